This design comes from an exercise in tuning for small area on the open sky130 flow, not from production work. At most, simulation tests tie the RTL to the original design; equivalence was not proved. Runs are listed by start time; runs that overlapped did not see each other's results, and the first one shown may already differ from the original design. The series may have gaps, and a smaller design here may also do less where the tests do not look. For runs 1 and 5, only the layout was checked, not whether the RTL still works. No driver is modelled on the clock port, so clocking that relies on it looks cheaper here than on a real chip. Power figures rest on the tool's default switching activity, not on a simulated workload.

===== design.v =====
`timescale 1ns / 1ps
module twosec_clk(fastclk, rst, slowclk, rise);
    input fastclk;  
    input rst;  
    output reg slowclk;  
    output rise;  
    reg[31:0] counter;
    assign rise = (counter == 50) && !slowclk;
    always @ (posedge fastclk)
    begin
    if(rst)
    begin
              counter <= 0;
              slowclk <= 0;
        end
    else if(counter == 50)
    begin
              counter <= 1;
              slowclk <= ~slowclk;
        end
    else
    begin
              counter <= counter + 1;
        end
    end
endmodule
`timescale 1ns / 1ps
module onesec_clk(fastclk, rst, slowclk, rise);
    input fastclk;  
    input rst;  
    output reg slowclk;  
    output rise;  
    reg[31:0] counter;
    assign rise = (counter == 100) && !slowclk;
    always @ (posedge fastclk)
    begin
    if(rst)
    begin
              counter <= 0;
              slowclk <= 0;
        end
    else if(counter == 100)
    begin
              counter <= 1;
              slowclk <= ~slowclk;
        end
    else
    begin
              counter <= counter + 1;
        end
    end
endmodule
`timescale 1ns / 1ps
module show_clk(fastclk, rst, slowclk, rise);
    input fastclk;  
    input rst;  
    output reg slowclk;  
    output rise;  
    reg[31:0] counter;
    assign rise = (counter == 5) && !slowclk;
    always @ (posedge fastclk)
    begin
    if(rst)
    begin
              counter <= 0;
              slowclk <= 0;
        end
    else if(counter == 5)
    begin
              counter <= 1;
              slowclk <= ~slowclk;
        end
    else
    begin
              counter <= counter + 1;
        end
    end
endmodule
`timescale 1ns / 1ps
module debounce_mod(
                    input clk,
                    input rst,
                    input en,
                    input PB,
                    output reg PB_state
                    );
 reg first_sync;
 always @(posedge clk)
    if(rst) begin
        first_sync <= 0;
        PB_state <= 0;
    end
    else if(en) begin
        first_sync <= PB;
        PB_state <= first_sync;
    end
endmodule
`timescale 1ns / 1ps
module synch_input(
                    input clk,
                    input rst,
                    input sync_button,
                    output reg one_pulse
                    );
    reg [2:0] current_state;
    reg [2:0] state_next;
always @(*)
begin
    begin
    case(current_state)
    0:begin
        if(sync_button == 1'b1)
        begin
            one_pulse = 1;
            state_next = 1;
        end
        else
        begin
            one_pulse = 0;
            state_next = 0;
        end
    end
    1:begin
        if(sync_button == 1'b0)
            begin
                one_pulse = 0;
                state_next = 0;
            end
        else
            begin
                one_pulse = 0;
                state_next = 1;
            end
        end
    default : begin
        one_pulse = 0;
        state_next = 0;
    end
    endcase
    end
end
always @ (posedge clk)
    begin
        if(rst)
            current_state <= 0;
        else
            current_state <= state_next;
    end
endmodule
`timescale 1ns / 1ps
module button_counter(CLK, RST, CLK_1sec, CLK_2sec, button_U, button_L, button_R, button_D, RESET_10, RESET_205, sec_out0, sec_out1, sec_out2, sec_out3, LED);
input CLK, RST, CLK_1sec, CLK_2sec, button_U, button_L, button_R, button_D, RESET_10, RESET_205;
output reg LED;
output reg[3:0] sec_out0;
output reg[3:0] sec_out1;
output reg[3:0] sec_out2;
output reg[3:0] sec_out3;
reg[15:0] count;
reg[1:0] module_type;
reg[1:0] next_module;
always @(posedge CLK)
begin
  if(RST)
  begin
    count <= 0;
    LED <= 0;
  end
  else
  begin
    if(RESET_10)
    begin 
        count <= 10;
        LED <= 1;
    end
    else if(RESET_205)
    begin
        count <= 205;
        LED <= 1;
    end
    else if(count >= 9999)
    begin
        count <= 9999;
    end
    else if(button_U)
    begin
        if((count + 10) >= 9999)
        begin
            count <= 9999;
        end
        else
        begin 
            count <= count + 10;
        end
    end
    else if(button_L == 1)
    begin 
        if((count + 180) >= 9999)
        begin
            count <= 9999;
        end
        else
        begin 
            count <= count + 180;
        end
    end
    else if(button_R == 1)
    begin 
        if((count + 200) >= 9999)
        begin
            count <= 9999;
        end
        else
        begin 
            count <= count + 200;
        end
    end
    else if(button_D == 1)
    begin 
        if((count + 550) >= 9999)
        begin
            count <= 9999;
        end
        else
        begin 
            count <= count + 550;
        end
    end
    else
    begin
        count <= count; 
    end
    if(CLK_1sec)
    begin
        if((count > 0) && (RESET_10 == 0) && (RESET_205 == 0))
        begin
            count <= count - 1;
        end
        else
        begin
            count <= count;
        end
     end
  end
end
always @(*) 
    begin
        case(module_type)   
            2'b00: next_module = 2'b01;
            2'b01: next_module = 2'b10;
            2'b10: next_module = 2'b11;
            2'b11: next_module = 2'b00;
        endcase
    end    
always @(*)
    begin    
        case (module_type)
            2'b00: 
                begin
                    if((count == 0))
                    begin
                        sec_out0 = 0;
                        sec_out1 = 0;
                        sec_out2 = 0;
                        sec_out3 = 0;    
                    end
                    else if(count < 200)
                    begin
                        sec_out0 = (count % 10);
                        sec_out1 = ((count / 10) % 10);
                        sec_out2 = ((count / 100) % 10);
                        sec_out3 = ((count / 1000) % 10);
                    end  
                    else
                    begin
                        sec_out0 = (count % 10);
                        sec_out1 = ((count / 10) % 10);
                        sec_out2 = ((count / 100) % 10);
                        sec_out3 = ((count / 1000) % 10);
                    end    
                end
            2'b01:
                begin
                    if((count == 0))
                    begin
                        sec_out0 = 4'b1111;
                        sec_out1 = 4'b1111;
                        sec_out2 = 4'b1111;
                        sec_out3 = 4'b1111;    
                    end
                    else if(count < 200)
                    begin
                        sec_out0 = (count % 10);
                        sec_out1 = ((count / 10) % 10);
                        sec_out2 = ((count / 100) % 10);
                        sec_out3 = ((count / 1000) % 10);
                    end  
                    else
                    begin
                        sec_out0 = (count % 10);
                        sec_out1 = ((count / 10) % 10);
                        sec_out2 = ((count / 100) % 10);
                        sec_out3 = ((count / 1000) % 10);
                    end                       
                end
            2'b10:
                begin 
                    if(count == 0)
                    begin
                        sec_out0 = 0;
                        sec_out1 = 0;
                        sec_out2 = 0;
                        sec_out3 = 0;    
                    end
                    else if(count < 200)
                    begin
                        sec_out0 = 4'b1111;
                        sec_out1 = 4'b1111;
                        sec_out2 = 4'b1111;
                        sec_out3 = 4'b1111; 
                    end  
                    else
                    begin
                        sec_out0 = (count % 10);
                        sec_out1 = ((count / 10) % 10);
                        sec_out2 = ((count / 100) % 10);
                        sec_out3 = ((count / 1000) % 10);
                    end
                end
        2'b11:
            begin
                    if(count == 0)
                    begin
                        sec_out0 = 4'b1111;
                        sec_out1 = 4'b1111;
                        sec_out2 = 4'b1111;
                        sec_out3 = 4'b1111;    
                    end
                    else if(count < 200)
                    begin
                        sec_out0 = 4'b1111;
                        sec_out1 = 4'b1111;
                        sec_out2 = 4'b1111;
                        sec_out3 = 4'b1111; 
                    end  
                    else
                    begin
                        sec_out0 = (count % 10);
                        sec_out1 = ((count / 10) % 10);
                        sec_out2 = ((count / 100) % 10);
                        sec_out3 = ((count / 1000) % 10);
                    end
            end 
        default: 
            begin
                sec_out0 = 0;
                sec_out1 = 0;
                sec_out2 = 0;
                sec_out3 = 0;
            end
    endcase
end
always @(posedge CLK) 
    begin
        if(RST)
            module_type <= 0;
        else if(CLK_2sec)
            module_type <= next_module;
    end
endmodule
`timescale 1ns / 1ps
module hexto7segment(x, r);
    input [3:0] x;
    output reg [6:0] r;
    always @(*) begin
        case (x) 
            4'b0000: r = 7'b0000001;
            4'b0001: r = 7'b1001111;
            4'b0010: r = 7'b0010010;
            4'b0011: r = 7'b0000110;
            4'b0100: r = 7'b1001100;
            4'b0101: r = 7'b0100100;
            4'b0110: r = 7'b0100000;
            4'b0111: r = 7'b0001111;
            4'b1000: r = 7'b0000000;
            4'b1001: r = 7'b0000100;
            4'b1010: r = 7'b0000010;
            4'b1011 : r = 7'b1100000;
            4'b1100 : r = 7'b0110001;
            4'b1101 : r = 7'b1000010;
            4'b1110 : r = 7'b0110000;
            4'b1111 : r = 7'b1111111;
        endcase
    end
endmodule
`timescale 1ns / 1ps
module clock_display(
    input CLK,
    input rst,
    output clk_rise
);
    reg[2:0] COUNT;
    assign clk_rise = (COUNT == 3'b011);
    always @(posedge CLK) begin
        if(rst)
            COUNT <= 0;
        else
            COUNT <= COUNT + 1;
    end
endmodule
`timescale 1ns / 1ps
module display_board(input clk,
    input rst,
    input en,
    input [6:0] in0,
    input [6:0] in1,
    input [6:0] in2,
    input [6:0] in3,
    output reg[3:0] an,
    output reg[6:0] sseg,
    output reg dp
);
    reg[1:0] state;
    reg[1:0] next_state;
    always @(*) begin
        case(state)
            2'b00: next_state = 2'b01;
            2'b01: next_state = 2'b10;
            2'b10: next_state = 2'b11;
            2'b11: next_state = 2'b00;
        endcase
    end
    always @(*) begin
        case(state)
            2'b00: begin sseg = in0; dp = 1; end
            2'b01: begin sseg = in1; dp = 1; end
            2'b10: begin sseg = in2; dp = 1; end
            2'b11: begin sseg = in3; dp = 1; end
        endcase
    end
    always @(*) begin
        case(state)
            2'b00: an = 4'b1110;
            2'b01: an = 4'b1101;
            2'b10: an = 4'b1011;
            2'b11: an = 4'b0111;
        endcase
    end
    always @(posedge clk) begin
        if(rst)
            state <= 0;
        else if(en)
            state <= next_state;
    end
endmodule
`timescale 1ns / 1ps
module Top(CLK, RST, BUTTON_U, BUTTON_L, BUTTON_R, BUTTON_D, RESET_10, RESET_205, an, sseg, dp, LED);
input CLK, RST, BUTTON_U, BUTTON_L, BUTTON_R, BUTTON_D, RESET_10, RESET_205;
output [3:0] an;
output [6:0] sseg;
output dp;
output LED;
wire[3:0] sec_out0;
wire[3:0] sec_out1;
wire[3:0] sec_out2;
wire[3:0] sec_out3;
wire two_clock;
wire two_clock_rise;
wire one_clock;
wire one_clock_rise;
wire one_clock_single_pulse;
wire show_clock;
wire show_clock_rise;
wire slow_clock_rise;
wire out_buttonU;
wire out_buttonL;
wire out_buttonR;
wire out_buttonD;
wire out_buttonU_1;
wire out_buttonL_1;
wire out_buttonR_1;
wire out_buttonD_1;
wire[6:0] in0;
wire[6:0] in1, in2, in3;
twosec_clk c1(CLK, RST, two_clock, two_clock_rise);
onesec_clk c2(CLK, RST, one_clock, one_clock_rise);
show_clk c18(CLK, RST, show_clock, show_clock_rise);
debounce_mod c3(CLK, RST, show_clock_rise, BUTTON_U, out_buttonU);
debounce_mod c4(CLK, RST, show_clock_rise, BUTTON_L, out_buttonL);
debounce_mod c5(CLK, RST, show_clock_rise, BUTTON_R, out_buttonR);
debounce_mod c6(CLK, RST, show_clock_rise, BUTTON_D, out_buttonD);
synch_input c7(CLK, RST, out_buttonU, out_buttonU_1);
synch_input c8(CLK, RST, out_buttonL, out_buttonL_1);
synch_input c9(CLK, RST, out_buttonR, out_buttonR_1);
synch_input c10(CLK, RST, out_buttonD, out_buttonD_1);
synch_input c20(CLK, RST, one_clock, one_clock_single_pulse);
button_counter c11(CLK, RST, one_clock_single_pulse, two_clock_rise, out_buttonU_1, out_buttonL_1, out_buttonR_1, out_buttonD_1, RESET_10, RESET_205, sec_out0, sec_out1, sec_out2, sec_out3, LED);
hexto7segment c12(.x(sec_out0), .r(in0));
hexto7segment c13(.x(sec_out1), .r(in1));
hexto7segment c14(.x(sec_out2), .r(in2));
hexto7segment c15(.x(sec_out3), .r(in3));
clock_display c16(CLK, RST, slow_clock_rise);
display_board c17(CLK, RST, slow_clock_rise, in0, in1, in2, in3, an, sseg, dp);
endmodule

===== constraint.sdc =====
create_clock -name core_clock -period 15.0 [get_ports {CLK}]
set_input_delay 3.0000 -clock core_clock [delete_from_list [all_inputs] [get_ports {CLK}]]
set_output_delay 3.0000 -clock core_clock [all_outputs]
set_load 0.01 [all_outputs]

===== run.sh =====
#!/bin/bash
# synth_recipe.tcl (not shown) runs the flow's synth.tcl, then flattens the netlist and writes it again
# the make line also repeats each setting of config.mk as NAME=value (left out here)
make -C /OpenROAD-flow-scripts/flow DESIGN_CONFIG=/design/flow/config.mk WORK_HOME=/design/flow/orfs CLKGATE_MAP_FILE= SYNTH_SCRIPT=/design/flow/synth_recipe.tcl finish

===== config.mk =====
export PLATFORM = sky130hd
export DESIGN_NAME = Top
export DESIGN_NICKNAME = Top
export VERILOG_FILES = /design/flow/design.v
export SDC_FILE = /design/flow/constraint.sdc
export NUM_CORES = 4
export LEC_CHECK = 0
export CAP_MARGIN = 20
export CORE_MARGIN = 2
export CORE_UTILIZATION = 40
export PLACE_DENSITY = 0.6
export SLEW_MARGIN = 20

==> results of run 1 <==
cell families (layout without fill, tap and decap cells):
family | after synthesis | after routing | share of synthesized area
adder cells (fa/ha/maj) | 92 | 92 | 0.0555
flip-flops | 136 | 136 | 0.135
buffers and inverters | 277 | 319 | 0.0610
multiplexers | 76 | 76 | 0.0416
AO/OA/AOI/OAI | 918 | 918 | 0.321
other | 1 | 1 | 0.000186
AND/OR/NAND/NOR | 1234 | 1234 | 0.302
XOR/XNOR | 187 | 187 | 0.0834
cell type report:
class,count,area (um2),area share
tap,672,841,0.0369
inverter,91,345,0.0151
clock inverter,7,96.3,0.00423
clock buffer,23,468,0.0205
sequential,136,2730,0.120
multi-input combinational,2508,16800,0.735
timing repair buffer,198,1560,0.0682
worst paths after layout:
| check | cells past startpoint | endpoint |
|---|---|---|
| setup reg to reg | 21 | c11.count[1] |
| setup / recovery | 45 | sseg[4] |
| hold reg to reg | 1 | c16.COUNT[0] |
| hold / removal | 1 | c16.COUNT[0] |
routing by layer:
layer  wire length [um]  up-vias
met4               2290        0
met3               3510      137
met1              31400    10900
met5                  0        -
met2              32100      745
li1                   -    11000
sequential cells by signal, summed over array words and instances, names as in the netlist, 2 cells and up:
| name | flops |
|---|---|
| c11.count | 16 |
| c16.COUNT | 3 |
| c1.counter | 32 |
| c11.module_type | 2 |
| c18.counter | 32 |
| c2.counter | 32 |
| c17.state | 2 |
placed cells by master, fill, tap and decap left out, types with 13 or more instances in the layout:
master / synthesis / routed
sky130_fd_sc_hd__or2_2: 26 / 26
sky130_fd_sc_hd__o21ai_0: 189 / 184
sky130_fd_sc_hd__or3_1: 38 / 37
sky130_fd_sc_hd__o22ai_1: 28 / 27
sky130_fd_sc_hd__xor2_1: 83 / 83
sky130_fd_sc_hd__a22oi_1: 16 / 16
sky130_fd_sc_hd__a211o_1: 18 / 17
sky130_fd_sc_hd__xnor2_1: 101 / 97
sky130_fd_sc_hd__a31oi_1: 49 / 49
sky130_fd_sc_hd__ha_1: 80 / 77
sky130_fd_sc_hd__mux2i_1: 56 / 54
sky130_fd_sc_hd__nand2_1: 281 / 281
sky130_fd_sc_hd__nor2b_1: 30 / 28
sky130_fd_sc_hd__nor3_1: 112 / 103
sky130_fd_sc_hd__a21boi_0: 13 / 13
sky130_fd_sc_hd__o211ai_1: 32 / 32
sky130_fd_sc_hd__nand3_1: 126 / 126
sky130_fd_sc_hd__clkbuf_16: 0 / 17
sky130_fd_sc_hd__o21ai_1: 18 / 21
sky130_fd_sc_hd__and3_1: 36 / 33
sky130_fd_sc_hd__inv_1: 82 / 81
sky130_fd_sc_hd__a21oi_1: 174 / 166
sky130_fd_sc_hd__nand4_1: 39 / 39
sky130_fd_sc_hd__a21o_1: 29 / 29
sky130_fd_sc_hd__nor2_1: 351 / 348
sky130_fd_sc_hd__o31ai_1: 22 / 21
sky130_fd_sc_hd__nand2b_1: 34 / 34
sky130_fd_sc_hd__nor4_1: 42 / 38
sky130_fd_sc_hd__a221oi_1: 19 / 15
sky130_fd_sc_hd__o21a_1: 21 / 18
sky130_fd_sc_hd__dfxtp_1: 136 / 133
sky130_fd_sc_hd__a211oi_1: 46 / 38
sky130_fd_sc_hd__buf_4: 15 / 176
sky130_fd_sc_hd__a31o_2: 21 / 21
sky130_fd_sc_hd__and2_1: 26 / 24
worst register-to-register path, cell delays in order (launching register included):
cell and delay, ns:
sky130_fd_sc_hd__dfxtp_2 0.33, sky130_fd_sc_hd__buf_4 0.48, sky130_fd_sc_hd__clkinv_1 0.79, sky130_fd_sc_hd__nand2_1 0.35, sky130_fd_sc_hd__o21ai_0 0.18, sky130_fd_sc_hd__and2_1 0.27, sky130_fd_sc_hd__o21ai_0 0.15, sky130_fd_sc_hd__o22ai_1 0.09
sky130_fd_sc_hd__o211ai_1 0.10, sky130_fd_sc_hd__and2_1 0.19, sky130_fd_sc_hd__a21oi_1 0.09, sky130_fd_sc_hd__o21a_1 0.20, sky130_fd_sc_hd__a2111oi_0 0.96, sky130_fd_sc_hd__nor2_1 0.07, sky130_fd_sc_hd__a31oi_1 0.28, sky130_fd_sc_hd__o21bai_1 0.20
sky130_fd_sc_hd__nor2_1 0.36, sky130_fd_sc_hd__a21oi_1 0.11, sky130_fd_sc_hd__o21ai_0 0.22, sky130_fd_sc_hd__o21ai_0 0.13, sky130_fd_sc_hd__mux2i_1 0.14, sky130_fd_sc_hd__nor2_1 0.05
power groups by stage:
stage | sequential [W] | clock (W) | combinational (W)
floorplan | 0.000379 | 0 | 0.000622
global placement | 0.000379 | 0 | 0.000868
detailed placement | 0.000379 | 0 | 0.000864
CTS | 0.000371 | 0.000414 | 0.000881
global route | 0.000372 | 0.000428 | 0.00103
finish | 0.000371 | 0.000406 | 0.000949
stage by stage:
| stage | worst slack (ns) | utilization | instance area [um2] | hold slack (ns) |
|---|---|---|---|---|
| 2_1_floorplan | 1.45 | - | 20200 | 0.399 |
| 3_3_place_gp | -0.169 | 0.428 | 21400 | 0.409 |
| 3_5_place_dp | -0.343 | 0.428 | 21400 | 0.414 |
| 4_1_cts | -0.0387 | 0.442 | 22100 | 0.422 |
| 5_1_grt | -0.0327 | 0.456 | 22800 | 0.451 |
| 6_report | 0.323 | 0.456 | 22800 | 0.421 |
repair_timing:
item / 4_1_cts / 5_1_grt
gates cloned: 0 / 0
buffers inserted: 2 / 40
pin swaps: 3 / 37
resized for setup: 32 / 91
endpoints found under the setup margin: 7 / 7
==> summary.md, run 1 <==
| Metric | Value |
|---|---|
| Tightest slew margin relative to the limit | `0.235` |
| CTS Root Cell | `sky130_fd_sc_hd__clkbuf_16` |
| Fraction of final layout cells with drive strength greater than 1 | `0.146` |
| Relative contribution of combinational cells to total power | `0.550` |
| Post-synthesis instance total | `2921` |
| Peak supply drop | `0.113 mV` |
| Pin count of the biggest net entering global routing | `50` |
| Internal power component | `0.00101 W` |
| Power Dens Cells | `75.7 nW/um2` |
| Worst setup path category | `register to primary output` |
| Starting DRC count in detailed routing | `between 2000 and 2500` |
| Critical Path Most Common Cell | `sky130_fd_sc_hd__buf_4` |
| Global routing met3 resource utilization | `0.0216` |
| Total net switching power | `~0.00071 W` |
| Cell with the most instances after synthesis | `sky130_fd_sc_hd__nor2_1` |
| Placeable core area | `50000 um2` |
| Synthesized Nets | `3009` |
| Min-delay worst type | `register to register` |
| Grt met2 use | `0.422` |
| Clock-pin slew on the worst setup and hold paths | `0.06 ns` |
| Overall power consumption | `around 0.0017 W` |
| Synthesized area divided by synthesized cell count | `slightly below 7 um2` |
| CP delay by family, top | `compound AO/OA/AOI/OAI gates` |
| Synth cell count leaders | `sky130_fd_sc_hd__nor2_1, sky130_fd_sc_hd__nand2_1, sky130_fd_sc_hd__o21ai_0` |
| Global routing's busiest layer | `met2` |
| Shortest period the worst path allows | `14.68 ns` |
| Die outline height | `229 um` |
| Max Fclk | `0.0681 GHz` |
| Relative contribution of the clock network to total power | `0.235` |
| Starting utilization of the core area | `0.404` |
| Wire length of the first global-routing pass | `approximately 110 mm` |
| Sinks on the clock net | `136` |
| H-tree levels | `4` |
| Average routed wire per standard cell | `19.1 um` |
| Routability congestion estimate from global placement | `0.969` |
| Number of placed instances, taps included | `3563` |
| Number of buffers created by CTS | `17` |
| Number of antenna violations at the first check in global routing | `2` |
| Flops & latches, synth | `136` |
| Warnings from Yosys | `9` |
| Die width | `229 um` |
| Slowest cell on the critical path | `sky130_fd_sc_hd__or4b_1` |
| Cell taking the most area after synthesis | `sky130_fd_sc_hd__dfxtp_1` |
| Startpoint type of the worst setup path | `register` |
| Setup_tns | `0 ns` |
| Worst setup path startpoint | `c11.count[13]` |
| Yosys cell types | `roughly 130` |
| Period utilisation layout | `0.978` |
| Fraction of synthesis flops using an asynchronous set or reset pin | `0` |
| Buffer levels on the longest clock path | `2` |
| Top-area cell type share of the netlist area | `0.135` |
| Cell types occupying the most area after synthesis | `sky130_fd_sc_hd__dfxtp_1, sky130_fd_sc_hd__nor2_1, sky130_fd_sc_hd__nand2_1` |
| Fraction of the yosys area taken by sequential cells | `0.135` |
| Reg2reg setup slack | `9.13 ns` |
| Worst EP arrival | `11.68 ns` |
| Remaining global-route overflow | `0` |
| Static Leakage | `8.63 nW` |
| Area growth from synthesis to final layout | `12.9%` |
| Max-capacitance violation count | `0` |
| DRC errors left | `0` |
| Total length of routed wires | `69.3 mm` |
| Buffers and inverters on the worst path | `6` |
| DR vias/cell | `6.25` |
| Net total in the final layout | `3040` |
| Drt pass-1 iters | `5` |
| Area of the mapped netlist | `20200 um2` |
| Post-detailed-placement half-perimeter wirelength | `52.5 mm` |
| # setup viols final | `0` |
| Worst Setup End Kind | `primary output` |
| Worst clock skew | `0.0109 ns` |
| Clk Latency, worst-skew pair | `0.43 ns` |
| Met1 layer usage reported by global route | `0.338` |
| Number of non-filler instances in the completed layout | `3635` |
| Number of pins with negative max-slew slack in the final report | `0` |
| Crit-path max FO | `6` |
| Fraction of power spent switching nets | `0.414` |
| Worst endpoint required time | `roughly 12 ns` |
| Routed Antenna Nets | `0` |
| Cts hold-fix bufs | `0` |
| Worst R2R Start | `c11.count[5]` |
| Number of ports placed on the die boundary | `21` |
| Via count | `22700` |
| Number of synthesized flops with an enable pin | `0` |
| ANT cells | `0` |
| Port Buffer Count | `19` |
| Worst Max-Slew Pin Slew | `between 1 and 1.5 ns` |
| Hold path start | `c16.COUNT[0]` |
| Sequential share of power | `0.215` |
| Final Hold Vio Count | `0` |
| Largest incremental delay on the critical path | `about 0.6 ns` |
| Most frequently used flop master after synthesis | `sky130_fd_sc_hd__dfxtp_1` |
| Row count | `between 80 and 90` |
| Status | `finished clean` |
| TritonCTS clock tree | `done` |
| Number of filler cells placed in the layout | `between 5000 and 6000` |
| GR Util All Layers | `0.253` |
| Die Area | `52300 um2` |
| Vias in the first global route | `~21000` |
==> run 2, diff against run 1 <==
==> design.v (replaced) <==
`timescale 1ns / 1ps
module Top(CLK, RST, BUTTON_U, BUTTON_L, BUTTON_R, BUTTON_D, RESET_10, RESET_205, an, sseg, dp, LED);
input CLK, RST, BUTTON_U, BUTTON_L, BUTTON_R, BUTTON_D, RESET_10, RESET_205;
output [3:0] an;
output [6:0] sseg;
output dp;
output reg LED;
reg [4:0] u;    
reg [4:0] v;    
wire v5   = (v == 5'd0) | (v == 5'd5) | (v == 5'd10) | (v == 5'd15) | (v == 5'd20);
wire samp = u[0] & v5;
wire tick = (u[2:0] == 3'd1) & (v == 5'd1);
wire madv = (u[1:0] == 2'd2) & (v == 5'd0);
reg [3:0] f1, f2, tq;
wire [3:0] p = f2 & ~tq;    
reg [3:0] d0, d1, d2, d3;
reg [1:0] m;
function [4:0] bcdadd;   
    input [3:0] a;
    input [3:0] b;
    input c;
    reg [4:0] s;
    begin
        s = a + b + c;
        bcdadd = (s > 9) ? {1'b1, s[3:0] + 4'd6} : s;
    end
endfunction
reg [3:0] a1, a2;
always @(*) begin
    a1 = 0; a2 = 0;
    if (p[3])      begin a1 = 1; a2 = 0; end
    else if (p[2]) begin a1 = 8; a2 = 1; end
    else if (p[1]) begin a1 = 0; a2 = 2; end
    else if (p[0]) begin a1 = 5; a2 = 5; end
end
wire [4:0] s1 = bcdadd(d1, a1, 1'b0);
wire [4:0] s2 = bcdadd(d2, a2, s1[4]);
wire [4:0] s3 = bcdadd(d3, 4'd0, s2[4]);
wire sat = s3[4];
wire zero = ({d3, d2, d1, d0} == 16'd0);
wire b0 = (d0 == 0);
wire b1 = b0 & (d1 == 0);
wire b2 = b1 & (d2 == 0);
wire [3:0] m0 = b0 ? 4'd9 : d0 - 4'd1;
wire [3:0] m1 = b0 ? (d1 == 0 ? 4'd9 : d1 - 4'd1) : d1;
wire [3:0] m2 = b1 ? (d2 == 0 ? 4'd9 : d2 - 4'd1) : d2;
wire [3:0] m3 = b2 ? d3 - 4'd1 : d3;
always @(posedge CLK) begin
    if (RST) begin
        u <= 5'd4; v <= 0; f1 <= 0; f2 <= 0; tq <= 0;
        d0 <= 0; d1 <= 0; d2 <= 0; d3 <= 0; LED <= 0; m <= 0;
    end else begin
        u <= u + 1'b1;
        v <= (v == 5'd24) ? 5'd0 : v + 1'b1;
        if (samp) begin f1 <= {BUTTON_U, BUTTON_L, BUTTON_R, BUTTON_D}; f2 <= f1; end
        tq <= f2;
        if (madv) m <= m + 1'b1;
        if (RESET_10 | RESET_205) LED <= 1;
        if (tick) begin
            if (!zero && !RESET_10 && !RESET_205) {d3, d2, d1, d0} <= {m3, m2, m1, m0};
        end else if (RESET_10) {d3, d2, d1, d0} <= 16'h0010;
        else if (RESET_205) {d3, d2, d1, d0} <= 16'h0205;
        else if (sat) {d3, d2, d1, d0} <= 16'h9999;
        else if (|p) {d3, d2, d1} <= {s3[3:0], s2[3:0], s1[3:0]};
    end
end
wire lt200 = (d3 == 0) & (d2 < 2);
wire blank = zero ? m[0] : (lt200 & m[1]);
wire [1:0] k = u[4:3];
reg [3:0] dig;
always @(*) begin
    case (k)
        2'd0: dig = d0;
        2'd1: dig = d1;
        2'd2: dig = d2;
        default: dig = d3;
    endcase
end
reg [6:0] seg;
always @(*) begin
    case (dig)
        4'd0: seg = 7'b0000001;
        4'd1: seg = 7'b1001111;
        4'd2: seg = 7'b0010010;
        4'd3: seg = 7'b0000110;
        4'd4: seg = 7'b1001100;
        4'd5: seg = 7'b0100100;
        4'd6: seg = 7'b0100000;
        4'd7: seg = 7'b0001111;
        4'd8: seg = 7'b0000000;
        default: seg = 7'b0000100;
    endcase
end
assign sseg = blank ? 7'b1111111 : seg;
assign an = ~(4'b0001 << k);
assign dp = 1'b1;
endmodule
--- a/config.mk
+++ b/config.mk
@@ -6,4 +6,5 @@
 export NUM_CORES = 4
 export LEC_CHECK = 0
+export ABC_AREA = 1
 export CAP_MARGIN = 20
 export CORE_MARGIN = 2
==> run 2 against run 1 <==
- still clean on timing, DRC and antenna
- synthesized area shrank 85%
- flip-flop and latch count shrank 95
- utilization grew 0.59 points
- clock skew shrank 0.00056 ns
- register-to-register slack gained 0.49 ns
- routed wire length shrank 90%
- sequential power shrank 66%
- fmax grew to 2.5 times the previous value
- critical path depth shrank 37
- critical endpoint is now sseg[3]
- highest routed layer unchanged
==> summary.md, run 2 <==
| Metric | Value |
|---|---|
| Setup repair bufs after CTS | `0 (-2)` |
| RR Endpoint | `d2[3]` |
| Slowest cell on the critical path | `sky130_fd_sc_hd__clkdlybuf4s50_1` |
| Power Dens Cells | `90.0 nW/um2 (+19%)` |
| Met1 layer usage reported by global route | `0.246 (-0.0923)` |
| Number of buffers created by CTS | `5 (-12)` |
| Via count | `2805 (-88%)` |
| Cell-by-cell trace of the critical path | `nand2_1, o21ai_0, inv_1, ha_1, nand2_1, inv_1, o21ai_0, clkdlybuf4s50_1` |
| Global routing's busiest layer | `met2` |
| Buffer levels on the longest clock path | `2 (unchanged)` |
| Placeable core area | `7250 um2 (-85%)` |
| Reg2reg setup slack | `9.62 ns (+0.49 ns)` |
| Fraction of final layout cells with drive strength greater than 1 | `0.0817 (-0.0644)` |
| CTS Root Cell | `sky130_fd_sc_hd__clkbuf_8` |
| Warnings from Yosys | `1 (-8)` |
| Status | `finished clean` |
| Die width | `90.6 um (-60%)` |
| Termination of the worst setup path | `sseg[3]` |
| Cell with the most instances after synthesis | `sky130_fd_sc_hd__nand2_1` |
| Min-delay worst type | `register to register` |
| Remaining global-route overflow | `0 (unchanged)` |
| Peak supply drop | `0.0501 mV (-56%)` |
| Post-detailed-placement half-perimeter wirelength | `5.73 mm (-89%)` |
| Worst Setup End Kind | `primary output` |
| Average routed wire per standard cell | `12.7 um (-33%)` |
| GR Util All Layers | `0.183 (-0.0703)` |
| Total length of routed wires | `7.19 mm (-90%)` |
| Post-route cell area | `3350 um2 (-85%)` |
| Drt pass-1 iters | `6 (+1)` |
| Synthesized area divided by synthesized cell count | `6.69 um2 (-3.3%)` |
| Most frequently used flop master after synthesis | `sky130_fd_sc_hd__dfxtp_1` |
| Number of gates given a new drive strength after cts | `0 (-100%)` |
| DR vias/cell | `4.97 (-20%)` |
| Clock-pin slew on the worst setup and hold paths | `0.09 ns (+0.03 ns)` |
| Fraction of the yosys area taken by sequential cells | `0.273 (+0.139)` |
| Row count | `31 (-62%)` |
| Overall power consumption | `0.000302 W (-83%)` |
| Cell types occupying the most area after synthesis | `sky130_fd_sc_hd__dfxtp_1, sky130_fd_sc_hd__ha_1, sky130_fd_sc_hd__nand2_1` |
| Global routing met3 resource utilization | `0.0467 (+0.0252)` |
| DRC errors left | `0 (unchanged)` |
| Clk Latency, worst-skew pair | `0.31 ns (-0.12 ns)` |
| Buffers and inverters on the worst path | `3 (-3)` |
| Worst EP arrival | `2.77 ns (-8.91 ns)` |
| Post-synthesis instance total | `449 (-85%)` |
| Die Area | `8210 um2 (-84%)` |
| Final Hold Vio Count | `0 (unchanged)` |
| Max Fclk | `0.173 GHz (+150%)` |
| Routed Antenna Nets | `0 (unchanged)` |
| CP delay by family, top | `buffers and inverters` |
| Cts hold-fix bufs | `0 (unchanged)` |
| Number of pins with negative max-slew slack in the final report | `0 (unchanged)` |
| Final design utilization | `0.462 (+0.00588)` |
| Worst endpoint required time | `12.00 ns (about the same)` |
| Top-area cell type share of the netlist area | `0.273 (+0.139)` |
| Area of the mapped netlist | `3000 um2 (-85%)` |
| Synth cell count leaders | `sky130_fd_sc_hd__nand2_1, sky130_fd_sc_hd__inv_1, sky130_fd_sc_hd__nor2_1` |
| Wire length of the first global-routing pass | `12.2 mm (-89%)` |
| Number of antenna violations at the first check in global routing | `0 (-2)` |
| Worst Max-Slew Pin Slew | `0.876 ns (-0.243 ns)` |
| Die outline height | `90.6 um (-60%)` |
| Shortest period the worst path allows | `5.77 ns (-8.91 ns)` |
| Number of synthesized flops with an enable pin | `0 (unchanged)` |
| ANT cells | `0 (unchanged)` |
| Unrepaired setup endpoints after global routing | `false` |
| Yosys cell types | `42 (-68%)` |
| Startpoint type of the worst setup path | `register` |
| Area growth from synthesis to final layout | `11.7%` |
| Worst clock skew | `0.0103 ns (-0.000562 ns)` |
| Number of ports placed on the die boundary | `21 (unchanged)` |
| Setup_tns | `0 ns (unchanged)` |
| H-tree levels | `2 (-2)` |
| Worst Reg-to-Reg Cells | `36 (+71%)` |
| # setup viols final | `0 (unchanged)` |
| Largest regs | `u (5), v (5)` |
| Commonest non-fill, non-tap cells in the layout | `sky130_fd_sc_hd__nand2_1, sky130_fd_sc_hd__inv_1, sky130_fd_sc_hd__nor2_1` |
| Worst setup path startpoint | `u[3]` |
| TritonCTS clock tree | `done` |
| Tightest hold margin | `0.446 ns (+0.0251 ns)` |
| Vias in the first global route | `2518 (-88%)` |
| Leading cell type in the layout, fill and taps excluded | `sky130_fd_sc_hd__nand2_1` |
| Port Buffer Count | `19 (unchanged)` |
| Worst R2R Start | `f2[1]` |
| Starting utilization of the core area | `0.414 (+0.00977)` |
| Pin count of the biggest net entering global routing | `30 (-40%)` |
| Starting DRC count in detailed routing | `118 (-94%)` |
| Period utilisation layout | `0.385 (-0.594)` |
| Cell taking the most area after synthesis | `sky130_fd_sc_hd__dfxtp_1` |
| Sinks on the clock net | `41 (-70%)` |
| Max-capacitance violation count | `0 (unchanged)` |
| Worst setup path category | `register to primary output` |
| Synthesized Nets | `485 (-84%)` |
| Fraction of synthesis flops using an asynchronous set or reset pin | `0 (unchanged)` |
| Area after detailed placement | `3260 um2 (-85%)` |
| Flops & latches, synth | `41 (-70%)` |
| Crit-path max FO | `9 (+3)` |
| Routability congestion estimate from global placement | `0.897 (-7.4%)` |
| Tightest slew margin relative to the limit | `0.408 (+0.174)` |
| Largest incremental delay on the critical path | `0.55 ns (-0.04 ns)` |
| Grt met2 use | `0.292 (-0.130)` |
| Crit path depth | `8 (-82%)` |
| Static Leakage | `1.54 nW (-82%)` |
| Net total in the final layout | `500 (-84%)` |
run 2: cell types whose count changed in the layout (fill, tap and decap cells not counted), moves of 80 or more:
cell                      delta
sky130_fd_sc_hd__o21ai_0   -142
sky130_fd_sc_hd__nor3_1    -101
sky130_fd_sc_hd__nand2_1   -206
sky130_fd_sc_hd__nor2_1    -298
sky130_fd_sc_hd__dfxtp_1    -92
sky130_fd_sc_hd__xnor2_1    -95
sky130_fd_sc_hd__nand3_1    -95
sky130_fd_sc_hd__a21oi_1   -131
sky130_fd_sc_hd__xor2_1     -80
sky130_fd_sc_hd__buf_4     -176
run 2: area by class of cell:
type | instances | area (um2)
Timing Repair Buffer | 19 | 190
Multi-Input combinational cell | 320 | 1830
Inverter | 77 | 289
Clock buffer | 5 | 68.8
Sequential cell | 41 | 821
Tap cell | 99 | 124
Fill cell | 770 | 3900
Clock inverter | 3 | 25.0
run 2: where the power goes:
part | leakage, nW | switching [W] | internal [W]
Clock | 0.0447 | 0.0000437 | 0.0000336
Combinational | 1.16 | 0.0000589 | 0.0000383
Sequential | 0.336 | 0.0000102 | 0.000117
Total | 1.54 | 0.000113 | 0.000189
run 2: cells by family after synthesis:
group / count (synthesis) / share of synthesized area
adders and majority gates: 28 / 0.122
DFF: 41 / 0.273
buffers and inverters: 88 / 0.115
other: 1 / 0.00125
and+or+nand+nor: 186 / 0.282
AOI/OAI and AO/OA: 99 / 0.183
xor gates and xnor gates: 6 / 0.0238
run 2: how the worst min path moves through the flow:
| stage | startpoint | endpoint | slack, ns | depth (start not counted) |
|---|---|---|---|---|
| after floorplan | f2[0] | tq[0] | 0.42 | 2 |
| after global placement | f2[3] | tq[3] | 0.44 | 2 |
| after detailed placement | f2[0] | tq[0] | 0.44 | 2 |
| after CTS | f2[0] | tq[0] | 0.44 | 2 |
| after global routing | f2[0] | tq[0] | 0.46 | 2 |
| final | f2[3] | tq[3] | 0.45 | 2 |
run 2: through the flow:
stage                     setup slack (ns)  std cells
final                                 9.23        564
after global routing                  8.99        564
after CTS                             9.27        564
after detailed placement              9.62        556
after global placement                9.69        556
after floorplan                      10.14        449
run 2: worst reg2reg max path, delay by kind of cell (launching register included):
family / cells / cell delay, ns
buf+inv: 4 / 0.24
simple gates: 19 / 1.93
xor+xnor: 1 / 0.15
flops: 1 / 0.31
fa+ha+maj: 9 / 2.23
compound gates: 3 / 0.40
run 2: metal layers:
layer	vias up	share of wire
met5	-	0
met4	0	0.017
met3	12	0.058
met2	69	0.46
met1	1244	0.47
li1	1480	-
==> run 3, diff against run 2 <==
==> design.v (replaced) <==
`timescale 1ns / 1ps
module Top(CLK, RST, BUTTON_U, BUTTON_L, BUTTON_R, BUTTON_D, RESET_10, RESET_205, an, sseg, dp, LED);
input CLK, RST, BUTTON_U, BUTTON_L, BUTTON_R, BUTTON_D, RESET_10, RESET_205;
output [3:0] an;
output [6:0] sseg;
output dp;
output reg LED;
localparam [4:0] J0 = 5'b00000, J1 = 5'b00001, J2 = 5'b00011, J5 = 5'b11111, J9 = 5'b10000;
function [4:0] dm; input [4:0] j; dm = {~j[0], j[4:1]}; endfunction             
function [4:0] p1; input [4:0] j; p1 = {j[3:0], ~j[4]}; endfunction             
function [4:0] p2; input [4:0] j; p2 = {j[2:0], ~j[4:3]}; endfunction           
function [4:0] p5; input [4:0] j; p5 = ~j; endfunction                           
function [4:0] p6; input [4:0] j; p6 = {~j[3:0], j[4]}; endfunction             
function [4:0] p8; input [4:0] j; p8 = {~j[1:0], j[4:2]}; endfunction           
function isz; input [4:0] j; isz = ~j[4] & ~j[0]; endfunction
function is9; input [4:0] j; is9 = j[4] & ~j[3]; endfunction
function ge2; input [4:0] j; ge2 = j[4] | j[1]; endfunction
function ge4; input [4:0] j; ge4 = j[4] | j[3]; endfunction
function ge8; input [4:0] j; ge8 = j[4] & ~j[2]; endfunction
function lt2; input [4:0] j; lt2 = ~j[4] & ~j[1]; endfunction
function [6:0] seg; input [4:0] x;
    begin
        seg[0] = (~x[1] & x[2]) | (~x[1] & ~x[4]);
        seg[1] = (~x[1] & x[2]) | (x[0] & ~x[3]);
        seg[2] = (~x[3] & x[4]) | (x[0] & ~x[1]) | (~x[1] & x[2]) | (x[0] & x[2]);
        seg[3] = (x[0] & ~x[1]) | (~x[1] & x[2]) | (x[3] & ~x[4]);
        seg[4] = (x[1] & ~x[2]);
        seg[5] = (x[1] & x[4]);
        seg[6] = (x[0] & ~x[1]) | (x[3] & ~x[4]);
    end
endfunction
reg [4:0] u;
reg [4:0] v;
wire v5   = (v == 5'd0) | (v == 5'd5) | (v == 5'd10) | (v == 5'd15) | (v == 5'd20);
wire samp = u[0] & v5;
wire tick = (u[2:0] == 3'd1) & (v == 5'd1);
wire madv = (u[1:0] == 2'd2) & (v == 5'd0);
reg [3:0] f1, f2, tq;
wire [3:0] p = f2 & ~tq;    
wire pu = p[3];
wire pl = p[2] & ~p[3];
wire pr = p[1] & ~p[2] & ~p[3];
wire pd = p[0] & ~p[1] & ~p[2] & ~p[3];
reg [4:0] d0, d1, d2, d3;
reg [1:0] m;
wire z0 = isz(d0), z1 = isz(d1), z2 = isz(d2), z3 = isz(d3);
wire zero = z0 & z1 & z2 & z3;
wire c1 = pu & is9(d1) | pl & ge2(d1) | pd & d1[4];
wire h1 = pu & c1 | pl & ~c1;
wire h2 = pl & c1 | pr;
wire h5 = pd & ~c1;
wire h6 = pd & c1;
wire c2 = h1 & is9(d2) | h2 & ge8(d2) | h5 & d2[4] | h6 & ge4(d2);
wire sat = c2 & is9(d3);
wire [4:0] a1 = pu ? p1(d1) : pl ? p8(d1) : pd ? p5(d1) : d1;
wire [4:0] a2 = h1 ? p1(d2) : h2 ? p2(d2) : h5 ? p5(d2) : h6 ? p6(d2) : d2;
wire [4:0] a3 = c2 ? p1(d3) : d3;
wire dec0 = tick & ~RESET_10 & ~RESET_205 & ~zero;
wire dec1 = dec0 & z0, dec2 = dec1 & z1, dec3 = dec2 & z2;
always @(posedge CLK) begin
    if (RST) begin
        u <= 5'd4; v <= 0; f1 <= 0; f2 <= 0;
        d0 <= J0; d1 <= J0; d2 <= J0; d3 <= J0; LED <= 0; m <= 0;
    end else begin
        u <= u + 1'b1;
        v <= (v == 5'd24) ? 5'd0 : v + 1'b1;
        if (samp) begin f1 <= {BUTTON_U, BUTTON_L, BUTTON_R, BUTTON_D}; f2 <= f1; end
        if (madv) m <= m + 1'b1;
        if (RESET_10 | RESET_205) LED <= 1;
        if (tick) begin
            if (dec0) d0 <= dm(d0);
            if (dec1) d1 <= dm(d1);
            if (dec2) d2 <= dm(d2);
            if (dec3) d3 <= dm(d3);
        end else if (RESET_10) begin d3 <= J0; d2 <= J0; d1 <= J1; d0 <= J0; end
        else if (RESET_205) begin d3 <= J0; d2 <= J2; d1 <= J0; d0 <= J5; end
        else if (sat) begin d3 <= J9; d2 <= J9; d1 <= J9; d0 <= J9; end
        else begin d1 <= a1; d2 <= a2; d3 <= a3; end
    end
end
always @(posedge CLK) tq <= f2;
wire lt200 = z3 & lt2(d2);
wire blank = zero ? m[0] : (lt200 & m[1]);
wire [1:0] k = u[4:3];
reg [4:0] dig;
always @(*) begin
    case (k)
        2'd0: dig = d0;
        2'd1: dig = d1;
        2'd2: dig = d2;
        default: dig = d3;
    endcase
end
assign sseg = blank ? 7'b1111111 : seg(dig);
assign an = ~(4'b0001 << k);
assign dp = 1'b1;
endmodule
==> run 3 against run 2 <==
- still clean
- synthesized cell count down 3.6%
- fmax grew 6.2%
- power down 1.1%
- non-clock buffer count is the same
- sequential power is 9% higher
- critical path depth fell by 1
- global-route usage up 0.15 points
- sequential share of layout area increased by 4.0 points
- critical path type unchanged
- critical endpoint is now sseg[0]
==> summary.md, run 3 <==
| Metric | Value |
|---|---|
| Leading cell type in the layout, fill and taps excluded | `sky130_fd_sc_hd__nand2_1` |
| Total length of routed wires | `6.74 mm (-6.2%)` |
| Die width | `88.2 um (-2.7%)` |
| Number of gates given a new drive strength after cts | `0 (unchanged)` |
| Static Leakage | `1.39 nW (-9.6%)` |
| Power Dens Cells | `94.3 nW/um2 (+4.8%)` |
| Fraction of the yosys area taken by sequential cells | `0.318 (+0.0444)` |
| Min-delay worst type | `register to register` |
| Startpoint type of the worst setup path | `register` |
| Number of pins with negative max-slew slack in the final report | `0 (unchanged)` |
| Worst Setup End Kind | `primary output` |
| Average routed wire per standard cell | `12.4 um (-2.7%)` |
| Wire length of the first global-routing pass | `11.3 mm (-6.8%)` |
| Clk Latency, worst-skew pair | `0.31 ns (about the same)` |
| Tightest slew margin relative to the limit | `0.509 (+0.100)` |
| Top-area cell type share of the netlist area | `0.318 (+0.0444)` |
| Placeable core area | `6830 um2 (-5.8%)` |
| Reg2reg setup slack | `12.66 ns (+3.04 ns)` |
| Buffer levels on the longest clock path | `2 (unchanged)` |
| Shortest period the worst path allows | `5.44 ns (-0.335 ns)` |
| Worst Hold Endpoint | `tq[0]` |
| Worst R2R Start | `v[1]` |
| Fraction of final layout cells with drive strength greater than 1 | `0.0848 (+0.00310)` |
| Starting DRC count in detailed routing | `161 (+36%)` |
| GR Util All Layers | `0.184 (+0.00147)` |
| Area growth from synthesis to final layout | `11.6% (about the same)` |
| Post-detailed-placement half-perimeter wirelength | `4.97 mm (-13%)` |
| Post-synthesis instance total | `433 (-3.6%)` |
| Cell types occupying the most area after synthesis | `sky130_fd_sc_hd__dfxtp_1, sky130_fd_sc_hd__nand2_1, sky130_fd_sc_hd__nor2_1` |
| Synthesized area divided by synthesized cell count | `6.54 um2 (-2.1%)` |
| Final Hold Vio Count | `0 (unchanged)` |
| Global routing's busiest layer | `met2` |
| Hold Path Depth | `0 (-2)` |
| Row count | `30 (-3.2%)` |
| Met1 layer usage reported by global route | `0.237 (-0.00859)` |
| Max-capacitance violation count | `0 (unchanged)` |
| Warnings from Yosys | `1 (unchanged)` |
| Worst endpoint required time | `12.00 ns (about the same)` |
| Global routing met3 resource utilization | `0.0386 (-0.00810)` |
| Routed Antenna Nets | `0 (unchanged)` |
| Starting utilization of the core area | `0.415 (+0.00100)` |
| Number of ports placed on the die boundary | `21 (unchanged)` |
| Cell taking the most area after synthesis | `sky130_fd_sc_hd__dfxtp_1` |
| Die outline height | `88.2 um (-2.7%)` |
| Drt pass-1 iters | `5 (-1)` |
| Sinks on the clock net | `45 (+9.8%)` |
| Worst Reg-to-Reg Cells | `12 (-67%)` |
| Worst clock skew | `0.00663 ns (-0.00371 ns)` |
| Crit-path max FO | `7 (-2)` |
| Grt met2 use | `0.306 (+0.0132)` |
| Hold path start | `f2[0]` |
| Max Fclk | `0.184 GHz (+6.2%)` |
| Area after detailed placement | `3080 um2 (-5.5%)` |
| Clock-pin slew on the worst setup and hold paths | `0.09 ns (about the same)` |
| # setup viols final | `0 (unchanged)` |
| Area of the mapped netlist | `2830 um2 (-5.6%)` |
| Tightest hold margin | `0.353 ns (-0.0924 ns)` |
| Yosys cell types | `40 (-4.8%)` |
| Setup repair bufs after CTS | `0 (unchanged)` |
| Number of buffers created by CTS | `5 (unchanged)` |
| Worst Max-Slew Pin Slew | `0.732 ns (-0.144 ns)` |
| Cell with the most instances after synthesis | `sky130_fd_sc_hd__nand2_1` |
| Synth cell count leaders | `sky130_fd_sc_hd__nand2_1, sky130_fd_sc_hd__nor2_1, sky130_fd_sc_hd__inv_1` |
| Cts hold-fix bufs | `0 (unchanged)` |
| Port Buffer Count | `19 (unchanged)` |
| Final design utilization | `0.463 (+0.000868)` |
| Net total in the final layout | `464 (-7.2%)` |
| Fraction of synthesis flops using an asynchronous set or reset pin | `0 (unchanged)` |
| Overall power consumption | `0.000298 W (-1.1%)` |
| Routability congestion estimate from global placement | `0.898 (+0.11%)` |
| TritonCTS clock tree | `done` |
| Most frequently used flop master after synthesis | `sky130_fd_sc_hd__dfxtp_1` |
| Worst setup path category | `register to primary output` |
| DR vias/cell | `5.00 (+0.61%)` |
| Number of synthesized flops with an enable pin | `0 (unchanged)` |
| CTS Root Cell | `sky130_fd_sc_hd__clkbuf_8` |
| Via count | `2722 (-3.0%)` |
| Commonest non-fill, non-tap cells in the layout | `sky130_fd_sc_hd__nand2_1, sky130_fd_sc_hd__nor2_1, sky130_fd_sc_hd__inv_1` |
| Status | `finished clean` |
| Post-route cell area | `3160 um2 (-5.6%)` |
| Unrepaired setup endpoints after global routing | `false` |
| Die Area | `7770 um2 (-5.3%)` |
| Worst EP arrival | `2.44 ns (-0.33 ns)` |
| Peak supply drop | `0.0451 mV (-10%)` |
| ANT cells | `0 (unchanged)` |
| Period utilisation layout | `0.362 (-0.0223)` |
| Remaining global-route overflow | `0 (unchanged)` |
| RR Endpoint | `d3[1]` |
| Flops & latches, synth | `45 (+9.8%)` |
| Pin count of the biggest net entering global routing | `29 (-3.3%)` |
| DRC errors left | `0 (unchanged)` |
| Number of antenna violations at the first check in global routing | `0 (unchanged)` |
| Setup_tns | `0 ns (unchanged)` |
| Vias in the first global route | `2477 (-1.6%)` |
| H-tree levels | `2 (unchanged)` |
| Synthesized Nets | `449 (-7.4%)` |
[run 3: cell families (layout without fill, tap and decap cells)]
kind of cell | Yosys count | in the layout | share of synthesized area
and+or+nand+nor | 223 | 223 | 0.371
AOI/OAI and AO/OA | 86 | 86 | 0.169
buffers and inverters | 68 | 83 | 0.0989
DFF | 45 | 45 | 0.318
adders and majority gates | 8 | 8 | 0.0353
xor gates and xnor gates | 2 | 2 | 0.00618
other | 1 | 1 | 0.00132
[run 3: critical path, cell delays in order (launching register included)]
cell and delay, ns:
sky130_fd_sc_hd__dfxtp_1 0.38, sky130_fd_sc_hd__inv_1 0.18, sky130_fd_sc_hd__nand3_1 0.13, sky130_fd_sc_hd__nand3b_1 0.25
sky130_fd_sc_hd__o21ai_0 0.36, sky130_fd_sc_hd__o21a_1 0.24, sky130_fd_sc_hd__o21ai_0 0.10, sky130_fd_sc_hd__clkdlybuf4s50_1 0.49
[run 3: stage by stage]
stage / instances / setup WS [ns]
after floorplan: 433 / 10.57
after global placement: 537 / 10.00
after detailed placement: 537 / 9.95
after CTS: 544 / 9.59
after global routing: 544 / 9.45
final: 544 / 9.56
[run 3: per-layer routing]
metal	part of all wire	up-vias
met2	0.46	37
met3	0.027	8
met1	0.50	1248
met5	0	-
met4	0.015	0
li1	-	1429
[run 3: worst max path at each step]
stage               depth (start not counted)       to  startpoint
floorplan                                   6  sseg[0]       d2[4]
global placement                            7  sseg[0]       d2[4]
detailed placement                          7  sseg[0]       d2[4]
CTS                                         7  sseg[0]       d2[4]
global route                                7  sseg[2]       d2[4]
finish                                      7  sseg[0]       d2[4]
[run 3: cell type report]
| type | instances | area (um2) |
|---|---|---|
| fillers | 745 | 3670 |
| repair buffers | 19 | 190 |
| multi-input cells | 320 | 1650 |
| flip-flops and latches | 45 | 901 |
| well taps | 96 | 120 |
| clock buffers | 5 | 68.8 |
| clock inverters | 2 | 16.3 |
| inverters | 57 | 214 |
[run 3: power by group]
group          internal (W)  switching, W
Sequential         0.000129    0.00000859
Clock             0.0000322     0.0000439
Combinational     0.0000331     0.0000517
Total              0.000194      0.000104
==> run 4, diff against run 3 <==
==> flow/run.sh (new file) <==
#!/bin/bash
# Own layout flow: the standard flow (standard.sh) with two changes:
#  - Yosys's ABC technology mapping uses the area-oriented script flow/abc_area.script
#    instead of ORFS's (which maps for delay, then buffers and upsizes);
#  - the port buffers are sky130_fd_sc_hd__buf_1 cells.
# Synthesis is otherwise synth_recipe.tcl unchanged, so the registers and their names are
# the standard synthesis's. Each tool's log: orfs/logs/..., make's output: flow_standard.log.
set -euo pipefail
W=$(pwd)
{
  head -n 1 synth_recipe.tcl
  echo "proc abc {args} { set i [lsearch -exact \$args -script]; if {\$i >= 0} { lset args [expr {\$i + 1}] $W/flow/abc_area.script }; yosys abc {*}\$args }"
  tail -n +2 synth_recipe.tcl
} > flow_synth.tcl
sed "s#$W/synth_recipe.tcl#$W/flow_synth.tcl#g" standard.sh > flow_standard.sh
grep -q flow_synth.tcl flow_standard.sh
export BUFFER_PORTS_ARGS="-buffer_cell sky130_fd_sc_hd__buf_1"
bash flow_standard.sh > flow_standard.log 2>&1
==> flow/abc_area.script (new file) <==
strash
dch
amap
topo
==> standard.sh (new file) <==
#!/bin/bash
# synth_recipe.tcl (not shown) runs the flow's synth.tcl, then flattens the netlist and writes it again
# the make line also repeats each setting of config.mk as NAME=value (left out here)
make -C /OpenROAD-flow-scripts/flow DESIGN_CONFIG=/design/flow/config.mk WORK_HOME=/design/flow/orfs CLKGATE_MAP_FILE= SYNTH_SCRIPT=/design/flow/synth_recipe.tcl "${@:-finish}"
removed: run.sh
==> run 4 against run 3 <==
- still clean on timing, DRC and antenna
- die area is 16% lower
- clock-buffer cell count rose by 1
- sequential power down 4%
- clock skew rose by 0.0022 ns
- utilization decreased by 0.86 points
- register-to-register slack got worse by 2.4 ns
- power decreased by 15%
- fmax is 3.0% lower
- combinational power down 47%
- largest cell class unchanged
==> summary.md, run 4 <==
| Metric | Value |
|---|---|
| Number of buffers created by CTS | `5 (unchanged)` |
| Buffer levels on the longest clock path | `2 (unchanged)` |
| Total length of routed wires | `6.05 mm (-10%)` |
| Starting DRC count in detailed routing | `178 (+11%)` |
| Setup repair bufs after CTS | `0 (unchanged)` |
| Routed Antenna Nets | `0 (unchanged)` |
| Post-detailed-placement half-perimeter wirelength | `4.49 mm (-9.7%)` |
| Average routed wire per standard cell | `14.6 um (+18%)` |
| Number of filler cells placed in the layout | `627 (-16%)` |
| Area growth from synthesis to final layout | `11.6% (about the same)` |
| Routability congestion estimate from global placement | `0.857 (-4.6%)` |
| Die outline height | `81.0 um (-8.2%)` |
| Setup_tns | `0 ns (unchanged)` |
| Synthesized area divided by synthesized cell count | `7.64 um2 (+17%)` |
| Tightest hold margin | `0.366 ns (+0.0127 ns)` |
| DR vias/cell | `5.77 (+15%)` |
| Vias in the first global route | `2094 (-15%)` |
| Cell types occupying the most area after synthesis | `sky130_fd_sc_hd__dfxtp_1, sky130_fd_sc_hd__clkinv_1, sky130_fd_sc_hd__nor2_1` |
| Min-delay worst type | `register to register` |
| Period utilisation layout | `0.374 (+0.0111)` |
| Cell with the most instances after synthesis | `sky130_fd_sc_hd__clkinv_1` |
| CTS Root Cell | `sky130_fd_sc_hd__clkbuf_8` |
| Die Area | `6550 um2 (-16%)` |
| Placeable core area | `5820 um2 (-15%)` |
| Unrepaired setup endpoints after global routing | `false` |
| Sequential standard cell area | `901 um2 (unchanged)` |
| Synth cell count leaders | `sky130_fd_sc_hd__clkinv_1, sky130_fd_sc_hd__dfxtp_1, sky130_fd_sc_hd__nor2_1` |
| Final Hold Vio Count | `0 (unchanged)` |
| H-tree levels | `2 (unchanged)` |
| Most frequently used flop master after synthesis | `sky130_fd_sc_hd__dfxtp_1` |
| Die width | `81.0 um (-8.2%)` |
| Peak supply drop | `0.0466 mV (+3.4%)` |
| Status | `finished clean` |
| Number of gates given a new drive strength after cts | `0 (unchanged)` |
| DRC errors left | `0 (unchanged)` |
| Warnings from Yosys | `1 (unchanged)` |
| Port Buffer Count | `19 (unchanged)` |
| Number of synthesized flops with an enable pin | `0 (unchanged)` |
| ANT cells | `0 (unchanged)` |
| Cts hold-fix bufs | `0 (unchanged)` |
| Post-synthesis instance total | `310 (-28%)` |
| Cell taking the most area after synthesis | `sky130_fd_sc_hd__dfxtp_1` |
| Number of placed instances, taps included | `406 (-24%)` |
| Fraction of the yosys area taken by sequential cells | `0.380 (+0.0625)` |
| Starting utilization of the core area | `0.407 (-0.00756)` |
| Commonest non-fill, non-tap cells in the layout | `sky130_fd_sc_hd__clkinv_1, sky130_fd_sc_hd__dfxtp_1, sky130_fd_sc_hd__nor2_1` |
| Final design utilization | `0.454 (-0.00862)` |
| Worst Setup End Kind | `primary output` |
| Fraction of synthesis flops using an asynchronous set or reset pin | `0 (unchanged)` |
| Flops & latches, synth | `45 (unchanged)` |
| Number of ports placed on the die boundary | `21 (unchanged)` |
| GR Util All Layers | `0.198 (+0.0139)` |
| Pin count of the biggest net entering global routing | `24 (-17%)` |
| Power Dens Cells | `95.7 nW/um2 (+1.4%)` |
| Area of the mapped netlist | `2370 um2 (-16%)` |
| Max-capacitance violation count | `0 (unchanged)` |
| Leading cell type in the layout, fill and taps excluded | `sky130_fd_sc_hd__clkinv_1` |
| TritonCTS clock tree | `done` |
| Worst endpoint required time | `12.00 ns (about the same)` |
| Net total in the final layout | `354 (-24%)` |
| # setup viols final | `0 (unchanged)` |
| Worst EP arrival | `2.60 ns (+0.16 ns)` |
| Max Fclk | `0.178 GHz (-3.0%)` |
| Sinks on the clock net | `45 (unchanged)` |
| Number of antenna violations at the first check in global routing | `0 (unchanged)` |
| Static Leakage | `0.879 nW (-37%)` |
| Multi-input gate area in the final layout | `1280 um2 (-22%)` |
| Drt pass-1 iters | `4 (-1)` |
| Wire length of the first global-routing pass | `10.1 mm (-11%)` |
| Worst setup path category | `register to primary output` |
| Number of non-filler instances in the completed layout | `414 (-24%)` |
| Remaining global-route overflow | `0 (unchanged)` |
| Clock-pin slew on the worst setup and hold paths | `0.09 ns (about the same)` |
| Top-area cell type share of the netlist area | `0.380 (+0.0625)` |
| Crit-path max FO | `8 (+1)` |
| Worst Max-Slew Pin Slew | `0.898 ns (+0.166 ns)` |
| Yosys cell types | `32 (-20%)` |
| Number of pins with negative max-slew slack in the final report | `0 (unchanged)` |
| Clk Latency, worst-skew pair | `0.30 ns (about the same)` |
| Shortest period the worst path allows | `5.60 ns (+0.167 ns)` |
| Row count | `28 (-6.7%)` |
| Fraction of final layout cells with drive strength greater than 1 | `0.0324 (-0.0524)` |
| Startpoint type of the worst setup path | `register` |
| Worst clock skew | `0.00878 ns (+0.00215 ns)` |
| Tightest slew margin relative to the limit | `0.393 (-0.115)` |
| Via count | `2387 (-12%)` |
| Synthesized Nets | `326 (-27%)` |
## run 4: changes by cell type after synthesis, sizes merged, moves of 9 or more
cell    delta
clkinv    +48
a21oi      -9
nand2     -89
o21ai      -9
a221oi    +11
a22oi     +12
nand3     -24
inv       -56
nor2      -37
## run 4: path summary, 6_finish.rpt
| check | startpoint | endpoint | slack (ns) | cells after the start |
|---|---|---|---|---|
| worst max register to register | f2[3] | d0[0] | 10.22 | 15 |
| worst max-delay path | u[3] | sseg[1] | 9.40 | 8 |
| worst min-delay path | f2[3] | tq[3] | 0.37 | 0 |
| worst min register to register | f2[3] | tq[3] | 0.37 | 0 |
## run 4: worst max-delay path, cell delays in order (launching register included)
cell and delay (ns):
sky130_fd_sc_hd__dfxtp_1 0.36, sky130_fd_sc_hd__clkinv_1 0.19, sky130_fd_sc_hd__nor2_1 0.37, sky130_fd_sc_hd__clkinv_1 0.26
sky130_fd_sc_hd__o32ai_1 0.27, sky130_fd_sc_hd__clkinv_1 0.19, sky130_fd_sc_hd__o21ai_0 0.33, sky130_fd_sc_hd__o21bai_1 0.17
sky130_fd_sc_hd__buf_1 0.16
## run 4: per-stage QoR
stage          instance area (um2)  setup WS [ns]  total power [W]
2_1_floorplan                 2370          10.03         0.000165
3_3_place_gp                  2550           9.64         0.000179
3_5_place_dp                  2550           9.53         0.000180
4_1_cts                       2640           9.39         0.000256
5_1_grt                       2640           9.06         0.000268
6_report                      2640           9.40         0.000253
## run 4: per-layer routing
layer  track usage  up-vias  part of all wire
met1         0.272     1066              0.48
li1              -     1209                 -
met5             0        -                 0
met4        0.0729        0             0.022
met2         0.310       97              0.43
met3        0.0356       15             0.063
## run 4: layout make-up
class,instances,share of cell area
Inverter,49,0.0696
Multi-Input combinational cell,215,0.485
Tap cell,75,0.0355
Sequential cell,45,0.341
Clock buffer,6,0.0275
Timing Repair Buffer,22,0.0355
Clock inverter,2,0.00568
## run 4: where the power goes
group | switching, W | internal, W
logic | 0.0000284 | 0.0000163
clock network | 0.0000425 | 0.0000329
registers | 0.00000669 | 0.000126
## run 4: logic make-up (layout without fill, tap and decap cells)
logic type,after synthesis,after routing,share of synthesized area
AO/OA/AOI/OAI,119,119,0.329
adder cells (fa/ha/maj),8,8,0.0423
buffers and inverters,50,79,0.0808
flip-flops,45,45,0.380
other,1,1,0.00158
AND/OR/NAND/NOR,87,87,0.166
==> run 5, diff against run 4 <==
--- a/design.v
+++ b/design.v
@@ -30,10 +30,13 @@
     end
 endfunction
-reg [4:0] u;
-reg [4:0] v;
-wire v5   = (v == 5'd0) | (v == 5'd5) | (v == 5'd10) | (v == 5'd15) | (v == 5'd20);
+reg [4:0] u;    
+reg [4:0] v;    
+wire vfb  = (~v[2] & ~v[3] & ~v[4]) | (v[0] & v[1] & ~v[3] & ~v[4]) | (v[3] & v[4]) | (~v[0] & ~v[1] & v[4]);
+wire v5   = v[0] & ~v[1] & (~v[2] | v[4]);         
+wire v0   = ~v[1] & ~v[2] & ~v[3] & ~v[4];         
+wire v1   = v[0] & v[1] & ~v[2] & ~v[4];           
 wire samp = u[0] & v5;
-wire tick = (u[2:0] == 3'd1) & (v == 5'd1);
-wire madv = (u[1:0] == 2'd2) & (v == 5'd0);
+wire tick = (u[2:0] == 3'd1) & v1;
+wire madv = (u[1:0] == 2'd2) & v0;
 reg [3:0] f1, f2, tq;
 wire [3:0] p = f2 & ~tq;    
@@ -60,9 +63,9 @@
 always @(posedge CLK) begin
     if (RST) begin
-        u <= 5'd4; v <= 0; f1 <= 0; f2 <= 0;
+        u <= 5'd4; v <= 5'd1; f1 <= 0; f2 <= 0;
         d0 <= J0; d1 <= J0; d2 <= J0; d3 <= J0; LED <= 0; m <= 0;
     end else begin
         u <= u + 1'b1;
-        v <= (v == 5'd24) ? 5'd0 : v + 1'b1;
+        v <= {v[3:0], vfb};
         if (samp) begin f1 <= {BUTTON_U, BUTTON_L, BUTTON_R, BUTTON_D}; f2 <= f1; end
         if (madv) m <= m + 1'b1;
--- a/config.mk
+++ b/config.mk
@@ -10,4 +10,7 @@
 export CORE_MARGIN = 2
 export CORE_UTILIZATION = 40
+export CTS_BUF_LIST = sky130_fd_sc_hd__clkbuf_8
+export CTS_CLUSTER_DIAMETER = 500
+export CTS_CLUSTER_SIZE = 50
 export PLACE_DENSITY = 0.6
 export SLEW_MARGIN = 20
==> run 5 against run 4 <==
- fmax rose by 2.2%
- sequential power about the same
- synthesized area shrank 4.0%
- clock power is 21% higher
- die area is 3.8% lower
- design area down 3.5%
- largest power group unchanged
- highest routed layer unchanged
==> summary.md, run 5 <==
| Metric | Value |
|---|---|
| Min-delay worst type | `register to register` |
| Tightest slew margin relative to the limit | `0.376 (-0.0171)` |
| Crit path depth | `9 (+1)` |
| Tightest hold margin | `0.371 ns (+0.00481 ns)` |
| Critical Path Most Common Cell | `sky130_fd_sc_hd__clkinv_1` |
| TritonCTS clock tree | `done` |
| Crit-path max FO | `7 (-1)` |
| Area growth from synthesis to final layout | `12.2%` |
| Startpoint type of the worst setup path | `register` |
| Grt met2 use | `0.306 (-0.00399)` |
| H-tree levels | `2 (unchanged)` |
| Worst EP arrival | `2.48 ns (-0.12 ns)` |
| Number of buffers created by CTS | `5 (unchanged)` |
| Synthesized area divided by synthesized cell count | `7.58 um2 (-0.82%)` |
| Sinks on the clock net | `45 (unchanged)` |
| Post-route cell area | `2550 um2 (-3.5%)` |
| Die outline height | `79.4 um (-1.9%)` |
| Number of filler cells placed in the layout | `564 (-10%)` |
| Die Area | `6300 um2 (-3.8%)` |
| Worst Max-Slew Pin Slew | `0.930 ns (+0.0318 ns)` |
| Average routed wire per standard cell | `14.4 um (-1.6%)` |
| Via count | `2268 (-5.0%)` |
| Setup repair bufs after CTS | `0 (unchanged)` |
| Number of placed instances, taps included | `392 (-3.4%)` |
| Total length of routed wires | `5.74 mm (-5.2%)` |
| Fraction of final layout cells with drive strength greater than 1 | `0.0275 (-0.00493)` |
| Shortest period the worst path allows | `5.48 ns (-0.119 ns)` |
| Clk Latency, worst-skew pair | `0.29 ns (about the same)` |
| Number of ports placed on the die boundary | `21 (unchanged)` |
| Post-synthesis instance total | `300 (-3.2%)` |
| Placeable core area | `5510 um2 (-5.3%)` |
| Number of pins with negative max-slew slack in the final report | `0 (unchanged)` |
| CP delay by family, top | `compound AO/OA/AOI/OAI gates` |
| Fraction of the yosys area taken by sequential cells | `0.396 (+0.0159)` |
| Routability congestion estimate from global placement | `0.927 (+8.1%)` |
| Remaining global-route overflow | `0 (unchanged)` |
| Worst Setup End Kind | `primary output` |
| # setup viols final | `0 (unchanged)` |
| Row count | `27 (-3.6%)` |
| Max Fclk | `0.182 GHz (+2.2%)` |
| Period utilisation layout | `0.366 (-0.00790)` |
| Power Dens Cells | `103 nW/um2 (+7.6%)` |
| Flops & latches, synth | `45 (unchanged)` |
| Buffer levels on the longest clock path | `2 (unchanged)` |
| Buffers and inverters on the worst path | `3 (-1)` |
| Vias in the first global route | `2024 (-3.3%)` |
| Synthesized Nets | `311 (-4.6%)` |
| Slowest cell on the critical path | `sky130_fd_sc_hd__o32ai_1` |
| Number of synthesized flops with an enable pin | `0 (unchanged)` |
| DR vias/cell | `5.68 (-1.4%)` |
| DRC errors left | `0 (unchanged)` |
| Setup_tns | `0 ns (unchanged)` |
| Static Leakage | `0.848 nW (-3.6%)` |
| GR Util All Layers | `0.192 (-0.00639)` |
| Post-detailed-placement half-perimeter wirelength | `4.19 mm (-6.7%)` |
| Area after detailed placement | `2440 um2 (-4.4%)` |
| Most frequently used flop master after synthesis | `sky130_fd_sc_hd__dfxtp_1` |
| Global routing's busiest layer | `met2` |
| Worst Reg-to-Reg Cells | `16 (+1)` |
| Warnings from Yosys | `1 (unchanged)` |
| ANT cells | `0 (unchanged)` |
| Status | `finished clean` |
| Clock-pin slew on the worst setup and hold paths | `0.08 ns (about the same)` |
| Die width | `79.4 um (-1.9%)` |
| Cell-by-cell trace of the critical path | `clkinv_1, nand2_1, nor2_1, o32ai_1, clkinv_1, o21bai_1, a21oi_1, o21ai_0, buf_1` |
| Drt pass-1 iters | `5 (+1)` |
| Number of antenna violations at the first check in global routing | `0 (unchanged)` |
| Largest incremental delay on the critical path | `0.45 ns (+0.08 ns)` |
| Fraction of synthesis flops using an asynchronous set or reset pin | `0 (unchanged)` |
| Routed Antenna Nets | `0 (unchanged)` |
| Commonest non-fill, non-tap cells in the layout | `sky130_fd_sc_hd__clkinv_1, sky130_fd_sc_hd__dfxtp_1, sky130_fd_sc_hd__nor2_1` |
| Starting DRC count in detailed routing | `195 (+9.6%)` |
| Worst endpoint required time | `12.00 ns (about the same)` |
| Starting utilization of the core area | `0.413 (+0.00559)` |
| Cell taking the most area after synthesis | `sky130_fd_sc_hd__dfxtp_1` |
| Cts hold-fix bufs | `0 (unchanged)` |
| Net total in the final layout | `338 (-4.5%)` |
| Global routing met3 resource utilization | `0.0351 (-0.000488)` |
| Synth cell count leaders | `sky130_fd_sc_hd__clkinv_1, sky130_fd_sc_hd__dfxtp_1, sky130_fd_sc_hd__nor2_1` |
| Top-area cell type share of the netlist area | `0.396 (+0.0159)` |
| Number of gates given a new drive strength after cts | `0 (unchanged)` |
| Cell with the most instances after synthesis | `sky130_fd_sc_hd__clkinv_1` |
| Port Buffer Count | `19 (unchanged)` |
| Wire length of the first global-routing pass | `9.52 mm (-5.3%)` |
| Worst clock skew | `0.00416 ns (-0.00462 ns)` |
| Leading cell type in the layout, fill and taps excluded | `sky130_fd_sc_hd__clkinv_1` |
| Cell types occupying the most area after synthesis | `sky130_fd_sc_hd__dfxtp_1, sky130_fd_sc_hd__clkinv_1, sky130_fd_sc_hd__nor2_1` |
| Final Hold Vio Count | `0 (unchanged)` |
| Number of non-filler instances in the completed layout | `399 (-3.6%)` |
| Peak supply drop | `0.0620 mV (+33%)` |
| Worst setup path category | `register to primary output` |
| Pin count of the biggest net entering global routing | `31 (+29%)` |
| Yosys cell types | `32 (unchanged)` |
| Hold Path Depth | `0 (unchanged)` |
| CTS Root Cell | `sky130_fd_sc_hd__clkbuf_8` |
| Max-capacitance violation count | `0 (unchanged)` |
| Unrepaired setup endpoints after global routing | `false` |
| Area of the mapped netlist | `2270 um2 (-4.0%)` |
| Met1 layer usage reported by global route | `0.267 (-0.00536)` |
[run 5: final cells by class]
type,count,area (um2),area share
clock buffers,5,68.8,0.0270
clock inverters,2,38.8,0.0152
inverters,46,173,0.0677
multi-input cells,208,1190,0.468
flip-flops and latches,45,901,0.353
well taps,72,90.1,0.0353
repair buffers,21,86.3,0.0339
[run 5: through the flow]
step	utilization	worst slack, ns	total power (W)
6_report	0.463	9.52	0.000263
2_1_floorplan	-	10.15	0.000161
3_3_place_gp	0.444	9.82	0.000174
4_1_cts	0.463	9.54	0.000266
3_5_place_dp	0.444	9.62	0.000174
5_1_grt	0.463	9.26	0.000276
[run 5: worst paths after layout]
kind                             from      end  slack (ns)
worst max-delay path             u[3]  sseg[2]        9.52
worst min-delay path            f2[2]    tq[2]        0.37
worst max register to register  f2[3]    d1[0]       10.26
worst min register to register  f2[2]    tq[2]        0.37
[run 5: worst reg2reg max path, stage by stage, from the launching register on]
cell                       delay, ns
sky130_fd_sc_hd__dfxtp_1        0.35
sky130_fd_sc_hd__nor2b_1        0.24
sky130_fd_sc_hd__clkinv_1       0.18
sky130_fd_sc_hd__nand2_1        0.16
sky130_fd_sc_hd__clkinv_1       0.13
sky130_fd_sc_hd__o21ai_0        0.13
sky130_fd_sc_hd__o211ai_1       0.18
sky130_fd_sc_hd__o21ai_0        0.70
sky130_fd_sc_hd__clkinv_1       0.40
sky130_fd_sc_hd__nor3_1         0.22
sky130_fd_sc_hd__a311oi_1       0.10
sky130_fd_sc_hd__nor3_1         0.52
sky130_fd_sc_hd__nor2_1         0.26
sky130_fd_sc_hd__a32oi_1        0.48
sky130_fd_sc_hd__clkinv_1       0.29
sky130_fd_sc_hd__a22oi_1        0.24
sky130_fd_sc_hd__nor2_1         0.05
[run 5: kinds of logic after synthesis]
| family | after synthesis | share of synthesized area |
|---|---|---|
| AO/OA/AOI/OAI | 115 | 0.334 |
| adder cells (fa/ha/maj) | 3 | 0.0165 |
| buffers and inverters | 47 | 0.0793 |
| flip-flops | 45 | 0.396 |
| other | 1 | 0.00165 |
| AND/OR/NAND/NOR | 89 | 0.173 |
[run 5: power breakdown]
| part | internal, W | total [W] | switching (W) |
|---|---|---|---|
| logic | 0.0000144 | 0.0000397 | 0.0000254 |
| clock network | 0.0000493 | 0.0000911 | 0.0000418 |
| registers | 0.000126 | 0.000132 | 0.00000591 |
[run 5: routing by layer]
| metal | share of wire | wire, um |
|---|---|---|
| met2 | 0.46 | 2640 |
| met5 | 0 | 0 |
| met3 | 0.049 | 280 |
| met1 | 0.48 | 2780 |
| met4 | 0.0070 | 40 |
==> run 6, diff against run 5 <==
--- a/design.v
+++ b/design.v
@@ -6,26 +6,30 @@
 output dp;
 output reg LED;
-localparam [4:0] J0 = 5'b00000, J1 = 5'b00001, J2 = 5'b00011, J5 = 5'b11111, J9 = 5'b10000;
-function [4:0] dm; input [4:0] j; dm = {~j[0], j[4:1]}; endfunction             
-function [4:0] p1; input [4:0] j; p1 = {j[3:0], ~j[4]}; endfunction             
-function [4:0] p2; input [4:0] j; p2 = {j[2:0], ~j[4:3]}; endfunction           
-function [4:0] p5; input [4:0] j; p5 = ~j; endfunction                           
-function [4:0] p6; input [4:0] j; p6 = {~j[3:0], j[4]}; endfunction             
-function [4:0] p8; input [4:0] j; p8 = {~j[1:0], j[4:2]}; endfunction           
-function isz; input [4:0] j; isz = ~j[4] & ~j[0]; endfunction
-function is9; input [4:0] j; is9 = j[4] & ~j[3]; endfunction
-function ge2; input [4:0] j; ge2 = j[4] | j[1]; endfunction
-function ge4; input [4:0] j; ge4 = j[4] | j[3]; endfunction
-function ge8; input [4:0] j; ge8 = j[4] & ~j[2]; endfunction
-function lt2; input [4:0] j; lt2 = ~j[4] & ~j[1]; endfunction
-function [6:0] seg; input [4:0] x;
+localparam [3:0] J0 = 4'b0000, J1 = 4'b0001, J2 = 4'b0011, J5 = 4'b1000, J9 = 4'b1100;
+function [2:0] li; input [2:0] l; li = {l[1:0], ~(l[2] | l[1])}; endfunction     
+function [2:0] ld; input [2:0] l; ld = {~(l[0] | l[1]), l[2:1]}; endfunction     
+function wu; input [3:0] x; wu = x[2] & ~x[1]; endfunction                      
+function wd; input [3:0] x; wd = ~x[2] & ~x[0]; endfunction                     
+function [3:0] dm; input [3:0] x; dm = {x[3] ^ wd(x), ld(x[2:0])}; endfunction              
+function [3:0] p1; input [3:0] x; p1 = {x[3] ^ wu(x), li(x[2:0])}; endfunction              
+function [3:0] p2; input [3:0] x; p2 = {x[3] ^ x[2], li(li(x[2:0]))}; endfunction           
+function [3:0] p5; input [3:0] x; p5 = {~x[3], x[2:0]}; endfunction                         
+function [3:0] p6; input [3:0] x; p6 = {~(x[3] ^ wu(x)), li(x[2:0])}; endfunction           
+function [3:0] p8; input [3:0] x; p8 = {x[3] ^ (~x[2] & ~x[1]), ld(ld(x[2:0]))}; endfunction  
+function isz; input [3:0] x; isz = ~x[3] & wd(x); endfunction
+function is9; input [3:0] x; is9 = x[3] & wu(x); endfunction
+function ge2; input [3:0] x; ge2 = x[3] | x[2] | x[1]; endfunction
+function ge4; input [3:0] x; ge4 = x[3] | wu(x); endfunction
+function ge8; input [3:0] x; ge8 = x[3] & x[2]; endfunction
+function lt2; input [3:0] x; lt2 = ~x[3] & ~x[2] & ~x[1]; endfunction
+function [6:0] seg; input [3:0] x;
     begin
-        seg[0] = (~x[1] & x[2]) | (~x[1] & ~x[4]);
-        seg[1] = (~x[1] & x[2]) | (x[0] & ~x[3]);
-        seg[2] = (~x[3] & x[4]) | (x[0] & ~x[1]) | (~x[1] & x[2]) | (x[0] & x[2]);
-        seg[3] = (x[0] & ~x[1]) | (~x[1] & x[2]) | (x[3] & ~x[4]);
-        seg[4] = (x[1] & ~x[2]);
-        seg[5] = (x[1] & x[4]);
-        seg[6] = (x[0] & ~x[1]) | (x[3] & ~x[4]);
+        seg[0] = (~x[1] & ~x[2] & ~x[3]) | (x[1] & ~x[2] & x[3]);
+        seg[1] = (x[0] & ~x[3]) | (x[1] & ~x[3]) | (x[1] & ~x[2]);
+        seg[2] = (x[0] & ~x[1] & ~x[3]) | (x[2] & ~x[3]) | (~x[0] & ~x[1] & x[3]) | (x[1] & ~x[2] & x[3]);
+        seg[3] = (x[0] & ~x[1] & ~x[3]) | (~x[1] & x[2] & ~x[3]) | (x[1] & ~x[2] & x[3]);
+        seg[4] = (x[1] & ~x[2] & ~x[3]);
+        seg[5] = (~x[1] & ~x[2] & x[3]);
+        seg[6] = (x[0] & ~x[1] & ~x[3]) | (~x[1] & x[2] & ~x[3]);
     end
 endfunction
@@ -45,18 +49,18 @@
 wire pr = p[1] & ~p[2] & ~p[3];
 wire pd = p[0] & ~p[1] & ~p[2] & ~p[3];
-reg [4:0] d0, d1, d2, d3;
+reg [3:0] d0, d1, d2, d3;
 reg [1:0] m;
 wire z0 = isz(d0), z1 = isz(d1), z2 = isz(d2), z3 = isz(d3);
 wire zero = z0 & z1 & z2 & z3;
-wire c1 = pu & is9(d1) | pl & ge2(d1) | pd & d1[4];
+wire c1 = pu & is9(d1) | pl & ge2(d1) | pd & d1[3];
 wire h1 = pu & c1 | pl & ~c1;
 wire h2 = pl & c1 | pr;
 wire h5 = pd & ~c1;
 wire h6 = pd & c1;
-wire c2 = h1 & is9(d2) | h2 & ge8(d2) | h5 & d2[4] | h6 & ge4(d2);
+wire c2 = h1 & is9(d2) | h2 & ge8(d2) | h5 & d2[3] | h6 & ge4(d2);
 wire sat = c2 & is9(d3);
-wire [4:0] a1 = pu ? p1(d1) : pl ? p8(d1) : pd ? p5(d1) : d1;
-wire [4:0] a2 = h1 ? p1(d2) : h2 ? p2(d2) : h5 ? p5(d2) : h6 ? p6(d2) : d2;
-wire [4:0] a3 = c2 ? p1(d3) : d3;
+wire [3:0] a1 = pu ? p1(d1) : pl ? p8(d1) : pd ? p5(d1) : d1;
+wire [3:0] a2 = h1 ? p1(d2) : h2 ? p2(d2) : h5 ? p5(d2) : h6 ? p6(d2) : d2;
+wire [3:0] a3 = c2 ? p1(d3) : d3;
 wire dec0 = tick & ~RESET_10 & ~RESET_205 & ~zero;
 wire dec1 = dec0 & z0, dec2 = dec1 & z1, dec3 = dec2 & z2;
@@ -86,5 +90,5 @@
 wire blank = zero ? m[0] : (lt200 & m[1]);
 wire [1:0] k = u[4:3];
-reg [4:0] dig;
+reg [3:0] dig;
 always @(*) begin
     case (k)
==> run 6 against run 5 <==
- sequential share of layout area down 2.5 points
- critical endpoint is now sseg[3]
- still clean on timing, DRC and antenna
- largest cell class unchanged
- die area down 2.3%
- fmax down 2.1%
- clock power up 3.0%
- clock-buffer cell count up 1
- utilization down 0.32 points
- via count down 5.8%
==> summary.md, run 6 <==
| Metric | Value |
|---|---|
| Routability congestion estimate from global placement | `0.912 (-1.6%)` |
| Number of buffers created by CTS | `5 (unchanged)` |
| Worst Max-Slew Pin Slew | `0.803 ns (-0.126 ns)` |
| Total length of routed wires | `5.22 mm (-9.0%)` |
| DR vias/cell | `5.45 (-4.1%)` |
| Final worst-path setup slack | `9.40 ns (-0.115 ns)` |
| Max Fclk | `0.179 GHz (-2.1%)` |
| Critical Path Most Common Cell | `sky130_fd_sc_hd__clkinv_1` |
| Worst setup path startpoint | `d2[3]` |
| Cell-by-cell trace of the critical path | `clkinv_1, ha_1, and2_0, nand3_1, clkinv_1, o22ai_1, nor2_1, a21oi_1, o21a_1, or2_0, buf_1` |
| Shortest period the worst path allows | `5.60 ns (+0.115 ns)` |
| GR Util All Layers | `0.180 (-0.0115)` |
| Final design utilization | `0.460 (-0.00322)` |
| Number of gates given a new drive strength after cts | `0 (unchanged)` |
| Worst setup path category | `register to primary output` |
| Relative contribution of the clock network to total power | `0.379 (+0.032)` |
| Tightest slew margin relative to the limit | `0.459 (+0.0824)` |
| Crit-path max FO | `6 (-1)` |
| Total net switching power | `0.0000667 W (-8.7%)` |
| Power Dens Cells | `99.1 nW/um2 (-3.7%)` |
| Termination of the worst setup path | `sseg[3]` |
| Number of synthesized flops with an enable pin | `0 (unchanged)` |
| Worst R2R Start | `tq[1]` |
| Peak supply drop | `0.0543 mV (-12%)` |
| Net total in the final layout | `340 (+0.59%)` |
| Clk Latency, worst-skew pair | `0.29 ns (about the same)` |
| Average routed wire per standard cell | `13.3 um (-7.4%)` |
| Area growth from synthesis to final layout | `12.7%` |
| Min-delay worst type | `register to register` |
| Commonest non-fill, non-tap cells in the layout | `sky130_fd_sc_hd__nor2_1, sky130_fd_sc_hd__clkinv_1, sky130_fd_sc_hd__dfxtp_1` |
| Number of placed instances, taps included | `384 (-2.0%)` |
| Wire length of the first global-routing pass | `8.86 mm (-7.0%)` |
| Largest incremental delay on the critical path | `0.39 ns (-0.06 ns)` |
| Synthesized area divided by synthesized cell count | `7.58 um2 (about the same)` |
| Cts hold-fix bufs | `0 (unchanged)` |
| Port Buffer Count | `19 (unchanged)` |
| Worst Reg-to-Reg Cells | `16 (unchanged)` |
| Number of antenna violations at the first check in global routing | `0 (unchanged)` |
| Fraction of synthesis flops using an asynchronous set or reset pin | `0 (unchanged)` |
| Multi-input gate area in the final layout | `1230 um2 (+2.8%)` |
| Number of non-filler instances in the completed layout | `392 (-1.8%)` |
| Fraction of the yosys area taken by sequential cells | `0.370 (-0.0265)` |
| Reg2reg setup slack | `11.01 ns (+0.75 ns)` |
| Max-capacitance violation count | `0 (unchanged)` |
| Row count | `27 (unchanged)` |
| Setup_tns | `0 ns (unchanged)` |
| Starting DRC count in detailed routing | `223 (+14%)` |
| Overall power consumption | `0.000248 W (-5.6%)` |
| Pin count of the biggest net entering global routing | `33 (+6.5%)` |
| Worst endpoint required time | `12.00 ns (about the same)` |
| RR Endpoint | `d1[3]` |
| DRC errors left | `0 (unchanged)` |
| Area of the mapped netlist | `2220 um2 (-2.4%)` |
| Crit path depth | `11 (+2)` |
| Static Leakage | `0.901 nW (+6.3%)` |
| Leading cell type in the layout, fill and taps excluded | `sky130_fd_sc_hd__nor2_1` |
| Final Hold Vio Count | `0 (unchanged)` |
| Drt pass-1 iters | `4 (-1)` |
| Largest regs | `u (5), v (5)` |
| Number of pins with negative max-slew slack in the final report | `0 (unchanged)` |
| Top-area cell type share of the netlist area | `0.370 (-0.0265)` |
| Slowest cell on the critical path | `sky130_fd_sc_hd__dfxtp_1` |
| Placeable core area | `5440 um2 (-1.2%)` |
| Sinks on the clock net | `41 (-8.9%)` |
| CP delay by family, top | `compound AO/OA/AOI/OAI gates` |
| H-tree levels | `2 (unchanged)` |
| Clock-pin slew on the worst setup and hold paths | `0.08 ns (about the same)` |
| Remaining global-route overflow | `0 (unchanged)` |
| Vias in the first global route | `1955 (-3.4%)` |
| Via count | `2136 (-5.8%)` |
| Relative contribution of combinational cells to total power | `0.147 (-0.004)` |
| Status | `finished clean` |
| Worst clock skew | `0.00652 ns (+0.00236 ns)` |
| Period utilisation layout | `0.373 (+0.00767)` |
| Warnings from Yosys | `1 (unchanged)` |
| Buffer levels on the longest clock path | `2 (unchanged)` |
| Worst slack after detailed placement | `9.60 ns (-0.0234 ns)` |
| Startpoint type of the worst setup path | `register` |
| Flops & latches, synth | `41 (-8.9%)` |
| Fraction of final layout cells with drive strength greater than 1 | `0.0281 (+0.000602)` |
| Sequential share of power | `0.475 (-0.027)` |
| Buffers and inverters on the worst path | `3 (unchanged)` |
| # setup viols final | `0 (unchanged)` |
| Cell types occupying the most area after synthesis | `sky130_fd_sc_hd__dfxtp_1, sky130_fd_sc_hd__nor2_1, sky130_fd_sc_hd__clkinv_1` |
| Cell with the most instances after synthesis | `sky130_fd_sc_hd__nor2_1` |
| Sequential standard cell area | `821 um2 (-8.9%)` |
| Synthesized Nets | `314 (+0.96%)` |
| Setup repair bufs after CTS | `0 (unchanged)` |
| Number of filler cells placed in the layout | `551 (-2.3%)` |
| Die width | `78.5 um (-1.1%)` |
| Internal power component | `0.000181 W (-4.4%)` |
| Post-synthesis instance total | `293 (-2.3%)` |
| Cell taking the most area after synthesis | `sky130_fd_sc_hd__dfxtp_1` |
| Unrepaired setup endpoints after global routing | `false` |
| Die outline height | `78.5 um (-1.1%)` |
| Number of ports placed on the die boundary | `21 (unchanged)` |
| Worst EP arrival | `2.60 ns (+0.12 ns)` |
| CTS Root Cell | `sky130_fd_sc_hd__clkbuf_8` |
| Routed Antenna Nets | `0 (unchanged)` |
| ANT cells | `0 (unchanged)` |
| Die Area | `6160 um2 (-2.3%)` |
| Most frequently used flop master after synthesis | `sky130_fd_sc_hd__dfxtp_1` |
| Yosys cell types | `35 (+9.4%)` |
| Synth cell count leaders | `sky130_fd_sc_hd__nor2_1, sky130_fd_sc_hd__clkinv_1, sky130_fd_sc_hd__dfxtp_1` |
| TritonCTS clock tree | `done` |
| Starting utilization of the core area | `0.408 (-0.00476)` |
| Worst Setup End Kind | `primary output` |
| Post-detailed-placement half-perimeter wirelength | `3.98 mm (-4.8%)` |
| Fraction of power spent switching nets | `0.269 (-0.00922)` |
[run 6: cell types whose count changed after synthesis, moves of 3 or more]
cell	change
sky130_fd_sc_hd__ha_1	+10
sky130_fd_sc_hd__o22ai_1	-7
sky130_fd_sc_hd__nand2_1	-6
sky130_fd_sc_hd__a221oi_1	-3
sky130_fd_sc_hd__o221a_1	+3
sky130_fd_sc_hd__o221ai_1	-3
sky130_fd_sc_hd__dfxtp_1	-4
sky130_fd_sc_hd__a21oi_1	-4
sky130_fd_sc_hd__o21bai_1	-3
sky130_fd_sc_hd__nor2_1	+17
[run 6: cells by family (layout without fill, tap and decap cells)]
logic type,after synthesis,in the layout,synth area share
AO/OA/AOI/OAI,95,95,0.287
flip-flops,41,41,0.370
AND/OR/NAND/NOR,98,98,0.191
adder cells (fa/ha/maj),13,13,0.0733
buffers and inverters,45,72,0.0778
other,1,1,0.00169
[run 6: cell type report]
class	count	share of cell area
inverters	44	0.0660
repair buffers	20	0.0315
well taps	72	0.0360
clock inverters	2	0.0150
multi-input cells	207	0.490
clock buffers	6	0.0330
flip-flops and latches	41	0.328
[run 6: worst min-delay path by stage]
| stage | startpoint | to | cells after the start |
|---|---|---|---|
| 2_1_floorplan | f2[2] | tq[2] | 0 |
| 3_3_place_gp | f2[3] | tq[3] | 0 |
| 3_5_place_dp | f2[3] | tq[3] | 0 |
| 4_1_cts | f2[3] | tq[3] | 0 |
| 5_1_grt | f2[2] | tq[2] | 0 |
| 6_report | f2[3] | tq[3] | 0 |
[run 6: metrics by stage]
stage / hold slack [ns] / instance area (um2)
after global routing: 0.391 / 2500
after global placement: 0.359 / 2380
after floorplan: 0.344 / 2220
final: 0.370 / 2500
after detailed placement: 0.365 / 2380
after CTS: 0.376 / 2500
[run 6: worst reg2reg max path: cells and delay by family, from the launching register on]
kind                   cells  cell delay [ns]
AO/OA/AOI/OAI              7             1.75
flip-flops                 1             0.31
buffers and inverters      2             0.39
AND/OR/NAND/NOR            7             1.48
[run 6: metal layers]
metal / vias up / global-route usage / wire length (um)
li1: 1097 / - / -
met1: 960 / 0.230 / 2430
met2: 65 / 0.299 / 2430
met3: 14 / 0.0368 / 233
met4: 0 / 0.0684 / 129
met5: - / 0 / 0
[run 6: power by group through the flow]
stage / clock, W / combinational, W / sequential [W]
finish: 0.0000938 / 0.0000364 / 0.000118
global route: 0.000101 / 0.0000415 / 0.000119
CTS: 0.0000955 / 0.0000364 / 0.000118
detailed placement: 0 / 0.0000363 / 0.000120
global placement: 0 / 0.0000363 / 0.000120
floorplan: 0 / 0.0000262 / 0.000119
==> run 7, diff against run 6 <==
--- a/config.mk
+++ b/config.mk
@@ -9,8 +9,8 @@
 export CAP_MARGIN = 20
 export CORE_MARGIN = 2
-export CORE_UTILIZATION = 40
+export CORE_UTILIZATION = 65
 export CTS_BUF_LIST = sky130_fd_sc_hd__clkbuf_8
 export CTS_CLUSTER_DIAMETER = 500
 export CTS_CLUSTER_SIZE = 50
-export PLACE_DENSITY = 0.6
+export PLACE_DENSITY = 0.8
 export SLEW_MARGIN = 20
==> run 7 against run 6 <==
- still clean
- hold slack got worse by 0.0018 ns
- synthesized cell count unchanged
- register-to-register slack improved by 0.07 ns
- critical path type unchanged
- largest power group unchanged
==> summary.md, run 7 <==
| Metric | Value |
|---|---|
| # setup viols final | `0 (unchanged)` |
| Port Buffer Count | `19 (unchanged)` |
| Largest regs | `u (5), v (5)` |
| Number of gates given a new drive strength after cts | `0 (unchanged)` |
| Relative contribution of the clock network to total power | `0.312 (-0.067)` |
| Number of synthesized flops with an enable pin | `0 (unchanged)` |
| Relative contribution of combinational cells to total power | `0.164 (+0.017)` |
| Top-area cell type share of the netlist area | `0.370 (unchanged)` |
| Cell taking the most area after synthesis | `sky130_fd_sc_hd__dfxtp_1` |
| Total length of routed wires | `5.07 mm (-3.0%)` |
| Worst setup path category | `register to primary output` |
| Worst setup path startpoint | `d1[3]` |
| H-tree levels | `2 (unchanged)` |
| Cell with the most instances after synthesis | `sky130_fd_sc_hd__nor2_1` |
| Leading cell type in the layout, fill and taps excluded | `sky130_fd_sc_hd__nor2_1` |
| Worst endpoint required time | `12.00 ns (about the same)` |
| Clk Latency, worst-skew pair | `0.29 ns (about the same)` |
| Number of ports placed on the die boundary | `21 (unchanged)` |
| Power Dens Cells | `92.3 nW/um2 (-6.8%)` |
| Number of pins with negative max-slew slack in the final report | `0 (unchanged)` |
| Clock-pin slew on the worst setup and hold paths | `0.08 ns (about the same)` |
| Die width | `62.4 um (-20%)` |
| Die outline height | `62.4 um (-20%)` |
| Synth cell count leaders | `sky130_fd_sc_hd__nor2_1, sky130_fd_sc_hd__clkinv_1, sky130_fd_sc_hd__dfxtp_1` |
| Die Area | `3900 um2 (-37%)` |
| Setup_tns | `0 ns (unchanged)` |
| Buffer levels on the longest clock path | `2 (unchanged)` |
| ANT cells | `0 (unchanged)` |
| DR vias/cell | `5.93 (+8.9%)` |
| Final design utilization | `0.736 (+0.276)` |
| Number of buffers created by CTS | `5 (unchanged)` |
| Yosys cell types | `35 (unchanged)` |
| Startpoint type of the worst setup path | `register` |
| Row count | `21 (-22%)` |
| Worst Reg-to-Reg Cells | `18 (+2)` |
| Post-detailed-placement half-perimeter wirelength | `3.87 mm (-2.8%)` |
| Sequential share of power | `0.524 (+0.049)` |
| Area growth from synthesis to final layout | `9.75%` |
| Wire length of the first global-routing pass | `8.80 mm (-0.70%)` |
| Final Hold Vio Count | `0 (unchanged)` |
| Area of the mapped netlist | `2220 um2 (unchanged)` |
| Commonest non-fill, non-tap cells in the layout | `sky130_fd_sc_hd__nor2_1, sky130_fd_sc_hd__clkinv_1, sky130_fd_sc_hd__dfxtp_1` |
| Hold Path Depth | `0 (unchanged)` |
| Synthesized area divided by synthesized cell count | `7.58 um2 (unchanged)` |
| DRC errors left | `0 (unchanged)` |
| Total net switching power | `0.0000657 W (-1.5%)` |
| Cts hold-fix bufs | `0 (unchanged)` |
| Worst clock skew | `0.00594 ns (-0.000572 ns)` |
| Worst EP arrival | `2.62 ns (+0.02 ns)` |
| Fraction of final layout cells with drive strength greater than 1 | `0.0250 (-0.00312)` |
| Net total in the final layout | `340 (unchanged)` |
| Period utilisation layout | `0.375 (+0.00162)` |
| Remaining global-route overflow | `0 (unchanged)` |
| Tightest hold margin | `0.368 ns (-0.00177 ns)` |
| Max-capacitance violation count | `0 (unchanged)` |
| Fraction of the yosys area taken by sequential cells | `0.370 (unchanged)` |
| Placeable core area | `3310 um2 (-39%)` |
| Unrepaired setup endpoints after global routing | `false` |
| Most frequently used flop master after synthesis | `sky130_fd_sc_hd__dfxtp_1` |
| Drt pass-1 iters | `5 (+1)` |
| Cell types occupying the most area after synthesis | `sky130_fd_sc_hd__dfxtp_1, sky130_fd_sc_hd__nor2_1, sky130_fd_sc_hd__clkinv_1` |
| Max Fclk | `0.178 GHz (-0.43%)` |
| Crit-path max FO | `6 (unchanged)` |
| Internal power component | `0.000159 W (-12%)` |
| Static Leakage | `0.885 nW (-1.8%)` |
| Sinks on the clock net | `41 (unchanged)` |
| Worst R2R Start | `f2[1]` |
| GR Util All Layers | `0.280 (+0.0999)` |
| Worst Setup End Kind | `primary output` |
| Starting utilization of the core area | `0.670 (+0.262)` |
| Average routed wire per standard cell | `13.8 um (+3.9%)` |
| Via count | `2171 (+1.6%)` |
| Flops & latches, synth | `41 (unchanged)` |
| Hold path start | `f2[2]` |
| Shortest period the worst path allows | `5.62 ns (+0.0242 ns)` |
| Starting DRC count in detailed routing | `243 (+9.0%)` |
| Setup repair bufs after CTS | `0 (unchanged)` |
| Routed Antenna Nets | `0 (unchanged)` |
| Status | `finished clean` |
| TritonCTS clock tree | `done` |
| Worst Max-Slew Pin Slew | `0.782 ns (-0.0219 ns)` |
| Pin count of the biggest net entering global routing | `33 (unchanged)` |
| Synthesized Nets | `314 (unchanged)` |
| Post-synthesis instance total | `293 (unchanged)` |
| Fraction of synthesis flops using an asynchronous set or reset pin | `0 (unchanged)` |
| Peak supply drop | `0.0710 mV (+31%)` |
| Warnings from Yosys | `1 (unchanged)` |
| Number of antenna violations at the first check in global routing | `0 (unchanged)` |
| Fraction of power spent switching nets | `0.292 (+0.0230)` |
| CTS Root Cell | `sky130_fd_sc_hd__clkbuf_8` |
| Vias in the first global route | `2065 (+5.6%)` |
| Routability congestion estimate from global placement | `0.926 (+1.6%)` |
| Tightest slew margin relative to the limit | `0.473 (+0.0148)` |
| Min-delay worst type | `register to register` |
## run 7: worst paths after layout
kind,to,slack [ns]
worst max-delay path,sseg[3],9.38
worst min register to register,tq[2],0.37
worst min-delay path,tq[2],0.37
worst max register to register,d1[3],11.08
## run 7: logic make-up after synthesis
logic type	share of synthesized area
simple gates	0.191
compound gates	0.287
buf+inv	0.0778
flops	0.370
fa+ha+maj	0.0733
other cells	0.00169
## run 7: final cells by class
| cell class | instances | area (um2) |
|---|---|---|
| multi-input combinational | 207 | 1230 |
| fill | 286 | 875 |
| sequential | 41 | 821 |
| inverter | 44 | 165 |
| timing repair buffer | 20 | 78.8 |
| clock buffer | 5 | 68.8 |
| tap | 46 | 57.6 |
| clock inverter | 3 | 18.8 |
## run 7: through the flow
| stage | instance area (um2) | power [W] | setup WS, ns | instances |
|---|---|---|---|---|
| 5_1_grt | 2440 | 0.000236 | 9.15 | 366 |
| 3_5_place_dp | 2350 | 0.000157 | 9.70 | 358 |
| 6_report | 2440 | 0.000225 | 9.38 | 366 |
| 4_1_cts | 2440 | 0.000226 | 9.40 | 366 |
| 2_1_floorplan | 2220 | 0.000146 | 10.05 | 293 |
| 3_3_place_gp | 2350 | 0.000156 | 9.83 | 358 |
## run 7: power groups by stage
| stage | sequential [W] | clock [W] | combinational [W] |
|---|---|---|---|
| 3_5_place_dp | 0.000120 | 0 | 0.0000364 |
| 5_1_grt | 0.000118 | 0.0000756 | 0.0000420 |
| 2_1_floorplan | 0.000119 | 0 | 0.0000262 |
| 6_report | 0.000118 | 0.0000702 | 0.0000369 |
| 4_1_cts | 0.000118 | 0.0000715 | 0.0000365 |
| 3_3_place_gp | 0.000120 | 0 | 0.0000355 |
## run 7: worst max-delay path, cell delays in order, from the launching register on
cell	delay (ns)
sky130_fd_sc_hd__dfxtp_1	0.39
sky130_fd_sc_hd__clkinv_1	0.18
sky130_fd_sc_hd__ha_1	0.26
sky130_fd_sc_hd__and2_0	0.16
sky130_fd_sc_hd__nand3_1	0.11
sky130_fd_sc_hd__clkinv_1	0.09
sky130_fd_sc_hd__o22ai_1	0.39
sky130_fd_sc_hd__nor2_1	0.11
sky130_fd_sc_hd__a21oi_1	0.21
sky130_fd_sc_hd__o21a_1	0.17
sky130_fd_sc_hd__or2_0	0.11
sky130_fd_sc_hd__buf_1	0.14
## run 7: routing by layer
metal	share of wire	wire length, um	up-vias	global-route usage
met5	0	0	-	0
met4	0.030	150	0	0.133
met3	0.068	346	21	0.0721
met2	0.46	2330	105	0.466
met1	0.44	2240	951	0.337
li1	-	-	1094	-
==> run 8, diff against run 7 <==
--- a/design.v
+++ b/design.v
@@ -60,13 +60,26 @@
 wire c2 = h1 & is9(d2) | h2 & ge8(d2) | h5 & d2[3] | h6 & ge4(d2);
 wire sat = c2 & is9(d3);
-wire [3:0] a1 = pu ? p1(d1) : pl ? p8(d1) : pd ? p5(d1) : d1;
-wire [3:0] a2 = h1 ? p1(d2) : h2 ? p2(d2) : h5 ? p5(d2) : h6 ? p6(d2) : d2;
-wire [3:0] a3 = c2 ? p1(d3) : d3;
+wire ld10 = ~tick & RESET_10;                 
+wire ld205 = ~tick & ~RESET_10 & RESET_205;   
 wire dec0 = tick & ~RESET_10 & ~RESET_205 & ~zero;
 wire dec1 = dec0 & z0, dec2 = dec1 & z1, dec3 = dec2 & z2;
+wire nold = ~RST & ~ld10 & ~ld205;             
+wire s9 = nold & sat;                           
+wire add = nold & ~sat;                         
+wire k0 = nold & ~sat & ~dec0;
+wire e0 = ~RST & dec0;
+wire k1 = nold & ~sat & ~dec1 & ~pu & ~pl & ~pd;
+wire e1 = ~RST & dec1;
+wire u1 = add & pu, l1 = add & pl, q1 = add & pd;
+wire k2 = nold & ~sat & ~dec2 & ~h1 & ~h2 & ~h5 & ~h6;
+wire e2 = ~RST & dec2;
+wire g1 = add & h1, g2 = add & h2, g5 = add & h5, g6 = add & h6;
+wire k3 = nold & ~sat & ~dec3 & ~c2;
+wire e3 = ~RST & dec3;
+wire g3 = add & c2;
+wire r10 = ~RST & ld10, r205 = ~RST & ld205;
 always @(posedge CLK) begin
     if (RST) begin
-        u <= 5'd4; v <= 5'd1; f1 <= 0; f2 <= 0;
-        d0 <= J0; d1 <= J0; d2 <= J0; d3 <= J0; LED <= 0; m <= 0;
+        u <= 5'd4; v <= 5'd1; f1 <= 0; f2 <= 0; LED <= 0; m <= 0;
     end else begin
         u <= u + 1'b1;
@@ -75,14 +88,9 @@
         if (madv) m <= m + 1'b1;
         if (RESET_10 | RESET_205) LED <= 1;
-        if (tick) begin
-            if (dec0) d0 <= dm(d0);
-            if (dec1) d1 <= dm(d1);
-            if (dec2) d2 <= dm(d2);
-            if (dec3) d3 <= dm(d3);
-        end else if (RESET_10) begin d3 <= J0; d2 <= J0; d1 <= J1; d0 <= J0; end
-        else if (RESET_205) begin d3 <= J0; d2 <= J2; d1 <= J0; d0 <= J5; end
-        else if (sat) begin d3 <= J9; d2 <= J9; d1 <= J9; d0 <= J9; end
-        else begin d1 <= a1; d2 <= a2; d3 <= a3; end
     end
+    d0 <= {4{k0}} & d0 | {4{e0}} & dm(d0) | {4{r205}} & J5 | {4{s9}} & J9;
+    d1 <= {4{k1}} & d1 | {4{e1}} & dm(d1) | {4{u1}} & p1(d1) | {4{l1}} & p8(d1) | {4{q1}} & p5(d1) | {4{r10}} & J1 | {4{s9}} & J9;
+    d2 <= {4{k2}} & d2 | {4{e2}} & dm(d2) | {4{g1}} & p1(d2) | {4{g2}} & p2(d2) | {4{g5}} & p5(d2) | {4{g6}} & p6(d2) | {4{r205}} & J2 | {4{s9}} & J9;
+    d3 <= {4{k3}} & d3 | {4{e3}} & dm(d3) | {4{g3}} & p1(d3) | {4{s9}} & J9;
 end
 always @(posedge CLK) tq <= f2;
==> flow/run.sh (replaced) <==
#!/bin/bash
# Own layout flow: the standard flow (standard.sh) with these changes:
#  - synthesis is synth_recipe.tcl with Yosys's extract_fa pass skipped and ABC mapping with the
#    area-oriented script flow/abc_area.script (registers and their names are unchanged);
#  - the port buffers are sky130_fd_sc_hd__buf_1 cells;
#  - CTS without dummy loads, then flow/post_cts.tcl downsizes clock buffers while the
#    estimated clock slew at the flip-flops stays small.
# Logs: make's output in flow_standard.log, each ORFS step's in orfs/logs/.
set -euo pipefail
W=$(pwd)
{
  head -n 1 synth_recipe.tcl
  echo 'proc extract_fa {args} {}'
  echo "proc abc {args} { set i [lsearch -exact \$args -script]; if {\$i >= 0} { lset args [expr {\$i + 1}] $W/flow/abc_area.script }; yosys abc {*}\$args }"
  tail -n +2 synth_recipe.tcl
} > flow_synth.tcl
sed "s#$W/synth_recipe.tcl#$W/flow_synth.tcl#g" standard.sh > flow_standard.sh
grep -q flow_synth.tcl flow_standard.sh
export BUFFER_PORTS_ARGS="-buffer_cell sky130_fd_sc_hd__buf_1"
export CTS_ARGS="-sink_clustering_enable -repair_clock_nets -sink_clustering_size 50 -sink_clustering_max_diameter 500 -buf_list sky130_fd_sc_hd__clkbuf_8 -dont_use_dummy_load"
export POST_CTS_TCL=$W/flow/post_cts.tcl
bash flow_standard.sh > flow_standard.log 2>&1
==> flow/post_cts.tcl (new file) <==
# Post-CTS: downsize each clock buffer that TritonCTS inserted to the smallest
# clkbuf whose estimated clock slew at every flip-flop stays under CLK_SLEW_TARGET (ns).
proc my_worst_clk_slew {} {
  estimate_parasitics -placement
  set w 0.0
  foreach pin [get_pins -hierarchical */CLK] {
    set s [get_property $pin slew_max]
    if { $s > $w } { set w $s }
  }
  return $w
}
set target 0.10
set db [ord::get_db]
set block [ord::get_db_block]
set sizes {sky130_fd_sc_hd__clkbuf_1 sky130_fd_sc_hd__clkbuf_2 sky130_fd_sc_hd__clkbuf_4 sky130_fd_sc_hd__clkbuf_8 sky130_fd_sc_hd__clkbuf_16}
set bufs {}
foreach inst [$block getInsts] {
  if { [string match "sky130_fd_sc_hd__clkbuf_*" [[$inst getMaster] getName]] && [string match "clkbuf_*" [$inst getName]] } {
    lappend bufs $inst
  }
}
puts "clock buffer sizing: start worst slew [my_worst_clk_slew]"
foreach inst $bufs {
  set orig [[$inst getMaster] getName]
  foreach m $sizes {
    if { $m eq $orig } { break }
    $inst swapMaster [$db findMaster $m]
    if { [my_worst_clk_slew] <= $target } { break }
    $inst swapMaster [$db findMaster $orig]
  }
  puts "clock buffer sizing: [$inst getName] $orig -> [[$inst getMaster] getName]"
}
puts "clock buffer sizing: end worst slew [my_worst_clk_slew]"
detailed_placement
check_placement
--- a/config.mk
+++ b/config.mk
@@ -10,7 +10,4 @@
 export CORE_MARGIN = 2
 export CORE_UTILIZATION = 65
-export CTS_BUF_LIST = sky130_fd_sc_hd__clkbuf_8
-export CTS_CLUSTER_DIAMETER = 500
-export CTS_CLUSTER_SIZE = 50
 export PLACE_DENSITY = 0.8
 export SLEW_MARGIN = 20
==> run 8 against run 7 <==
- via count is 0.51% lower
- clock skew up 0.030 ns
- still clean
- power is 17% lower
==> summary.md, run 8 <==
| Metric | Value |
|---|---|
| Max-capacitance violation count | `0 (unchanged)` |
| Worst setup path startpoint | `d2[3]` |
| Routed Antenna Nets | `0 (unchanged)` |
| Number of ports placed on the die boundary | `21 (unchanged)` |
| Clock-pin slew on the worst setup and hold paths | `0.10 ns (+0.02 ns)` |
| Worst EP arrival | `2.92 ns (+0.30 ns)` |
| Relative contribution of the clock network to total power | `0.296 (-0.016)` |
| Worst R2R Start | `f2[1]` |
| Number of filler cells placed in the layout | `254 (-11%)` |
| Relative contribution of combinational cells to total power | `0.095 (-0.069)` |
| Worst Reg-to-Reg Cells | `16 (-2)` |
| Number of synthesized flops with an enable pin | `0 (unchanged)` |
| # setup viols final | `0 (unchanged)` |
| Final Hold Vio Count | `0 (unchanged)` |
| Tightest slew margin relative to the limit | `0.415 (-0.0588)` |
| Max Fclk | `0.169 GHz (-5.1%)` |
| Wire length of the first global-routing pass | `8.00 mm (-9.0%)` |
| Peak supply drop | `0.0871 mV (+23%)` |
| Worst slack after detailed placement | `9.46 ns (-0.235 ns)` |
| Post-detailed-placement half-perimeter wirelength | `3.81 mm (-1.5%)` |
| Synthesized Nets | `294 (-6.4%)` |
| Yosys cell types | `34 (-2.9%)` |
| Status | `finished clean` |
| Worst Setup End Kind | `primary output` |
| Starting utilization of the core area | `0.687 (+0.0164)` |
| Area after detailed placement | `2220 um2 (-5.6%)` |
| Crit-path max FO | `6 (unchanged)` |
| Worst endpoint required time | `12.00 ns (about the same)` |
| Number of antenna violations at the first check in global routing | `0 (unchanged)` |
| Hold path start | `f2[1]` |
| Number of placed instances, taps included | `348 (-2.8%)` |
| Routability congestion estimate from global placement | `1.00 (+8.3%)` |
| Leading cell type in the layout, fill and taps excluded | `sky130_fd_sc_hd__nor2_1` |
| Vias in the first global route | `1957 (-5.2%)` |
| Setup_tns | `0 ns (unchanged)` |
| Synth cell count leaders | `sky130_fd_sc_hd__nor2_1, sky130_fd_sc_hd__clkinv_1, sky130_fd_sc_hd__dfxtp_1` |
| Post-route cell area | `2270 um2 (-6.9%)` |
| Min-delay worst type | `register to register` |
| Power Dens Cells | `82.6 nW/um2 (-11%)` |
| Period utilisation layout | `0.395 (+0.0200)` |
| Area growth from synthesis to final layout | `8.17%` |
| Drt pass-1 iters | `5 (unchanged)` |
| Sinks on the clock net | `41 (unchanged)` |
| Net total in the final layout | `319 (-6.2%)` |
| Warnings from Yosys | `1 (unchanged)` |
| Hold Path Depth | `0 (unchanged)` |
| Total net switching power | `0.0000481 W (-27%)` |
| DR vias/cell | `6.12 (+3.2%)` |
| GR Util All Layers | `0.285 (+0.00508)` |
| Die width | `60.8 um (-2.6%)` |
| Die outline height | `60.8 um (-2.6%)` |
| Via count | `2160 (-0.51%)` |
| Top-area cell type share of the netlist area | `0.391 (+0.0216)` |
| Port Buffer Count | `19 (unchanged)` |
| Final worst-path setup slack | `9.08 ns (-0.300 ns)` |
| Fraction of final layout cells with drive strength greater than 1 | `0.0129 (-0.0121)` |
| Clk Latency, worst-skew pair | `0.49 ns (+0.20 ns)` |
| Remaining global-route overflow | `0 (unchanged)` |
| Placeable core area | `3050 um2 (-7.8%)` |
| Die Area | `3700 um2 (-5.2%)` |
| Cell taking the most area after synthesis | `sky130_fd_sc_hd__dfxtp_1` |
| Internal power component | `0.000139 W (-13%)` |
| Fraction of power spent switching nets | `0.257 (-0.0352)` |
| Total length of routed wires | `4.99 mm (-1.5%)` |
| TritonCTS clock tree | `done` |
| Cell types occupying the most area after synthesis | `sky130_fd_sc_hd__dfxtp_1, sky130_fd_sc_hd__nor2_1, sky130_fd_sc_hd__clkinv_1` |
| Area of the mapped netlist | `2100 um2 (-5.5%)` |
| Worst setup path category | `register to primary output` |
| Fraction of the yosys area taken by sequential cells | `0.391 (+0.0216)` |
| Startpoint type of the worst setup path | `register` |
| Worst clock skew | `0.0362 ns (+0.0303 ns)` |
| Cell with the most instances after synthesis | `sky130_fd_sc_hd__nor2_1` |
| Number of pins with negative max-slew slack in the final report | `0 (unchanged)` |
| Worst Max-Slew Pin Slew | `0.878 ns (+0.0965 ns)` |
| Fraction of synthesis flops using an asynchronous set or reset pin | `0 (unchanged)` |
| Unrepaired setup endpoints after global routing | `false` |
| Commonest non-fill, non-tap cells in the layout | `sky130_fd_sc_hd__nor2_1, sky130_fd_sc_hd__clkinv_1, sky130_fd_sc_hd__dfxtp_1` |
| Largest regs | `u (5), v (5)` |
| Number of non-filler instances in the completed layout | `353 (-3.6%)` |
| Post-synthesis instance total | `286 (-2.4%)` |
| Starting DRC count in detailed routing | `313 (+29%)` |
| Synthesized area divided by synthesized cell count | `7.33 um2 (-3.2%)` |
| Pin count of the biggest net entering global routing | `23 (-30%)` |
| Average routed wire per standard cell | `14.1 um (+2.1%)` |
| ANT cells | `0 (unchanged)` |
| Static Leakage | `0.775 nW (-13%)` |
| Flops & latches, synth | `41 (unchanged)` |
| Row count | `20 (-4.8%)` |
| Sequential share of power | `0.609 (+0.085)` |
| DRC errors left | `0 (unchanged)` |
| Shortest period the worst path allows | `5.92 ns (+0.300 ns)` |
| Most frequently used flop master after synthesis | `sky130_fd_sc_hd__dfxtp_1` |
==> run 8: worst paths after layout <==
check	endpoint	slack (ns)
worst max register to register	d2[3]	11.36
worst min register to register	tq[1]	0.37
worst min-delay path	tq[1]	0.37
worst max-delay path	sseg[2]	9.08
==> run 8: kinds of logic (layout without fill, tap and decap cells) <==
| group | Yosys count | count (layout) | share of synthesized area |
|---|---|---|---|
| flip-flops | 41 | 41 | 0.391 |
| AO/OA/AOI/OAI | 76 | 76 | 0.262 |
| AND/OR/NAND/NOR | 125 | 125 | 0.266 |
| buffers and inverters | 43 | 66 | 0.0788 |
| other | 1 | 1 | 0.00179 |
==> run 8: worst max-delay path, cell delays in order (launching register included) <==
cell,delay (ns)
sky130_fd_sc_hd__dfxtp_1,0.39
sky130_fd_sc_hd__nor2_1,0.25
sky130_fd_sc_hd__nand4_1,0.19
sky130_fd_sc_hd__nor3_1,0.33
sky130_fd_sc_hd__clkinv_1,0.18
sky130_fd_sc_hd__o21ai_0,0.52
sky130_fd_sc_hd__nor2_1,0.18
sky130_fd_sc_hd__o221ai_1,0.22
sky130_fd_sc_hd__buf_1,0.17
==> run 8: final cells by class <==
| type | instances | area [um2] | area share |
|---|---|---|---|
| Inverter | 42 | 158 | 0.0695 |
| Multi-Input combinational cell | 202 | 1110 | 0.490 |
| Clock buffer | 5 | 52.6 | 0.0232 |
| Timing Repair Buffer | 19 | 71.3 | 0.0314 |
| Tap cell | 44 | 55.1 | 0.0243 |
| Sequential cell | 41 | 821 | 0.362 |
==> run 8: metrics by stage <==
step           total power, W  hold slack (ns)   util
2_1_floorplan        0.000128            0.344      -
3_3_place_gp         0.000134            0.355  0.726
3_5_place_dp         0.000134            0.362  0.726
5_1_grt              0.000193            0.381  0.743
6_report             0.000187            0.371  0.743
==> run 8: power groups by stage <==
stage          registers (W)  clock network [W]  logic [W]
2_1_floorplan       0.000116                  0  0.0000123
3_3_place_gp        0.000116                  0  0.0000172
3_5_place_dp        0.000117                  0  0.0000175
5_1_grt             0.000114          0.0000591  0.0000200
6_report            0.000114          0.0000554  0.0000178
==> run 8: metal layers <==
layer	GRT usage	vias up	wire, um
met4	0.130	0	128
met5	0	-	0
met3	0.0704	19	425
met2	0.478	101	2360
met1	0.344	965	2080
li1	-	1075	-
==> run 9, diff against run 8 <==
--- a/flow/run.sh
+++ b/flow/run.sh
@@ -2,5 +2,6 @@
 # Own layout flow: the standard flow (standard.sh) with these changes:
 #  - synthesis is synth_recipe.tcl with Yosys's extract_fa pass skipped and ABC mapping with the
-#    area-oriented script flow/abc_area.script (registers and their names are unchanged);
+#    script flow/abc_area.script (ABC's &deepsyn AIG optimisation for a fixed time, then
+#    area-oriented mapping); registers and their names are unchanged;
 #  - the port buffers are sky130_fd_sc_hd__buf_1 cells;
 #  - CTS without dummy loads, then flow/post_cts.tcl downsizes clock buffers while the
==> flow/abc_area.script (replaced) <==
strash
&get -n
&deepsyn -T 150
&put
dch
amap
topo
--- a/flow/post_cts.tcl
+++ b/flow/post_cts.tcl
@@ -1,4 +1,4 @@
 # Post-CTS: downsize each clock buffer that TritonCTS inserted to the smallest
-# clkbuf whose estimated clock slew at every flip-flop stays under CLK_SLEW_TARGET (ns).
+# clkbuf whose estimated clock slew at every flip-flop stays under 0.10 ns.
 proc my_worst_clk_slew {} {
   estimate_parasitics -placement
--- a/config.mk
+++ b/config.mk
@@ -9,5 +9,5 @@
 export CAP_MARGIN = 20
 export CORE_MARGIN = 2
-export CORE_UTILIZATION = 65
-export PLACE_DENSITY = 0.8
+export CORE_UTILIZATION = 85
+export PLACE_DENSITY = 0.92
 export SLEW_MARGIN = 20
==> run 9 against run 8 <==
- the run now fails in global placement without I/O (3_1_place_gp_skip_io)
- synthesized cell count is 5.6% lower
- synthesized area is 7.6% lower
==> summary.md, run 9 <==
| Metric | Value |
|---|---|
| Status | `stopped before the end` |
| Halt Stage | `global placement without I/O (3_1_place_gp_skip_io)` |
| First Error | `[ERROR GPL-0301] Utilization 102.858 % exceeds 100%.` |
| Synthesized area divided by synthesized cell count | `7.18 um2 (-2.1%)` |
| Cell types occupying the most area after synthesis | `sky130_fd_sc_hd__dfxtp_1, sky130_fd_sc_hd__clkinv_1, sky130_fd_sc_hd__nor2_1` |
| Cell taking the most area after synthesis | `sky130_fd_sc_hd__dfxtp_1` |
| Fraction of synthesis flops using an asynchronous set or reset pin | `0 (unchanged)` |
| Die outline height | `51.8 um (-15%)` |
| Yosys cell types | `33 (-2.9%)` |
| Die width | `51.8 um (-15%)` |
| Most frequently used flop master after synthesis | `sky130_fd_sc_hd__dfxtp_1` |
| Area of the mapped netlist | `1940 um2 (-7.6%)` |
| Warnings from Yosys | `1 (unchanged)` |
| Top-area cell type share of the netlist area | `0.423 (+0.0321)` |
| Starting utilization of the core area | `0.885 (+0.198)` |
| Fraction of the yosys area taken by sequential cells | `0.423 (+0.0321)` |
| Row count | `17 (-15%)` |
| Post-synthesis instance total | `270 (-5.6%)` |
| Synth cell count leaders | `sky130_fd_sc_hd__clkinv_1, sky130_fd_sc_hd__nor2_1, sky130_fd_sc_hd__dfxtp_1` |
| Number of synthesized flops with an enable pin | `0 (unchanged)` |
| Flops & latches, synth | `41 (unchanged)` |
| Synthesized Nets | `278 (-5.4%)` |
## run 9: cell count changes after synthesis, moves of 7 or more
cell / delta
sky130_fd_sc_hd__a22oi_1: -8
sky130_fd_sc_hd__nor2_1: -12
sky130_fd_sc_hd__clkinv_1: +11
sky130_fd_sc_hd__o22ai_1: +13
sky130_fd_sc_hd__o221ai_1: -7
## run 9: cells by family after synthesis
family                 count (synthesis)  share of synthesized area
and+or+nand+nor                      108                      0.240
AOI/OAI and AO/OA                     66                      0.228
buffers and inverters                 54                      0.107
DFF                                   41                      0.424
other                                  1                    0.00193
==> run 10, diff against run 9 <==
--- a/design.v
+++ b/design.v
@@ -43,10 +43,11 @@
 wire tick = (u[2:0] == 3'd1) & v1;
 wire madv = (u[1:0] == 2'd2) & v0;
-reg [3:0] f1, f2, tq;
-wire [3:0] p = f2 & ~tq;    
-wire pu = p[3];
-wire pl = p[2] & ~p[3];
-wire pr = p[1] & ~p[2] & ~p[3];
-wire pd = p[0] & ~p[1] & ~p[2] & ~p[3];
+reg [3:0] f1, f2;           
+reg [2:0] sel;
+wire [3:0] r = f1 & ~f2;     
+wire pu = sel[2];
+wire pl = sel[1] & ~sel[0];
+wire pr = ~sel[1] & sel[0];
+wire pd = sel[1] & sel[0];
 reg [3:0] d0, d1, d2, d3;
 reg [1:0] m;
@@ -81,9 +82,10 @@
 always @(posedge CLK) begin
     if (RST) begin
-        u <= 5'd4; v <= 5'd1; f1 <= 0; f2 <= 0; LED <= 0; m <= 0;
+        u <= 5'd4; v <= 5'd1; f1 <= 0; f2 <= 0; sel <= 0; LED <= 0; m <= 0;
     end else begin
         u <= u + 1'b1;
         v <= {v[3:0], vfb};
         if (samp) begin f1 <= {BUTTON_U, BUTTON_L, BUTTON_R, BUTTON_D}; f2 <= f1; end
+        sel <= samp ? {r[3], ~r[3] & (r[2] | ~r[1] & r[0]), ~r[3] & ~r[2] & (r[1] | r[0])} : 3'b000;
         if (madv) m <= m + 1'b1;
         if (RESET_10 | RESET_205) LED <= 1;
@@ -94,5 +96,4 @@
     d3 <= {4{k3}} & d3 | {4{e3}} & dm(d3) | {4{g3}} & p1(d3) | {4{s9}} & J9;
 end
-always @(posedge CLK) tq <= f2;
 wire lt200 = z3 & lt2(d2);
 wire blank = zero ? m[0] : (lt200 & m[1]);
--- a/config.mk
+++ b/config.mk
@@ -8,6 +8,6 @@
 export ABC_AREA = 1
 export CAP_MARGIN = 20
-export CORE_MARGIN = 2
-export CORE_UTILIZATION = 85
-export PLACE_DENSITY = 0.92
+export CORE_AREA = 2.3 2.72 59.34 58.48
+export DIE_AREA = 0 0 61.5 61.5
+export PLACE_DENSITY = 0.8
 export SLEW_MARGIN = 20
==> run 10 against run 9 <==
- the run now finishes clean
- synthesized cell count rose by 6.3%
- synthesized area rose by 3.2%
==> summary.md, run 10 <==
| Metric | Value |
|---|---|
| Status | `finished clean` |
| Worst Max-Slew Pin Slew | `0.892 ns` |
| Highest metal layer with signal wires | `met4` |
| Fraction of final layout cells with drive strength greater than 1 | `0.0129` |
| Worst Setup End Kind | `primary output` |
| Die outline height | `61.5 um (+19%)` |
| Max Fclk | `0.176 GHz` |
| Synthesized area divided by synthesized cell count | `6.97 um2 (-2.9%)` |
| Most frequently used flop master after synthesis | `sky130_fd_sc_hd__dfxtp_1` |
| Share of the synthesized netlist area taken by xor and xnor gates | `0 (unchanged)` |
| DRC errors left | `0` |
| Power Dens Cells | `82.8 nW/um2` |
| Multi-input gate area in the final layout | `between 1000 and 1500 um2` |
| Synth cell count leaders | `sky130_fd_sc_hd__nor2_1, sky130_fd_sc_hd__clkinv_1, sky130_fd_sc_hd__dfxtp_1` |
| Total length of routed wires | `around 4.6 mm` |
| Area growth from synthesis to final layout | `8.26%` |
| Routed Antenna Nets | `0` |
| Unrepaired setup endpoints after global routing | `false` |
| Sequential standard cell area | `roughly 800 um2` |
| Static Leakage | `0.776 nW` |
| Net total in the final layout | `320` |
| Reg2reg setup slack | `11.25 ns` |
| Synthesized Nets | `295 (+6.1%)` |
| Worst setup path startpoint | `d1[3]` |
| # setup viols final | `0` |
| Starting utilization of the core area | `0.644 (-0.240)` |
| Warnings from Yosys | `1 (unchanged)` |
| ANT cells | `0` |
| Placeable core area | `3100 um2` |
| RR Endpoint | `d2[2]` |
| Remaining global-route overflow | `0` |
| Worst EP arrival | `about 2.7 ns` |
| Buffers and inverters on the worst path | `2` |
| Met3 wire length | `229 um` |
| Max-capacitance violation count | `0` |
| Crit-path max FO | `6` |
| Post-detailed-placement half-perimeter wirelength | `3.55 mm` |
| Hold Path Depth | `1` |
| Slowest cell on the critical path | `sky130_fd_sc_hd__o41ai_1` |
| Pin count of the biggest net entering global routing | `17` |
| Fraction of synthesis flops using an asynchronous set or reset pin | `0 (unchanged)` |
| Cell-by-cell trace of the critical path | `clkinv_1, nand3_1, nor4_1, o41ai_1, or3_1, a211o_1, buf_1` |
| Peak supply drop | `roughly 0.08 mV` |
| Routability congestion estimate from global placement | `0.985` |
| Flops & latches, synth | `40 (-2.4%)` |
| Period utilisation layout | `0.380` |
| Arithmetic-cell share of the synthesized area counting full adders, half adders and majority gates | `0 (unchanged)` |
| GR Util All Layers | `0.274` |
| Startpoint type of the worst setup path | `register` |
| Tightest slew margin relative to the limit | `0.398` |
| Total length of routed met2 wires | `roughly 2.2 mm` |
| Crit path depth | `7` |
| Termination of the worst setup path | `sseg[2]` |
| Synthesized-area fraction occupied by and/or/nand/nor cells | `0.275 (+0.0352)` |
| CP delay by family, top | `compound AO/OA/AOI/OAI gates` |
| Setup_tns | `0 ns` |
| Post-synthesis instance total | `287 (+6.3%)` |
| Port Buffer Count | `19` |
| Largest incremental delay on the critical path | `between 0.8 and 0.9 ns` |
| Row count | `20 (+3)` |
| Sinks on the clock net | `40` |
| Wire length of the first global-routing pass | `7.55 mm` |
| Number of antenna violations at the first check in global routing | `0` |
| Top-area cell type share of the netlist area | `0.401 (-0.0230)` |
| Leading cell type in the layout, fill and taps excluded | `sky130_fd_sc_hd__nor2_1` |
| Number of pins with negative max-slew slack in the final report | `0` |
| Worst setup path category | `register to primary output` |
| Starting DRC count in detailed routing | `257` |
| Worst endpoint required time | `12.00 ns` |
| Number of ports placed on the die boundary | `21` |
| Shortest period the worst path allows | `5.69 ns` |
| Vias in the first global route | `1747` |
| Length of routed wiring on met1 | `2.07 mm` |
| Main combinational cell family by area after synthesis | `simple AND/OR/NAND/NOR gates` |
| Die width | `61.5 um (+19%)` |
| Die Area | `roughly 3800 um2` |
| Area of the mapped netlist | `2000 um2 (+3.2%)` |
| Drt pass-1 iters | `4` |
| Clk Latency, worst-skew pair | `0.53 ns` |
| Worst clock skew | `0.0325 ns` |
| Complex-gate fraction of the synthesized area | `0.228 (+0.000522)` |
| Final Hold Vio Count | `0` |
| Commonest non-fill, non-tap cells in the layout | `sky130_fd_sc_hd__nor2_1, sky130_fd_sc_hd__clkinv_1, sky130_fd_sc_hd__dfxtp_1` |
| Via count | `2013` |
| TritonCTS clock tree | `done` |
| Worst Reg-to-Reg Cells | `17` |
| Yosys cell types | `32 (-3.0%)` |
| Worst R2R Start | `d1[2]` |
| DR vias/cell | `5.69` |
| Overall power consumption | `0.000179 W` |
| Multiplexer area fraction after synthesis | `0 (unchanged)` |
| Cell taking the most area after synthesis | `sky130_fd_sc_hd__dfxtp_1` |
| Average routed wire per standard cell | `13.0 um` |
| Fraction of the yosys area taken by sequential cells | `0.401 (-0.0230)` |
| Min-delay worst type | `register to register` |
| Cell with the most instances after synthesis | `sky130_fd_sc_hd__nor2_1` |
| Clock-pin slew on the worst setup and hold paths | `~0.09 ns` |
| Number of synthesized flops with an enable pin | `0 (unchanged)` |
| Number of filler cells placed in the layout | `306` |
| Largest regs | `u (5), v (5)` |
| Cell types occupying the most area after synthesis | `sky130_fd_sc_hd__dfxtp_1, sky130_fd_sc_hd__nor2_1, sky130_fd_sc_hd__clkinv_1` |
==> run 10: changes by cell type after synthesis, moves of 3 or more <==
| cell | delta |
|---|---|
| sky130_fd_sc_hd__clkinv_1 | -5 |
| sky130_fd_sc_hd__nand2_1 | +6 |
| sky130_fd_sc_hd__nand3_1 | +6 |
| sky130_fd_sc_hd__nor3_1 | +7 |
| sky130_fd_sc_hd__o211ai_1 | -3 |
| sky130_fd_sc_hd__o21ai_0 | +9 |
| sky130_fd_sc_hd__o221ai_1 | +3 |
| sky130_fd_sc_hd__o22ai_1 | -8 |
==> run 10: cell type report <==
cell class                      count  share of cell area
Clock buffer                        5              0.0214
Inverter                           48              0.0832
Multi-Input combinational cell    198               0.467
Sequential cell                    40               0.370
Tap cell                           44              0.0254
Timing Repair Buffer               19              0.0329
==> run 10: metal layers <==
metal | vias to the layer above | track usage
met5 | - | 0
met4 | 0 | 0.109
met3 | 12 | 0.0693
met2 | 59 | 0.462
met1 | 904 | 0.333
li1 | 1038 | -
==> run 10: worst min-delay path by stage <==
stage           from  endpoint  slack [ns]
2_1_floorplan  f2[3]    sel[2]        0.40
3_3_place_gp    u[0]      u[0]        0.42
3_5_place_dp    u[0]      u[0]        0.42
5_1_grt        f2[3]    sel[2]        0.44
6_report       f2[3]    sel[2]        0.43
==> run 10: where the power goes <==
| part | switching (W) | internal [W] | total (W) | leakage, nW |
|---|---|---|---|---|
| registers | 0.00000215 | 0.000109 | 0.000111 | 0.326 |
| logic | 0.0000117 | 0.00000596 | 0.0000177 | 0.426 |
| clock network | 0.0000313 | 0.0000188 | 0.0000501 | 0.0248 |
| total | 0.0000452 | 0.000134 | 0.000179 | 0.776 |
==> run 10: metrics by stage <==
step | util | cell area [um2] | hold slack (ns) | instances | setup WS, ns
global route | 0.698 | 2160 | 0.441 | 354 | 9.04
detailed placement | 0.683 | 2120 | 0.417 | 349 | 9.19
finish | 0.698 | 2160 | 0.427 | 354 | 9.31
global placement | 0.683 | 2120 | 0.415 | 349 | 9.27
floorplan | - | 2000 | 0.400 | 287 | 9.75
==> run 10: cells by family after synthesis <==
kind of cell,Yosys count
DFF,40
and+or+nand+nor,127
AOI/OAI and AO/OA,70
buffers and inverters,49
other,1
==> run 11, diff against run 10 <==
--- a/flow/run.sh
+++ b/flow/run.sh
@@ -3,5 +3,5 @@
 #  - synthesis is synth_recipe.tcl with Yosys's extract_fa pass skipped and ABC mapping with the
 #    script flow/abc_area.script (ABC's &deepsyn AIG optimisation for a fixed time, then
-#    area-oriented mapping); registers and their names are unchanged;
+#    area-oriented mapping with &nf); registers and their names are unchanged;
 #  - the port buffers are sky130_fd_sc_hd__buf_1 cells;
 #  - CTS without dummy loads, then flow/post_cts.tcl downsizes clock buffers while the
==> flow/abc_area.script (replaced) <==
strash
&get -n
&deepsyn -T 300
&dch -f
&nf -R 1000
&put
topo
==> run 11 against run 10 <==
- synthesized area decreased by 2.7%
- highest routed layer unchanged
- design area shrank 1.9%
- combinational power is 19% higher
- register-to-register slack improved by 0.14 ns
- via count shrank 6.5%
- die area unchanged
- clock-buffer cell count unchanged
- critical path depth stayed put
- cell count down 13%
- global-route usage fell by 2.3 points
- first-iteration DRC count fell by 18%
- sequential power about the same
==> summary.md, run 11 <==
| Metric | Value |
|---|---|
| Status | `finished clean` |
| Starting DRC count in detailed routing | `211 (-18%)` |
| Power Dens Cells | `90.3 nW/um2 (+9.0%)` |
| Worst Max-Slew Pin Slew | `0.576 ns (-0.316 ns)` |
| Static Leakage | `0.761 nW (-2.0%)` |
| DRC errors left | `0 (unchanged)` |
| Max Fclk | `0.178 GHz (+1.3%)` |
| Number of synthesized flops with an enable pin | `0 (unchanged)` |
| Unrepaired setup endpoints after global routing | `false` |
| Largest incremental delay on the critical path | `0.42 ns (-0.40 ns)` |
| Startpoint type of the worst setup path | `register` |
| Sinks on the clock net | `40 (unchanged)` |
| Routed Antenna Nets | `0 (unchanged)` |
| ANT cells | `0 (unchanged)` |
| Internal power component | `0.000142 W (+6.2%)` |
| Fraction of final layout cells with drive strength greater than 1 | `0.0228 (+0.00991)` |
| Die width | `61.5 um (unchanged)` |
| Commonest non-fill, non-tap cells in the layout | `sky130_fd_sc_hd__dfxtp_1, sky130_fd_sc_hd__nand2_1, sky130_fd_sc_hd__nor2_1` |
| # setup viols final | `0 (unchanged)` |
| Placeable core area | `3100 um2 (unchanged)` |
| Cell types occupying the most area after synthesis | `sky130_fd_sc_hd__dfxtp_1, sky130_fd_sc_hd__nand2_1, sky130_fd_sc_hd__nor2_1` |
| Die Area | `3780 um2 (unchanged)` |
| Clk Latency, worst-skew pair | `0.50 ns (-0.03 ns)` |
| Number of filler cells placed in the layout | `274 (-10%)` |
| Via count | `1883 (-6.5%)` |
| Routability congestion estimate from global placement | `0.967 (-1.8%)` |
| Final Hold Vio Count | `0 (unchanged)` |
| Period utilisation layout | `0.375 (-0.00492)` |
| Final worst-path setup slack | `9.38 ns (+0.0738 ns)` |
| Worst endpoint required time | `12.00 ns (about the same)` |
| DR vias/cell | `6.13 (+7.9%)` |
| Buffers and inverters on the worst path | `1 (-1)` |
| Final design utilization | `0.684 (-0.0133)` |
| Min-delay worst type | `register to register` |
| Pin count of the biggest net entering global routing | `16 (-1)` |
| Relative contribution of combinational cells to total power | `0.109 (+0.010)` |
| Warnings from Yosys | `1 (unchanged)` |
| Shortest period the worst path allows | `5.62 ns (-0.0738 ns)` |
| Fraction of synthesis flops using an asynchronous set or reset pin | `0 (unchanged)` |
| Number of non-filler instances in the completed layout | `307 (-13%)` |
| Number of ports placed on the die boundary | `21 (unchanged)` |
| GR Util All Layers | `0.251 (-0.0231)` |
| Cell-by-cell trace of the critical path | `nor3_1, nand4b_1, o211ai_1, nand2_1, or2_0, a211o_1, buf_1` |
| Wire length of the first global-routing pass | `7.13 mm (-5.6%)` |
| Row count | `20 (unchanged)` |
| Leading cell type in the layout, fill and taps excluded | `sky130_fd_sc_hd__dfxtp_1` |
| Clock-pin slew on the worst setup and hold paths | `0.07 ns (-0.02 ns)` |
| Drt pass-1 iters | `6 (+2)` |
| TritonCTS clock tree | `done` |
| Average routed wire per standard cell | `13.8 um (+5.8%)` |
| Remaining global-route overflow | `0 (unchanged)` |
| Number of pins with negative max-slew slack in the final report | `0 (unchanged)` |
| Fraction of the yosys area taken by sequential cells | `0.412 (+0.0111)` |
| Cell with the most instances after synthesis | `sky130_fd_sc_hd__dfxtp_1` |
| Number of antenna violations at the first check in global routing | `0 (unchanged)` |
| Slowest cell on the critical path | `sky130_fd_sc_hd__dfxtp_1` |
| Yosys cell types | `39 (+22%)` |
| Vias in the first global route | `1677 (-4.0%)` |
| Sequential share of power | `0.592 (-0.030)` |
| Post-synthesis instance total | `240 (-16%)` |
| Total net switching power | `0.0000493 W (+9.1%)` |
| Tightest slew margin relative to the limit | `0.616 (+0.218)` |
| Net total in the final layout | `273 (-15%)` |
| Fraction of power spent switching nets | `0.257 (+0.00513)` |
| Area growth from synthesis to final layout | `9.13%` |
| Synth cell count leaders | `sky130_fd_sc_hd__dfxtp_1, sky130_fd_sc_hd__nand2_1, sky130_fd_sc_hd__nor2_1` |
| Cell taking the most area after synthesis | `sky130_fd_sc_hd__dfxtp_1` |
| Total length of routed wires | `4.23 mm (-8.3%)` |
| CP delay by family, top | `simple AND/OR/NAND/NOR gates` |
| Largest regs | `u (5), v (5)` |
| Starting utilization of the core area | `0.627 (-0.0173)` |
| Die outline height | `61.5 um (unchanged)` |
| Setup_tns | `0 ns (unchanged)` |
| Worst EP arrival | `2.62 ns (-0.07 ns)` |
| Worst setup path category | `register to primary output` |
| Top-area cell type share of the netlist area | `0.412 (+0.0111)` |
| Post-detailed-placement half-perimeter wirelength | `2.99 mm (-16%)` |
| Worst Setup End Kind | `primary output` |
| Relative contribution of the clock network to total power | `0.299 (+0.019)` |
| Number of placed instances, taps included | `302 (-13%)` |
| Port Buffer Count | `19 (unchanged)` |
| Peak supply drop | `0.0630 mV (-23%)` |
| Area of the mapped netlist | `1950 um2 (-2.7%)` |
| Most frequently used flop master after synthesis | `sky130_fd_sc_hd__dfxtp_1` |
| Crit-path max FO | `10 (+4)` |
| Synthesized Nets | `248 (-16%)` |
| Worst clock skew | `0.00707 ns (-0.0255 ns)` |
| Max-capacitance violation count | `0 (unchanged)` |
| Worst slack after detailed placement | `9.22 ns (+0.0366 ns)` |
| Flops & latches, synth | `40 (unchanged)` |
| Synthesized area divided by synthesized cell count | `8.11 um2 (+16%)` |
==> run 11: cell count changes in the layout (fill, tap and decap cells not counted), moves of 6 or more <==
cell                       change
sky130_fd_sc_hd__nor2_1       -26
sky130_fd_sc_hd__nand2b_1      +7
sky130_fd_sc_hd__nand3_1       -6
sky130_fd_sc_hd__clkinv_1     -42
sky130_fd_sc_hd__nor2b_1       +8
sky130_fd_sc_hd__o22ai_1       -6
sky130_fd_sc_hd__and3_1        +6
sky130_fd_sc_hd__a22o_1       +10
==> run 11: path summary, 6_finish.rpt <==
kind              startpoint      end  slack (ns)  cells past startpoint
hold / removal         f2[3]   sel[2]        0.43                      1
setup reg to reg      sel[1]    d2[2]       11.39                     14
setup / recovery       d1[3]  sseg[2]        9.38                      7
hold reg to reg        f2[3]   sel[2]        0.43                      1
==> run 11: through the flow <==
step	hold slack [ns]	cell area (um2)	total power, W
2_1_floorplan	0.408	1950	0.000130
3_3_place_gp	0.421	2060	0.000136
3_5_place_dp	0.424	2060	0.000136
5_1_grt	0.460	2120	0.000201
6_report	0.431	2120	0.000192
==> run 11: power by group through the flow <==
stage | Clock, W | Combinational (W) | Sequential [W]
after floorplan | 0 | 0.0000150 | 0.000115
after global placement | 0 | 0.0000206 | 0.000116
after detailed placement | 0 | 0.0000208 | 0.000116
after global routing | 0.0000632 | 0.0000239 | 0.000114
final | 0.0000573 | 0.0000210 | 0.000113
==> run 11: cell type report <==
class                           count  area [um2]  area share
Sequential cell                    40         801       0.377
Multi-Input combinational cell    193        1110       0.525
Clock buffer                        5        58.8      0.0277
Tap cell                           44        55.1      0.0259
Inverter                            6        22.5      0.0106
Timing Repair Buffer               19        71.3      0.0336
==> run 11: per-layer routing <==
metal / vias up / share of wire / GRT usage
met5: - / 0 / 0
met2: 93 / 0.44 / 0.403
met4: 0 / 0.012 / 0.112
li1: 949 / - / -
met1: 835 / 0.47 / 0.328
met3: 6 / 0.078 / 0.0462
==> run 11: cells by family (layout without fill, tap and decap cells) <==
| logic type | after synthesis | in the layout | share of synthesized area |
|---|---|---|---|
| xor gates and xnor gates | 1 | 1 | 0.00450 |
| other | 1 | 1 | 0.00193 |
| DFF | 40 | 40 | 0.412 |
| muxes | 2 | 2 | 0.0231 |
| buffers and inverters | 7 | 30 | 0.0154 |
| and+or+nand+nor | 118 | 118 | 0.298 |
| AOI/OAI and AO/OA | 71 | 71 | 0.246 |
==> run 12, diff against run 11 <==
--- a/design.v
+++ b/design.v
@@ -43,7 +43,7 @@
 wire tick = (u[2:0] == 3'd1) & v1;
 wire madv = (u[1:0] == 2'd2) & v0;
-reg [3:0] f1, f2;           
-reg [2:0] sel;
-wire [3:0] r = f1 & ~f2;     
+reg [3:0] f1;               
+reg [2:0] pend, sel;
+wire [3:0] r = {BUTTON_U, BUTTON_L, BUTTON_R, BUTTON_D} & ~f1;
 wire pu = sel[2];
 wire pl = sel[1] & ~sel[0];
@@ -82,10 +82,13 @@
 always @(posedge CLK) begin
     if (RST) begin
-        u <= 5'd4; v <= 5'd1; f1 <= 0; f2 <= 0; sel <= 0; LED <= 0; m <= 0;
+        u <= 5'd4; v <= 5'd1; f1 <= 0; pend <= 0; sel <= 0; LED <= 0; m <= 0;
     end else begin
         u <= u + 1'b1;
         v <= {v[3:0], vfb};
-        if (samp) begin f1 <= {BUTTON_U, BUTTON_L, BUTTON_R, BUTTON_D}; f2 <= f1; end
-        sel <= samp ? {r[3], ~r[3] & (r[2] | ~r[1] & r[0]), ~r[3] & ~r[2] & (r[1] | r[0])} : 3'b000;
+        if (samp) begin
+            f1 <= {BUTTON_U, BUTTON_L, BUTTON_R, BUTTON_D};
+            pend <= {r[3], ~r[3] & (r[2] | ~r[1] & r[0]), ~r[3] & ~r[2] & (r[1] | r[0])};
+        end
+        sel <= samp ? pend : 3'b000;
         if (madv) m <= m + 1'b1;
         if (RESET_10 | RESET_205) LED <= 1;
==> run 12 against run 11 <==
- still clean
- synthesized area fell by 0.71%
- first-iteration DRC count up 17%
- sequential power hardly changed
- flip-flop and latch count shrank 1
- non-clock buffer count stayed put
- utilization fell by 0.73 points
- critical endpoint is now sseg[0]
- largest cell class unchanged
- largest power group unchanged
==> summary.md, run 12 <==
| Metric | Value |
|---|---|
| Placeable core area | `3100 um2 (unchanged)` |
| Flops & latches, synth | `39 (-2.5%)` |
| Number of ports placed on the die boundary | `21 (unchanged)` |
| Overall power consumption | `0.000182 W (-5.1%)` |
| Number of pins with negative max-slew slack in the final report | `0 (unchanged)` |
| CP delay by family, top | `simple AND/OR/NAND/NOR gates` |
| Leading cell type in the layout, fill and taps excluded | `sky130_fd_sc_hd__dfxtp_1` |
| Yosys cell types | `41 (+5.1%)` |
| Net total in the final layout | `274 (+0.37%)` |
| Worst clock skew | `0.0195 ns (+0.0124 ns)` |
| Die width | `61.5 um (unchanged)` |
| Sinks on the clock net | `39 (-2.5%)` |
| Starting DRC count in detailed routing | `247 (+17%)` |
| Routed Antenna Nets | `0 (unchanged)` |
| Starting utilization of the core area | `0.623 (-0.00444)` |
| Number of filler cells placed in the layout | `282 (+2.9%)` |
| Fraction of final layout cells with drive strength greater than 1 | `0.0152 (-0.00766)` |
| Average routed wire per standard cell | `14.0 um (+1.8%)` |
| Die outline height | `61.5 um (unchanged)` |
| Top-area cell type share of the netlist area | `0.404 (-0.00743)` |
| Synthesized Nets | `249 (+0.40%)` |
| Synth cell count leaders | `sky130_fd_sc_hd__dfxtp_1, sky130_fd_sc_hd__nor2_1, sky130_fd_sc_hd__a21oi_1` |
| Area growth from synthesis to final layout | `8.74%` |
| Period utilisation layout | `0.367 (-0.00804)` |
| DR vias/cell | `6.23 (+1.5%)` |
| Largest regs | `u (5), v (5)` |
| Worst EP arrival | `2.50 ns (-0.12 ns)` |
| Row count | `20 (unchanged)` |
| Warnings from Yosys | `1 (unchanged)` |
| Tightest slew margin relative to the limit | `0.481 (-0.135)` |
| Die Area | `3780 um2 (unchanged)` |
| Worst endpoint required time | `12.00 ns (about the same)` |
| Shortest period the worst path allows | `5.50 ns (-0.121 ns)` |
| Peak supply drop | `0.0797 mV (+27%)` |
| Area of the mapped netlist | `1930 um2 (-0.71%)` |
| Final design utilization | `0.677 (-0.00726)` |
| Post-synthesis instance total | `241 (+0.42%)` |
| Number of synthesized flops with an enable pin | `0 (unchanged)` |
| Via count | `1918 (+1.9%)` |
| ANT cells | `0 (unchanged)` |
| Largest incremental delay on the critical path | `0.49 ns (+0.07 ns)` |
| Power Dens Cells | `86.6 nW/um2 (-4.1%)` |
| Pin count of the biggest net entering global routing | `20 (+4)` |
| Fraction of synthesis flops using an asynchronous set or reset pin | `0 (unchanged)` |
| GR Util All Layers | `0.252 (+0.00119)` |
| Cell taking the most area after synthesis | `sky130_fd_sc_hd__dfxtp_1` |
| Clock-pin slew on the worst setup and hold paths | `0.08 ns (about the same)` |
| Max-capacitance violation count | `0 (unchanged)` |
| Setup_tns | `0 ns (unchanged)` |
| Vias in the first global route | `1640 (-2.2%)` |
| Routability congestion estimate from global placement | `0.923 (-4.5%)` |
| Slowest cell on the critical path | `sky130_fd_sc_hd__dfxtp_1` |
| Startpoint type of the worst setup path | `register` |
| Min-delay worst type | `register to register` |
| Most frequently used flop master after synthesis | `sky130_fd_sc_hd__dfxtp_1` |
| Post-detailed-placement half-perimeter wirelength | `3.15 mm (+5.4%)` |
| Worst Setup End Kind | `primary output` |
| Drt pass-1 iters | `7 (+1)` |
| Worst setup path category | `register to primary output` |
| Cell with the most instances after synthesis | `sky130_fd_sc_hd__dfxtp_1` |
| Remaining global-route overflow | `0 (unchanged)` |
| Cell types occupying the most area after synthesis | `sky130_fd_sc_hd__dfxtp_1, sky130_fd_sc_hd__a21oi_1, sky130_fd_sc_hd__nor2_1` |
| # setup viols final | `0 (unchanged)` |
| Synthesized area divided by synthesized cell count | `8.02 um2 (-1.1%)` |
| Number of antenna violations at the first check in global routing | `0 (unchanged)` |
| Crit-path max FO | `10 (unchanged)` |
| Buffers and inverters on the worst path | `1 (unchanged)` |
| TritonCTS clock tree | `done` |
| Clk Latency, worst-skew pair | `0.52 ns (+0.02 ns)` |
| Port Buffer Count | `19 (unchanged)` |
| Worst Max-Slew Pin Slew | `0.778 ns (+0.203 ns)` |
| Status | `finished clean` |
| Fraction of the yosys area taken by sequential cells | `0.404 (-0.00743)` |
| Total length of routed wires | `4.32 mm (+2.1%)` |
| Unrepaired setup endpoints after global routing | `false` |
| Cell-by-cell trace of the critical path | `or2_0, o22ai_1, nor3_1, nand2_1, o21a_1, o21ai_0, buf_1` |
| Static Leakage | `0.757 nW (-0.53%)` |
| Final Hold Vio Count | `0 (unchanged)` |
| Max Fclk | `0.182 GHz (+2.2%)` |
| DRC errors left | `0 (unchanged)` |
| Commonest non-fill, non-tap cells in the layout | `sky130_fd_sc_hd__dfxtp_1, sky130_fd_sc_hd__nor2_1, sky130_fd_sc_hd__a21oi_1` |
| Wire length of the first global-routing pass | `7.07 mm (-0.87%)` |
[run 12: changes by cell type after synthesis, sizes merged, moves of 3 or more]
| cell | before | now |
|---|---|---|
| o211ai | 3 | 0 |
| nand2 | 30 | 19 |
| or2 | 5 | 1 |
| a21oi | 13 | 22 |
| nand3 | 4 | 7 |
| a32o | 0 | 3 |
| clkinv | 6 | 9 |
| o21a | 1 | 4 |
| nor4 | 1 | 4 |
[run 12: layer usage]
metal  share of wire  vias up  global-route usage
met4           0.027        0               0.119
met3           0.048       13              0.0672
met5               0        -                   0
li1                -      965                   -
met1            0.46      875               0.322
met2            0.47       65               0.395
[run 12: where the power goes]
group / leakage (nW) / total, W / internal (W) / switching, W
sequential: 0.318 / 0.000111 / 0.000107 / 0.00000384
clock: 0.0269 / 0.0000516 / 0.0000204 / 0.0000312
combinational: 0.412 / 0.0000196 / 0.00000770 / 0.0000119
total: 0.757 / 0.000182 / 0.000135 / 0.0000470
[run 12: layout make-up]
type,instances,area (um2),area share
Multi-Input combinational cell,192,1110,0.528
Clock buffer,5,50.0,0.0238
Timing Repair Buffer,19,71.3,0.0339
Sequential cell,39,781,0.372
Inverter,9,33.8,0.0161
Tap cell,44,55.1,0.0262
[run 12: through the flow]
stage               cells  setup slack [ns]  hold WS (ns)  area (um2)
global route          308              9.35         0.490        2100
global placement      303             10.01         0.444        2050
detailed placement    303              9.93         0.448        2050
floorplan             241             10.26         0.431        1930
finish                308              9.50         0.471        2100
[run 12: cells by family (layout without fill, tap and decap cells)]
group                  after synthesis  count (layout)  synth area share
other                                1               1           0.00194
AO/OA/AOI/OAI                       85              85             0.295
XOR/XNOR                             1               1           0.00453
AND/OR/NAND/NOR                    105             105             0.273
flip-flops                          39              39             0.404
buffers and inverters               10              33            0.0214
[run 12: worst paths after layout]
path,startpoint,slack [ns],to,depth (start not counted)
worst max-delay path,u[3],9.50,sseg[0],7
worst min-delay path,pend[0],0.47,pend[0],1
worst max register to register,d1[2],11.35,d1[0],13
worst min register to register,pend[0],0.47,pend[0],1
==> run 13, diff against run 12 <==
--- a/flow/run.sh
+++ b/flow/run.sh
@@ -2,6 +2,6 @@
 # Own layout flow: the standard flow (standard.sh) with these changes:
 #  - synthesis is synth_recipe.tcl with Yosys's extract_fa pass skipped and ABC mapping with the
-#    script flow/abc_area.script (ABC's &deepsyn AIG optimisation for a fixed time, then
-#    area-oriented mapping with &nf); registers and their names are unchanged;
+#    script flow/abc_area.script (two rounds of ABC's &deepsyn AIG optimisation for a fixed time,
+#    each followed by area-oriented mapping with &nf); registers and their names are unchanged;
 #  - the port buffers are sky130_fd_sc_hd__buf_1 cells;
 #  - CTS without dummy loads, then flow/post_cts.tcl downsizes clock buffers while the
==> flow/abc_area.script (replaced) <==
strash
&get -n
&deepsyn -S 7 -T 150
&dch -f
&nf -R 1000
&put
strash
&get -n
&deepsyn -S 3 -T 150
&dch -f
&nf -R 1000
&put
topo
==> run 13 against run 12 <==
- cell count decreased by 0.97%
- clock-buffer cell count stayed put
- non-clock buffer count did not move
- critical path depth is the same
- utilization shrank 0.52 points
- design area fell by 0.77%
- synthesized cell count shrank 1.2%
- via count decreased by 2.7%
- routed wire length fell by 1.1%
- global-route usage fell by 0.14 points
- critical endpoint unchanged
==> summary.md, run 13 <==
| Metric | Value |
|---|---|
| Status | `finished clean` |
| Clock-pin slew on the worst setup and hold paths | `0.09 ns (about the same)` |
| Slowest cell on the critical path | `sky130_fd_sc_hd__or4_1` |
| Pin count of the biggest net entering global routing | `18 (-10%)` |
| Port Buffer Count | `19 (unchanged)` |
| Cell-by-cell trace of the critical path | `or4_1, nor4_1, nor4_1, a21oi_1, o21a_1, o21ai_0, buf_1` |
| Synthesized area divided by synthesized cell count | `8.04 um2 (+0.28%)` |
| Worst endpoint required time | `12.00 ns (about the same)` |
| Most frequently used flop master after synthesis | `sky130_fd_sc_hd__dfxtp_1` |
| Die width | `61.5 um (unchanged)` |
| Peak supply drop | `0.0699 mV (-12%)` |
| Critical Path Most Common Cell | `sky130_fd_sc_hd__nor4_1` |
| Shortest period the worst path allows | `5.69 ns (+0.186 ns)` |
| Largest incremental delay on the critical path | `0.57 ns (+0.08 ns)` |
| Min-delay worst type | `register to register` |
| Sequential standard cell area | `781 um2 (unchanged)` |
| Worst Setup End Kind | `primary output` |
| Final design utilization | `0.672 (-0.00524)` |
| DRC errors left | `0 (unchanged)` |
| Largest regs | `u (5), v (5)` |
| Cell taking the most area after synthesis | `sky130_fd_sc_hd__dfxtp_1` |
| Number of antenna violations at the first check in global routing | `0 (unchanged)` |
| Final Hold Vio Count | `0 (unchanged)` |
| Worst Max-Slew Pin Slew | `0.779 ns (+0.000774 ns)` |
| Post-detailed-placement half-perimeter wirelength | `3.07 mm (-2.4%)` |
| Row count | `20 (unchanged)` |
| Setup_tns | `0 ns (unchanged)` |
| ANT cells | `0 (unchanged)` |
| Power Dens Cells | `87.4 nW/um2 (+0.93%)` |
| DR vias/cell | `6.12 (-1.8%)` |
| Top-area cell type share of the netlist area | `0.408 (+0.00396)` |
| # setup viols final | `0 (unchanged)` |
| Synth cell count leaders | `sky130_fd_sc_hd__dfxtp_1, sky130_fd_sc_hd__a21oi_1, sky130_fd_sc_hd__nand2_1, sky130_fd_sc_hd__nor2_1, sky130_fd_sc_hd__o21ai_0` |
| Routed Antenna Nets | `0 (unchanged)` |
| Cell types occupying the most area after synthesis | `sky130_fd_sc_hd__dfxtp_1, sky130_fd_sc_hd__a21oi_1, sky130_fd_sc_hd__a22o_1` |
| Placeable core area | `3100 um2 (unchanged)` |
| Leading cell type in the layout, fill and taps excluded | `sky130_fd_sc_hd__dfxtp_1` |
| Number of synthesized flops with an enable pin | `0 (unchanged)` |
| Sinks on the clock net | `39 (unchanged)` |
| Warnings from Yosys | `1 (unchanged)` |
| Worst EP arrival | `2.69 ns (+0.19 ns)` |
| Max Fclk | `0.176 GHz (-3.3%)` |
| Period utilisation layout | `0.379 (+0.0124)` |
| Total length of routed wires | `4.27 mm (-1.1%)` |
| Fraction of final layout cells with drive strength greater than 1 | `0.0153 (+0.000174)` |
| Yosys cell types | `39 (-4.9%)` |
| Fraction of the yosys area taken by sequential cells | `0.408 (+0.00396)` |
| Number of ports placed on the die boundary | `21 (unchanged)` |
| Overall power consumption | `0.000182 W (+0.15%)` |
| Starting utilization of the core area | `0.617 (-0.00605)` |
| Tightest slew margin relative to the limit | `0.480 (-0.00159)` |
| Area growth from synthesis to final layout | `8.96%` |
| Unrepaired setup endpoints after global routing | `false` |
| Routability congestion estimate from global placement | `0.849 (-8.0%)` |
| Synthesized Nets | `246 (-1.2%)` |
| Worst clock skew | `0.0289 ns (+0.00941 ns)` |
| Number of filler cells placed in the layout | `283 (+0.35%)` |
| Crit-path max FO | `6 (-4)` |
| Via count | `1866 (-2.7%)` |
| Average routed wire per standard cell | `14.0 um (-0.16%)` |
| Static Leakage | `0.769 nW (+1.6%)` |
| Multi-input gate area in the final layout | `1100 um2 (-1.0%)` |
| Number of pins with negative max-slew slack in the final report | `0 (unchanged)` |
| Die Area | `3780 um2 (unchanged)` |
| Net total in the final layout | `271 (-1.1%)` |
| Fraction of synthesis flops using an asynchronous set or reset pin | `0 (unchanged)` |
| Area of the mapped netlist | `1910 um2 (-0.97%)` |
| Cell with the most instances after synthesis | `sky130_fd_sc_hd__dfxtp_1` |
| Worst setup path category | `register to primary output` |
| TritonCTS clock tree | `done` |
| Starting DRC count in detailed routing | `190 (-23%)` |
| Flops & latches, synth | `39 (unchanged)` |
| GR Util All Layers | `0.251 (-0.00141)` |
| Commonest non-fill, non-tap cells in the layout | `sky130_fd_sc_hd__dfxtp_1, sky130_fd_sc_hd__a21oi_1, sky130_fd_sc_hd__nor2_1, sky130_fd_sc_hd__nand2_1, sky130_fd_sc_hd__buf_1` |
| Wire length of the first global-routing pass | `7.07 mm (unchanged)` |
| Drt pass-1 iters | `4 (-3)` |
| Die outline height | `61.5 um (unchanged)` |
| Post-synthesis instance total | `238 (-1.2%)` |
| Remaining global-route overflow | `0 (unchanged)` |
| Max-capacitance violation count | `0 (unchanged)` |
| Clk Latency, worst-skew pair | `0.49 ns (-0.03 ns)` |
| Startpoint type of the worst setup path | `register` |
| Vias in the first global route | `1630 (-0.61%)` |
-- run 13: changes by cell type in the layout (fill, tap and decap cells not counted), sizes merged, moves of 3 or more --
cell    delta
a21oi      +3
a31oi      -3
nand2b     -3
nor2b      +3
nor2       -4
nand2      +4
-- run 13: kinds of logic after synthesis --
family	Yosys count	synth area share
flip-flops	39	0.408
AND/OR/NAND/NOR	106	0.278
XOR/XNOR	3	0.0137
AO/OA/AOI/OAI	81	0.281
buffers and inverters	8	0.0177
other	1	0.00196
-- run 13: layout make-up --
cell class,instances,area share
flip-flops and latches,39,0.375
repair buffers,19,0.0342
well taps,44,0.0264
inverters,7,0.0126
multi-input cells,191,0.527
clock buffers,5,0.0252
-- run 13: worst paths after layout --
| path | startpoint | to | slack, ns | cells past startpoint |
|---|---|---|---|---|
| min | pend[0] | sel[0] | 0.47 | 1 |
| min reg2reg | pend[0] | sel[0] | 0.47 | 1 |
| max | d3[2] | sseg[0] | 9.31 | 7 |
| max reg2reg | d1[2] | d0[0] | 11.49 | 16 |
-- run 13: report_power, final --
group	leakage, nW	switching (W)	internal (W)
sequential	0.318	0.00000357	0.000107
clock	0.0274	0.0000317	0.0000216
combinational	0.424	0.0000111	0.00000735
total	0.769	0.0000464	0.000136
-- run 13: through the flow --
step	cell area, um2	worst slack, ns	std cells	hold slack, ns
after floorplan	1910	10.09	238	0.431
after global placement	2030	9.89	300	0.442
after detailed placement	2030	9.85	300	0.444
after global routing	2080	9.03	305	0.480
final	2080	9.31	305	0.471
-- run 13: critical path: cells and delay by family (launching register included) --
kind	cells	cell delay, ns
compound gates	3	0.56
buf+inv	1	0.13
flops	1	0.36
simple gates	3	1.13
-- run 13: layer usage --
metal | up-vias | track usage | share of wire | routed length (um)
met5 | - | 0 | 0 | 0
met4 | 0 | 0.106 | 0.0096 | 41
met3 | 6 | 0.0504 | 0.040 | 171
met2 | 63 | 0.406 | 0.50 | 2130
met1 | 863 | 0.324 | 0.45 | 1930
li1 | 934 | - | - | -
==> run 14, diff against run 13 <==
--- a/design.v
+++ b/design.v
@@ -34,6 +34,9 @@
     end
 endfunction
-reg [4:0] u;    
-reg [4:0] v;    
+localparam [4:0] M_u = 5'b01000, M_v = 5'b01000;
+localparam [2:0] M_sel = 3'b100;
+localparam [3:0] M_d0 = 4'b1000;
+reg [4:0] u_s; wire [4:0] u = u_s ^ M_u;    
+reg [4:0] v_s; wire [4:0] v = v_s ^ M_v;    
 wire vfb  = (~v[2] & ~v[3] & ~v[4]) | (v[0] & v[1] & ~v[3] & ~v[4]) | (v[3] & v[4]) | (~v[0] & ~v[1] & v[4]);
 wire v5   = v[0] & ~v[1] & (~v[2] | v[4]);         
@@ -44,5 +47,5 @@
 wire madv = (u[1:0] == 2'd2) & v0;
 reg [3:0] f1;               
-reg [2:0] pend, sel;
+reg [2:0] pend, sel_s; wire [2:0] sel = sel_s ^ M_sel;
 wire [3:0] r = {BUTTON_U, BUTTON_L, BUTTON_R, BUTTON_D} & ~f1;
 wire pu = sel[2];
@@ -50,5 +53,5 @@
 wire pr = ~sel[1] & sel[0];
 wire pd = sel[1] & sel[0];
-reg [3:0] d0, d1, d2, d3;
+reg [3:0] d0_s, d1, d2, d3; wire [3:0] d0 = d0_s ^ M_d0;
 reg [1:0] m;
 wire z0 = isz(d0), z1 = isz(d1), z2 = isz(d2), z3 = isz(d3);
@@ -82,17 +85,17 @@
 always @(posedge CLK) begin
     if (RST) begin
-        u <= 5'd4; v <= 5'd1; f1 <= 0; pend <= 0; sel <= 0; LED <= 0; m <= 0;
+        u_s <= (5'd4) ^ M_u; v_s <= (5'd1) ^ M_v; f1 <= 0; pend <= 0; sel_s <= (0) ^ M_sel; LED <= 0; m <= 0;
     end else begin
-        u <= u + 1'b1;
-        v <= {v[3:0], vfb};
+        u_s <= (u + 1'b1) ^ M_u;
+        v_s <= ({v[3:0], vfb}) ^ M_v;
         if (samp) begin
             f1 <= {BUTTON_U, BUTTON_L, BUTTON_R, BUTTON_D};
             pend <= {r[3], ~r[3] & (r[2] | ~r[1] & r[0]), ~r[3] & ~r[2] & (r[1] | r[0])};
         end
-        sel <= samp ? pend : 3'b000;
+        sel_s <= (samp ? pend : 3'b000) ^ M_sel;
         if (madv) m <= m + 1'b1;
         if (RESET_10 | RESET_205) LED <= 1;
     end
-    d0 <= {4{k0}} & d0 | {4{e0}} & dm(d0) | {4{r205}} & J5 | {4{s9}} & J9;
+    d0_s <= ({4{k0}} & d0 | {4{e0}} & dm(d0) | {4{r205}} & J5 | {4{s9}} & J9) ^ M_d0;
     d1 <= {4{k1}} & d1 | {4{e1}} & dm(d1) | {4{u1}} & p1(d1) | {4{l1}} & p8(d1) | {4{q1}} & p5(d1) | {4{r10}} & J1 | {4{s9}} & J9;
     d2 <= {4{k2}} & d2 | {4{e2}} & dm(d2) | {4{g1}} & p1(d2) | {4{g2}} & p2(d2) | {4{g5}} & p5(d2) | {4{g6}} & p6(d2) | {4{r205}} & J2 | {4{s9}} & J9;
==> run 14 against run 13 <==
- largest cell class unchanged
- die area stayed put
- synthesized area is 1.2% higher
- non-clock buffer count is 1 higher
- still clean
- hold slack worse by 0.052 ns
- sequential power hardly changed
- design area is 1.4% higher
- utilization is 0.97 points higher
- clock-buffer cell count stayed put
- via count is 2.3% higher
- worst setup slack worse by 0.052 ns
- synthesized cell count is 2.5% higher
==> summary.md, run 14 <==
| Metric | Value |
|---|---|
| Total length of routed wires | `4.33 mm (+1.4%)` |
| Number of filler cells placed in the layout | `298 (+5.3%)` |
| Average routed wire per standard cell | `13.9 um (-0.89%)` |
| Clock-pin slew on the worst setup and hold paths | `0.08 ns (about the same)` |
| Via count | `1909 (+2.3%)` |
| Number of pins with negative max-slew slack in the final report | `0 (unchanged)` |
| Largest regs | `u_s (5), v_s (5)` |
| Post-detailed-placement half-perimeter wirelength | `3.17 mm (+3.3%)` |
| Worst setup path category | `register to primary output` |
| Worst Max-Slew Pin Slew | `0.882 ns (+0.103 ns)` |
| Yosys cell types | `41 (+5.1%)` |
| Flops & latches, synth | `39 (unchanged)` |
| Post-synthesis instance total | `244 (+2.5%)` |
| Area growth from synthesis to final layout | `9.24%` |
| GR Util All Layers | `0.238 (-0.0128)` |
| Worst setup path startpoint | `u_s[3]` |
| Fraction of the yosys area taken by sequential cells | `0.403 (-0.00475)` |
| Cell types occupying the most area after synthesis | `sky130_fd_sc_hd__dfxtp_1, sky130_fd_sc_hd__o21ai_0, sky130_fd_sc_hd__nor2_1` |
| Cell taking the most area after synthesis | `sky130_fd_sc_hd__dfxtp_1` |
| Routed Antenna Nets | `0 (unchanged)` |
| Shortest period the worst path allows | `5.74 ns (+0.0519 ns)` |
| Tightest hold margin | `0.418 ns (-0.0521 ns)` |
| Area of the mapped netlist | `1940 um2 (+1.2%)` |
| ANT cells | `0 (unchanged)` |
| Net total in the final layout | `278 (+2.6%)` |
| Fraction of final layout cells with drive strength greater than 1 | `0.0224 (+0.00706)` |
| Number of synthesized flops with an enable pin | `0 (unchanged)` |
| Crit-path max FO | `9 (+3)` |
| Status | `finished clean` |
| Worst endpoint required time | `12.00 ns (about the same)` |
| Setup_tns | `0 ns (unchanged)` |
| DRC errors left | `0 (unchanged)` |
| Top-area cell type share of the netlist area | `0.403 (-0.00475)` |
| Warnings from Yosys | `1 (unchanged)` |
| Number of ports placed on the die boundary | `21 (unchanged)` |
| Worst R2R Start | `d1[2]` |
| Hold path start | `pend[2]` |
| Power Dens Cells | `86.3 nW/um2 (-1.3%)` |
| Port Buffer Count | `19 (unchanged)` |
| Worst EP arrival | `2.74 ns (+0.05 ns)` |
| Routability congestion estimate from global placement | `0.875 (+3.0%)` |
| Period utilisation layout | `0.383 (+0.00346)` |
| Peak supply drop | `0.0826 mV (+18%)` |
| Starting utilization of the core area | `0.624 (+0.00726)` |
| Final design utilization | `0.681 (+0.00968)` |
| Remaining global-route overflow | `0 (unchanged)` |
| Static Leakage | `0.786 nW (+2.3%)` |
| Clk Latency, worst-skew pair | `0.52 ns (+0.03 ns)` |
| Sinks on the clock net | `39 (unchanged)` |
| Unrepaired setup endpoints after global routing | `false` |
| Fraction of synthesis flops using an asynchronous set or reset pin | `0 (unchanged)` |
| Wire length of the first global-routing pass | `6.60 mm (-6.5%)` |
| TritonCTS clock tree | `done` |
| Commonest non-fill, non-tap cells in the layout | `sky130_fd_sc_hd__dfxtp_1, sky130_fd_sc_hd__nor2_1, sky130_fd_sc_hd__nand2_1` |
| Drt pass-1 iters | `4 (unchanged)` |
| Pin count of the biggest net entering global routing | `20 (+2)` |
| Die width | `61.5 um (unchanged)` |
| Slowest cell on the critical path | `sky130_fd_sc_hd__dfxtp_1` |
| Vias in the first global route | `1514 (-7.1%)` |
| Placeable core area | `3100 um2 (unchanged)` |
| Max Fclk | `0.174 GHz (-0.90%)` |
| Largest incremental delay on the critical path | `0.48 ns (-0.09 ns)` |
| Cell with the most instances after synthesis | `sky130_fd_sc_hd__dfxtp_1` |
| Starting DRC count in detailed routing | `128 (-33%)` |
| Worst clock skew | `0.0226 ns (-0.00637 ns)` |
| Tightest slew margin relative to the limit | `0.397 (-0.0825)` |
| Die outline height | `61.5 um (unchanged)` |
| DR vias/cell | `6.12 (about the same)` |
| Synthesized Nets | `252 (+2.4%)` |
| Worst Setup End Kind | `primary output` |
| Final Hold Vio Count | `0 (unchanged)` |
| Die Area | `3780 um2 (unchanged)` |
| CP delay by family, top | `simple AND/OR/NAND/NOR gates` |
| Most frequently used flop master after synthesis | `sky130_fd_sc_hd__dfxtp_1` |
| Row count | `20 (unchanged)` |
| Cell-by-cell trace of the critical path | `nor2b_1, clkinv_1, nor2_1, nor3_1, clkinv_1, nand2_1, or2_0, nand2_1, a21o_1, o21ai_0, a31o_1, buf_1` |
| Buffers and inverters on the worst path | `3 (+2)` |
| Number of antenna violations at the first check in global routing | `0 (unchanged)` |
| Max-capacitance violation count | `0 (unchanged)` |
| Leading cell type in the layout, fill and taps excluded | `sky130_fd_sc_hd__dfxtp_1` |
| Startpoint type of the worst setup path | `register` |
| Synth cell count leaders | `sky130_fd_sc_hd__dfxtp_1, sky130_fd_sc_hd__nor2_1, sky130_fd_sc_hd__nand2_1` |
| Min-delay worst type | `register to register` |
| Synthesized area divided by synthesized cell count | `7.93 um2 (-1.3%)` |
| # setup viols final | `0 (unchanged)` |
run 14: worst paths after layout:
check	to	slack (ns)	depth (start not counted)
setup / recovery	sseg[3]	9.26	12
hold / removal	sel_s[2]	0.42	1
setup reg to reg	d2[2]	11.67	12
hold reg to reg	sel_s[2]	0.42	1
run 14: cell type report:
type                       instances  area (um2)  area share
inverter                           9        33.8      0.0160
sequential                        39         781       0.369
tap                               44        55.1      0.0260
multi-input combinational        195        1110       0.527
timing repair buffer              20        78.8      0.0373
clock buffer                       5        52.6      0.0249
run 14: power by group:
group / leakage (nW) / switching [W] / total (W) / internal, W
registers: 0.318 / 0.00000393 / 0.000111 / 0.000107
logic: 0.441 / 0.0000107 / 0.0000179 / 0.00000728
clock network: 0.0274 / 0.0000321 / 0.0000537 / 0.0000216
total: 0.786 / 0.0000467 / 0.000183 / 0.000136
run 14: metrics by stage:
stage                     total power (W)  std cells  worst slack [ns]  area (um2)
after floorplan                  0.000125        244              9.96        1940
after global placement           0.000131        307              9.84        2060
after detailed placement         0.000131        307              9.79        2060
after global routing             0.000190        312              9.00        2110
final                            0.000183        312              9.26        2110
run 14: cells by family (layout without fill, tap and decap cells):
| group | Yosys count | in the layout | synth area share |
|---|---|---|---|
| AND/OR/NAND/NOR | 113 | 113 | 0.288 |
| AO/OA/AOI/OAI | 80 | 80 | 0.273 |
| flip-flops | 39 | 39 | 0.403 |
| buffers and inverters | 10 | 34 | 0.0213 |
| other | 1 | 1 | 0.00194 |
| multiplexers | 1 | 1 | 0.0116 |
run 14: per-layer routing:
layer | GRT usage | vias up | share of wire
met5 | 0 | - | 0
met4 | 0.0851 | 0 | 0.013
met3 | 0.0504 | 4 | 0.059
met2 | 0.386 | 58 | 0.47
met1 | 0.312 | 888 | 0.45
li1 | - | 959 | -

## port drivers added, routing unchanged
No port has a modelled driver above. Below, the same layouts with a new extraction and two added sets of constraints.
Step 1, drivers: a clkbuf_16 drives CLK and a buf_2 each remaining input, both assumed.
Step 2, shift: input delay + t, output delay - t, t = (earliest + latest rising clock arrival at the registers) / 2. This alone moves slack from input paths to output paths.
Slacks: no drivers / after step 1 / after step 2; pairs: no drivers / after step 1.
run	shift t [ns]	slack for setup (ns)	slew at the worst register clock pin (ns)	pins driven straight from the clock port
run 1	0.470	0.323 / 0.276 / 0.746	0.06 / 0.06	1
run 2	0.333	9.229 / 9.200 / 9.533	0.09 / 0.09	1
run 3	0.334	9.563 / 9.534 / 9.868	0.09 / 0.09	1
run 4	0.325	9.397 / 9.368 / 9.470	0.09 / 0.09	1
run 5	0.320	9.515 / 9.488 / 9.559	0.09 / 0.09	1
run 6	0.317	9.400 / 9.371 / 9.519	0.08 / 0.08	1
run 7	0.316	9.376 / 9.350 / 9.558	0.08 / 0.08	1
run 8	0.498	9.076 / 9.053 / 9.386	0.10 / 0.10	1
run 10	0.534	9.306 / 9.283 / 9.148	0.10 / 0.10	1
run 11	0.526	9.380 / 9.355 / 9.140	0.08 / 0.08	1
run 12	0.532	9.500 / 9.478 / 9.890	0.10 / 0.10	1
run 13	0.496	9.314 / 9.294 / 9.790	0.09 / 0.09	1
run 14	0.531	9.262 / 9.238 / 9.761	0.08 / 0.08	1
After both steps setup and hold are still met in every run listed. For run 11, which loses most, drivers alone change the setup slack by -0.025 ns; drivers and shift together by -0.240 ns.
